Background: an optimization exercise with open tools, aiming at small area, a short achievable clock period and few clock cycles. Do not read the settings as production practice.
RTL that was checked went through simulation tests only; none was proved equivalent to the original.
The runs stand in the order in which they began. Some may have run side by side, so a run need not build on the results above it, and the first need not be the original design.
The series may have gaps, and a smaller design here may also do less where the tests do not look.
Function not checked in runs 6 to 8: the RTL went through the layout flow alone.

==> design/flow/design.v <==
`timescale 1ns/1ps
  module small_fifo
    #(parameter WIDTH = 72,
      parameter MAX_DEPTH_BITS = 3,
      parameter PROG_FULL_THRESHOLD = 2**MAX_DEPTH_BITS - 1
      )
    (
     input [WIDTH-1:0] din,      
     input          wr_en,    
     input          rd_en,    
     output reg [WIDTH-1:0]  dout,     
     output         full,
     output         nearly_full,
     output         prog_full,
     output         empty,
     input          reset,
     input          clk
     );
parameter MAX_DEPTH        = 2 ** MAX_DEPTH_BITS;
reg [WIDTH-1:0] queue [MAX_DEPTH - 1 : 0];
reg [MAX_DEPTH_BITS - 1 : 0] rd_ptr;
reg [MAX_DEPTH_BITS - 1 : 0] wr_ptr;
reg [MAX_DEPTH_BITS : 0] depth;
always @(posedge clk)
begin
   if (wr_en)
      queue[wr_ptr] <= din;
   if (rd_en)
      dout <=
	      queue[rd_ptr];
end
always @(posedge clk)
begin
   if (reset) begin
      rd_ptr <= 'h0;
      wr_ptr <= 'h0;
      depth  <= 'h0;
   end
   else begin
      if (wr_en) wr_ptr <= wr_ptr + 'h1;
      if (rd_en) rd_ptr <= rd_ptr + 'h1;
      if (wr_en & ~rd_en) depth <=
				   depth + 'h1;
      else if (~wr_en & rd_en) depth <=
				   depth - 'h1;
   end
end
assign full = depth == MAX_DEPTH;
assign prog_full = (depth >= PROG_FULL_THRESHOLD);
assign nearly_full = depth >= MAX_DEPTH-1;
assign empty = depth == 'h0;
always @(posedge clk)
begin
   if (wr_en && depth == MAX_DEPTH && !rd_en)
      $display($time, " ERROR: Attempt to write to full FIFO: %m");
   if (rd_en && depth == 'h0)
      $display($time, " ERROR: Attempt to read an empty FIFO: %m");
end
endmodule  
`timescale 1ns/1ps
  module fallthrough_small_fifo
    #(parameter WIDTH = 72,
      parameter MAX_DEPTH_BITS = 3,
      parameter PROG_FULL_THRESHOLD = 2**MAX_DEPTH_BITS - 1)
    (
     input [WIDTH-1:0] din,      
     input          wr_en,    
     input          rd_en,    
     output [WIDTH-1:0]  dout,     
     output         full,
     output         nearly_full,
     output         prog_full,
     output reg     empty,
     input          reset,
     input          clk
     );
   reg  fifo_rd_en, empty_nxt;
   small_fifo
     #(.WIDTH (WIDTH),
       .MAX_DEPTH_BITS (MAX_DEPTH_BITS),
       .PROG_FULL_THRESHOLD (PROG_FULL_THRESHOLD))
       fifo
        (.din           (din),
         .wr_en         (wr_en),
         .rd_en         (fifo_rd_en),
         .dout          (dout),
         .full          (full),
         .nearly_full   (nearly_full),
         .prog_full     (prog_full),
         .empty         (fifo_empty),
         .reset         (reset),
         .clk           (clk)
         );
   always @(*) begin
      empty_nxt  = empty;
      fifo_rd_en = 0;
      case (empty)
         1'b1: begin
            if(!fifo_empty) begin
               fifo_rd_en = 1;
               empty_nxt  = 0;
            end
         end
         1'b0: begin
            if(rd_en) begin
               if(fifo_empty) begin
                  empty_nxt = 1;
               end
               else begin
                  fifo_rd_en = 1;
               end
            end
         end
      endcase  
   end  
   always @(posedge clk) begin
      if(reset) begin
         empty <= 1'b1;
      end
      else begin
         empty <= empty_nxt;
      end
   end
   always @(posedge clk)
   begin
      if (wr_en && full) begin
         $display("%t ERROR: Attempt to write to full FIFO: %m", $time);
      end
      if (rd_en && empty) begin
         $display("%t ERROR: Attempt to read an empty FIFO: %m", $time);
      end
   end  
endmodule  
module tpp_ram #(
  parameter DEPTH_BITS = 4
) (
  input         clka,
  input         rsta,
  input  [0:0]  wea,
  input  [9:0]  addra,
  input  [63:0] dina,
  output reg [63:0] douta
);
reg [63:0] mem [0:(1<<DEPTH_BITS)-1];
wire [DEPTH_BITS-1:0] a = addra[DEPTH_BITS-1:0];
always @(posedge clka) begin
  if (wea[0])
    mem[a] <= dina;
end
always @(posedge clka) begin
  if (rsta)
    douta <= 64'd0;
  else if (wea[0])
    douta <= dina;
  else
    douta <= mem[a];
end
endmodule
module tpp
#(
    parameter C_FAMILY              = "virtex5",
    parameter C_M_AXIS_DATA_WIDTH=256,
    parameter C_S_AXIS_DATA_WIDTH=256,
    parameter C_M_AXIS_TUSER_WIDTH=128,
    parameter C_S_AXIS_TUSER_WIDTH=128,
    parameter TPP_STAGE=0,
    parameter TPP_REG_WRITE_PERMISSION = 8'b11111111,
    parameter TPP_REG0_DEFAULT = 64'd0,
    parameter TPP_REG1_DEFAULT = 64'd0,
    parameter TPP_REG2_DEFAULT = 64'd0,
    parameter TPP_REG3_DEFAULT = 64'd0,
    parameter TPP_REG4_DEFAULT = 64'd0,
    parameter TPP_REG5_DEFAULT = 64'd0,
    parameter TPP_REG6_DEFAULT = 64'd0,
    parameter TPP_REG7_DEFAULT = 64'd0
)
(
    input [63:0] tpp_reg0_in,
    input [63:0] tpp_reg1_in,
    input [63:0] tpp_reg2_in,
    input [63:0] tpp_reg3_in,
    input [63:0] tpp_reg4_in,
    input [63:0] tpp_reg5_in,
    input [63:0] tpp_reg6_in,
    input [63:0] tpp_reg7_in,
    output [63:0] tpp_reg0_out,
    output [63:0] tpp_reg1_out,
    output [63:0] tpp_reg2_out,
    output [63:0] tpp_reg3_out,
    output [63:0] tpp_reg4_out,
    output [63:0] tpp_reg5_out,
    output [63:0] tpp_reg6_out,
    output [63:0] tpp_reg7_out,
    input axi_aclk,
    input axi_resetn,
    output reg [C_M_AXIS_DATA_WIDTH - 1:0] m_axis_tdata,
    output reg [((C_M_AXIS_DATA_WIDTH / 8)) - 1:0] m_axis_tstrb,
    output reg [C_M_AXIS_TUSER_WIDTH-1:0] m_axis_tuser,
    output reg m_axis_tvalid,
    input  m_axis_tready,
    output reg m_axis_tlast,
    input [C_S_AXIS_DATA_WIDTH - 1:0] s_axis_tdata,
    input [((C_S_AXIS_DATA_WIDTH / 8)) - 1:0] s_axis_tstrb,
    input [C_S_AXIS_TUSER_WIDTH-1:0] s_axis_tuser,
    input  s_axis_tvalid,
    output s_axis_tready,
    input  s_axis_tlast
);
   function integer log2;
      input integer number;
      begin
         log2=0;
         while(2**log2<number) begin
            log2=log2+1;
         end
      end
   endfunction  
   reg [63:0] tpp_reg0, tpp_reg0_next;
   reg [63:0] tpp_reg1, tpp_reg1_next;
   reg [63:0] tpp_reg2, tpp_reg2_next;
   reg [63:0] tpp_reg3, tpp_reg3_next;
   reg [63:0] tpp_reg4, tpp_reg4_next;
   reg [63:0] tpp_reg5, tpp_reg5_next;
   reg [63:0] tpp_reg6, tpp_reg6_next;
   reg [63:0] tpp_reg7, tpp_reg7_next;
   assign tpp_reg0_out = tpp_reg0;
   assign tpp_reg1_out = tpp_reg1;
   assign tpp_reg2_out = tpp_reg2;
   assign tpp_reg3_out = tpp_reg3;
   assign tpp_reg4_out = tpp_reg4;
   assign tpp_reg5_out = tpp_reg5;
   assign tpp_reg6_out = tpp_reg6;
   assign tpp_reg7_out = tpp_reg7;
   always @(posedge axi_aclk) begin
      if(~axi_resetn) begin
	 tpp_reg0 <= TPP_REG0_DEFAULT;
	 tpp_reg1 <= TPP_REG1_DEFAULT;
	 tpp_reg2 <= TPP_REG2_DEFAULT;
	 tpp_reg3 <= TPP_REG3_DEFAULT;
	 tpp_reg4 <= TPP_REG4_DEFAULT;
	 tpp_reg5 <= TPP_REG5_DEFAULT;
	 tpp_reg6 <= TPP_REG6_DEFAULT;
	 tpp_reg7 <= TPP_REG7_DEFAULT;
      end
      else begin
	 if(~TPP_REG_WRITE_PERMISSION[0]) begin
             tpp_reg0 <= tpp_reg0_in;
         end
         else begin
             tpp_reg0 <= tpp_reg0_next;
         end
	 if(~TPP_REG_WRITE_PERMISSION[1]) begin
             tpp_reg1 <= tpp_reg1_in;
         end
         else begin
             tpp_reg1 <= tpp_reg1_next;
         end
	 if(~TPP_REG_WRITE_PERMISSION[2]) begin
             tpp_reg2 <= tpp_reg2_in;
         end
         else begin
             tpp_reg2 <= tpp_reg2_next;
         end
	 if(~TPP_REG_WRITE_PERMISSION[3]) begin
             tpp_reg3 <= tpp_reg3_in;
         end
         else begin
             tpp_reg3 <= tpp_reg3_next;
         end
	 if(~TPP_REG_WRITE_PERMISSION[4]) begin
             tpp_reg4 <= tpp_reg4_in;
         end
         else begin
             tpp_reg4 <= tpp_reg4_next;
         end
	 if(~TPP_REG_WRITE_PERMISSION[5]) begin
             tpp_reg5 <= tpp_reg5_in;
         end
         else begin
             tpp_reg5 <= tpp_reg5_next;
         end
	 if(~TPP_REG_WRITE_PERMISSION[6]) begin
             tpp_reg6 <= tpp_reg6_in;
         end
         else begin
             tpp_reg6 <= tpp_reg6_next;
         end
	 if(~TPP_REG_WRITE_PERMISSION[7]) begin
             tpp_reg7 <= tpp_reg7_in;
         end
         else begin
             tpp_reg7 <= tpp_reg7_next;
         end
      end
   end
   localparam MODULE_HEADER = 0;
   localparam HEADER_2      = 1;
   localparam INS           = 2;
   localparam INS_LOAD_REG_HOPMEM = 3;
   localparam INS_LOAD_SMEM_HOPMEM = 4;
   localparam INS_STORE_HOPMEM_REG = 5;
   localparam INS_STORE_HOPMEM_SMEM = 6;
   localparam INS_STOREC_HOPMEM_HOPMEM_REG_0 = 7;
   localparam INS_STOREC_HOPMEM_HOPMEM_REG_1 = 8;
   localparam INS_STOREC_HOPMEM_HOPMEM_REG_2 = 9;
   localparam INS_STOREC_HOPMEM_HOPMEM_SMEM_0 = 11;
   localparam INS_STOREC_HOPMEM_HOPMEM_SMEM_1 = 12;
   localparam INS_STOREC_HOPMEM_HOPMEM_SMEM_2 = 13;
   localparam IN_PACKET     = 14;
   localparam LOAD_REG_HOPMEM = 0;
   localparam LOAD_SMEM_HOPMEM = 1;
   localparam STORE_HOPMEM_REG = 2;
   localparam STORE_HOPMEM_SMEM = 3;
   localparam STOREC_HOPMEM_HOPMEM_REG = 4;
   localparam STOREC_HOPMEM_HOPMEM_SMEM = 5;
   wire [255:0] tdata_fifo_out;
   wire  [C_M_AXIS_TUSER_WIDTH-1:0] tuser_fifo_out;
   wire [31:0] tstrb_fifo_out;
   wire tlast_fifo_out;
   reg in_fifo_rd_en;
   reg [7:0] tpp_reg_addr, tpp_reg_addr_next;
   reg [3:0] tpp_hopmem_addr_0, tpp_hopmem_addr_0_next;
   reg [3:0] tpp_hopmem_addr_1, tpp_hopmem_addr_1_next;
   reg [63:0] tpp_hopmem_0, tpp_hopmem_0_next, tpp_hopmem_1, tpp_hopmem_1_next;
   reg [3:0] state, state_next;
   fallthrough_small_fifo
        #( .WIDTH(C_M_AXIS_DATA_WIDTH+C_M_AXIS_TUSER_WIDTH+C_M_AXIS_DATA_WIDTH/8+1),
           .MAX_DEPTH_BITS(2))
      input_fifo
        ( 
         .dout                           ({tlast_fifo_out, tuser_fifo_out, tstrb_fifo_out, tdata_fifo_out}),
         .full                           (),
         .nearly_full                    (in_fifo_nearly_full),
         .prog_full                      (),
         .empty                          (in_fifo_empty),
         .din                            ({s_axis_tlast, s_axis_tuser, s_axis_tstrb, s_axis_tdata}),
         .wr_en                          (s_axis_tvalid & ~in_fifo_nearly_full),
         .rd_en                          (in_fifo_rd_en),
         .reset                          (~axi_resetn),
         .clk                            (axi_aclk));
   reg ram_wr_en;
   reg [9:0] ram_addr, ram_addr_reg, ram_addr_next;
   reg [63:0] ram_din;
   wire [63:0] ram_dout;
   tpp_ram ram(axi_aclk, ~axi_resetn, ram_wr_en, ram_addr, ram_din, ram_dout);
   assign s_axis_tready = !in_fifo_nearly_full;
   always @(*) begin
      m_axis_tdata = tdata_fifo_out;
      m_axis_tuser = tuser_fifo_out;
      m_axis_tstrb = tstrb_fifo_out;
      m_axis_tlast = tlast_fifo_out;
      m_axis_tvalid = 0;
      in_fifo_rd_en = 0;
      state_next      = state;
      tpp_reg_addr_next = tpp_reg_addr;
      tpp_reg0_next = tpp_reg0;
      tpp_reg1_next = tpp_reg1;
      tpp_reg2_next = tpp_reg2;
      tpp_reg3_next = tpp_reg3;
      tpp_reg4_next = tpp_reg4;
      tpp_reg5_next = tpp_reg5;
      tpp_reg6_next = tpp_reg6;
      tpp_reg7_next = tpp_reg7;
      ram_wr_en = 0;
      ram_addr = ram_addr_reg;
      ram_din = 0;
      ram_addr_next = ram_addr_reg;
      tpp_hopmem_addr_0_next = tpp_hopmem_addr_0;
      tpp_hopmem_addr_1_next = tpp_hopmem_addr_1;
      tpp_hopmem_0_next = tpp_hopmem_0;
      tpp_hopmem_1_next = tpp_hopmem_1;
      case(state)
	MODULE_HEADER: begin
           if(~in_fifo_empty) begin
              m_axis_tvalid = 1;
              if(m_axis_tready) begin
                 in_fifo_rd_en = 1;
                 if(~m_axis_tlast) begin
                    state_next = HEADER_2;
                 end
                 else begin
                    state_next = MODULE_HEADER;
                 end
              end
           end
	end  
        HEADER_2: begin
           if(~in_fifo_empty) begin
              m_axis_tvalid = 1;
              if(m_axis_tready) begin
                 in_fifo_rd_en = 1;
                 if(~m_axis_tlast) begin
                    state_next = INS;
                 end
                 else begin
                    state_next = MODULE_HEADER;
                 end
              end
           end
        end
        INS: begin
           if(~in_fifo_empty) begin
              m_axis_tvalid = 1;
              if(m_axis_tready) begin
                 in_fifo_rd_en = 1;
                 if(~m_axis_tlast) begin
                    case(m_axis_tdata[7+TPP_STAGE*32:TPP_STAGE*32])
                       LOAD_REG_HOPMEM: begin
                          tpp_reg_addr_next = m_axis_tdata[15+TPP_STAGE*32:8+TPP_STAGE*32];
                          state_next = INS_LOAD_REG_HOPMEM;
                       end
                       LOAD_SMEM_HOPMEM: begin
                          ram_addr = m_axis_tdata[17+TPP_STAGE*32:8+TPP_STAGE*32];
                          ram_addr_next = m_axis_tdata[17+TPP_STAGE*32:8+TPP_STAGE*32];
                          state_next = INS_LOAD_SMEM_HOPMEM;
                       end
                       STORE_HOPMEM_REG: begin
                          tpp_reg_addr_next = m_axis_tdata[15+TPP_STAGE*32:8+TPP_STAGE*32];
                          state_next = INS_STORE_HOPMEM_REG;
                       end
                       STORE_HOPMEM_SMEM: begin
                          ram_addr_next = m_axis_tdata[17+TPP_STAGE*32:8+TPP_STAGE*32];
                          state_next = INS_STORE_HOPMEM_SMEM;
                       end
                       STOREC_HOPMEM_HOPMEM_REG: begin
                          tpp_reg_addr_next = m_axis_tdata[23+TPP_STAGE*32:16+TPP_STAGE*32];
                          tpp_hopmem_addr_0_next = m_axis_tdata[11+TPP_STAGE*32:8+TPP_STAGE*32];
                          tpp_hopmem_addr_1_next = m_axis_tdata[15+TPP_STAGE*32:12+TPP_STAGE*32];
                          state_next = INS_STOREC_HOPMEM_HOPMEM_REG_0;
                       end
                       STOREC_HOPMEM_HOPMEM_SMEM: begin
                          ram_addr_next = m_axis_tdata[25+TPP_STAGE*32:16+TPP_STAGE*32];
                          tpp_hopmem_addr_0_next = m_axis_tdata[11+TPP_STAGE*32:8+TPP_STAGE*32];
                          tpp_hopmem_addr_1_next = m_axis_tdata[15+TPP_STAGE*32:12+TPP_STAGE*32];
                          state_next = INS_STOREC_HOPMEM_HOPMEM_SMEM_0;
                       end
                       default: begin
                          state_next = IN_PACKET;
                       end
                    endcase
                 end
                 else begin
                    state_next = MODULE_HEADER;
                 end
              end
           end
        end
        INS_LOAD_REG_HOPMEM: begin
           case(tpp_reg_addr[2:0])
              3'd0: begin
                 m_axis_tdata[63+64*TPP_STAGE:64*TPP_STAGE] = tpp_reg0;
              end
              3'd1: begin
                 m_axis_tdata[63+64*TPP_STAGE:64*TPP_STAGE] = tpp_reg1;
              end
              3'd2: begin
                 m_axis_tdata[63+64*TPP_STAGE:64*TPP_STAGE] = tpp_reg2;
              end
              3'd3: begin
                 m_axis_tdata[63+64*TPP_STAGE:64*TPP_STAGE] = tpp_reg3;
              end
              3'd4: begin
                 m_axis_tdata[63+64*TPP_STAGE:64*TPP_STAGE] = tpp_reg4;
              end
              3'd5: begin
                 m_axis_tdata[63+64*TPP_STAGE:64*TPP_STAGE] = tpp_reg5;
              end
              3'd6: begin
                 m_axis_tdata[63+64*TPP_STAGE:64*TPP_STAGE] = tpp_reg6;
              end
              3'd7: begin
                 m_axis_tdata[63+64*TPP_STAGE:64*TPP_STAGE] = tpp_reg7;
              end
           endcase
           if(~in_fifo_empty) begin
              m_axis_tvalid = 1;
              if(m_axis_tready) begin
                 in_fifo_rd_en = 1;
                 if(~m_axis_tlast) begin
                    state_next = IN_PACKET;
                 end
                 else begin
                    state_next = MODULE_HEADER;
                 end
              end
           end
        end
        INS_LOAD_SMEM_HOPMEM: begin
           m_axis_tdata[63+64*TPP_STAGE:64*TPP_STAGE] = ram_dout;
           if(~in_fifo_empty) begin
              m_axis_tvalid = 1;
              if(m_axis_tready) begin
                 in_fifo_rd_en = 1;
                 if(~m_axis_tlast) begin
                    state_next = IN_PACKET;
                 end
                 else begin
                    state_next = MODULE_HEADER;
                 end
              end
           end
        end
        INS_STORE_HOPMEM_REG: begin
           if(~in_fifo_empty) begin
              m_axis_tvalid = 1;
              case(tpp_reg_addr[2:0])
                 3'd0: begin
                    tpp_reg0_next = m_axis_tdata[63+64*TPP_STAGE:64*TPP_STAGE];
                 end
                 3'd1: begin
                    tpp_reg1_next = m_axis_tdata[63+64*TPP_STAGE:64*TPP_STAGE];
                 end
                 3'd2: begin
                    tpp_reg2_next = m_axis_tdata[63+64*TPP_STAGE:64*TPP_STAGE];
                 end
                 3'd3: begin
                    tpp_reg3_next = m_axis_tdata[63+64*TPP_STAGE:64*TPP_STAGE];
                 end
                 3'd4: begin
                    tpp_reg4_next = m_axis_tdata[63+64*TPP_STAGE:64*TPP_STAGE];
                 end
                 3'd5: begin
                    tpp_reg5_next = m_axis_tdata[63+64*TPP_STAGE:64*TPP_STAGE];
                 end
                 3'd6: begin
                    tpp_reg6_next = m_axis_tdata[63+64*TPP_STAGE:64*TPP_STAGE];
                 end
                 3'd7: begin
                    tpp_reg7_next = m_axis_tdata[63+64*TPP_STAGE:64*TPP_STAGE];
                 end
              endcase
              if(m_axis_tready) begin
                 in_fifo_rd_en = 1;
                 if(~m_axis_tlast) begin
                    state_next = IN_PACKET;
                 end
                 else begin
                    state_next = MODULE_HEADER;
                 end
              end
           end
        end
        INS_STORE_HOPMEM_SMEM: begin
           if(~in_fifo_empty) begin
              m_axis_tvalid = 1;
              if(m_axis_tready) begin
                 in_fifo_rd_en = 1;
                 ram_din = m_axis_tdata[63+64*TPP_STAGE:64*TPP_STAGE];
                 ram_wr_en = 1;
                 if(~m_axis_tlast) begin
                    state_next = IN_PACKET;
                 end
                 else begin
                    state_next = MODULE_HEADER;
                 end
              end
           end
        end
        INS_STOREC_HOPMEM_HOPMEM_REG_0: begin
           case(tpp_hopmem_addr_0[1:0])
             2'd0: begin
                tpp_hopmem_0_next = m_axis_tdata[63:0];
             end
             2'd1: begin
                tpp_hopmem_0_next = m_axis_tdata[127:64];
             end
             2'd2: begin
                tpp_hopmem_0_next = m_axis_tdata[191:128];
             end
             2'd3: begin
                tpp_hopmem_0_next = m_axis_tdata[255:192];
             end   
           endcase
           case(tpp_hopmem_addr_1[1:0])
             2'd0: begin
                tpp_hopmem_1_next = m_axis_tdata[63:0];
             end
             2'd1: begin
                tpp_hopmem_1_next = m_axis_tdata[127:64];
             end
             2'd2: begin
                tpp_hopmem_1_next = m_axis_tdata[191:128];
             end
             2'd3: begin
                tpp_hopmem_1_next = m_axis_tdata[255:192];
             end   
           endcase
           if(~in_fifo_empty) begin
              m_axis_tvalid = 1;
              if(m_axis_tready) begin
                 in_fifo_rd_en = 1;
                 if(~m_axis_tlast) begin
                    state_next = INS_STOREC_HOPMEM_HOPMEM_REG_1;
                 end
                 else begin
                    state_next = INS_STOREC_HOPMEM_HOPMEM_REG_2;
                 end
              end
           end
        end
        INS_STOREC_HOPMEM_HOPMEM_REG_1: begin
           if(tpp_hopmem_0 == tpp_hopmem_1) begin
              case(tpp_reg_addr[2:0])
                 3'd0: begin
                    tpp_reg0_next = tpp_hopmem_1;
                 end
                 3'd1: begin
                    tpp_reg1_next = tpp_hopmem_1;
                 end
                 3'd2: begin
                    tpp_reg2_next = tpp_hopmem_1;
                 end
                 3'd3: begin
                    tpp_reg3_next = tpp_hopmem_1;
                 end
                 3'd4: begin
                    tpp_reg4_next = tpp_hopmem_1;
                 end
                 3'd5: begin
                    tpp_reg5_next = tpp_hopmem_1;
                 end
                 3'd6: begin
                    tpp_reg6_next = tpp_hopmem_1;
                 end
                 3'd7: begin
                    tpp_reg7_next = tpp_hopmem_1;
                 end
              endcase
           end
           if(~in_fifo_empty) begin
              m_axis_tvalid = 1;
              if(m_axis_tready) begin
                 in_fifo_rd_en = 1;
                 if(~m_axis_tlast) begin
                    state_next = IN_PACKET;
                 end
                 else begin
                    state_next = MODULE_HEADER;
                 end
              end
           end
        end
        INS_STOREC_HOPMEM_HOPMEM_REG_2: begin
           if(tpp_hopmem_0 == tpp_hopmem_1) begin
              case(tpp_reg_addr[2:0])
                 3'd0: begin
                    tpp_reg0_next = tpp_hopmem_1;
                 end
                 3'd1: begin
                    tpp_reg1_next = tpp_hopmem_1;
                 end
                 3'd2: begin
                    tpp_reg2_next = tpp_hopmem_1;
                 end
                 3'd3: begin
                    tpp_reg3_next = tpp_hopmem_1;
                 end
                 3'd4: begin
                    tpp_reg4_next = tpp_hopmem_1;
                 end
                 3'd5: begin
                    tpp_reg5_next = tpp_hopmem_1;
                 end
                 3'd6: begin
                    tpp_reg6_next = tpp_hopmem_1;
                 end
                 3'd7: begin
                    tpp_reg7_next = tpp_hopmem_1;
                 end
              endcase
           end
           state_next = MODULE_HEADER;
        end
        INS_STOREC_HOPMEM_HOPMEM_SMEM_0: begin
           case(tpp_hopmem_addr_0[1:0])
             2'd0: begin
                tpp_hopmem_0_next = m_axis_tdata[63:0];
             end
             2'd1: begin
                tpp_hopmem_0_next = m_axis_tdata[127:64];
             end
             2'd2: begin
                tpp_hopmem_0_next = m_axis_tdata[191:128];
             end
             2'd3: begin
                tpp_hopmem_0_next = m_axis_tdata[255:192];
             end   
           endcase
           case(tpp_hopmem_addr_1[1:0])
             2'd0: begin
                tpp_hopmem_1_next = m_axis_tdata[63:0];
             end
             2'd1: begin
                tpp_hopmem_1_next = m_axis_tdata[127:64];
             end
             2'd2: begin
                tpp_hopmem_1_next = m_axis_tdata[191:128];
             end
             2'd3: begin
                tpp_hopmem_1_next = m_axis_tdata[255:192];
             end   
           endcase
           if(~in_fifo_empty) begin
              m_axis_tvalid = 1;
              if(m_axis_tready) begin
                 in_fifo_rd_en = 1;
                 if(~m_axis_tlast) begin
                    state_next = INS_STOREC_HOPMEM_HOPMEM_SMEM_1;
                 end
                 else begin
                    state_next = INS_STOREC_HOPMEM_HOPMEM_SMEM_2;
                 end
              end
           end
        end
        INS_STOREC_HOPMEM_HOPMEM_SMEM_1: begin
            if(tpp_hopmem_0 == tpp_hopmem_1) begin
                ram_din = tpp_hopmem_1;
                ram_wr_en = 1;
            end
           if(~in_fifo_empty) begin
              m_axis_tvalid = 1;
              if(m_axis_tready) begin
                 in_fifo_rd_en = 1;
                 if(~m_axis_tlast) begin
                    state_next = IN_PACKET;
                 end
                 else begin
                    state_next = MODULE_HEADER;
                 end
              end
           end
        end
        INS_STOREC_HOPMEM_HOPMEM_SMEM_2: begin
            if(tpp_hopmem_0 == tpp_hopmem_1) begin
                ram_din = tpp_hopmem_1;
                ram_wr_en = 1;
            end
            state_next = MODULE_HEADER;
        end
	IN_PACKET: begin
           if(~in_fifo_empty) begin
              m_axis_tvalid = 1;
              if(m_axis_tready) begin
                 in_fifo_rd_en = 1;
                 if(m_axis_tlast) begin
                    state_next = MODULE_HEADER;
                 end
              end
           end
	end
      endcase  
   end  
   always @(posedge axi_aclk) begin
      if(~axi_resetn) begin
	 state <= MODULE_HEADER;
         tpp_reg_addr <= 0;
         ram_addr_reg <= 0;
         tpp_hopmem_addr_0 <= 0;
         tpp_hopmem_addr_1 <= 0;
         tpp_hopmem_0 <= 0;
         tpp_hopmem_1 <= 0;
      end
      else begin
	 state <= state_next;
         tpp_reg_addr <= tpp_reg_addr_next;
         ram_addr_reg <= ram_addr_next;
         tpp_hopmem_addr_0 <= tpp_hopmem_addr_0_next;
         tpp_hopmem_addr_1 <= tpp_hopmem_addr_1_next;
         tpp_hopmem_0 <= tpp_hopmem_0_next;
         tpp_hopmem_1 <= tpp_hopmem_1_next;
      end
   end
endmodule  
module tpp_top (
    input         axi_aclk,
    input         axi_resetn,
    input  [63:0] tpp_reg0_in,
    input  [63:0] tpp_reg1_in,
    input  [63:0] tpp_reg2_in,
    output [63:0] tpp_reg0_out,
    output [63:0] tpp_reg1_out,
    output [63:0] tpp_reg2_out,
    output [63:0] tpp_reg3_out,
    output [63:0] tpp_reg4_out,
    output [63:0] tpp_reg5_out,
    output [63:0] tpp_reg6_out,
    output [63:0] tpp_reg7_out,
    output [255:0] m_axis_tdata,
    output [31:0]  m_axis_tstrb,
    output [127:0] m_axis_tuser,
    output         m_axis_tvalid,
    input          m_axis_tready,
    output         m_axis_tlast,
    input  [255:0] s_axis_tdata,
    input  [31:0]  s_axis_tstrb,
    input  [127:0] s_axis_tuser,
    input          s_axis_tvalid,
    output         s_axis_tready,
    input          s_axis_tlast
);
   tpp
     #(.TPP_STAGE(0),
       .TPP_REG_WRITE_PERMISSION(8'b11111000),
       .TPP_REG3_DEFAULT(64'd160000))
   tpp_processor_0
     (.tpp_reg0_in(tpp_reg0_in),
      .tpp_reg1_in(tpp_reg1_in),
      .tpp_reg2_in(tpp_reg2_in),
      .tpp_reg3_in(64'd0),
      .tpp_reg4_in(64'd0),
      .tpp_reg5_in(64'd0),
      .tpp_reg6_in(64'd0),
      .tpp_reg7_in(64'd0),
      .tpp_reg0_out(tpp_reg0_out),
      .tpp_reg1_out(tpp_reg1_out),
      .tpp_reg2_out(tpp_reg2_out),
      .tpp_reg3_out(tpp_reg3_out),
      .tpp_reg4_out(tpp_reg4_out),
      .tpp_reg5_out(tpp_reg5_out),
      .tpp_reg6_out(tpp_reg6_out),
      .tpp_reg7_out(tpp_reg7_out),
      .axi_aclk(axi_aclk),
      .axi_resetn(axi_resetn),
      .m_axis_tdata(m_axis_tdata),
      .m_axis_tstrb(m_axis_tstrb),
      .m_axis_tuser(m_axis_tuser),
      .m_axis_tvalid(m_axis_tvalid),
      .m_axis_tready(m_axis_tready),
      .m_axis_tlast(m_axis_tlast),
      .s_axis_tdata(s_axis_tdata),
      .s_axis_tstrb(s_axis_tstrb),
      .s_axis_tuser(s_axis_tuser),
      .s_axis_tvalid(s_axis_tvalid),
      .s_axis_tready(s_axis_tready),
      .s_axis_tlast(s_axis_tlast));
endmodule
==> design/flow/run.sh <==
#!/bin/bash
# synth_recipe.tcl (not shown) runs the flow's synth.tcl, then flattens the netlist and writes it again
# the make line also repeats each setting of config.mk as NAME=value (left out here)
make -C /OpenROAD-flow-scripts/flow DESIGN_CONFIG=/design/flow/config.mk WORK_HOME=/design/flow/orfs CLKGATE_MAP_FILE= SYNTH_SCRIPT=/design/flow/synth_recipe.tcl finish
==> design/flow/config.mk <==
export PLATFORM = sky130hd
export DESIGN_NAME = tpp_top
export DESIGN_NICKNAME = tpp_top
export VERILOG_FILES = /design/flow/design.v
export SDC_FILE = /design/flow/constraint.sdc
export NUM_CORES = 4
export LEC_CHECK = 0
export CAP_MARGIN = 20
export CORE_MARGIN = 2
export CORE_UTILIZATION = 40
export PLACE_DENSITY = 0.6
export SLEW_MARGIN = 20
==> design/flow/constraint.sdc <==
create_clock -name core_clock -period 6.0 [get_ports {axi_aclk}]
set_input_delay 1.2000 -clock core_clock [delete_from_list [all_inputs] [get_ports {axi_aclk}]]
set_output_delay 1.2000 -clock core_clock [all_outputs]
set_load 0.01 [all_outputs]
==> results of run 1 <==
==> area by class of cell <==
cell class / count / area, sq um / share of cell area
Multi-Input combinational cell: 3943 / 35600 / 0.196
Inverter: 18 / 80.1 / 0.000442
Clock buffer: 518 / 10700 / 0.0592
Timing Repair Buffer: 1823 / 18300 / 0.101
Sequential cell: 3836 / 108000 / 0.596
Antenna cell: 69 / 173 / 0.000954
Clock inverter: 215 / 2050 / 0.0113
Tap cell: 4950 / 6190 / 0.0342
==> per-layer routing <==
layer  up-vias  wire length, microns  GRT usage
met3      1043                 62900     0.0965
li1      36539                     -          -
met5         -                   488          0
met2      4708                259000      0.454
met4        76                 28700      0.134
met1     46192                210000      0.367
==> worst max-delay path: cells and delay by family (launching register included) <==
kind	cells	cell delay (ns)
compound gates	3	1.34
buf+inv	2	1.11
flops	1	0.78
mux	1	0.49
==> kinds of logic after synthesis <==
| logic type | share of synthesized area |
|---|---|
| buffers and inverters | 0.0347 |
| AO/OA/AOI/OAI | 0.0529 |
| XOR/XNOR | 0.00437 |
| AND/OR/NAND/NOR | 0.0385 |
| flip-flops | 0.728 |
| multiplexers | 0.141 |
| adder cells (fa/ha/maj) | 0.000557 |
==> layout by cell type (no fill, tap or decap), types with 19 or more instances in the layout <==
master	netlist	layout
a211oi_1	228	227
a21oi_1	288	288
a221oi_1	61	61
a22oi_1	70	66
and2_1	194	193
buf_12	0	62
buf_4	363	217
bufinv_16	0	28
clkbuf_1	333	92
clkbuf_16	0	401
clkbuf_8	0	24
clkdlybuf4s50_1	0	1541
clkinv_1	1	66
clkinv_2	0	83
dfxtp_1	727	715
diode_2	0	69
edfxtp_1	3109	3109
mux2_2	19	19
mux2i_1	788	782
mux4_2	564	564
nand2_1	539	533
nand2b_1	78	78
nand3_1	68	67
nor2_1	214	193
nor2_4	0	20
nor4_1	71	71
o21ai_0	289	288
o22ai_1	265	265
xnor2_1	69	69
==> final timing paths <==
kind | start | end | slack (ns) | depth (start not counted)
min reg2reg | tpp_processor_0.tpp_hopmem_0[47] | tpp_processor_0.tpp_hopmem_0[47] | 0.47 | 2
max | tpp_processor_0.tpp_reg_addr[1] | m_axis_tdata[54] | 0.07 | 6
max reg2reg | tpp_processor_0.tpp_hopmem_1[42] | tpp_processor_0.tpp_reg6[16] | 1.22 | 9
min | tpp_processor_0.tpp_hopmem_0[47] | tpp_processor_0.tpp_hopmem_0[47] | 0.47 | 2
==> timing repair <==
item / 4_1_cts / 5_1_grt
endpoints found under the setup margin: 5 / 9
endpoints found under the hold margin: 0 / 0
resized for setup: 5 / 2
==> metrics by stage <==
| step | setup slack (ns) | utilization | cells | cell area [sq um] | hold slack [ns] |
|---|---|---|---|---|---|
| floorplan | -1.27 | - | 8707 | 148000 | 0.449 |
| global placement | 0.709 | 0.456 | 14568 | 168000 | 0.455 |
| detailed placement | 0.701 | 0.456 | 14570 | 168000 | 0.462 |
| CTS | 0.00609 | 0.490 | 15303 | 181000 | 0.469 |
| global route | 0.0136 | 0.491 | 15329 | 181000 | 0.489 |
| finish | 0.0667 | 0.491 | 15372 | 181000 | 0.466 |
==> results.sh, run 1 <==
export IMPL_status="complete, no violations"
export IMPL_fmax_mhz=169
export IMPL_place_gp_congestion=0.918
export IMPL_setup_violations=0
export IMPL_crit_slowest_cell="dfxtp_4"
export IMPL_clock_skew_ns=0.102
export IMPL_ys_async_sr_fraction=0
export IMPL_fillers=30698
export IMPL_io_pins=1544
export IMPL_crit_path_start_kind="register"
export IMPL_cp_required_ns=4.80
export IMPL_tns_ns=0
export IMPL_cts_buffers=398
export IMPL_rsz0062_at_grt="no"
export IMPL_synthesis_area_sq_um=148000
export IMPL_vias=88558
export IMPL_synth_top_area_frac=0.630
export IMPL_finalMaxSlewViolations=0
export IMPL_netlist_top_cells_area="edfxtp_1, dfxtp_1, mux4_2, mux2i_1, buf_4"
export IMPL_synth_top_cells_by_count="edfxtp_1, mux2i_1, dfxtp_1"
export IMPL_largestRegisters="tpp_processor_0.input_fifo.fifo.queue: 1668 flops, tpp_processor_0.ram.mem: 1024 flops, tpp_processor_0.input_fifo.fifo.dout: 417 flops"
export IMPL_largest_reg_flops=1668
export IMPL_period_share=0.989
export IMPL_timing_critical_path_mode_cell="o21ai_0"
export IMPL_synth_cell_types=63
export IMPL_cp_slowest_stage_delay_ns=0.78
export IMPL_routed_wirelength_mm=561
export IMPL_maxCapViolCount=0
export IMPL_overflow=0
export IMPL_arrival_ns=4.73
export IMPL_ys_ff_latch=3836
export IMPL_first_iter_violations=11649
export IMPL_hold_viol=0
export IMPL_detail_route_wl_per_cell_microns=36.5
export IMPL_portBuffers=1543
export IMPL_layout_drive_gt1_share=0.148
export IMPL_synth_edf_count=3109
export IMPL_initial_utilization=0.402
export IMPL_cts_tree="done"
export IMPL_period_needed_ns=5.93
export IMPL_syn_inst=8707
export IMPL_htree_levels=5
export IMPL_synth_most_common_cell="edfxtp_1"
export IMPL_grt_max_degree=166
export IMPL_synth_net_count=9326
export IMPL_ys_seq_area_frac=0.728
export IMPL_clock_path_buffers=4
export IMPL_slew_headroom=0.256
export IMPL_antenna_found_initial=169
export IMPL_core_area_sq_um=369000
export IMPL_drt_pre_antenna_iters=6
export IMPL_postCtsSetupBuffers=0
export IMPL_die_x_microns=613
export IMPL_grt_pass1_vias=85633
export IMPL_regMostFlops="tpp_processor_0.input_fifo.fifo.queue"
export IMPL_clockRootBuffer="clkbuf_16"
export IMPL_synth_area_leader_cell="edfxtp_1"
export IMPL_grt_pass1_wl_mm=744
export IMPL_avgViaCountPerCell=5.76
export IMPL_ant_nets=0
export IMPL_hold_class="reg -> reg"
export IMPL_synth_main_ff_cell="edfxtp_1"
export IMPL_crit_type="reg -> out"
export IMPL_nNetsFinal=10639
export IMPL_ys_warn_count=7
export IMPL_dieArea_sq_um=375000
export IMPL_worst_pin_slew_ns=1.09
export IMPL_path_cells="buf_6 > mux2i_1 > o21ai_0 > a221oi_1 > o21ai_0 > clkdlybuf4s50_1"
export IMPL_clkSinkCount=3836
export IMPL_drcViolationCount=0
export IMPL_cts_hold_buffers_added=0
export IMPL_area_growth_pct=22.2
export IMPL_syn_area_per_cell_sq_um=17.0
export IMPL_rows=223
export IMPL_clk_latency_ns=0.98
export IMPL_cp_max_fo=26
export IMPL_die_h_microns=613
export IMPL_track_usage=0.291
export IMPL_clk_pin_slew_ns=0.07
export IMPL_hpwlAfterDp_mm=390
export IMPL_cp_end_kind="primary output"
Testbench counts, summed over its fixed seeds: cycles 16,647.
Power of run 1 is not shown: the default activity estimate is doubtful for this run.
==> run 2, diff against run 1 <==
==> design/flow/design.v (replaced) <==
module tpp_top (
    input         axi_aclk,
    input         axi_resetn,
    input  [63:0] tpp_reg0_in,
    input  [63:0] tpp_reg1_in,
    input  [63:0] tpp_reg2_in,
    output [63:0] tpp_reg0_out,
    output [63:0] tpp_reg1_out,
    output [63:0] tpp_reg2_out,
    output [63:0] tpp_reg3_out,
    output [63:0] tpp_reg4_out,
    output [63:0] tpp_reg5_out,
    output [63:0] tpp_reg6_out,
    output [63:0] tpp_reg7_out,
    output [255:0] m_axis_tdata,
    output [31:0]  m_axis_tstrb,
    output [127:0] m_axis_tuser,
    output         m_axis_tvalid,
    input          m_axis_tready,
    output         m_axis_tlast,
    input  [255:0] s_axis_tdata,
    input  [31:0]  s_axis_tstrb,
    input  [127:0] s_axis_tuser,
    input          s_axis_tvalid,
    output         s_axis_tready,
    input          s_axis_tlast
);
   localparam [63:0] REG3_DEFAULT = 64'd160000;
   wire acc = axi_resetn & s_axis_tvalid & m_axis_tready;
   assign s_axis_tready = m_axis_tready;
   assign m_axis_tvalid = s_axis_tvalid;
   assign m_axis_tstrb  = s_axis_tstrb;
   assign m_axis_tuser  = s_axis_tuser;
   assign m_axis_tlast  = s_axis_tlast;
   assign m_axis_tdata[255:64] = s_axis_tdata[255:64];
   reg p0, p1, p2, w3;
   reg use_ld;                  
   reg [7:0]  rsel;             
   reg [15:0] asel;             
   reg        st;               
   reg        cond;             
   reg [1:0]  isel, jsel;       
   wire [7:0] op = s_axis_tdata[7:0];
   wire op0 = op == 8'd0;
   wire op1 = op == 8'd1;
   wire op2 = op == 8'd2;
   wire op3 = op == 8'd3;
   wire op4 = op == 8'd4;
   wire op5 = op == 8'd5;
   wire [2:0] r_in = op4 ? s_axis_tdata[18:16] : s_axis_tdata[10:8];
   wire [3:0] a_in = op5 ? s_axis_tdata[19:16] : s_axis_tdata[11:8];
   always @(posedge axi_aclk) begin
      if (~axi_resetn) begin
         p0 <= 1'b1;
         p1 <= 1'b0;
         p2 <= 1'b0;
         w3 <= 1'b0;
         use_ld <= 1'b0;
      end else if (acc) begin
         p0 <= s_axis_tlast;
         p1 <= p0 & ~s_axis_tlast;
         p2 <= p1 & ~s_axis_tlast;
         w3 <= p2 & ~s_axis_tlast;
         use_ld <= p2 & ~s_axis_tlast & (op0 | op1);
      end
   end
   always @(posedge axi_aclk) begin
      if (acc & p2) begin
         rsel <= (op0 | op2 | op4) ? (8'd1 << r_in) : 8'd0;
         asel <= (op1 | op3 | op5) ? (16'd1 << a_in) : 16'd0;
         st   <= op2 | op3 | op4 | op5;
         cond <= op4 | op5;
         isel <= s_axis_tdata[9:8];
         jsel <= (op4 | op5) ? s_axis_tdata[13:12] : 2'd0;
      end
   end
   wire [63:0] lane_i = s_axis_tdata[64*isel +: 64];
   wire [63:0] lane_j = s_axis_tdata[64*jsel +: 64];
   wire do_st = acc & w3 & st & (~cond | (lane_i == lane_j));
   reg [63:0] wd;
   reg [7:3]  wen_r;
   reg [15:0] wen_m;
   always @(posedge axi_aclk) begin
      wd    <= lane_j;
      wen_r <= do_st ? rsel[7:3] : 5'd0;
      wen_m <= do_st ? asel : 16'd0;
   end
   reg [63:0] r0, r1, r2, r3, r4, r5, r6, r7;
   always @(posedge axi_aclk) begin
      r0 <= axi_resetn ? tpp_reg0_in : 64'd0;
      r1 <= axi_resetn ? tpp_reg1_in : 64'd0;
      r2 <= axi_resetn ? tpp_reg2_in : 64'd0;
   end
   always @(posedge axi_aclk) begin
      if (~axi_resetn) begin
         r3 <= REG3_DEFAULT;
         r4 <= 64'd0;
         r5 <= 64'd0;
         r6 <= 64'd0;
         r7 <= 64'd0;
      end else begin
         if (wen_r[3]) r3 <= wd;
         if (wen_r[4]) r4 <= wd;
         if (wen_r[5]) r5 <= wd;
         if (wen_r[6]) r6 <= wd;
         if (wen_r[7]) r7 <= wd;
      end
   end
   assign tpp_reg0_out = r0;
   assign tpp_reg1_out = r1;
   assign tpp_reg2_out = r2;
   assign tpp_reg3_out = r3;
   assign tpp_reg4_out = r4;
   assign tpp_reg5_out = r5;
   assign tpp_reg6_out = r6;
   assign tpp_reg7_out = r7;
   reg [1023:0] mem;
   integer k;
   always @(posedge axi_aclk) begin
      for (k = 0; k < 16; k = k + 1)
         if (wen_m[k]) mem[64*k +: 64] <= wd;
   end
   reg [63:0] ld_data;
   always @(*) begin
      ld_data = ({64{rsel[0]}} & r0) | ({64{rsel[1]}} & r1) |
                ({64{rsel[2]}} & r2) | ({64{rsel[3]}} & r3) |
                ({64{rsel[4]}} & r4) | ({64{rsel[5]}} & r5) |
                ({64{rsel[6]}} & r6) | ({64{rsel[7]}} & r7);
      for (k = 0; k < 16; k = k + 1)
         ld_data = ld_data | ({64{asel[k]}} & mem[64*k +: 64]);
   end
   assign m_axis_tdata[63:0] = use_ld ? ld_data : s_axis_tdata[63:0];
endmodule
==> results.sh, run 2 <==
export IMPL_status="did not finish"
export IMPL_synthesis_area_sq_um=66200
export IMPL_synth_top_area_frac=0.478
export IMPL_rows=149
export IMPL_ys_seq_area_frac=0.661
export IMPL_netlist_top_cells_area="edfxtp_1, dfxtp_1, mux2i_1, mux4_2, buf_4"
export IMPL_synth_top_cells_by_count="edfxtp_1, dfxtp_1, buf_4"
export IMPL_error_line="[ERROR PPL-0024] Number of IO pins (1544) exceeds maximum number of available positions (1486). Increase the die perimeter from 1642.84um to 2099.84um."
export IMPL_synth_area_leader_cell="edfxtp_1"
export IMPL_synth_cell_types=37
export IMPL_ys_warn_count=1
export IMPL_flow_stopped_at="I/O pin placement"
export IMPL_initial_utilization=0.402
export IMPL_die_h_microns=411
export IMPL_synth_edf_count=1054
export IMPL_ys_async_sr_fraction=0
export IMPL_syn_inst=4525
export IMPL_syn_area_per_cell_sq_um=14.6
export IMPL_die_x_microns=411
export IMPL_synth_main_ff_cell="edfxtp_1"
export IMPL_synth_most_common_cell="edfxtp_1"
export IMPL_ys_ff_latch=1656
export IMPL_synth_net_count=5138
## run 2: cell count changes after synthesis, moves of 228 or more
cell      before   now
edfxtp_1    3109  1054
nand2_1      539    76
mux2i_1      788   326
mux4_2       564   128
nor2b_1        4   326
o21ai_0      289     1
a21oi_1      288     6
a22oi_1       70   334
o22ai_1      265     2
a211oi_1     228     0
## run 2: kinds of logic after synthesis
family / share of synthesized area
DFF: 0.661
and+or+nand+nor: 0.0781
AOI/OAI and AO/OA: 0.100
buffers and inverters: 0.0593
muxes: 0.0931
xor gates and xnor gates: 0.00860
Testbench counts for the RTL of run 2, summed over its fixed seeds: cycles 16,624.
==> run 3, diff against run 2 <==
--- a/design/flow/config.mk
+++ b/design/flow/config.mk
@@ -6,7 +6,7 @@
 export NUM_CORES = 4
 export LEC_CHECK = 0
 export CAP_MARGIN = 20
-export CORE_MARGIN = 2
-export CORE_UTILIZATION = 40
+export CORE_AREA = 4 4 536 536
+export DIE_AREA = 0 0 540 540
 export PLACE_DENSITY = 0.6
 export SLEW_MARGIN = 20
==> results.sh, run 3 <==
export IMPL_status="complete, no violations"
export IMPL_io_pins=1544
export IMPL_grt_pass1_wl_mm=457
export IMPL_antenna_found_initial=37
export IMPL_clk_latency_ns=0.89
export IMPL_rsz0062_at_grt="no"
export IMPL_cts_tree="done"
export IMPL_path_cells="buf_12 > a22o_1 > a221oi_1 > nand4_1 > o22a_1 > clkdlybuf4s50_1"
export IMPL_reg2reg_depth=8
export IMPL_clk_pin_slew_ns=0.06
export IMPL_arrival_ns=4.07
export IMPL_crit_path_start_kind="register"
export IMPL_crit_slowest_cell="edfxtp_1"
export IMPL_synth_most_common_cell="edfxtp_1"
export IMPL_syn_inst=4525
export IMPL_overflow=0
export IMPL_reg2reg_from="jsel[0]"
export IMPL_synth_cell_types=37
export IMPL_core_area_sq_um=282000
export IMPL_maxCapViolCount=0
export IMPL_hold_class="reg -> reg"
export IMPL_initial_utilization=0.235
export IMPL_ys_warn_count=1
export IMPL_place_gp_congestion=0.865
export IMPL_htree_levels=4
export IMPL_ys_ff_latch=1656
export IMPL_worst_pin_slew_ns=1.15
export IMPL_fin_cells=9346
export IMPL_ys_seq_area_frac=0.661
export IMPL_clock_skew_ns=0.0814
export IMPL_crit_type="reg -> out"
export IMPL_vias=48539
export IMPL_cp_slowest_stage_delay_ns=0.77
export IMPL_largest_reg_flops=1024
export IMPL_ys_async_sr_fraction=0
export IMPL_cts_buffers=191
export IMPL_fillers=27949
export IMPL_crit_start="asel[11]"
export IMPL_synth_top_cells_by_count="edfxtp_1, dfxtp_1, buf_4"
export IMPL_placed_cells=8981
export IMPL_synth_edf_count=1054
export IMPL_ctsResizeCount=0
export IMPL_period_share=0.879
export IMPL_die_x_microns=540
export IMPL_final_common_cell="clkdlybuf4s50_1"
export IMPL_grt_max_degree=160
export IMPL_synth_area_leader_cell="edfxtp_1"
export IMPL_tns_ns=0
export IMPL_first_iter_violations=7368
export IMPL_avgViaCountPerCell=5.19
export IMPL_detail_route_wl_per_cell_microns=37.7
export IMPL_regMostFlops="mem"
export IMPL_layout_drive_gt1_share=0.113
export IMPL_drcViolationCount=0
export IMPL_dieArea_sq_um=292000
export IMPL_fmax_mhz=190
export IMPL_clkSinkCount=1656
export IMPL_grt_pass1_vias=46644
export IMPL_finalMaxSlewViolations=0
export IMPL_postCtsSetupBuffers=0
export IMPL_clock_path_buffers=4
export IMPL_ant_nets=0
export IMPL_cts_hold_buffers_added=0
export IMPL_period_needed_ns=5.27
export IMPL_cp_max_fo=19
export IMPL_rows=195
export IMPL_die_h_microns=540
export IMPL_clockRootBuffer="clkbuf_16"
export IMPL_cp_depth=6
export IMPL_holdPathStages=2
export IMPL_area_growth_pct=32.0
export IMPL_synth_main_ff_cell="edfxtp_1"
export IMPL_syn_area_per_cell_sq_um=14.6
export IMPL_netlist_top_cells_area="edfxtp_1, dfxtp_1, mux2i_1, mux4_2, buf_4"
export IMPL_slew_headroom=0.229
export IMPL_hpwlAfterDp_mm=250
export IMPL_setup_violations=0
export IMPL_layout_common_cells="clkdlybuf4s50_1, edfxtp_1, dfxtp_1, a22oi_1"
export IMPL_routed_wirelength_mm=352
export IMPL_synthesis_area_sq_um=66200
export IMPL_portBuffers=1223
export IMPL_critPathTopFamily="compound AO/OA/AOI/OAI gates"
export IMPL_track_usage=0.230
export IMPL_synth_net_count=5138
export IMPL_hold_viol=0
export IMPL_hold_path_startpoint="p0"
export IMPL_drt_pre_antenna_iters=7
export IMPL_cp_required_ns=4.80
export IMPL_synth_top_area_frac=0.478
export IMPL_cp_end_kind="primary output"
export IMPL_path_buf_inv=2
export IMPL_nNetsFinal=6044
-- run 3: path summary, 6_finish.rpt --
path | endpoint | slack [ns]
worst min-delay path | p0 | 0.48
worst max register to register | wen_m[2] | 1.63
worst min register to register | p0 | 0.48
worst max-delay path | m_axis_tdata[52] | 0.73
-- run 3: worst reg2reg max path: stages (launching register included) --
cell and delay (ns):
edfxtp_1 0.39, buf_4 0.64, mux4_2 0.72, xnor2_1 0.70
nand4_1 0.52, nor4_1 0.51, nand4_1 0.28, buf_4 0.34
a21oi_2 0.19
-- run 3: cell type report --
type / count / area, sq um / share of cell area
clock inverter: 85 / 933 / 0.0107
timing repair buffer: 1383 / 13900 / 0.159
multi-input combinational: 2199 / 18600 / 0.213
antenna: 9 / 22.5 / 0.000258
clock buffer: 271 / 5370 / 0.0615
tap: 3743 / 4680 / 0.0536
sequential: 1656 / 43800 / 0.501
-- run 3: metal layers --
layer	part of all wire	vias up	track usage
li1	-	19167	-
met1	0.35	24929	0.274
met2	0.48	3686	0.385
met3	0.11	747	0.0597
met4	0.057	10	0.112
met5	0.00018	-	0
-- run 3: kinds of logic after synthesis --
family | synth area share
multiplexers | 0.0931
AND/OR/NAND/NOR | 0.0781
buffers and inverters | 0.0593
AO/OA/AOI/OAI | 0.100
flip-flops | 0.661
XOR/XNOR | 0.00860
-- run 3: through the flow --
| step | setup WS (ns) | util | hold WS, ns | cell area, sq um |
|---|---|---|---|---|
| 6_report | 0.727 | 0.310 | 0.478 | 87300 |
| 3_5_place_dp | 0.944 | 0.287 | 0.452 | 81000 |
| 5_1_grt | 0.726 | 0.310 | 0.513 | 87300 |
| 2_1_floorplan | 2.91 | - | 0.432 | 66200 |
| 3_3_place_gp | 0.764 | 0.287 | 0.451 | 81000 |
| 4_1_cts | 0.730 | 0.310 | 0.477 | 87300 |
Power of run 3 is not shown: the default activity estimate is doubtful for this run.
==> run 4, diff against run 3 <==
--- a/design/flow/design.v
+++ b/design/flow/design.v
@@ -91,20 +91,14 @@
       r1 <= axi_resetn ? tpp_reg1_in : 64'd0;
       r2 <= axi_resetn ? tpp_reg2_in : 64'd0;
    end
+   wire [63:0] wd_z = wd & {64{axi_resetn}};
+   wire [63:0] wd_3 = (wd & {64{axi_resetn}}) | (REG3_DEFAULT & {64{~axi_resetn}});
    always @(posedge axi_aclk) begin
-      if (~axi_resetn) begin
-         r3 <= REG3_DEFAULT;
-         r4 <= 64'd0;
-         r5 <= 64'd0;
-         r6 <= 64'd0;
-         r7 <= 64'd0;
-      end else begin
-         if (wen_r[3]) r3 <= wd;
-         if (wen_r[4]) r4 <= wd;
-         if (wen_r[5]) r5 <= wd;
-         if (wen_r[6]) r6 <= wd;
-         if (wen_r[7]) r7 <= wd;
-      end
+      if (wen_r[3] | ~axi_resetn) r3 <= wd_3;
+      if (wen_r[4] | ~axi_resetn) r4 <= wd_z;
+      if (wen_r[5] | ~axi_resetn) r5 <= wd_z;
+      if (wen_r[6] | ~axi_resetn) r6 <= wd_z;
+      if (wen_r[7] | ~axi_resetn) r7 <= wd_z;
    end
    assign tpp_reg0_out = r0;
    assign tpp_reg1_out = r1;
==> results.sh, run 4 <==
export IMPL_arrival_ns=4.46
export IMPL_fmax_mhz=177
export IMPL_ys_seq_area_frac=0.729
export IMPL_fin_cells=8778
export IMPL_postCtsSetupBuffers=0
export IMPL_layout_drive_gt1_share=0.114
export IMPL_synth_most_common_cell="edfxtp_1"
export IMPL_hold_class="reg -> reg"
export IMPL_synth_top_cells_by_count="edfxtp_1, buf_4, a22oi_1"
export IMPL_ff_latch_area_sq_um=47000
export IMPL_ys_ff_latch=1656
export IMPL_reg2reg_from="jsel[1]"
export IMPL_hpwlAfterDp_mm=284
export IMPL_hold_path_startpoint="p0"
export IMPL_avgViaCountPerCell=5.31
export IMPL_grt_max_degree=105
export IMPL_layout_common_cells="edfxtp_1, clkdlybuf4s50_1, a22oi_1, dfxtp_1, and2_1"
export IMPL_die_h_microns=540
export IMPL_synth_edf_count=1374
export IMPL_cp_end_kind="primary output"
export IMPL_die_x_microns=540
export IMPL_detail_route_wl_per_cell_microns=44.4
export IMPL_period_share=0.943
export IMPL_htree_levels=4
export IMPL_ant_nets=0
export IMPL_ys_async_sr_fraction=0
export IMPL_multi_input_area_sq_um=13800
export IMPL_cts_tree="done"
export IMPL_clk_pin_slew_ns=0.06
export IMPL_ctsResizeCount=0
export IMPL_overflow=0
export IMPL_place_gp_congestion=0.921
export IMPL_hold_viol=0
export IMPL_first_iter_violations=8341
export IMPL_ys_warn_count=1
export IMPL_clockRootBuffer="clkbuf_16"
export IMPL_area_growth_pct=32.3
export IMPL_vias=46607
export IMPL_r2r_slack_ns=1.72
export IMPL_reg2reg_to="wen_m[11]"
export IMPL_crit_type="reg -> out"
export IMPL_portBuffers=1223
export IMPL_cp_max_fo=37
export IMPL_synth_net_count=4512
export IMPL_setup_violations=0
export IMPL_worst_pin_slew_ns=1.27
export IMPL_core_area_sq_um=282000
export IMPL_hold_path_end="p0"
export IMPL_grt_pass1_wl_mm=486
export IMPL_holdPathStages=2
export IMPL_syn_area_per_cell_sq_um=16.5
export IMPL_nNetsFinal=5470
export IMPL_tns_ns=0
export IMPL_largest_reg_flops=1024
export IMPL_regMostFlops="mem"
export IMPL_clk_latency_ns=0.87
export IMPL_reg2reg_depth=10
export IMPL_finalCoreUtilization=0.302
export IMPL_syn_inst=3899
export IMPL_io_pins=1544
export IMPL_synth_area_leader_cell="edfxtp_1"
export IMPL_drcViolationCount=0
export IMPL_drt_pre_antenna_iters=8
export IMPL_grt_pass1_vias=43966
export IMPL_synth_cell_types=41
export IMPL_finalMaxSlewViolations=0
export IMPL_synth_main_ff_cell="edfxtp_1"
export IMPL_slew_headroom=0.144
export IMPL_clkSinkCount=1656
export IMPL_synthesis_area_sq_um=64300
export IMPL_fillers=27920
export IMPL_clock_path_buffers=4
export IMPL_cts_buffers=187
export IMPL_final_common_cell="edfxtp_1"
export IMPL_maxCapViolCount=0
export IMPL_antenna_found_initial=100
export IMPL_netlist_top_cells_area="edfxtp_1, dfxtp_1, mux4_2, buf_4, a22oi_1"
export IMPL_rsz0062_at_grt="no"
export IMPL_routed_wirelength_mm=389
export IMPL_synth_top_area_frac=0.642
export IMPL_crit_path_start_kind="register"
export IMPL_cts_hold_buffers_added=0
export IMPL_track_usage=0.255
export IMPL_clock_skew_ns=0.0992
export IMPL_cp_required_ns=4.80
export IMPL_dieArea_sq_um=292000
export IMPL_rows=195
export IMPL_placed_cells=8411
export IMPL_period_needed_ns=5.66
export IMPL_status="complete, no violations"
export IMPL_initial_utilization=0.228
==> run 4: cell types whose count changed after synthesis, sizes merged, moves of 11 or more <==
cell	before	now
a221oi	179	190
o22a	51	62
dfxtp	602	282
and2	195	259
clkbuf	250	190
edfxtp	1054	1374
o32a	13	2
nor4	4	21
mux2i	326	1
nor2b	326	5
nor2	29	11
a22oi	334	322
==> run 4: layer usage <==
layer	track usage	share of wire	up-vias
li1	-	-	17470
met1	0.267	0.31	24055
met2	0.422	0.47	4065
met3	0.0996	0.13	925
met4	0.170	0.084	92
met5	0.000164	0.0015	-
==> run 4: worst max-delay path, cell delays in order (launching register included) <==
cell,delay [ns]
edfxtp_1,0.42
buf_12,0.20
buf_4,0.35
a22oi_1,0.18
nand3_1,0.09
a221oi_1,0.31
nand4_1,0.61
o22a_1,0.66
clkdlybuf4s50_1,0.61
==> run 4: how the worst max path moves through the flow <==
stage | startpoint | endpoint | cells after the start
2_1_floorplan | axi_resetn | r3[0] | 3
3_3_place_gp | s_axis_tdata[6] | rsel[2] | 7
3_5_place_dp | s_axis_tdata[6] | asel[12] | 6
4_1_cts | rsel[6] | m_axis_tdata[15] | 6
5_1_grt | rsel[7] | m_axis_tdata[4] | 7
6_report | asel[13] | m_axis_tdata[15] | 8
==> run 4: logic make-up after synthesis <==
kind of cell              count (synthesis)  share of synthesized area
AOI/OAI and AO/OA                       807                      0.103
xor gates and xnor gates                 64                    0.00872
buffers and inverters                   616                     0.0571
DFF                                    1656                      0.729
muxes                                   130                     0.0452
and+or+nand+nor                         626                     0.0566
==> run 4: area by class of cell <==
cell class,instances,area share
Antenna cell,33,0.000970
Clock buffer,260,0.0596
Clock inverter,74,0.00857
Inverter,5,0.000221
Multi-Input combinational cell,1627,0.162
Sequential cell,1656,0.552
Tap cell,3743,0.0550
Timing Repair Buffer,1380,0.162
==> run 4: through the flow <==
stage	cell area, sq um	worst slack (ns)	hold WS, ns
2_1_floorplan	64300	2.44	0.433
3_3_place_gp	79200	1.13	0.443
3_5_place_dp	79200	1.16	0.458
4_1_cts	85000	0.346	0.466
5_1_grt	85000	0.341	0.507
6_report	85100	0.345	0.464
Testbench counts for the RTL of run 4, summed over its fixed seeds: cycles 16,624.
Power of run 4 is not shown: the default activity estimate is doubtful for this run.
==> run 5, diff against run 4 <==
--- a/design/flow/config.mk
+++ b/design/flow/config.mk
@@ -9,4 +9,5 @@
 export CORE_AREA = 4 4 536 536
 export DIE_AREA = 0 0 540 540
 export PLACE_DENSITY = 0.6
+export SETUP_SLACK_MARGIN = 3.4
 export SLEW_MARGIN = 20
==> results.sh, run 5 <==
export IMPL_clock_skew_ns=0.0694
export IMPL_drt_pre_antenna_iters=6
export IMPL_syn_inst=3899
export IMPL_core_area_sq_um=282000
export IMPL_hold_class="reg -> reg"
export IMPL_drcViolationCount=0
export IMPL_ys_warn_count=1
export IMPL_place_gp_congestion=0.878
export IMPL_cp_depth=8
export IMPL_routed_wirelength_mm=416
export IMPL_path_buf_inv=3
export IMPL_setup_violations=0
export IMPL_overflow=0
export IMPL_synth_edf_count=1374
export IMPL_clk_pin_slew_ns=0.06
export IMPL_cp_end_kind="primary output"
export IMPL_die_x_microns=540
export IMPL_synth_top_cells_by_count="edfxtp_1, buf_4, a22oi_1"
export IMPL_cts_tree="done"
export IMPL_ys_ff_latch=1656
export IMPL_period_needed_ns=4.83
export IMPL_grt_pass1_vias=46532
export IMPL_area_growth_pct=47.9
export IMPL_fmax_mhz=207
export IMPL_cts_hold_buffers_added=0
export IMPL_largest_reg_flops=1024
export IMPL_period_share=0.806
export IMPL_fillers=26943
export IMPL_cp_max_fo=12
export IMPL_ant_nets=0
export IMPL_grt_pass1_wl_mm=514
export IMPL_syn_area_per_cell_sq_um=16.5
export IMPL_crit_slowest_cell="nand4_1"
export IMPL_worst_pin_slew_ns=1.23
export IMPL_antenna_found_initial=69
export IMPL_reg2reg_depth=11
export IMPL_synth_area_leader_cell="edfxtp_1"
export IMPL_holdPathStages=2
export IMPL_clk_latency_ns=0.88
export IMPL_netlist_top_cells_area="edfxtp_1, dfxtp_1, mux4_2, buf_4, a22oi_1"
export IMPL_grt_max_degree=103
export IMPL_synth_main_ff_cell="edfxtp_1"
export IMPL_cts_buffers=186
export IMPL_maxCapViolCount=0
export IMPL_portBuffers=1223
export IMPL_vias=49207
export IMPL_crit_type="reg -> out"
export IMPL_layout_drive_gt1_share=0.458
export IMPL_die_h_microns=540
export IMPL_status="complete, no violations"
export IMPL_critPathTopFamily="compound AO/OA/AOI/OAI gates"
export IMPL_cp_required_ns=4.80
export IMPL_hold_viol=0
export IMPL_clkSinkCount=1656
export IMPL_dieArea_sq_um=292000
export IMPL_arrival_ns=3.63
export IMPL_ys_seq_area_frac=0.729
export IMPL_synthesis_area_sq_um=64300
export IMPL_synth_most_common_cell="edfxtp_1"
export IMPL_slew_headroom=0.181
export IMPL_finalMaxSlewViolations=0
export IMPL_detail_route_wl_per_cell_microns=44.7
export IMPL_rsz0062_at_grt="yes"
export IMPL_hpwlAfterDp_mm=283
export IMPL_clock_path_buffers=4
export IMPL_avgViaCountPerCell=5.28
export IMPL_first_iter_violations=7919
export IMPL_synth_net_count=4512
export IMPL_synth_cell_types=41
export IMPL_initial_utilization=0.228
export IMPL_crit_path_start_kind="register"
export IMPL_clockRootBuffer="clkbuf_16"
export IMPL_path_cells="buf_4 > buf_12 > a22oi_2 > nand3_2 > a221oi_2 > nand4_1 > o22a_4 > buf_6"
export IMPL_io_pins=1544
export IMPL_cp_slowest_stage_delay_ns=0.76
export IMPL_htree_levels=4
export IMPL_synth_top_area_frac=0.642
export IMPL_layout_common_cells="edfxtp_1, buf_6, buf_4, a22oi_1, and2_1"
export IMPL_nNetsFinal=5990
export IMPL_tns_ns=0
export IMPL_final_common_cell="edfxtp_1"
export IMPL_regMostFlops="mem"
export IMPL_rows=195
export IMPL_ys_async_sr_fraction=0
export IMPL_finalCoreUtilization=0.337
export IMPL_track_usage=0.270
[run 5: cell types whose count changed in the layout (fill, tap and decap cells not counted), moves of 125 or more]
cell             before  now
buf_8                 1  195
clkdlybuf4s50_1    1220  243
buf_2                 2  127
buf_4               129  286
buf_6                 0  906
dfxtp_1             265   78
[run 5: worst reg2reg max path: stages (launching register included)]
cell	delay (ns)
edfxtp_1	0.46
buf_12	0.30
buf_6	0.35
mux4_2	0.58
xnor2_1	0.55
nand4_1	0.20
nor4_2	0.38
nand4_1	0.16
buf_6	0.19
buf_12	0.15
buf_16	0.13
a21oi_2	0.11
[run 5: final timing paths]
| path | start | end | slack (ns) |
|---|---|---|---|
| setup / recovery | asel[6] | m_axis_tdata[15] | 1.17 |
| hold / removal | p0 | p0 | 0.47 |
| setup reg to reg | isel[0] | wen_m[0] | 2.38 |
| hold reg to reg | p0 | p0 | 0.47 |
[run 5: kinds of logic after synthesis]
kind of cell,Yosys count,synth area share
flops,1656,0.729
compound gates,807,0.103
simple gates,626,0.0566
buf+inv,616,0.0571
mux,130,0.0452
xor+xnor,64,0.00872
[run 5: metrics by stage]
stage                     worst slack (ns)  hold WS, ns  std cells  cell area (sq um)
after floorplan                       3.01        0.433       3899              65000
after global placement              0.0880        0.447       8410              79500
after detailed placement             0.603        0.459       8410              79500
after CTS                             1.25        0.468       9179              92700
after global routing                 0.997        0.490       9289              95000
final                                 1.17        0.469       9314              95100
[run 5: layer usage]
metal  global-route usage  part of all wire  vias up
met4                0.202             0.097       48
li1                     -                 -    18549
met1                0.287              0.31    25177
met3                0.107              0.14     1064
met2                0.435              0.45     4369
met5                    0           0.00080        -
[run 5: what timing repair did]
item	in CTS	in global routing
setup buffers	404	87
resized for setup	5997	403
setup endpoints to repair	851	748
pin swaps	172	176
cloned	25	5
[run 5: layout make-up]
class	count	area, sq um	share of cell area
diodes	42	105	0.00111
clock buffers	230	4920	0.0518
clock inverters	110	1090	0.0114
inverters	5	18.8	0.000197
multi-input cells	1627	15400	0.162
flip-flops and latches	1656	47500	0.499
well taps	3743	4680	0.0492
repair buffers	1901	21400	0.226
Power of run 5 is not shown: the default activity estimate is doubtful for this run.
==> run 6, diff against run 5 <==
--- a/design/flow/design.v
+++ b/design/flow/design.v
@@ -35,6 +35,8 @@
    assign m_axis_tdata[255:64] = s_axis_tdata[255:64];
    reg p0, p1, p2, w3;
    reg use_ld;                  
+   reg use_st;                  
+   reg [2:0] lsel;              
    reg [7:0]  rsel;             
    reg [15:0] asel;             
    reg        st;               
@@ -56,18 +58,22 @@
          p2 <= 1'b0;
          w3 <= 1'b0;
          use_ld <= 1'b0;
+         use_st <= 1'b0;
+         lsel <= 3'd0;
       end else if (acc) begin
          p0 <= s_axis_tlast;
          p1 <= p0 & ~s_axis_tlast;
          p2 <= p1 & ~s_axis_tlast;
          w3 <= p2 & ~s_axis_tlast;
          use_ld <= p2 & ~s_axis_tlast & (op0 | op1);
+         use_st <= p2 & ~s_axis_tlast & (op1 | (op0 & (r_in >= 3'd3)));
+         lsel <= (p2 & ~s_axis_tlast & op0) ? (3'd1 << r_in) : 3'd0;
       end
    end
    always @(posedge axi_aclk) begin
       if (acc & p2) begin
-         rsel <= (op0 | op2 | op4) ? (8'd1 << r_in) : 8'd0;
-         asel <= (op1 | op3 | op5) ? (16'd1 << a_in) : 16'd0;
+         rsel <= (op2 | op4) ? (8'd1 << r_in) : 8'd0;
+         asel <= (op3 | op5) ? (16'd1 << a_in) : 16'd0;
          st   <= op2 | op3 | op4 | op5;
          cond <= op4 | op5;
          isel <= s_axis_tdata[9:8];
@@ -114,14 +120,21 @@
       for (k = 0; k < 16; k = k + 1)
          if (wen_m[k]) mem[64*k +: 64] <= wd;
    end
-   reg [63:0] ld_data;
+   wire [7:0]  lr_in = op0 ? (8'd1 << r_in) : 8'd0;
+   wire [15:0] la_in = op1 ? (16'd1 << a_in) : 16'd0;
+   reg [63:0] ld_next, ld_data;
    always @(*) begin
-      ld_data = ({64{rsel[0]}} & r0) | ({64{rsel[1]}} & r1) |
-                ({64{rsel[2]}} & r2) | ({64{rsel[3]}} & r3) |
-                ({64{rsel[4]}} & r4) | ({64{rsel[5]}} & r5) |
-                ({64{rsel[6]}} & r6) | ({64{rsel[7]}} & r7);
+      ld_next = ({64{lr_in[3]}} & r3) | ({64{lr_in[4]}} & r4) |
+                ({64{lr_in[5]}} & r5) | ({64{lr_in[6]}} & r6) |
+                ({64{lr_in[7]}} & r7);
       for (k = 0; k < 16; k = k + 1)
-         ld_data = ld_data | ({64{asel[k]}} & mem[64*k +: 64]);
+         ld_next = ld_next | ({64{la_in[k]}} & mem[64*k +: 64]);
    end
-   assign m_axis_tdata[63:0] = use_ld ? ld_data : s_axis_tdata[63:0];
+   always @(posedge axi_aclk) begin
+      if (acc & p2) ld_data <= ld_next;
+   end
+   wire [63:0] ld_word = use_st ? ld_data :
+                         (({64{lsel[0]}} & r0) | ({64{lsel[1]}} & r1) |
+                          ({64{lsel[2]}} & r2));
+   assign m_axis_tdata[63:0] = use_ld ? ld_word : s_axis_tdata[63:0];
 endmodule
--- a/design/flow/config.mk
+++ b/design/flow/config.mk
@@ -9,5 +9,6 @@
 export CORE_AREA = 4 4 536 536
 export DIE_AREA = 0 0 540 540
 export PLACE_DENSITY = 0.6
-export SETUP_SLACK_MARGIN = 3.4
+export SETUP_SLACK_MARGIN = 3.2
 export SLEW_MARGIN = 20
+export TNS_END_PERCENT = 20
==> results.sh, run 6 <==
export IMPL_arrival_ns=3.13
export IMPL_place_gp_congestion=0.943
export IMPL_layout_common_cells="edfxtp_1, clkdlybuf4s50_1, buf_4, and2_1, dfxtp_1"
export IMPL_drcViolationCount=0
export IMPL_reg2reg_to="wen_m[0]"
export IMPL_dieArea_sq_um=292000
export IMPL_syn_inst=4310
export IMPL_synth_edf_count=1435
export IMPL_finalMaxSlewViolations=0
export IMPL_period_share=0.721
export IMPL_die_h_microns=540
export IMPL_crit_type="reg -> out"
export IMPL_setup_violations=0
export IMPL_htree_levels=4
export IMPL_reg2reg_from="jsel[0]"
export IMPL_detail_route_wl_per_cell_microns=48.3
export IMPL_first_iter_violations=8558
export IMPL_ant_nets=0
export IMPL_clockRootBuffer="clkbuf_16"
export IMPL_vias=51027
export IMPL_portBuffers=1223
export IMPL_grt_max_degree=126
export IMPL_synth_area_leader_cell="edfxtp_1"
export IMPL_ys_ff_latch=1721
export IMPL_drt_pre_antenna_iters=10
export IMPL_syn_area_per_cell_sq_um=15.9
export IMPL_r2r_slack_ns=2.80
export IMPL_synth_top_cells_by_count="edfxtp_1, buf_4, dfxtp_1"
export IMPL_track_usage=0.303
export IMPL_rsz0062_at_grt="yes"
export IMPL_die_x_microns=540
export IMPL_nNetsFinal=6164
export IMPL_hold_viol=0
export IMPL_synth_cell_types=71
export IMPL_antenna_found_initial=158
export IMPL_clkSinkCount=1721
export IMPL_netlist_top_cells_area="edfxtp_1, dfxtp_1, mux4_2, buf_4, a222oi_1"
export IMPL_ys_seq_area_frac=0.713
export IMPL_avgViaCountPerCell=5.35
export IMPL_clock_skew_ns=0.0774
export IMPL_synth_net_count=4923
export IMPL_area_growth_pct=39.6
export IMPL_regMostFlops="mem"
export IMPL_initial_utilization=0.243
export IMPL_clock_path_buffers=4
export IMPL_holdPathStages=2
export IMPL_layout_drive_gt1_share=0.274
export IMPL_cp_max_fo=5
export IMPL_hold_path_startpoint="p0"
export IMPL_tns_ns=0
export IMPL_clk_latency_ns=0.86
export IMPL_overflow=0
export IMPL_grt_pass1_vias=48154
export IMPL_cts_tree="done"
export IMPL_synthesis_area_sq_um=68400
export IMPL_fmax_mhz=231
export IMPL_final_common_cell="edfxtp_1"
export IMPL_rows=195
export IMPL_cp_end_kind="primary output"
export IMPL_timing_hold_ws_ns=0.466
export IMPL_worst_pin_slew_ns=1.18
export IMPL_slew_headroom=0.216
export IMPL_status="complete, no violations"
export IMPL_core_area_sq_um=282000
export IMPL_hold_class="reg -> reg"
export IMPL_clk_pin_slew_ns=0.06
export IMPL_crit_path_start_kind="register"
export IMPL_period_needed_ns=4.33
export IMPL_routed_wirelength_mm=461
export IMPL_cp_required_ns=4.80
export IMPL_reg2reg_depth=10
export IMPL_synth_most_common_cell="edfxtp_1"
export IMPL_hpwlAfterDp_mm=352
export IMPL_largest_reg_flops=1024
export IMPL_io_pins=1544
export IMPL_ys_async_sr_fraction=0
export IMPL_cts_buffers=184
export IMPL_synth_top_area_frac=0.630
export IMPL_maxCapViolCount=0
export IMPL_ys_warn_count=1
export IMPL_grt_pass1_wl_mm=569
export IMPL_synth_main_ff_cell="edfxtp_1"
export IMPL_hold_path_end="p0"
[run 6: cell types whose count changed after synthesis, sizes merged, moves of 61 or more]
| cell | previous run | this run |
|---|---|---|
| o21ai | 3 | 83 |
| a21oi | 25 | 87 |
| nand2 | 73 | 216 |
| mux2 | 1 | 83 |
| o22a | 62 | 0 |
| a222oi | 64 | 194 |
| a22oi | 322 | 193 |
| edfxtp | 1374 | 1435 |
| a221oi | 190 | 59 |
| nand4 | 166 | 44 |
[run 6: through the flow]
stage / cell area, sq um / cells / setup WS, ns / utilization
global placement: 83300 / 8810 / 0.163 / 0.295
global route: 95500 / 9504 / 1.70 / 0.338
finish: 95500 / 9536 / 1.67 / 0.339
CTS: 94800 / 9409 / 1.56 / 0.336
detailed placement: 83400 / 8814 / 0.339 / 0.296
floorplan: 68500 / 4310 / 2.20 / -
[run 6: worst max path at each step]
stage	depth (start not counted)	slack [ns]	endpoint	from
after floorplan	9	2.20	ld_data[45]	s_axis_tdata[3]
after global placement	7	0.16	wen_m[8]	s_axis_tdata[31]
after detailed placement	9	0.34	ld_data[34]	s_axis_tdata[7]
after CTS	6	1.56	m_axis_tdata[12]	lsel[0]
after global routing	7	1.70	m_axis_tdata[21]	lsel[0]
final	6	1.67	m_axis_tdata[12]	lsel[0]
[run 6: cell type report]
cell class | count | area [sq um]
well taps | 3743 | 4680
flip-flops and latches | 1721 | 48900
clock buffers | 219 | 4890
inverters | 9 | 35.0
fillers | 27190 | 187000
repair buffers | 1682 | 18000
diodes | 101 | 253
multi-input cells | 1953 | 17700
clock inverters | 108 | 1160
[run 6: kinds of logic (layout without fill, tap and decap cells)]
| family | count (synthesis) | after routing | synth area share |
|---|---|---|---|
| muxes | 271 | 272 | 0.0648 |
| DFF | 1721 | 1721 | 0.713 |
| other | 0 | 101 | 0 |
| buffers and inverters | 642 | 2018 | 0.0558 |
| and+or+nand+nor | 765 | 767 | 0.0595 |
| AOI/OAI and AO/OA | 847 | 850 | 0.0983 |
| xor gates and xnor gates | 64 | 64 | 0.00819 |
[run 6: critical path: stages, from the launching register on]
cell	delay (ns)
dfxtp_4	0.39
buf_12	0.16
buf_12	0.14
a222oi_1	0.92
o21ai_1	0.21
mux2_4	0.36
buf_6	0.14
[run 6: timing repair]
| action | CTS | global route |
|---|---|---|
| gates resized for setup | 1497 | 781 |
| hold buffers | 0 | 0 |
| endpoints found under the setup margin | 972 | 899 |
| pin swaps | 249 | 94 |
| buffers inserted | 228 | 25 |
| gates cloned | 40 | 1 |
[run 6: metal layers]
| metal | GRT usage | share of wire |
|---|---|---|
| met1 | 0.361 | 0.35 |
| met4 | 0.116 | 0.047 |
| met5 | 0 | 0.00045 |
| met2 | 0.494 | 0.47 |
| met3 | 0.119 | 0.14 |
Power of run 6 is not shown: the default activity estimate is doubtful for this run.
==> run 7, diff against run 6 <==
--- a/design/flow/design.v
+++ b/design/flow/design.v
@@ -82,15 +82,19 @@
    end
    wire [63:0] lane_i = s_axis_tdata[64*isel +: 64];
    wire [63:0] lane_j = s_axis_tdata[64*jsel +: 64];
-   wire do_st = acc & w3 & st & (~cond | (lane_i == lane_j));
    reg [63:0] wd;
-   reg [7:3]  wen_r;
-   reg [15:0] wen_m;
+   reg [7:0]  eqb;
+   reg        do_w;
+   integer b;
    always @(posedge axi_aclk) begin
-      wd    <= lane_j;
-      wen_r <= do_st ? rsel[7:3] : 5'd0;
-      wen_m <= do_st ? asel : 16'd0;
+      wd   <= lane_j;
+      for (b = 0; b < 8; b = b + 1)
+         eqb[b] <= lane_i[8*b +: 8] == lane_j[8*b +: 8];
+      do_w <= acc & w3 & st;
    end
+   wire       wr    = do_w & (~cond | (&eqb));
+   wire [7:3] wen_r = wr ? rsel[7:3] : 5'd0;
+   wire [15:0] wen_m = wr ? asel : 16'd0;
    reg [63:0] r0, r1, r2, r3, r4, r5, r6, r7;
    always @(posedge axi_aclk) begin
       r0 <= axi_resetn ? tpp_reg0_in : 64'd0;
--- a/design/flow/config.mk
+++ b/design/flow/config.mk
@@ -9,6 +9,6 @@
 export CORE_AREA = 4 4 536 536
 export DIE_AREA = 0 0 540 540
 export PLACE_DENSITY = 0.6
-export SETUP_SLACK_MARGIN = 3.2
+export SETUP_SLACK_MARGIN = 3.3
 export SLEW_MARGIN = 20
 export TNS_END_PERCENT = 20
==> results.sh, run 7 <==
export IMPL_status="complete, no violations"
export IMPL_synth_top_cells_by_count="edfxtp_1, buf_4, dfxtp_1"
export IMPL_arrival_ns=3.17
export IMPL_ant_nets=0
export IMPL_antenna_found_initial=119
export IMPL_cp_required_ns=4.80
export IMPL_grt_max_degree=146
export IMPL_synthesis_area_sq_um=69400
export IMPL_cts_tree="done"
export IMPL_multi_input_area_sq_um=18500
export IMPL_final_common_cell="edfxtp_1"
export IMPL_cts_hold_buffers_added=0
export IMPL_fin_area_sq_um=95600
export IMPL_portBuffers=1223
export IMPL_ys_seq_area_frac=0.700
export IMPL_track_usage=0.314
export IMPL_period_share=0.729
export IMPL_ys_async_sr_fraction=0
export IMPL_setup_violations=0
export IMPL_maxCapViolCount=0
export IMPL_synth_main_ff_cell="edfxtp_1"
export IMPL_synth_edf_count=1435
export IMPL_crit_path_start_kind="register"
export IMPL_crit_type="reg -> out"
export IMPL_routed_wirelength_mm=483
export IMPL_hold_path_startpoint="w3"
export IMPL_dpl_cell_area_sq_um=84500
export IMPL_netlist_top_cells_area="edfxtp_1, dfxtp_1, mux4_2, buf_4, and2_1"
export IMPL_regMostFlops="mem"
export IMPL_cts_buffers=184
export IMPL_htree_levels=4
export IMPL_hpwlAfterDp_mm=362
export IMPL_grt_pass1_vias=49165
export IMPL_slew_headroom=0.111
export IMPL_layout_drive_gt1_share=0.311
export IMPL_syn_inst=4415
export IMPL_vias=53120
export IMPL_period_needed_ns=4.37
export IMPL_hold_class="reg -> reg"
export IMPL_rows=195
export IMPL_nNetsFinal=6284
export IMPL_area_growth_pct=37.7
export IMPL_cp_end_kind="primary output"
export IMPL_clock_skew_ns=0.0715
export IMPL_drcViolationCount=0
export IMPL_worst_pin_slew_ns=1.33
export IMPL_finalMaxSlewViolations=0
export IMPL_clkSinkCount=1709
export IMPL_clk_latency_ns=0.87
export IMPL_core_area_sq_um=282000
export IMPL_drt_pre_antenna_iters=10
export IMPL_syn_area_per_cell_sq_um=15.7
export IMPL_synth_cell_types=73
export IMPL_timing_hold_ws_ns=0.429
export IMPL_grt_pass1_wl_mm=589
export IMPL_avgViaCountPerCell=5.54
export IMPL_ys_ff_latch=1709
export IMPL_io_pins=1544
export IMPL_hold_viol=0
export IMPL_dieArea_sq_um=292000
export IMPL_clk_pin_slew_ns=0.06
export IMPL_overflow=0
export IMPL_fillers=27068
export IMPL_synth_area_leader_cell="edfxtp_1"
export IMPL_synth_most_common_cell="edfxtp_1"
export IMPL_layout_common_cells="edfxtp_1, clkdlybuf4s50_1, buf_4, buf_6, and2_1"
export IMPL_fmax_mhz=229
export IMPL_clock_path_buffers=4
export IMPL_cp_max_fo=4
export IMPL_crit_start="lsel[0]"
export IMPL_synth_net_count=5028
export IMPL_ff_latch_area_sq_um=48700
export IMPL_detail_route_wl_per_cell_microns=50.3
export IMPL_rsz0062_at_grt="yes"
export IMPL_initial_utilization=0.246
export IMPL_die_h_microns=540
export IMPL_reg2reg_from="eqb[5]"
export IMPL_largest_reg_flops=1024
export IMPL_synth_top_area_frac=0.621
export IMPL_ys_warn_count=1
export IMPL_clockRootBuffer="clkbuf_16"
export IMPL_place_gp_congestion=0.946
export IMPL_die_x_microns=540
export IMPL_tns_ns=0
export IMPL_first_iter_violations=9634
[run 7: cell types whose count changed after synthesis, moves of 25 or more]
cell and delta:
mux2i_1 +97, a222oi_1 -84, clkbuf_1 -53, o21ai_0 +43, nor2_1 +41, buf_2 +35
mux2_2 +32, xnor2_1 +32, xor2_1 -31, nand2_1 -25
[run 7: repair_timing]
item / CTS / global route
gates cloned: 37 / 11
setup buffers: 161 / 71
pin swaps: 133 / 90
endpoints found under the setup margin: 2304 / 1727
resized for setup: 2457 / 1039
[run 7: metrics by stage]
| step | setup slack (ns) | utilization | instances |
|---|---|---|---|
| after floorplan | 2.60 | - | 4415 |
| after global placement | 0.874 | 0.300 | 8947 |
| after CTS | 1.47 | 0.336 | 9475 |
| after global routing | 1.63 | 0.339 | 9580 |
| after detailed placement | 0.786 | 0.300 | 8947 |
| final | 1.63 | 0.339 | 9593 |
[run 7: layer usage]
layer / track usage / up-vias / wire length (microns)
met1: 0.377 / 26982 / 165000
met3: 0.142 / 833 / 75600
met2: 0.497 / 5533 / 217000
met4: 0.113 / 30 / 24500
li1: - / 19742 / -
met5: 0 / - / 231
[run 7: worst max-delay path: stages (launching register included)]
cell,delay (ns)
dfxtp_4,0.37
buf_12,0.14
buf_16,0.12
buf_4,0.21
buf_4,0.17
a222oi_1,0.56
o21ai_2,0.22
mux2_4,0.34
buf_2,0.15
[run 7: final cells by class]
cell class                 count  area share
antenna                       35    0.000916
clock buffer                 236      0.0524
clock inverter                94      0.0100
inverter                      10    0.000576
multi-input combinational   2088       0.193
sequential                  1709       0.510
tap                         3743      0.0490
timing repair buffer        1677       0.184
timing repair inverter         1   0.0000523
[run 7: logic make-up (layout without fill, tap and decap cells)]
logic type	after synthesis	count (layout)	share of synthesized area
other	0	35	0
buffers and inverters	631	2018	0.0554
xor gates and xnor gates	65	65	0.00820
muxes	404	404	0.0836
and+or+nand+nor	748	761	0.0582
AOI/OAI and AO/OA	858	858	0.0949
DFF	1709	1709	0.700
[run 7: final timing paths]
path                                          to  slack (ns)  cells after the start
worst min register to register              do_w        0.43                      2
worst min-delay path                        do_w        0.43                      2
worst max register to register          mem[244]        2.92                      6
worst max-delay path            m_axis_tdata[34]        1.63                      8
Power of run 7 is not shown: the default activity estimate is doubtful for this run.
==> run 8, diff against run 7 <==
==> design/flow/flow/run.sh (new file) <==
#!/bin/bash
# Layout flow: the standard ORFS flow (standard.sh, unchanged synthesis,
# floorplan, power grid, placement, CTS and routing) with these changes:
#  - each pass-through input pin is placed next to the output pin it feeds
#    (flow/pins.tcl, sourced just before ORFS places the pins);
#  - the port buffers that ORFS inserts are buf_1 cells.
# The make output goes to layout.log; ORFS keeps each step's log under orfs/logs.
set -euo pipefail
here=$(pwd)
export PRE_IO_PLACEMENT_TCL=$here/flow/pins.tcl
export BUFFER_PORTS_ARGS="-buffer_cell sky130_fd_sc_hd__buf_1"
bash standard.sh > "$here/layout.log" 2>&1
==> design/flow/flow/pins.tcl (new file) <==
# Keep each pass-through input next to the output it feeds.
set_io_pin_constraint -group -order -pin_names {s_axis_tdata[0] m_axis_tdata[0]}
set_io_pin_constraint -group -order -pin_names {s_axis_tdata[1] m_axis_tdata[1]}
set_io_pin_constraint -group -order -pin_names {s_axis_tdata[2] m_axis_tdata[2]}
set_io_pin_constraint -group -order -pin_names {s_axis_tdata[3] m_axis_tdata[3]}
set_io_pin_constraint -group -order -pin_names {s_axis_tdata[4] m_axis_tdata[4]}
set_io_pin_constraint -group -order -pin_names {s_axis_tdata[5] m_axis_tdata[5]}
set_io_pin_constraint -group -order -pin_names {s_axis_tdata[6] m_axis_tdata[6]}
set_io_pin_constraint -group -order -pin_names {s_axis_tdata[7] m_axis_tdata[7]}
set_io_pin_constraint -group -order -pin_names {s_axis_tdata[8] m_axis_tdata[8]}
set_io_pin_constraint -group -order -pin_names {s_axis_tdata[9] m_axis_tdata[9]}
set_io_pin_constraint -group -order -pin_names {s_axis_tdata[10] m_axis_tdata[10]}
set_io_pin_constraint -group -order -pin_names {s_axis_tdata[11] m_axis_tdata[11]}
set_io_pin_constraint -group -order -pin_names {s_axis_tdata[12] m_axis_tdata[12]}
set_io_pin_constraint -group -order -pin_names {s_axis_tdata[13] m_axis_tdata[13]}
set_io_pin_constraint -group -order -pin_names {s_axis_tdata[14] m_axis_tdata[14]}
set_io_pin_constraint -group -order -pin_names {s_axis_tdata[15] m_axis_tdata[15]}
set_io_pin_constraint -group -order -pin_names {s_axis_tdata[16] m_axis_tdata[16]}
set_io_pin_constraint -group -order -pin_names {s_axis_tdata[17] m_axis_tdata[17]}
set_io_pin_constraint -group -order -pin_names {s_axis_tdata[18] m_axis_tdata[18]}
set_io_pin_constraint -group -order -pin_names {s_axis_tdata[19] m_axis_tdata[19]}
set_io_pin_constraint -group -order -pin_names {s_axis_tdata[20] m_axis_tdata[20]}
set_io_pin_constraint -group -order -pin_names {s_axis_tdata[21] m_axis_tdata[21]}
set_io_pin_constraint -group -order -pin_names {s_axis_tdata[22] m_axis_tdata[22]}
set_io_pin_constraint -group -order -pin_names {s_axis_tdata[23] m_axis_tdata[23]}
set_io_pin_constraint -group -order -pin_names {s_axis_tdata[24] m_axis_tdata[24]}
set_io_pin_constraint -group -order -pin_names {s_axis_tdata[25] m_axis_tdata[25]}
set_io_pin_constraint -group -order -pin_names {s_axis_tdata[26] m_axis_tdata[26]}
set_io_pin_constraint -group -order -pin_names {s_axis_tdata[27] m_axis_tdata[27]}
set_io_pin_constraint -group -order -pin_names {s_axis_tdata[28] m_axis_tdata[28]}
set_io_pin_constraint -group -order -pin_names {s_axis_tdata[29] m_axis_tdata[29]}
set_io_pin_constraint -group -order -pin_names {s_axis_tdata[30] m_axis_tdata[30]}
set_io_pin_constraint -group -order -pin_names {s_axis_tdata[31] m_axis_tdata[31]}
set_io_pin_constraint -group -order -pin_names {s_axis_tdata[32] m_axis_tdata[32]}
set_io_pin_constraint -group -order -pin_names {s_axis_tdata[33] m_axis_tdata[33]}
set_io_pin_constraint -group -order -pin_names {s_axis_tdata[34] m_axis_tdata[34]}
set_io_pin_constraint -group -order -pin_names {s_axis_tdata[35] m_axis_tdata[35]}
set_io_pin_constraint -group -order -pin_names {s_axis_tdata[36] m_axis_tdata[36]}
set_io_pin_constraint -group -order -pin_names {s_axis_tdata[37] m_axis_tdata[37]}
set_io_pin_constraint -group -order -pin_names {s_axis_tdata[38] m_axis_tdata[38]}
set_io_pin_constraint -group -order -pin_names {s_axis_tdata[39] m_axis_tdata[39]}
set_io_pin_constraint -group -order -pin_names {s_axis_tdata[40] m_axis_tdata[40]}
set_io_pin_constraint -group -order -pin_names {s_axis_tdata[41] m_axis_tdata[41]}
set_io_pin_constraint -group -order -pin_names {s_axis_tdata[42] m_axis_tdata[42]}
set_io_pin_constraint -group -order -pin_names {s_axis_tdata[43] m_axis_tdata[43]}
set_io_pin_constraint -group -order -pin_names {s_axis_tdata[44] m_axis_tdata[44]}
set_io_pin_constraint -group -order -pin_names {s_axis_tdata[45] m_axis_tdata[45]}
set_io_pin_constraint -group -order -pin_names {s_axis_tdata[46] m_axis_tdata[46]}
set_io_pin_constraint -group -order -pin_names {s_axis_tdata[47] m_axis_tdata[47]}
set_io_pin_constraint -group -order -pin_names {s_axis_tdata[48] m_axis_tdata[48]}
set_io_pin_constraint -group -order -pin_names {s_axis_tdata[49] m_axis_tdata[49]}
set_io_pin_constraint -group -order -pin_names {s_axis_tdata[50] m_axis_tdata[50]}
set_io_pin_constraint -group -order -pin_names {s_axis_tdata[51] m_axis_tdata[51]}
set_io_pin_constraint -group -order -pin_names {s_axis_tdata[52] m_axis_tdata[52]}
set_io_pin_constraint -group -order -pin_names {s_axis_tdata[53] m_axis_tdata[53]}
set_io_pin_constraint -group -order -pin_names {s_axis_tdata[54] m_axis_tdata[54]}
set_io_pin_constraint -group -order -pin_names {s_axis_tdata[55] m_axis_tdata[55]}
set_io_pin_constraint -group -order -pin_names {s_axis_tdata[56] m_axis_tdata[56]}
set_io_pin_constraint -group -order -pin_names {s_axis_tdata[57] m_axis_tdata[57]}
set_io_pin_constraint -group -order -pin_names {s_axis_tdata[58] m_axis_tdata[58]}
set_io_pin_constraint -group -order -pin_names {s_axis_tdata[59] m_axis_tdata[59]}
set_io_pin_constraint -group -order -pin_names {s_axis_tdata[60] m_axis_tdata[60]}
set_io_pin_constraint -group -order -pin_names {s_axis_tdata[61] m_axis_tdata[61]}
set_io_pin_constraint -group -order -pin_names {s_axis_tdata[62] m_axis_tdata[62]}
set_io_pin_constraint -group -order -pin_names {s_axis_tdata[63] m_axis_tdata[63]}
set_io_pin_constraint -group -order -pin_names {s_axis_tdata[64] m_axis_tdata[64]}
set_io_pin_constraint -group -order -pin_names {s_axis_tdata[65] m_axis_tdata[65]}
set_io_pin_constraint -group -order -pin_names {s_axis_tdata[66] m_axis_tdata[66]}
set_io_pin_constraint -group -order -pin_names {s_axis_tdata[67] m_axis_tdata[67]}
set_io_pin_constraint -group -order -pin_names {s_axis_tdata[68] m_axis_tdata[68]}
set_io_pin_constraint -group -order -pin_names {s_axis_tdata[69] m_axis_tdata[69]}
set_io_pin_constraint -group -order -pin_names {s_axis_tdata[70] m_axis_tdata[70]}
set_io_pin_constraint -group -order -pin_names {s_axis_tdata[71] m_axis_tdata[71]}
set_io_pin_constraint -group -order -pin_names {s_axis_tdata[72] m_axis_tdata[72]}
set_io_pin_constraint -group -order -pin_names {s_axis_tdata[73] m_axis_tdata[73]}
set_io_pin_constraint -group -order -pin_names {s_axis_tdata[74] m_axis_tdata[74]}
set_io_pin_constraint -group -order -pin_names {s_axis_tdata[75] m_axis_tdata[75]}
set_io_pin_constraint -group -order -pin_names {s_axis_tdata[76] m_axis_tdata[76]}
set_io_pin_constraint -group -order -pin_names {s_axis_tdata[77] m_axis_tdata[77]}
set_io_pin_constraint -group -order -pin_names {s_axis_tdata[78] m_axis_tdata[78]}
set_io_pin_constraint -group -order -pin_names {s_axis_tdata[79] m_axis_tdata[79]}
set_io_pin_constraint -group -order -pin_names {s_axis_tdata[80] m_axis_tdata[80]}
set_io_pin_constraint -group -order -pin_names {s_axis_tdata[81] m_axis_tdata[81]}
set_io_pin_constraint -group -order -pin_names {s_axis_tdata[82] m_axis_tdata[82]}
set_io_pin_constraint -group -order -pin_names {s_axis_tdata[83] m_axis_tdata[83]}
set_io_pin_constraint -group -order -pin_names {s_axis_tdata[84] m_axis_tdata[84]}
set_io_pin_constraint -group -order -pin_names {s_axis_tdata[85] m_axis_tdata[85]}
set_io_pin_constraint -group -order -pin_names {s_axis_tdata[86] m_axis_tdata[86]}
set_io_pin_constraint -group -order -pin_names {s_axis_tdata[87] m_axis_tdata[87]}
set_io_pin_constraint -group -order -pin_names {s_axis_tdata[88] m_axis_tdata[88]}
set_io_pin_constraint -group -order -pin_names {s_axis_tdata[89] m_axis_tdata[89]}
set_io_pin_constraint -group -order -pin_names {s_axis_tdata[90] m_axis_tdata[90]}
set_io_pin_constraint -group -order -pin_names {s_axis_tdata[91] m_axis_tdata[91]}
set_io_pin_constraint -group -order -pin_names {s_axis_tdata[92] m_axis_tdata[92]}
set_io_pin_constraint -group -order -pin_names {s_axis_tdata[93] m_axis_tdata[93]}
set_io_pin_constraint -group -order -pin_names {s_axis_tdata[94] m_axis_tdata[94]}
set_io_pin_constraint -group -order -pin_names {s_axis_tdata[95] m_axis_tdata[95]}
set_io_pin_constraint -group -order -pin_names {s_axis_tdata[96] m_axis_tdata[96]}
set_io_pin_constraint -group -order -pin_names {s_axis_tdata[97] m_axis_tdata[97]}
set_io_pin_constraint -group -order -pin_names {s_axis_tdata[98] m_axis_tdata[98]}
set_io_pin_constraint -group -order -pin_names {s_axis_tdata[99] m_axis_tdata[99]}
set_io_pin_constraint -group -order -pin_names {s_axis_tdata[100] m_axis_tdata[100]}
set_io_pin_constraint -group -order -pin_names {s_axis_tdata[101] m_axis_tdata[101]}
set_io_pin_constraint -group -order -pin_names {s_axis_tdata[102] m_axis_tdata[102]}
set_io_pin_constraint -group -order -pin_names {s_axis_tdata[103] m_axis_tdata[103]}
set_io_pin_constraint -group -order -pin_names {s_axis_tdata[104] m_axis_tdata[104]}
set_io_pin_constraint -group -order -pin_names {s_axis_tdata[105] m_axis_tdata[105]}
set_io_pin_constraint -group -order -pin_names {s_axis_tdata[106] m_axis_tdata[106]}
set_io_pin_constraint -group -order -pin_names {s_axis_tdata[107] m_axis_tdata[107]}
set_io_pin_constraint -group -order -pin_names {s_axis_tdata[108] m_axis_tdata[108]}
set_io_pin_constraint -group -order -pin_names {s_axis_tdata[109] m_axis_tdata[109]}
set_io_pin_constraint -group -order -pin_names {s_axis_tdata[110] m_axis_tdata[110]}
set_io_pin_constraint -group -order -pin_names {s_axis_tdata[111] m_axis_tdata[111]}
set_io_pin_constraint -group -order -pin_names {s_axis_tdata[112] m_axis_tdata[112]}
set_io_pin_constraint -group -order -pin_names {s_axis_tdata[113] m_axis_tdata[113]}
set_io_pin_constraint -group -order -pin_names {s_axis_tdata[114] m_axis_tdata[114]}
set_io_pin_constraint -group -order -pin_names {s_axis_tdata[115] m_axis_tdata[115]}
set_io_pin_constraint -group -order -pin_names {s_axis_tdata[116] m_axis_tdata[116]}
set_io_pin_constraint -group -order -pin_names {s_axis_tdata[117] m_axis_tdata[117]}
set_io_pin_constraint -group -order -pin_names {s_axis_tdata[118] m_axis_tdata[118]}
set_io_pin_constraint -group -order -pin_names {s_axis_tdata[119] m_axis_tdata[119]}
set_io_pin_constraint -group -order -pin_names {s_axis_tdata[120] m_axis_tdata[120]}
set_io_pin_constraint -group -order -pin_names {s_axis_tdata[121] m_axis_tdata[121]}
set_io_pin_constraint -group -order -pin_names {s_axis_tdata[122] m_axis_tdata[122]}
set_io_pin_constraint -group -order -pin_names {s_axis_tdata[123] m_axis_tdata[123]}
set_io_pin_constraint -group -order -pin_names {s_axis_tdata[124] m_axis_tdata[124]}
set_io_pin_constraint -group -order -pin_names {s_axis_tdata[125] m_axis_tdata[125]}
set_io_pin_constraint -group -order -pin_names {s_axis_tdata[126] m_axis_tdata[126]}
set_io_pin_constraint -group -order -pin_names {s_axis_tdata[127] m_axis_tdata[127]}
set_io_pin_constraint -group -order -pin_names {s_axis_tdata[128] m_axis_tdata[128]}
set_io_pin_constraint -group -order -pin_names {s_axis_tdata[129] m_axis_tdata[129]}
set_io_pin_constraint -group -order -pin_names {s_axis_tdata[130] m_axis_tdata[130]}
set_io_pin_constraint -group -order -pin_names {s_axis_tdata[131] m_axis_tdata[131]}
set_io_pin_constraint -group -order -pin_names {s_axis_tdata[132] m_axis_tdata[132]}
set_io_pin_constraint -group -order -pin_names {s_axis_tdata[133] m_axis_tdata[133]}
set_io_pin_constraint -group -order -pin_names {s_axis_tdata[134] m_axis_tdata[134]}
set_io_pin_constraint -group -order -pin_names {s_axis_tdata[135] m_axis_tdata[135]}
set_io_pin_constraint -group -order -pin_names {s_axis_tdata[136] m_axis_tdata[136]}
set_io_pin_constraint -group -order -pin_names {s_axis_tdata[137] m_axis_tdata[137]}
set_io_pin_constraint -group -order -pin_names {s_axis_tdata[138] m_axis_tdata[138]}
set_io_pin_constraint -group -order -pin_names {s_axis_tdata[139] m_axis_tdata[139]}
set_io_pin_constraint -group -order -pin_names {s_axis_tdata[140] m_axis_tdata[140]}
set_io_pin_constraint -group -order -pin_names {s_axis_tdata[141] m_axis_tdata[141]}
set_io_pin_constraint -group -order -pin_names {s_axis_tdata[142] m_axis_tdata[142]}
set_io_pin_constraint -group -order -pin_names {s_axis_tdata[143] m_axis_tdata[143]}
set_io_pin_constraint -group -order -pin_names {s_axis_tdata[144] m_axis_tdata[144]}
set_io_pin_constraint -group -order -pin_names {s_axis_tdata[145] m_axis_tdata[145]}
set_io_pin_constraint -group -order -pin_names {s_axis_tdata[146] m_axis_tdata[146]}
set_io_pin_constraint -group -order -pin_names {s_axis_tdata[147] m_axis_tdata[147]}
set_io_pin_constraint -group -order -pin_names {s_axis_tdata[148] m_axis_tdata[148]}
set_io_pin_constraint -group -order -pin_names {s_axis_tdata[149] m_axis_tdata[149]}
set_io_pin_constraint -group -order -pin_names {s_axis_tdata[150] m_axis_tdata[150]}
set_io_pin_constraint -group -order -pin_names {s_axis_tdata[151] m_axis_tdata[151]}
set_io_pin_constraint -group -order -pin_names {s_axis_tdata[152] m_axis_tdata[152]}
set_io_pin_constraint -group -order -pin_names {s_axis_tdata[153] m_axis_tdata[153]}
set_io_pin_constraint -group -order -pin_names {s_axis_tdata[154] m_axis_tdata[154]}
set_io_pin_constraint -group -order -pin_names {s_axis_tdata[155] m_axis_tdata[155]}
set_io_pin_constraint -group -order -pin_names {s_axis_tdata[156] m_axis_tdata[156]}
set_io_pin_constraint -group -order -pin_names {s_axis_tdata[157] m_axis_tdata[157]}
set_io_pin_constraint -group -order -pin_names {s_axis_tdata[158] m_axis_tdata[158]}
set_io_pin_constraint -group -order -pin_names {s_axis_tdata[159] m_axis_tdata[159]}
set_io_pin_constraint -group -order -pin_names {s_axis_tdata[160] m_axis_tdata[160]}
set_io_pin_constraint -group -order -pin_names {s_axis_tdata[161] m_axis_tdata[161]}
set_io_pin_constraint -group -order -pin_names {s_axis_tdata[162] m_axis_tdata[162]}
set_io_pin_constraint -group -order -pin_names {s_axis_tdata[163] m_axis_tdata[163]}
set_io_pin_constraint -group -order -pin_names {s_axis_tdata[164] m_axis_tdata[164]}
set_io_pin_constraint -group -order -pin_names {s_axis_tdata[165] m_axis_tdata[165]}
set_io_pin_constraint -group -order -pin_names {s_axis_tdata[166] m_axis_tdata[166]}
set_io_pin_constraint -group -order -pin_names {s_axis_tdata[167] m_axis_tdata[167]}
set_io_pin_constraint -group -order -pin_names {s_axis_tdata[168] m_axis_tdata[168]}
set_io_pin_constraint -group -order -pin_names {s_axis_tdata[169] m_axis_tdata[169]}
set_io_pin_constraint -group -order -pin_names {s_axis_tdata[170] m_axis_tdata[170]}
set_io_pin_constraint -group -order -pin_names {s_axis_tdata[171] m_axis_tdata[171]}
set_io_pin_constraint -group -order -pin_names {s_axis_tdata[172] m_axis_tdata[172]}
set_io_pin_constraint -group -order -pin_names {s_axis_tdata[173] m_axis_tdata[173]}
set_io_pin_constraint -group -order -pin_names {s_axis_tdata[174] m_axis_tdata[174]}
set_io_pin_constraint -group -order -pin_names {s_axis_tdata[175] m_axis_tdata[175]}
set_io_pin_constraint -group -order -pin_names {s_axis_tdata[176] m_axis_tdata[176]}
set_io_pin_constraint -group -order -pin_names {s_axis_tdata[177] m_axis_tdata[177]}
set_io_pin_constraint -group -order -pin_names {s_axis_tdata[178] m_axis_tdata[178]}
set_io_pin_constraint -group -order -pin_names {s_axis_tdata[179] m_axis_tdata[179]}
set_io_pin_constraint -group -order -pin_names {s_axis_tdata[180] m_axis_tdata[180]}
set_io_pin_constraint -group -order -pin_names {s_axis_tdata[181] m_axis_tdata[181]}
set_io_pin_constraint -group -order -pin_names {s_axis_tdata[182] m_axis_tdata[182]}
set_io_pin_constraint -group -order -pin_names {s_axis_tdata[183] m_axis_tdata[183]}
set_io_pin_constraint -group -order -pin_names {s_axis_tdata[184] m_axis_tdata[184]}
set_io_pin_constraint -group -order -pin_names {s_axis_tdata[185] m_axis_tdata[185]}
set_io_pin_constraint -group -order -pin_names {s_axis_tdata[186] m_axis_tdata[186]}
set_io_pin_constraint -group -order -pin_names {s_axis_tdata[187] m_axis_tdata[187]}
set_io_pin_constraint -group -order -pin_names {s_axis_tdata[188] m_axis_tdata[188]}
set_io_pin_constraint -group -order -pin_names {s_axis_tdata[189] m_axis_tdata[189]}
set_io_pin_constraint -group -order -pin_names {s_axis_tdata[190] m_axis_tdata[190]}
set_io_pin_constraint -group -order -pin_names {s_axis_tdata[191] m_axis_tdata[191]}
set_io_pin_constraint -group -order -pin_names {s_axis_tdata[192] m_axis_tdata[192]}
set_io_pin_constraint -group -order -pin_names {s_axis_tdata[193] m_axis_tdata[193]}
set_io_pin_constraint -group -order -pin_names {s_axis_tdata[194] m_axis_tdata[194]}
set_io_pin_constraint -group -order -pin_names {s_axis_tdata[195] m_axis_tdata[195]}
set_io_pin_constraint -group -order -pin_names {s_axis_tdata[196] m_axis_tdata[196]}
set_io_pin_constraint -group -order -pin_names {s_axis_tdata[197] m_axis_tdata[197]}
set_io_pin_constraint -group -order -pin_names {s_axis_tdata[198] m_axis_tdata[198]}
set_io_pin_constraint -group -order -pin_names {s_axis_tdata[199] m_axis_tdata[199]}
set_io_pin_constraint -group -order -pin_names {s_axis_tdata[200] m_axis_tdata[200]}
set_io_pin_constraint -group -order -pin_names {s_axis_tdata[201] m_axis_tdata[201]}
set_io_pin_constraint -group -order -pin_names {s_axis_tdata[202] m_axis_tdata[202]}
set_io_pin_constraint -group -order -pin_names {s_axis_tdata[203] m_axis_tdata[203]}
set_io_pin_constraint -group -order -pin_names {s_axis_tdata[204] m_axis_tdata[204]}
set_io_pin_constraint -group -order -pin_names {s_axis_tdata[205] m_axis_tdata[205]}
set_io_pin_constraint -group -order -pin_names {s_axis_tdata[206] m_axis_tdata[206]}
set_io_pin_constraint -group -order -pin_names {s_axis_tdata[207] m_axis_tdata[207]}
set_io_pin_constraint -group -order -pin_names {s_axis_tdata[208] m_axis_tdata[208]}
set_io_pin_constraint -group -order -pin_names {s_axis_tdata[209] m_axis_tdata[209]}
set_io_pin_constraint -group -order -pin_names {s_axis_tdata[210] m_axis_tdata[210]}
set_io_pin_constraint -group -order -pin_names {s_axis_tdata[211] m_axis_tdata[211]}
set_io_pin_constraint -group -order -pin_names {s_axis_tdata[212] m_axis_tdata[212]}
set_io_pin_constraint -group -order -pin_names {s_axis_tdata[213] m_axis_tdata[213]}
set_io_pin_constraint -group -order -pin_names {s_axis_tdata[214] m_axis_tdata[214]}
set_io_pin_constraint -group -order -pin_names {s_axis_tdata[215] m_axis_tdata[215]}
set_io_pin_constraint -group -order -pin_names {s_axis_tdata[216] m_axis_tdata[216]}
set_io_pin_constraint -group -order -pin_names {s_axis_tdata[217] m_axis_tdata[217]}
set_io_pin_constraint -group -order -pin_names {s_axis_tdata[218] m_axis_tdata[218]}
set_io_pin_constraint -group -order -pin_names {s_axis_tdata[219] m_axis_tdata[219]}
set_io_pin_constraint -group -order -pin_names {s_axis_tdata[220] m_axis_tdata[220]}
set_io_pin_constraint -group -order -pin_names {s_axis_tdata[221] m_axis_tdata[221]}
set_io_pin_constraint -group -order -pin_names {s_axis_tdata[222] m_axis_tdata[222]}
set_io_pin_constraint -group -order -pin_names {s_axis_tdata[223] m_axis_tdata[223]}
set_io_pin_constraint -group -order -pin_names {s_axis_tdata[224] m_axis_tdata[224]}
set_io_pin_constraint -group -order -pin_names {s_axis_tdata[225] m_axis_tdata[225]}
set_io_pin_constraint -group -order -pin_names {s_axis_tdata[226] m_axis_tdata[226]}
set_io_pin_constraint -group -order -pin_names {s_axis_tdata[227] m_axis_tdata[227]}
set_io_pin_constraint -group -order -pin_names {s_axis_tdata[228] m_axis_tdata[228]}
set_io_pin_constraint -group -order -pin_names {s_axis_tdata[229] m_axis_tdata[229]}
set_io_pin_constraint -group -order -pin_names {s_axis_tdata[230] m_axis_tdata[230]}
set_io_pin_constraint -group -order -pin_names {s_axis_tdata[231] m_axis_tdata[231]}
set_io_pin_constraint -group -order -pin_names {s_axis_tdata[232] m_axis_tdata[232]}
set_io_pin_constraint -group -order -pin_names {s_axis_tdata[233] m_axis_tdata[233]}
set_io_pin_constraint -group -order -pin_names {s_axis_tdata[234] m_axis_tdata[234]}
set_io_pin_constraint -group -order -pin_names {s_axis_tdata[235] m_axis_tdata[235]}
set_io_pin_constraint -group -order -pin_names {s_axis_tdata[236] m_axis_tdata[236]}
set_io_pin_constraint -group -order -pin_names {s_axis_tdata[237] m_axis_tdata[237]}
set_io_pin_constraint -group -order -pin_names {s_axis_tdata[238] m_axis_tdata[238]}
set_io_pin_constraint -group -order -pin_names {s_axis_tdata[239] m_axis_tdata[239]}
set_io_pin_constraint -group -order -pin_names {s_axis_tdata[240] m_axis_tdata[240]}
set_io_pin_constraint -group -order -pin_names {s_axis_tdata[241] m_axis_tdata[241]}
set_io_pin_constraint -group -order -pin_names {s_axis_tdata[242] m_axis_tdata[242]}
set_io_pin_constraint -group -order -pin_names {s_axis_tdata[243] m_axis_tdata[243]}
set_io_pin_constraint -group -order -pin_names {s_axis_tdata[244] m_axis_tdata[244]}
set_io_pin_constraint -group -order -pin_names {s_axis_tdata[245] m_axis_tdata[245]}
set_io_pin_constraint -group -order -pin_names {s_axis_tdata[246] m_axis_tdata[246]}
set_io_pin_constraint -group -order -pin_names {s_axis_tdata[247] m_axis_tdata[247]}
set_io_pin_constraint -group -order -pin_names {s_axis_tdata[248] m_axis_tdata[248]}
set_io_pin_constraint -group -order -pin_names {s_axis_tdata[249] m_axis_tdata[249]}
set_io_pin_constraint -group -order -pin_names {s_axis_tdata[250] m_axis_tdata[250]}
set_io_pin_constraint -group -order -pin_names {s_axis_tdata[251] m_axis_tdata[251]}
set_io_pin_constraint -group -order -pin_names {s_axis_tdata[252] m_axis_tdata[252]}
set_io_pin_constraint -group -order -pin_names {s_axis_tdata[253] m_axis_tdata[253]}
set_io_pin_constraint -group -order -pin_names {s_axis_tdata[254] m_axis_tdata[254]}
set_io_pin_constraint -group -order -pin_names {s_axis_tdata[255] m_axis_tdata[255]}
set_io_pin_constraint -group -order -pin_names {s_axis_tstrb[0] m_axis_tstrb[0]}
set_io_pin_constraint -group -order -pin_names {s_axis_tstrb[1] m_axis_tstrb[1]}
set_io_pin_constraint -group -order -pin_names {s_axis_tstrb[2] m_axis_tstrb[2]}
set_io_pin_constraint -group -order -pin_names {s_axis_tstrb[3] m_axis_tstrb[3]}
set_io_pin_constraint -group -order -pin_names {s_axis_tstrb[4] m_axis_tstrb[4]}
set_io_pin_constraint -group -order -pin_names {s_axis_tstrb[5] m_axis_tstrb[5]}
set_io_pin_constraint -group -order -pin_names {s_axis_tstrb[6] m_axis_tstrb[6]}
set_io_pin_constraint -group -order -pin_names {s_axis_tstrb[7] m_axis_tstrb[7]}
set_io_pin_constraint -group -order -pin_names {s_axis_tstrb[8] m_axis_tstrb[8]}
set_io_pin_constraint -group -order -pin_names {s_axis_tstrb[9] m_axis_tstrb[9]}
set_io_pin_constraint -group -order -pin_names {s_axis_tstrb[10] m_axis_tstrb[10]}
set_io_pin_constraint -group -order -pin_names {s_axis_tstrb[11] m_axis_tstrb[11]}
set_io_pin_constraint -group -order -pin_names {s_axis_tstrb[12] m_axis_tstrb[12]}
set_io_pin_constraint -group -order -pin_names {s_axis_tstrb[13] m_axis_tstrb[13]}
set_io_pin_constraint -group -order -pin_names {s_axis_tstrb[14] m_axis_tstrb[14]}
set_io_pin_constraint -group -order -pin_names {s_axis_tstrb[15] m_axis_tstrb[15]}
set_io_pin_constraint -group -order -pin_names {s_axis_tstrb[16] m_axis_tstrb[16]}
set_io_pin_constraint -group -order -pin_names {s_axis_tstrb[17] m_axis_tstrb[17]}
set_io_pin_constraint -group -order -pin_names {s_axis_tstrb[18] m_axis_tstrb[18]}
set_io_pin_constraint -group -order -pin_names {s_axis_tstrb[19] m_axis_tstrb[19]}
set_io_pin_constraint -group -order -pin_names {s_axis_tstrb[20] m_axis_tstrb[20]}
set_io_pin_constraint -group -order -pin_names {s_axis_tstrb[21] m_axis_tstrb[21]}
set_io_pin_constraint -group -order -pin_names {s_axis_tstrb[22] m_axis_tstrb[22]}
set_io_pin_constraint -group -order -pin_names {s_axis_tstrb[23] m_axis_tstrb[23]}
set_io_pin_constraint -group -order -pin_names {s_axis_tstrb[24] m_axis_tstrb[24]}
set_io_pin_constraint -group -order -pin_names {s_axis_tstrb[25] m_axis_tstrb[25]}
set_io_pin_constraint -group -order -pin_names {s_axis_tstrb[26] m_axis_tstrb[26]}
set_io_pin_constraint -group -order -pin_names {s_axis_tstrb[27] m_axis_tstrb[27]}
set_io_pin_constraint -group -order -pin_names {s_axis_tstrb[28] m_axis_tstrb[28]}
set_io_pin_constraint -group -order -pin_names {s_axis_tstrb[29] m_axis_tstrb[29]}
set_io_pin_constraint -group -order -pin_names {s_axis_tstrb[30] m_axis_tstrb[30]}
set_io_pin_constraint -group -order -pin_names {s_axis_tstrb[31] m_axis_tstrb[31]}
set_io_pin_constraint -group -order -pin_names {s_axis_tuser[0] m_axis_tuser[0]}
set_io_pin_constraint -group -order -pin_names {s_axis_tuser[1] m_axis_tuser[1]}
set_io_pin_constraint -group -order -pin_names {s_axis_tuser[2] m_axis_tuser[2]}
set_io_pin_constraint -group -order -pin_names {s_axis_tuser[3] m_axis_tuser[3]}
set_io_pin_constraint -group -order -pin_names {s_axis_tuser[4] m_axis_tuser[4]}
set_io_pin_constraint -group -order -pin_names {s_axis_tuser[5] m_axis_tuser[5]}
set_io_pin_constraint -group -order -pin_names {s_axis_tuser[6] m_axis_tuser[6]}
set_io_pin_constraint -group -order -pin_names {s_axis_tuser[7] m_axis_tuser[7]}
set_io_pin_constraint -group -order -pin_names {s_axis_tuser[8] m_axis_tuser[8]}
set_io_pin_constraint -group -order -pin_names {s_axis_tuser[9] m_axis_tuser[9]}
set_io_pin_constraint -group -order -pin_names {s_axis_tuser[10] m_axis_tuser[10]}
set_io_pin_constraint -group -order -pin_names {s_axis_tuser[11] m_axis_tuser[11]}
set_io_pin_constraint -group -order -pin_names {s_axis_tuser[12] m_axis_tuser[12]}
set_io_pin_constraint -group -order -pin_names {s_axis_tuser[13] m_axis_tuser[13]}
set_io_pin_constraint -group -order -pin_names {s_axis_tuser[14] m_axis_tuser[14]}
set_io_pin_constraint -group -order -pin_names {s_axis_tuser[15] m_axis_tuser[15]}
set_io_pin_constraint -group -order -pin_names {s_axis_tuser[16] m_axis_tuser[16]}
set_io_pin_constraint -group -order -pin_names {s_axis_tuser[17] m_axis_tuser[17]}
set_io_pin_constraint -group -order -pin_names {s_axis_tuser[18] m_axis_tuser[18]}
set_io_pin_constraint -group -order -pin_names {s_axis_tuser[19] m_axis_tuser[19]}
set_io_pin_constraint -group -order -pin_names {s_axis_tuser[20] m_axis_tuser[20]}
set_io_pin_constraint -group -order -pin_names {s_axis_tuser[21] m_axis_tuser[21]}
set_io_pin_constraint -group -order -pin_names {s_axis_tuser[22] m_axis_tuser[22]}
set_io_pin_constraint -group -order -pin_names {s_axis_tuser[23] m_axis_tuser[23]}
set_io_pin_constraint -group -order -pin_names {s_axis_tuser[24] m_axis_tuser[24]}
set_io_pin_constraint -group -order -pin_names {s_axis_tuser[25] m_axis_tuser[25]}
set_io_pin_constraint -group -order -pin_names {s_axis_tuser[26] m_axis_tuser[26]}
set_io_pin_constraint -group -order -pin_names {s_axis_tuser[27] m_axis_tuser[27]}
set_io_pin_constraint -group -order -pin_names {s_axis_tuser[28] m_axis_tuser[28]}
set_io_pin_constraint -group -order -pin_names {s_axis_tuser[29] m_axis_tuser[29]}
set_io_pin_constraint -group -order -pin_names {s_axis_tuser[30] m_axis_tuser[30]}
set_io_pin_constraint -group -order -pin_names {s_axis_tuser[31] m_axis_tuser[31]}
set_io_pin_constraint -group -order -pin_names {s_axis_tuser[32] m_axis_tuser[32]}
set_io_pin_constraint -group -order -pin_names {s_axis_tuser[33] m_axis_tuser[33]}
set_io_pin_constraint -group -order -pin_names {s_axis_tuser[34] m_axis_tuser[34]}
set_io_pin_constraint -group -order -pin_names {s_axis_tuser[35] m_axis_tuser[35]}
set_io_pin_constraint -group -order -pin_names {s_axis_tuser[36] m_axis_tuser[36]}
set_io_pin_constraint -group -order -pin_names {s_axis_tuser[37] m_axis_tuser[37]}
set_io_pin_constraint -group -order -pin_names {s_axis_tuser[38] m_axis_tuser[38]}
set_io_pin_constraint -group -order -pin_names {s_axis_tuser[39] m_axis_tuser[39]}
set_io_pin_constraint -group -order -pin_names {s_axis_tuser[40] m_axis_tuser[40]}
set_io_pin_constraint -group -order -pin_names {s_axis_tuser[41] m_axis_tuser[41]}
set_io_pin_constraint -group -order -pin_names {s_axis_tuser[42] m_axis_tuser[42]}
set_io_pin_constraint -group -order -pin_names {s_axis_tuser[43] m_axis_tuser[43]}
set_io_pin_constraint -group -order -pin_names {s_axis_tuser[44] m_axis_tuser[44]}
set_io_pin_constraint -group -order -pin_names {s_axis_tuser[45] m_axis_tuser[45]}
set_io_pin_constraint -group -order -pin_names {s_axis_tuser[46] m_axis_tuser[46]}
set_io_pin_constraint -group -order -pin_names {s_axis_tuser[47] m_axis_tuser[47]}
set_io_pin_constraint -group -order -pin_names {s_axis_tuser[48] m_axis_tuser[48]}
set_io_pin_constraint -group -order -pin_names {s_axis_tuser[49] m_axis_tuser[49]}
set_io_pin_constraint -group -order -pin_names {s_axis_tuser[50] m_axis_tuser[50]}
set_io_pin_constraint -group -order -pin_names {s_axis_tuser[51] m_axis_tuser[51]}
set_io_pin_constraint -group -order -pin_names {s_axis_tuser[52] m_axis_tuser[52]}
set_io_pin_constraint -group -order -pin_names {s_axis_tuser[53] m_axis_tuser[53]}
set_io_pin_constraint -group -order -pin_names {s_axis_tuser[54] m_axis_tuser[54]}
set_io_pin_constraint -group -order -pin_names {s_axis_tuser[55] m_axis_tuser[55]}
set_io_pin_constraint -group -order -pin_names {s_axis_tuser[56] m_axis_tuser[56]}
set_io_pin_constraint -group -order -pin_names {s_axis_tuser[57] m_axis_tuser[57]}
set_io_pin_constraint -group -order -pin_names {s_axis_tuser[58] m_axis_tuser[58]}
set_io_pin_constraint -group -order -pin_names {s_axis_tuser[59] m_axis_tuser[59]}
set_io_pin_constraint -group -order -pin_names {s_axis_tuser[60] m_axis_tuser[60]}
set_io_pin_constraint -group -order -pin_names {s_axis_tuser[61] m_axis_tuser[61]}
set_io_pin_constraint -group -order -pin_names {s_axis_tuser[62] m_axis_tuser[62]}
set_io_pin_constraint -group -order -pin_names {s_axis_tuser[63] m_axis_tuser[63]}
set_io_pin_constraint -group -order -pin_names {s_axis_tuser[64] m_axis_tuser[64]}
set_io_pin_constraint -group -order -pin_names {s_axis_tuser[65] m_axis_tuser[65]}
set_io_pin_constraint -group -order -pin_names {s_axis_tuser[66] m_axis_tuser[66]}
set_io_pin_constraint -group -order -pin_names {s_axis_tuser[67] m_axis_tuser[67]}
set_io_pin_constraint -group -order -pin_names {s_axis_tuser[68] m_axis_tuser[68]}
set_io_pin_constraint -group -order -pin_names {s_axis_tuser[69] m_axis_tuser[69]}
set_io_pin_constraint -group -order -pin_names {s_axis_tuser[70] m_axis_tuser[70]}
set_io_pin_constraint -group -order -pin_names {s_axis_tuser[71] m_axis_tuser[71]}
set_io_pin_constraint -group -order -pin_names {s_axis_tuser[72] m_axis_tuser[72]}
set_io_pin_constraint -group -order -pin_names {s_axis_tuser[73] m_axis_tuser[73]}
set_io_pin_constraint -group -order -pin_names {s_axis_tuser[74] m_axis_tuser[74]}
set_io_pin_constraint -group -order -pin_names {s_axis_tuser[75] m_axis_tuser[75]}
set_io_pin_constraint -group -order -pin_names {s_axis_tuser[76] m_axis_tuser[76]}
set_io_pin_constraint -group -order -pin_names {s_axis_tuser[77] m_axis_tuser[77]}
set_io_pin_constraint -group -order -pin_names {s_axis_tuser[78] m_axis_tuser[78]}
set_io_pin_constraint -group -order -pin_names {s_axis_tuser[79] m_axis_tuser[79]}
set_io_pin_constraint -group -order -pin_names {s_axis_tuser[80] m_axis_tuser[80]}
set_io_pin_constraint -group -order -pin_names {s_axis_tuser[81] m_axis_tuser[81]}
set_io_pin_constraint -group -order -pin_names {s_axis_tuser[82] m_axis_tuser[82]}
set_io_pin_constraint -group -order -pin_names {s_axis_tuser[83] m_axis_tuser[83]}
set_io_pin_constraint -group -order -pin_names {s_axis_tuser[84] m_axis_tuser[84]}
set_io_pin_constraint -group -order -pin_names {s_axis_tuser[85] m_axis_tuser[85]}
set_io_pin_constraint -group -order -pin_names {s_axis_tuser[86] m_axis_tuser[86]}
set_io_pin_constraint -group -order -pin_names {s_axis_tuser[87] m_axis_tuser[87]}
set_io_pin_constraint -group -order -pin_names {s_axis_tuser[88] m_axis_tuser[88]}
set_io_pin_constraint -group -order -pin_names {s_axis_tuser[89] m_axis_tuser[89]}
set_io_pin_constraint -group -order -pin_names {s_axis_tuser[90] m_axis_tuser[90]}
set_io_pin_constraint -group -order -pin_names {s_axis_tuser[91] m_axis_tuser[91]}
set_io_pin_constraint -group -order -pin_names {s_axis_tuser[92] m_axis_tuser[92]}
set_io_pin_constraint -group -order -pin_names {s_axis_tuser[93] m_axis_tuser[93]}
set_io_pin_constraint -group -order -pin_names {s_axis_tuser[94] m_axis_tuser[94]}
set_io_pin_constraint -group -order -pin_names {s_axis_tuser[95] m_axis_tuser[95]}
set_io_pin_constraint -group -order -pin_names {s_axis_tuser[96] m_axis_tuser[96]}
set_io_pin_constraint -group -order -pin_names {s_axis_tuser[97] m_axis_tuser[97]}
set_io_pin_constraint -group -order -pin_names {s_axis_tuser[98] m_axis_tuser[98]}
set_io_pin_constraint -group -order -pin_names {s_axis_tuser[99] m_axis_tuser[99]}
set_io_pin_constraint -group -order -pin_names {s_axis_tuser[100] m_axis_tuser[100]}
set_io_pin_constraint -group -order -pin_names {s_axis_tuser[101] m_axis_tuser[101]}
set_io_pin_constraint -group -order -pin_names {s_axis_tuser[102] m_axis_tuser[102]}
set_io_pin_constraint -group -order -pin_names {s_axis_tuser[103] m_axis_tuser[103]}
set_io_pin_constraint -group -order -pin_names {s_axis_tuser[104] m_axis_tuser[104]}
set_io_pin_constraint -group -order -pin_names {s_axis_tuser[105] m_axis_tuser[105]}
set_io_pin_constraint -group -order -pin_names {s_axis_tuser[106] m_axis_tuser[106]}
set_io_pin_constraint -group -order -pin_names {s_axis_tuser[107] m_axis_tuser[107]}
set_io_pin_constraint -group -order -pin_names {s_axis_tuser[108] m_axis_tuser[108]}
set_io_pin_constraint -group -order -pin_names {s_axis_tuser[109] m_axis_tuser[109]}
set_io_pin_constraint -group -order -pin_names {s_axis_tuser[110] m_axis_tuser[110]}
set_io_pin_constraint -group -order -pin_names {s_axis_tuser[111] m_axis_tuser[111]}
set_io_pin_constraint -group -order -pin_names {s_axis_tuser[112] m_axis_tuser[112]}
set_io_pin_constraint -group -order -pin_names {s_axis_tuser[113] m_axis_tuser[113]}
set_io_pin_constraint -group -order -pin_names {s_axis_tuser[114] m_axis_tuser[114]}
set_io_pin_constraint -group -order -pin_names {s_axis_tuser[115] m_axis_tuser[115]}
set_io_pin_constraint -group -order -pin_names {s_axis_tuser[116] m_axis_tuser[116]}
set_io_pin_constraint -group -order -pin_names {s_axis_tuser[117] m_axis_tuser[117]}
set_io_pin_constraint -group -order -pin_names {s_axis_tuser[118] m_axis_tuser[118]}
set_io_pin_constraint -group -order -pin_names {s_axis_tuser[119] m_axis_tuser[119]}
set_io_pin_constraint -group -order -pin_names {s_axis_tuser[120] m_axis_tuser[120]}
set_io_pin_constraint -group -order -pin_names {s_axis_tuser[121] m_axis_tuser[121]}
set_io_pin_constraint -group -order -pin_names {s_axis_tuser[122] m_axis_tuser[122]}
set_io_pin_constraint -group -order -pin_names {s_axis_tuser[123] m_axis_tuser[123]}
set_io_pin_constraint -group -order -pin_names {s_axis_tuser[124] m_axis_tuser[124]}
set_io_pin_constraint -group -order -pin_names {s_axis_tuser[125] m_axis_tuser[125]}
set_io_pin_constraint -group -order -pin_names {s_axis_tuser[126] m_axis_tuser[126]}
set_io_pin_constraint -group -order -pin_names {s_axis_tuser[127] m_axis_tuser[127]}
set_io_pin_constraint -group -order -pin_names {s_axis_tlast m_axis_tlast}
set_io_pin_constraint -group -order -pin_names {s_axis_tvalid m_axis_tvalid}
set_io_pin_constraint -group -order -pin_names {m_axis_tready s_axis_tready}
set_io_pin_constraint -group -order -pin_names {tpp_reg0_in[0] tpp_reg0_out[0]}
set_io_pin_constraint -group -order -pin_names {tpp_reg0_in[1] tpp_reg0_out[1]}
set_io_pin_constraint -group -order -pin_names {tpp_reg0_in[2] tpp_reg0_out[2]}
set_io_pin_constraint -group -order -pin_names {tpp_reg0_in[3] tpp_reg0_out[3]}
set_io_pin_constraint -group -order -pin_names {tpp_reg0_in[4] tpp_reg0_out[4]}
set_io_pin_constraint -group -order -pin_names {tpp_reg0_in[5] tpp_reg0_out[5]}
set_io_pin_constraint -group -order -pin_names {tpp_reg0_in[6] tpp_reg0_out[6]}
set_io_pin_constraint -group -order -pin_names {tpp_reg0_in[7] tpp_reg0_out[7]}
set_io_pin_constraint -group -order -pin_names {tpp_reg0_in[8] tpp_reg0_out[8]}
set_io_pin_constraint -group -order -pin_names {tpp_reg0_in[9] tpp_reg0_out[9]}
set_io_pin_constraint -group -order -pin_names {tpp_reg0_in[10] tpp_reg0_out[10]}
set_io_pin_constraint -group -order -pin_names {tpp_reg0_in[11] tpp_reg0_out[11]}
set_io_pin_constraint -group -order -pin_names {tpp_reg0_in[12] tpp_reg0_out[12]}
set_io_pin_constraint -group -order -pin_names {tpp_reg0_in[13] tpp_reg0_out[13]}
set_io_pin_constraint -group -order -pin_names {tpp_reg0_in[14] tpp_reg0_out[14]}
set_io_pin_constraint -group -order -pin_names {tpp_reg0_in[15] tpp_reg0_out[15]}
set_io_pin_constraint -group -order -pin_names {tpp_reg0_in[16] tpp_reg0_out[16]}
set_io_pin_constraint -group -order -pin_names {tpp_reg0_in[17] tpp_reg0_out[17]}
set_io_pin_constraint -group -order -pin_names {tpp_reg0_in[18] tpp_reg0_out[18]}
set_io_pin_constraint -group -order -pin_names {tpp_reg0_in[19] tpp_reg0_out[19]}
set_io_pin_constraint -group -order -pin_names {tpp_reg0_in[20] tpp_reg0_out[20]}
set_io_pin_constraint -group -order -pin_names {tpp_reg0_in[21] tpp_reg0_out[21]}
set_io_pin_constraint -group -order -pin_names {tpp_reg0_in[22] tpp_reg0_out[22]}
set_io_pin_constraint -group -order -pin_names {tpp_reg0_in[23] tpp_reg0_out[23]}
set_io_pin_constraint -group -order -pin_names {tpp_reg0_in[24] tpp_reg0_out[24]}
set_io_pin_constraint -group -order -pin_names {tpp_reg0_in[25] tpp_reg0_out[25]}
set_io_pin_constraint -group -order -pin_names {tpp_reg0_in[26] tpp_reg0_out[26]}
set_io_pin_constraint -group -order -pin_names {tpp_reg0_in[27] tpp_reg0_out[27]}
set_io_pin_constraint -group -order -pin_names {tpp_reg0_in[28] tpp_reg0_out[28]}
set_io_pin_constraint -group -order -pin_names {tpp_reg0_in[29] tpp_reg0_out[29]}
set_io_pin_constraint -group -order -pin_names {tpp_reg0_in[30] tpp_reg0_out[30]}
set_io_pin_constraint -group -order -pin_names {tpp_reg0_in[31] tpp_reg0_out[31]}
set_io_pin_constraint -group -order -pin_names {tpp_reg0_in[32] tpp_reg0_out[32]}
set_io_pin_constraint -group -order -pin_names {tpp_reg0_in[33] tpp_reg0_out[33]}
set_io_pin_constraint -group -order -pin_names {tpp_reg0_in[34] tpp_reg0_out[34]}
set_io_pin_constraint -group -order -pin_names {tpp_reg0_in[35] tpp_reg0_out[35]}
set_io_pin_constraint -group -order -pin_names {tpp_reg0_in[36] tpp_reg0_out[36]}
set_io_pin_constraint -group -order -pin_names {tpp_reg0_in[37] tpp_reg0_out[37]}
set_io_pin_constraint -group -order -pin_names {tpp_reg0_in[38] tpp_reg0_out[38]}
set_io_pin_constraint -group -order -pin_names {tpp_reg0_in[39] tpp_reg0_out[39]}
set_io_pin_constraint -group -order -pin_names {tpp_reg0_in[40] tpp_reg0_out[40]}
set_io_pin_constraint -group -order -pin_names {tpp_reg0_in[41] tpp_reg0_out[41]}
set_io_pin_constraint -group -order -pin_names {tpp_reg0_in[42] tpp_reg0_out[42]}
set_io_pin_constraint -group -order -pin_names {tpp_reg0_in[43] tpp_reg0_out[43]}
set_io_pin_constraint -group -order -pin_names {tpp_reg0_in[44] tpp_reg0_out[44]}
set_io_pin_constraint -group -order -pin_names {tpp_reg0_in[45] tpp_reg0_out[45]}
set_io_pin_constraint -group -order -pin_names {tpp_reg0_in[46] tpp_reg0_out[46]}
set_io_pin_constraint -group -order -pin_names {tpp_reg0_in[47] tpp_reg0_out[47]}
set_io_pin_constraint -group -order -pin_names {tpp_reg0_in[48] tpp_reg0_out[48]}
set_io_pin_constraint -group -order -pin_names {tpp_reg0_in[49] tpp_reg0_out[49]}
set_io_pin_constraint -group -order -pin_names {tpp_reg0_in[50] tpp_reg0_out[50]}
set_io_pin_constraint -group -order -pin_names {tpp_reg0_in[51] tpp_reg0_out[51]}
set_io_pin_constraint -group -order -pin_names {tpp_reg0_in[52] tpp_reg0_out[52]}
set_io_pin_constraint -group -order -pin_names {tpp_reg0_in[53] tpp_reg0_out[53]}
set_io_pin_constraint -group -order -pin_names {tpp_reg0_in[54] tpp_reg0_out[54]}
set_io_pin_constraint -group -order -pin_names {tpp_reg0_in[55] tpp_reg0_out[55]}
set_io_pin_constraint -group -order -pin_names {tpp_reg0_in[56] tpp_reg0_out[56]}
set_io_pin_constraint -group -order -pin_names {tpp_reg0_in[57] tpp_reg0_out[57]}
set_io_pin_constraint -group -order -pin_names {tpp_reg0_in[58] tpp_reg0_out[58]}
set_io_pin_constraint -group -order -pin_names {tpp_reg0_in[59] tpp_reg0_out[59]}
set_io_pin_constraint -group -order -pin_names {tpp_reg0_in[60] tpp_reg0_out[60]}
set_io_pin_constraint -group -order -pin_names {tpp_reg0_in[61] tpp_reg0_out[61]}
set_io_pin_constraint -group -order -pin_names {tpp_reg0_in[62] tpp_reg0_out[62]}
set_io_pin_constraint -group -order -pin_names {tpp_reg0_in[63] tpp_reg0_out[63]}
set_io_pin_constraint -group -order -pin_names {tpp_reg1_in[0] tpp_reg1_out[0]}
set_io_pin_constraint -group -order -pin_names {tpp_reg1_in[1] tpp_reg1_out[1]}
set_io_pin_constraint -group -order -pin_names {tpp_reg1_in[2] tpp_reg1_out[2]}
set_io_pin_constraint -group -order -pin_names {tpp_reg1_in[3] tpp_reg1_out[3]}
set_io_pin_constraint -group -order -pin_names {tpp_reg1_in[4] tpp_reg1_out[4]}
set_io_pin_constraint -group -order -pin_names {tpp_reg1_in[5] tpp_reg1_out[5]}
set_io_pin_constraint -group -order -pin_names {tpp_reg1_in[6] tpp_reg1_out[6]}
set_io_pin_constraint -group -order -pin_names {tpp_reg1_in[7] tpp_reg1_out[7]}
set_io_pin_constraint -group -order -pin_names {tpp_reg1_in[8] tpp_reg1_out[8]}
set_io_pin_constraint -group -order -pin_names {tpp_reg1_in[9] tpp_reg1_out[9]}
set_io_pin_constraint -group -order -pin_names {tpp_reg1_in[10] tpp_reg1_out[10]}
set_io_pin_constraint -group -order -pin_names {tpp_reg1_in[11] tpp_reg1_out[11]}
set_io_pin_constraint -group -order -pin_names {tpp_reg1_in[12] tpp_reg1_out[12]}
set_io_pin_constraint -group -order -pin_names {tpp_reg1_in[13] tpp_reg1_out[13]}
set_io_pin_constraint -group -order -pin_names {tpp_reg1_in[14] tpp_reg1_out[14]}
set_io_pin_constraint -group -order -pin_names {tpp_reg1_in[15] tpp_reg1_out[15]}
set_io_pin_constraint -group -order -pin_names {tpp_reg1_in[16] tpp_reg1_out[16]}
set_io_pin_constraint -group -order -pin_names {tpp_reg1_in[17] tpp_reg1_out[17]}
set_io_pin_constraint -group -order -pin_names {tpp_reg1_in[18] tpp_reg1_out[18]}
set_io_pin_constraint -group -order -pin_names {tpp_reg1_in[19] tpp_reg1_out[19]}
set_io_pin_constraint -group -order -pin_names {tpp_reg1_in[20] tpp_reg1_out[20]}
set_io_pin_constraint -group -order -pin_names {tpp_reg1_in[21] tpp_reg1_out[21]}
set_io_pin_constraint -group -order -pin_names {tpp_reg1_in[22] tpp_reg1_out[22]}
set_io_pin_constraint -group -order -pin_names {tpp_reg1_in[23] tpp_reg1_out[23]}
set_io_pin_constraint -group -order -pin_names {tpp_reg1_in[24] tpp_reg1_out[24]}
set_io_pin_constraint -group -order -pin_names {tpp_reg1_in[25] tpp_reg1_out[25]}
set_io_pin_constraint -group -order -pin_names {tpp_reg1_in[26] tpp_reg1_out[26]}
set_io_pin_constraint -group -order -pin_names {tpp_reg1_in[27] tpp_reg1_out[27]}
set_io_pin_constraint -group -order -pin_names {tpp_reg1_in[28] tpp_reg1_out[28]}
set_io_pin_constraint -group -order -pin_names {tpp_reg1_in[29] tpp_reg1_out[29]}
set_io_pin_constraint -group -order -pin_names {tpp_reg1_in[30] tpp_reg1_out[30]}
set_io_pin_constraint -group -order -pin_names {tpp_reg1_in[31] tpp_reg1_out[31]}
set_io_pin_constraint -group -order -pin_names {tpp_reg1_in[32] tpp_reg1_out[32]}
set_io_pin_constraint -group -order -pin_names {tpp_reg1_in[33] tpp_reg1_out[33]}
set_io_pin_constraint -group -order -pin_names {tpp_reg1_in[34] tpp_reg1_out[34]}
set_io_pin_constraint -group -order -pin_names {tpp_reg1_in[35] tpp_reg1_out[35]}
set_io_pin_constraint -group -order -pin_names {tpp_reg1_in[36] tpp_reg1_out[36]}
set_io_pin_constraint -group -order -pin_names {tpp_reg1_in[37] tpp_reg1_out[37]}
set_io_pin_constraint -group -order -pin_names {tpp_reg1_in[38] tpp_reg1_out[38]}
set_io_pin_constraint -group -order -pin_names {tpp_reg1_in[39] tpp_reg1_out[39]}
set_io_pin_constraint -group -order -pin_names {tpp_reg1_in[40] tpp_reg1_out[40]}
set_io_pin_constraint -group -order -pin_names {tpp_reg1_in[41] tpp_reg1_out[41]}
set_io_pin_constraint -group -order -pin_names {tpp_reg1_in[42] tpp_reg1_out[42]}
set_io_pin_constraint -group -order -pin_names {tpp_reg1_in[43] tpp_reg1_out[43]}
set_io_pin_constraint -group -order -pin_names {tpp_reg1_in[44] tpp_reg1_out[44]}
set_io_pin_constraint -group -order -pin_names {tpp_reg1_in[45] tpp_reg1_out[45]}
set_io_pin_constraint -group -order -pin_names {tpp_reg1_in[46] tpp_reg1_out[46]}
set_io_pin_constraint -group -order -pin_names {tpp_reg1_in[47] tpp_reg1_out[47]}
set_io_pin_constraint -group -order -pin_names {tpp_reg1_in[48] tpp_reg1_out[48]}
set_io_pin_constraint -group -order -pin_names {tpp_reg1_in[49] tpp_reg1_out[49]}
set_io_pin_constraint -group -order -pin_names {tpp_reg1_in[50] tpp_reg1_out[50]}
set_io_pin_constraint -group -order -pin_names {tpp_reg1_in[51] tpp_reg1_out[51]}
set_io_pin_constraint -group -order -pin_names {tpp_reg1_in[52] tpp_reg1_out[52]}
set_io_pin_constraint -group -order -pin_names {tpp_reg1_in[53] tpp_reg1_out[53]}
set_io_pin_constraint -group -order -pin_names {tpp_reg1_in[54] tpp_reg1_out[54]}
set_io_pin_constraint -group -order -pin_names {tpp_reg1_in[55] tpp_reg1_out[55]}
set_io_pin_constraint -group -order -pin_names {tpp_reg1_in[56] tpp_reg1_out[56]}
set_io_pin_constraint -group -order -pin_names {tpp_reg1_in[57] tpp_reg1_out[57]}
set_io_pin_constraint -group -order -pin_names {tpp_reg1_in[58] tpp_reg1_out[58]}
set_io_pin_constraint -group -order -pin_names {tpp_reg1_in[59] tpp_reg1_out[59]}
set_io_pin_constraint -group -order -pin_names {tpp_reg1_in[60] tpp_reg1_out[60]}
set_io_pin_constraint -group -order -pin_names {tpp_reg1_in[61] tpp_reg1_out[61]}
set_io_pin_constraint -group -order -pin_names {tpp_reg1_in[62] tpp_reg1_out[62]}
set_io_pin_constraint -group -order -pin_names {tpp_reg1_in[63] tpp_reg1_out[63]}
set_io_pin_constraint -group -order -pin_names {tpp_reg2_in[0] tpp_reg2_out[0]}
set_io_pin_constraint -group -order -pin_names {tpp_reg2_in[1] tpp_reg2_out[1]}
set_io_pin_constraint -group -order -pin_names {tpp_reg2_in[2] tpp_reg2_out[2]}
set_io_pin_constraint -group -order -pin_names {tpp_reg2_in[3] tpp_reg2_out[3]}
set_io_pin_constraint -group -order -pin_names {tpp_reg2_in[4] tpp_reg2_out[4]}
set_io_pin_constraint -group -order -pin_names {tpp_reg2_in[5] tpp_reg2_out[5]}
set_io_pin_constraint -group -order -pin_names {tpp_reg2_in[6] tpp_reg2_out[6]}
set_io_pin_constraint -group -order -pin_names {tpp_reg2_in[7] tpp_reg2_out[7]}
set_io_pin_constraint -group -order -pin_names {tpp_reg2_in[8] tpp_reg2_out[8]}
set_io_pin_constraint -group -order -pin_names {tpp_reg2_in[9] tpp_reg2_out[9]}
set_io_pin_constraint -group -order -pin_names {tpp_reg2_in[10] tpp_reg2_out[10]}
set_io_pin_constraint -group -order -pin_names {tpp_reg2_in[11] tpp_reg2_out[11]}
set_io_pin_constraint -group -order -pin_names {tpp_reg2_in[12] tpp_reg2_out[12]}
set_io_pin_constraint -group -order -pin_names {tpp_reg2_in[13] tpp_reg2_out[13]}
set_io_pin_constraint -group -order -pin_names {tpp_reg2_in[14] tpp_reg2_out[14]}
set_io_pin_constraint -group -order -pin_names {tpp_reg2_in[15] tpp_reg2_out[15]}
set_io_pin_constraint -group -order -pin_names {tpp_reg2_in[16] tpp_reg2_out[16]}
set_io_pin_constraint -group -order -pin_names {tpp_reg2_in[17] tpp_reg2_out[17]}
set_io_pin_constraint -group -order -pin_names {tpp_reg2_in[18] tpp_reg2_out[18]}
set_io_pin_constraint -group -order -pin_names {tpp_reg2_in[19] tpp_reg2_out[19]}
set_io_pin_constraint -group -order -pin_names {tpp_reg2_in[20] tpp_reg2_out[20]}
set_io_pin_constraint -group -order -pin_names {tpp_reg2_in[21] tpp_reg2_out[21]}
set_io_pin_constraint -group -order -pin_names {tpp_reg2_in[22] tpp_reg2_out[22]}
set_io_pin_constraint -group -order -pin_names {tpp_reg2_in[23] tpp_reg2_out[23]}
set_io_pin_constraint -group -order -pin_names {tpp_reg2_in[24] tpp_reg2_out[24]}
set_io_pin_constraint -group -order -pin_names {tpp_reg2_in[25] tpp_reg2_out[25]}
set_io_pin_constraint -group -order -pin_names {tpp_reg2_in[26] tpp_reg2_out[26]}
set_io_pin_constraint -group -order -pin_names {tpp_reg2_in[27] tpp_reg2_out[27]}
set_io_pin_constraint -group -order -pin_names {tpp_reg2_in[28] tpp_reg2_out[28]}
set_io_pin_constraint -group -order -pin_names {tpp_reg2_in[29] tpp_reg2_out[29]}
set_io_pin_constraint -group -order -pin_names {tpp_reg2_in[30] tpp_reg2_out[30]}
set_io_pin_constraint -group -order -pin_names {tpp_reg2_in[31] tpp_reg2_out[31]}
set_io_pin_constraint -group -order -pin_names {tpp_reg2_in[32] tpp_reg2_out[32]}
set_io_pin_constraint -group -order -pin_names {tpp_reg2_in[33] tpp_reg2_out[33]}
set_io_pin_constraint -group -order -pin_names {tpp_reg2_in[34] tpp_reg2_out[34]}
set_io_pin_constraint -group -order -pin_names {tpp_reg2_in[35] tpp_reg2_out[35]}
set_io_pin_constraint -group -order -pin_names {tpp_reg2_in[36] tpp_reg2_out[36]}
set_io_pin_constraint -group -order -pin_names {tpp_reg2_in[37] tpp_reg2_out[37]}
set_io_pin_constraint -group -order -pin_names {tpp_reg2_in[38] tpp_reg2_out[38]}
set_io_pin_constraint -group -order -pin_names {tpp_reg2_in[39] tpp_reg2_out[39]}
set_io_pin_constraint -group -order -pin_names {tpp_reg2_in[40] tpp_reg2_out[40]}
set_io_pin_constraint -group -order -pin_names {tpp_reg2_in[41] tpp_reg2_out[41]}
set_io_pin_constraint -group -order -pin_names {tpp_reg2_in[42] tpp_reg2_out[42]}
set_io_pin_constraint -group -order -pin_names {tpp_reg2_in[43] tpp_reg2_out[43]}
set_io_pin_constraint -group -order -pin_names {tpp_reg2_in[44] tpp_reg2_out[44]}
set_io_pin_constraint -group -order -pin_names {tpp_reg2_in[45] tpp_reg2_out[45]}
set_io_pin_constraint -group -order -pin_names {tpp_reg2_in[46] tpp_reg2_out[46]}
set_io_pin_constraint -group -order -pin_names {tpp_reg2_in[47] tpp_reg2_out[47]}
set_io_pin_constraint -group -order -pin_names {tpp_reg2_in[48] tpp_reg2_out[48]}
set_io_pin_constraint -group -order -pin_names {tpp_reg2_in[49] tpp_reg2_out[49]}
set_io_pin_constraint -group -order -pin_names {tpp_reg2_in[50] tpp_reg2_out[50]}
set_io_pin_constraint -group -order -pin_names {tpp_reg2_in[51] tpp_reg2_out[51]}
set_io_pin_constraint -group -order -pin_names {tpp_reg2_in[52] tpp_reg2_out[52]}
set_io_pin_constraint -group -order -pin_names {tpp_reg2_in[53] tpp_reg2_out[53]}
set_io_pin_constraint -group -order -pin_names {tpp_reg2_in[54] tpp_reg2_out[54]}
set_io_pin_constraint -group -order -pin_names {tpp_reg2_in[55] tpp_reg2_out[55]}
set_io_pin_constraint -group -order -pin_names {tpp_reg2_in[56] tpp_reg2_out[56]}
set_io_pin_constraint -group -order -pin_names {tpp_reg2_in[57] tpp_reg2_out[57]}
set_io_pin_constraint -group -order -pin_names {tpp_reg2_in[58] tpp_reg2_out[58]}
set_io_pin_constraint -group -order -pin_names {tpp_reg2_in[59] tpp_reg2_out[59]}
set_io_pin_constraint -group -order -pin_names {tpp_reg2_in[60] tpp_reg2_out[60]}
set_io_pin_constraint -group -order -pin_names {tpp_reg2_in[61] tpp_reg2_out[61]}
set_io_pin_constraint -group -order -pin_names {tpp_reg2_in[62] tpp_reg2_out[62]}
set_io_pin_constraint -group -order -pin_names {tpp_reg2_in[63] tpp_reg2_out[63]}
==> design/flow/standard.sh (new file) <==
#!/bin/bash
# synth_recipe.tcl (not shown) runs the flow's synth.tcl, then flattens the netlist and writes it again
# the make line also repeats each setting of config.mk as NAME=value (left out here)
make -C /OpenROAD-flow-scripts/flow DESIGN_CONFIG=/design/flow/config.mk WORK_HOME=/design/flow/orfs CLKGATE_MAP_FILE= SYNTH_SCRIPT=/design/flow/synth_recipe.tcl "${@:-finish}"
removed: design/flow/run.sh
==> results.sh, run 8 <==
export IMPL_rsz0062_at_grt="yes"
export IMPL_cp_required_ns=4.80
export IMPL_drt_pre_antenna_iters=9
export IMPL_fmax_mhz=229
export IMPL_nNetsFinal=6247
export IMPL_tns_ns=0
export IMPL_cp_slowest_stage_delay_ns=0.76
export IMPL_core_area_sq_um=282000
export IMPL_track_usage=0.254
export IMPL_hold_path_end="do_w"
export IMPL_grt_pass1_vias=47230
export IMPL_finalCoreUtilization=0.318
export IMPL_avgViaCountPerCell=5.38
export IMPL_cp_max_fo=5
export IMPL_clkSinkCount=1709
export IMPL_layout_common_cells="edfxtp_1, buf_1, and2_1, buf_4, dfxtp_1"
export IMPL_hold_viol=0
export IMPL_regMostFlops="mem"
export IMPL_ys_warn_count=1
export IMPL_ys_async_sr_fraction=0
export IMPL_dieArea_sq_um=292000
export IMPL_synth_net_count=5028
export IMPL_crit_slowest_cell="a222oi_1"
export IMPL_holdPathStages=2
export IMPL_maxCapViolCount=0
export IMPL_clock_skew_ns=0.0921
export IMPL_synth_main_ff_cell="edfxtp_1"
export IMPL_synth_top_area_frac=0.621
export IMPL_syn_inst=4415
export IMPL_finalMaxSlewViolations=0
export IMPL_reg2reg_to="r3[27]"
export IMPL_detail_route_wl_per_cell_microns=41.2
export IMPL_reg2reg_depth=6
export IMPL_critPathTopFamily="compound AO/OA/AOI/OAI gates"
export IMPL_ant_nets=0
export IMPL_arrival_ns=3.17
export IMPL_crit_path_start_kind="register"
export IMPL_grt_pass1_wl_mm=489
export IMPL_cp_end_kind="primary output"
export IMPL_status="complete, no violations"
export IMPL_hpwlAfterDp_mm=276
export IMPL_layout_drive_gt1_share=0.246
export IMPL_routed_wirelength_mm=394
export IMPL_antenna_found_initial=103
export IMPL_rows=195
export IMPL_synth_most_common_cell="edfxtp_1"
export IMPL_period_share=0.728
export IMPL_path_cells="buf_12 > buf_4 > a222oi_1 > o21ai_2 > mux2_2 > buf_1"
export IMPL_clk_latency_ns=0.88
export IMPL_portBuffers=1223
export IMPL_synthesis_area_sq_um=69400
export IMPL_clk_pin_slew_ns=0.06
export IMPL_path_buf_inv=3
export IMPL_fin_area_sq_um=89600
export IMPL_reg2reg_from="eqb[4]"
export IMPL_setup_violations=0
export IMPL_synth_top_cells_by_count="edfxtp_1, buf_4, dfxtp_1"
export IMPL_crit_type="reg -> out"
export IMPL_cts_buffers=190
export IMPL_htree_levels=4
export IMPL_die_h_microns=540
export IMPL_synth_cell_types=73
export IMPL_grt_max_degree=173
export IMPL_cts_tree="done"
export IMPL_netlist_top_cells_area="edfxtp_1, dfxtp_1, mux4_2, buf_4, and2_1"
export IMPL_drcViolationCount=0
export IMPL_largest_reg_flops=1024
export IMPL_place_gp_congestion=0.955
export IMPL_overflow=0
export IMPL_clockRootBuffer="clkbuf_16"
export IMPL_final_common_cell="edfxtp_1"
export IMPL_synth_area_leader_cell="edfxtp_1"
export IMPL_syn_area_per_cell_sq_um=15.7
export IMPL_vias=51438
export IMPL_first_iter_violations=8839
export IMPL_area_growth_pct=29.0
export IMPL_dpl_cell_area_sq_um=77100
export IMPL_ys_ff_latch=1709
export IMPL_synth_edf_count=1435
export IMPL_worst_pin_slew_ns=1.31
export IMPL_ys_seq_area_frac=0.700
export IMPL_r2r_slack_ns=3.23
export IMPL_initial_utilization=0.246
export IMPL_io_pins=1544
export IMPL_clock_path_buffers=4
export IMPL_cts_hold_buffers_added=0
export IMPL_period_needed_ns=4.37
export IMPL_hold_path_startpoint="w3"
export IMPL_slew_headroom=0.129
export IMPL_die_x_microns=540
export IMPL_hold_class="reg -> reg"
==> run 8: cell count changes in the layout (fill, tap and decap cells not counted), moves of 17 or more <==
cell / previous run / this run
buf_1: 0 / 1036
clkdlybuf4s50_1: 641 / 0
buf_6: 310 / 167
buf_2: 99 / 10
clkbuf_2: 93 / 18
buf_4: 316 / 251
buf_12: 93 / 67
buf_8: 48 / 25
mux2_2: 60 / 81
mux2i_1: 153 / 134
mux2_4: 52 / 35
==> run 8: worst min-delay path, stage by stage, from the launching register on <==
cell and delay, ns:
dfxtp_1 0.32, nand2_1 0.05, nor2_1 0.04
==> run 8: layer usage <==
metal / share of wire / wire length (microns) / global-route usage
met4: 0.055 / 21600 / 0.113
met5: 0.00084 / 329 / 0
met3: 0.13 / 52100 / 0.0791
met2: 0.42 / 166000 / 0.369
met1: 0.39 / 153000 / 0.345
==> run 8: worst max path at each step <==
stage,from,to,slack (ns),cells past startpoint
final,lsel[1],m_axis_tdata[38],1.63,6
after CTS,lsel[0],m_axis_tdata[37],1.46,5
after global placement,s_axis_tdata[0],ld_data[46],0.63,8
after floorplan,s_axis_tdata[1],ld_data[62],2.60,7
after detailed placement,s_axis_tdata[0],ld_data[40],0.81,7
after global routing,lsel[0],m_axis_tdata[8],1.60,9
==> run 8: cell type report <==
type                    instances  area (sq um)
flip-flops and latches       1709         48700
clock buffers                 225          4960
repair buffers               1637         11100
multi-input cells            2086         18700
inverters                      10          47.5
well taps                    3743          4680
diodes                         43           108
clock inverters               112          1220
fillers                     27684        192000
==> run 8: logic make-up (layout without fill, tap and decap cells) <==
family | Yosys count | after routing | share of synthesized area
xor gates and xnor gates | 65 | 65 | 0.00820
other | 0 | 43 | 0
buffers and inverters | 631 | 1984 | 0.0554
DFF | 1709 | 1709 | 0.700
muxes | 404 | 404 | 0.0836
AOI/OAI and AO/OA | 858 | 858 | 0.0949
and+or+nand+nor | 748 | 759 | 0.0582
==> run 8: what timing repair did <==
item                       in CTS  in global routing
pin swaps                     119                102
setup endpoints to repair    1924               1206
gates resized for setup       549                622
buffers inserted              124                 56
cloned                         30                 13
==> run 8: per-stage QoR <==
| step | std cells | hold WS (ns) | setup slack [ns] |
|---|---|---|---|
| final | 9565 | 0.448 | 1.63 |
| after global routing | 9528 | 0.486 | 1.60 |
| after CTS | 9451 | 0.433 | 1.46 |
| after detailed placement | 8960 | 0.426 | 0.812 |
| after global placement | 8959 | 0.432 | 0.633 |
| after floorplan | 4415 | 0.410 | 2.60 |
Power of run 8 is not shown: the default activity estimate is doubtful for this run.
==> run 9, diff against run 8 <==
--- a/design/flow/design.v
+++ b/design/flow/design.v
@@ -35,7 +35,7 @@
    assign m_axis_tdata[255:64] = s_axis_tdata[255:64];
    reg p0, p1, p2, w3;
    reg use_ld;                  
-   reg use_st;                  
+   reg use_live;                
    reg [2:0] lsel;              
    reg [7:0]  rsel;             
    reg [15:0] asel;             
@@ -58,24 +58,23 @@
          p2 <= 1'b0;
          w3 <= 1'b0;
          use_ld <= 1'b0;
-         use_st <= 1'b0;
-         lsel <= 3'd0;
+         use_live <= 1'b0;
       end else if (acc) begin
          p0 <= s_axis_tlast;
          p1 <= p0 & ~s_axis_tlast;
          p2 <= p1 & ~s_axis_tlast;
          w3 <= p2 & ~s_axis_tlast;
          use_ld <= p2 & ~s_axis_tlast & (op0 | op1);
-         use_st <= p2 & ~s_axis_tlast & (op1 | (op0 & (r_in >= 3'd3)));
-         lsel <= (p2 & ~s_axis_tlast & op0) ? (3'd1 << r_in) : 3'd0;
+         use_live <= p2 & ~s_axis_tlast & op0 & (r_in < 3'd3);
       end
    end
    always @(posedge axi_aclk) begin
-      if (acc & p2) begin
+      if (p2) begin
          rsel <= (op2 | op4) ? (8'd1 << r_in) : 8'd0;
          asel <= (op3 | op5) ? (16'd1 << a_in) : 16'd0;
          st   <= op2 | op3 | op4 | op5;
          cond <= op4 | op5;
+         lsel <= op0 ? (3'd1 << r_in) : 3'd0;
          isel <= s_axis_tdata[9:8];
          jsel <= (op4 | op5) ? s_axis_tdata[13:12] : 2'd0;
       end
@@ -128,17 +127,18 @@
    wire [15:0] la_in = op1 ? (16'd1 << a_in) : 16'd0;
    reg [63:0] ld_next, ld_data;
    always @(*) begin
-      ld_next = ({64{lr_in[3]}} & r3) | ({64{lr_in[4]}} & r4) |
-                ({64{lr_in[5]}} & r5) | ({64{lr_in[6]}} & r6) |
-                ({64{lr_in[7]}} & r7);
+      ld_next = ({64{lr_in[0]}} & r0) | ({64{lr_in[1]}} & r1) |
+                ({64{lr_in[2]}} & r2) | ({64{lr_in[3]}} & r3) |
+                ({64{lr_in[4]}} & r4) | ({64{lr_in[5]}} & r5) |
+                ({64{lr_in[6]}} & r6) | ({64{lr_in[7]}} & r7);
       for (k = 0; k < 16; k = k + 1)
          ld_next = ld_next | ({64{la_in[k]}} & mem[64*k +: 64]);
    end
+   wire [63:0] ld_live = ({64{lsel[0]}} & r0) | ({64{lsel[1]}} & r1) |
+                         ({64{lsel[2]}} & r2);
    always @(posedge axi_aclk) begin
-      if (acc & p2) ld_data <= ld_next;
+      if (p2) ld_data <= ld_next;
+      else if (use_live) ld_data <= ld_live;
    end
-   wire [63:0] ld_word = use_st ? ld_data :
-                         (({64{lsel[0]}} & r0) | ({64{lsel[1]}} & r1) |
-                          ({64{lsel[2]}} & r2));
-   assign m_axis_tdata[63:0] = use_ld ? ld_word : s_axis_tdata[63:0];
+   assign m_axis_tdata[63:0] = use_ld ? ld_data : s_axis_tdata[63:0];
 endmodule
==> results.sh, run 9 <==
export IMPL_status="complete, no violations"
export IMPL_path_cells="mux2_4 > buf_6"
export IMPL_io_pins=1544
export IMPL_hold_viol=0
export IMPL_hold_path_startpoint="w3"
export IMPL_rows=195
export IMPL_hold_class="reg -> reg"
export IMPL_clock_path_buffers=4
export IMPL_layout_common_cells="edfxtp_1, buf_1, mux2i_1, buf_4, dfxtp_1"
export IMPL_crit_type="reg -> out"
export IMPL_cts_tree="done"
export IMPL_fillers=27405
export IMPL_first_iter_violations=8262
export IMPL_regMostFlops="mem"
export IMPL_fin_cells=9961
export IMPL_initial_utilization=0.257
export IMPL_setup_violations=0
export IMPL_period_needed_ns=3.54
export IMPL_period_share=0.589
export IMPL_ys_seq_area_frac=0.671
export IMPL_largest_reg_flops=1024
export IMPL_antenna_found_initial=72
export IMPL_arrival_ns=2.34
export IMPL_core_area_sq_um=282000
export IMPL_clk_latency_ns=0.92
export IMPL_synth_top_cells_by_count="edfxtp_1, buf_4, mux2i_1"
export IMPL_synthesis_area_sq_um=72500
export IMPL_reg2reg_to="mem[961]"
export IMPL_fmax_mhz=283
export IMPL_cp_max_fo=1
export IMPL_critPathTopFamily="flip-flops"
export IMPL_crit_slowest_cell="edfxtp_1"
export IMPL_grt_pass1_wl_mm=511
export IMPL_hold_path_end="do_w"
export IMPL_tns_ns=0
export IMPL_netlist_top_cells_area="edfxtp_1, dfxtp_1, mux2i_1, mux4_2, buf_4"
export IMPL_cp_end_kind="primary output"
export IMPL_routed_wirelength_mm=411
export IMPL_area_growth_pct=28.8
export IMPL_syn_inst=4796
export IMPL_die_x_microns=540
export IMPL_maxCapViolCount=0
export IMPL_reg2reg_from="eqb[7]"
export IMPL_ys_ff_latch=1709
export IMPL_portBuffers=1223
export IMPL_overflow=0
export IMPL_synth_edf_count=1438
export IMPL_clock_skew_ns=0.0716
export IMPL_ys_async_sr_fraction=0
export IMPL_synth_net_count=5409
export IMPL_finalMaxSlewViolations=0
export IMPL_synth_area_leader_cell="edfxtp_1"
export IMPL_worst_pin_slew_ns=1.33
export IMPL_grt_max_degree=160
export IMPL_layout_drive_gt1_share=0.257
export IMPL_avgViaCountPerCell=5.51
export IMPL_cp_required_ns=4.80
export IMPL_hpwlAfterDp_mm=290
export IMPL_htree_levels=4
export IMPL_path_buf_inv=1
export IMPL_clk_pin_slew_ns=0.06
export IMPL_synth_top_area_frac=0.596
export IMPL_clockRootBuffer="clkbuf_16"
export IMPL_dieArea_sq_um=292000
export IMPL_final_common_cell="edfxtp_1"
export IMPL_die_h_microns=540
export IMPL_drt_pre_antenna_iters=9
export IMPL_r2r_slack_ns=2.75
export IMPL_crit_path_start_kind="register"
export IMPL_cts_buffers=188
export IMPL_place_gp_congestion=0.961
export IMPL_detail_route_wl_per_cell_microns=41.2
export IMPL_clkSinkCount=1709
export IMPL_timing_hold_ws_ns=0.455
export IMPL_synth_cell_types=78
export IMPL_drcViolationCount=0
export IMPL_ant_nets=0
export IMPL_synth_most_common_cell="edfxtp_1"
export IMPL_slew_headroom=0.0914
export IMPL_nNetsFinal=6641
export IMPL_reg2reg_depth=5
export IMPL_synth_main_ff_cell="edfxtp_1"
export IMPL_placed_cells=9268
export IMPL_cp_slowest_stage_delay_ns=0.92
export IMPL_ys_warn_count=1
export IMPL_holdPathStages=2
export IMPL_track_usage=0.264
export IMPL_vias=54851
export IMPL_grt_pass1_vias=50636
export IMPL_syn_area_per_cell_sq_um=15.1
export IMPL_rsz0062_at_grt="yes"
==> run 9: changes by cell type after synthesis, sizes merged, moves of 33 or more <==
cell and change:
o21ai -33, a22oi +36, a222oi -97, a221oi -36, buf +41, a211oi +41, a21oi +49, o2111ai -42
mux2i +143, a2111oi +40, o22ai +35
==> run 9: worst max path at each step <==
stage / start / depth (start not counted) / end / slack (ns)
final: ld_data[18] / 2 / m_axis_tdata[18] / 2.46
after global routing: ld_data[18] / 2 / m_axis_tdata[18] / 2.42
after CTS: ld_data[18] / 2 / m_axis_tdata[18] / 2.33
after detailed placement: s_axis_tdata[3] / 10 / ld_data[16] / 1.24
after global placement: s_axis_tdata[3] / 10 / ld_data[16] / 1.26
after floorplan: s_axis_tdata[9] / 8 / m_axis_tdata[9] / 2.45
==> run 9: final cells by class <==
class / count / area [sq um] / share of cell area
multi-input cells: 2430 / 21900 / 0.235
well taps: 3743 / 4680 / 0.0502
clock inverters: 85 / 853 / 0.00915
clock buffers: 264 / 5280 / 0.0565
diodes: 31 / 77.6 / 0.000831
inverters: 11 / 50.0 / 0.000536
repair buffers: 1688 / 11800 / 0.127
flip-flops and latches: 1709 / 48600 / 0.521
==> run 9: worst register-to-register path: stages, from the launching register on <==
cell     delay [ns]
dfxtp_1        0.32
nand4_1        0.13
o21ai_1        0.17
buf_4          0.51
and3_4         0.95
buf_4          0.71
==> run 9: cells by family (layout without fill, tap and decap cells) <==
kind of cell	count (synthesis)	count (layout)	share of synthesized area
buf+inv	671	2048	0.0572
simple gates	853	867	0.0680
mux	564	564	0.103
other cells	0	31	0
compound gates	935	935	0.0931
xor+xnor	64	64	0.00774
flops	1709	1709	0.671
==> run 9: timing repair <==
action / CTS / global route
hold endpoints to repair: 0 / 0
cloned: 33 / 15
resized for setup: 908 / 419
endpoints found under the setup margin: 1184 / 1182
hold buffers: 0 / 0
pin swaps: 157 / 101
setup buffers: 202 / 63
==> run 9: through the flow <==
stage / setup slack [ns] / area, sq um / util
after CTS: 2.33 / 91400 / 0.324
final: 2.46 / 93300 / 0.331
after global routing: 2.42 / 93200 / 0.331
after floorplan: 2.45 / 72600 / -
after global placement: 1.26 / 79300 / 0.281
after detailed placement: 1.24 / 79300 / 0.281
==> run 9: routing by layer <==
layer  routed length, microns  vias to the layer above  GRT usage
met3                    62100                     1114      0.116
li1                         -                    21054          -
met2                   167000                     5235      0.377
met1                   152000                    27431      0.334
met5                      377                        -          0
met4                    29500                       17      0.140
Testbench counts for the RTL of run 9, summed over its fixed seeds: cycles 16,624.
Power of run 9 is not shown: the default activity estimate is doubtful for this run.
==> run 10, diff against run 9 <==
--- a/design/flow/design.v
+++ b/design/flow/design.v
@@ -35,8 +35,8 @@
    assign m_axis_tdata[255:64] = s_axis_tdata[255:64];
    reg p0, p1, p2, w3;
    reg use_ld;                  
-   reg use_live;                
-   reg [2:0] lsel;              
+   reg        lsm;              
+   reg [3:0]  laddr;            
    reg [7:0]  rsel;             
    reg [15:0] asel;             
    reg        st;               
@@ -58,14 +58,12 @@
          p2 <= 1'b0;
          w3 <= 1'b0;
          use_ld <= 1'b0;
-         use_live <= 1'b0;
       end else if (acc) begin
          p0 <= s_axis_tlast;
          p1 <= p0 & ~s_axis_tlast;
          p2 <= p1 & ~s_axis_tlast;
          w3 <= p2 & ~s_axis_tlast;
          use_ld <= p2 & ~s_axis_tlast & (op0 | op1);
-         use_live <= p2 & ~s_axis_tlast & op0 & (r_in < 3'd3);
       end
    end
    always @(posedge axi_aclk) begin
@@ -74,7 +72,8 @@
          asel <= (op3 | op5) ? (16'd1 << a_in) : 16'd0;
          st   <= op2 | op3 | op4 | op5;
          cond <= op4 | op5;
-         lsel <= op0 ? (3'd1 << r_in) : 3'd0;
+         lsm   <= s_axis_tdata[0];
+         laddr <= s_axis_tdata[11:8];
          isel <= s_axis_tdata[9:8];
          jsel <= (op4 | op5) ? s_axis_tdata[13:12] : 2'd0;
       end
@@ -123,22 +122,22 @@
       for (k = 0; k < 16; k = k + 1)
          if (wen_m[k]) mem[64*k +: 64] <= wd;
    end
-   wire [7:0]  lr_in = op0 ? (8'd1 << r_in) : 8'd0;
-   wire [15:0] la_in = op1 ? (16'd1 << a_in) : 16'd0;
-   reg [63:0] ld_next, ld_data;
+   wire       ls = p2 ? s_axis_tdata[0] : lsm;
+   wire [3:0] la = p2 ? s_axis_tdata[11:8] : laddr;
+   reg [63:0] rd_reg, rd_mem, ld_data;
    always @(*) begin
-      ld_next = ({64{lr_in[0]}} & r0) | ({64{lr_in[1]}} & r1) |
-                ({64{lr_in[2]}} & r2) | ({64{lr_in[3]}} & r3) |
-                ({64{lr_in[4]}} & r4) | ({64{lr_in[5]}} & r5) |
-                ({64{lr_in[6]}} & r6) | ({64{lr_in[7]}} & r7);
-      for (k = 0; k < 16; k = k + 1)
-         ld_next = ld_next | ({64{la_in[k]}} & mem[64*k +: 64]);
+      case (la[2:0])
+        3'd0: rd_reg = r0;
+        3'd1: rd_reg = r1;
+        3'd2: rd_reg = r2;
+        3'd3: rd_reg = r3;
+        3'd4: rd_reg = r4;
+        3'd5: rd_reg = r5;
+        3'd6: rd_reg = r6;
+        default: rd_reg = r7;
+      endcase
+      rd_mem = mem[64*la +: 64];
    end
-   wire [63:0] ld_live = ({64{lsel[0]}} & r0) | ({64{lsel[1]}} & r1) |
-                         ({64{lsel[2]}} & r2);
-   always @(posedge axi_aclk) begin
-      if (p2) ld_data <= ld_next;
-      else if (use_live) ld_data <= ld_live;
-   end
+   always @(posedge axi_aclk) ld_data <= ls ? rd_mem : rd_reg;
    assign m_axis_tdata[63:0] = use_ld ? ld_data : s_axis_tdata[63:0];
 endmodule
==> design/flow/flow/run.sh (replaced) <==
#!/bin/bash
# Layout flow: the standard ORFS flow (standard.sh, unchanged synthesis,
# floorplan, power grid, placement, CTS and routing) with these changes:
#  - pin placement constraints (flow/pins.tcl,
#    sourced just before ORFS places the pins): each pass-through input pin
#    sits next to the output pin it feeds, and each group of pins is kept on
#    one edge of the die;
#  - the port buffers that ORFS inserts are buf_1 cells.
# The make output goes to layout.log; ORFS keeps each step's log under orfs/logs.
set -euo pipefail
here=$(pwd)
export PRE_IO_PLACEMENT_TCL=$here/flow/pins.tcl
export BUFFER_PORTS_ARGS="-buffer_cell sky130_fd_sc_hd__buf_1"
bash standard.sh > "$here/layout.log" 2>&1
==> design/flow/flow/pins.tcl (replaced) <==
# Pin placement constraints, sourced by ORFS just before it places the pins.
#  - each pass-through input pin sits next to the output pin it feeds;
#  - the stream data and control pins share the bottom edge, so that the
#    LOAD/STORE logic can sit close to all of them;
#  - tuser/tstrb (plain wires) go on the left edge, register mirrors 0-1 on
#    the right, mirror 2 and registers 3-7 on the top.
proc tpp_pair {edge a b} {
  set_io_pin_constraint -group -order -region $edge:* -pin_names [list $a $b]
}
for {set k 0} {$k < 256} {incr k} {
  tpp_pair bottom "s_axis_tdata\[$k\]" "m_axis_tdata\[$k\]"
}
tpp_pair bottom s_axis_tlast m_axis_tlast
tpp_pair bottom s_axis_tvalid m_axis_tvalid
tpp_pair bottom m_axis_tready s_axis_tready
set_io_pin_constraint -region bottom:* -pin_names {axi_resetn}
for {set k 0} {$k < 32} {incr k} {
  tpp_pair left "s_axis_tstrb\[$k\]" "m_axis_tstrb\[$k\]"
}
for {set k 0} {$k < 128} {incr k} {
  tpp_pair left "s_axis_tuser\[$k\]" "m_axis_tuser\[$k\]"
}
foreach r {0 1} {
  for {set k 0} {$k < 64} {incr k} {
    tpp_pair right "tpp_reg${r}_in\[$k\]" "tpp_reg${r}_out\[$k\]"
  }
}
for {set k 0} {$k < 64} {incr k} {
  tpp_pair top "tpp_reg2_in\[$k\]" "tpp_reg2_out\[$k\]"
}
set tpp_top_pins {}
foreach r {3 4 5 6 7} {
  for {set k 0} {$k < 64} {incr k} { lappend tpp_top_pins "tpp_reg${r}_out\[$k\]" }
}
set_io_pin_constraint -region top:* -pin_names $tpp_top_pins
==> results.sh, run 10 <==
export IMPL_status="complete, no violations"
export IMPL_drcViolationCount=0
export IMPL_crit_path_start_kind="primary input"
export IMPL_cts_hold_buffers_added=0
export IMPL_hold_class="reg -> reg"
export IMPL_drt_pre_antenna_iters=7
export IMPL_cts_buffers=180
export IMPL_layout_drive_gt1_share=0.199
export IMPL_track_usage=0.257
export IMPL_finalMaxSlewViolations=0
export IMPL_fillers=27859
export IMPL_die_x_microns=540
export IMPL_portBuffers=1223
export IMPL_ys_ff_latch=1710
export IMPL_synth_compound_area_frac=0.0818
export IMPL_die_h_microns=540
export IMPL_fin_cells=10026
export IMPL_grt_pass1_wl_mm=498
export IMPL_clk_latency_ns=0.90
export IMPL_clkSinkCount=1710
export IMPL_timing_hold_ws_ns=0.467
export IMPL_synth_xor_area_share=0.00793
export IMPL_largest_reg_flops=1024
export IMPL_clock_path_buffers=4
export IMPL_synth_simple_area_share=0.0870
export IMPL_ys_async_sr_fraction=0
export IMPL_cp_end_kind="primary output"
export IMPL_area_growth_pct=25.7
export IMPL_period_share=0.559
export IMPL_ant_nets=0
export IMPL_grt_max_degree=93
export IMPL_cp_max_fo=3
export IMPL_overflow=0
export IMPL_core_area_sq_um=282000
export IMPL_layout_common_cells="edfxtp_1, buf_1, nand2_1, and2_1, dfxtp_1"
export IMPL_place_gp_congestion=1.03
export IMPL_hold_path_startpoint="p0"
export IMPL_period_needed_ns=3.35
export IMPL_cts_tree="done"
export IMPL_crit_type="in -> out"
export IMPL_synthesis_area_sq_um=70700
export IMPL_synth_main_ff_cell="edfxtp_1"
export IMPL_ys_warn_count=1
export IMPL_setup_violations=0
export IMPL_rsz0062_at_grt="yes"
export IMPL_reg2reg_to="ld_data[34]"
export IMPL_r2r_slack_ns=3.01
export IMPL_synthAdderAreaFrac=0
export IMPL_clockRootBuffer="clkbuf_16"
export IMPL_reg2reg_depth=13
export IMPL_syn_inst=5009
export IMPL_placed_cells=9427
export IMPL_antenna_found_initial=54
export IMPL_arrival_ns=2.15
export IMPL_detail_route_wl_per_cell_microns=39.3
export IMPL_synth_top_family_by_area="simple AND/OR/NAND/NOR gates"
export IMPL_synth_area_leader_cell="edfxtp_1"
export IMPL_holdPathStages=2
export IMPL_reg2reg_from="p2"
export IMPL_fmax_mhz=298
export IMPL_hold_viol=0
export IMPL_dieArea_sq_um=292000
export IMPL_regMostFlops="mem"
export IMPL_synth_cell_types=69
export IMPL_grt_pass1_vias=49163
export IMPL_synth_top_cells_by_count="edfxtp_1, nand2_1, buf_4"
export IMPL_netlist_top_cells_area="edfxtp_1, dfxtp_1, mux4_2, buf_4, nand2_1"
export IMPL_worst_pin_slew_ns=1.19
export IMPL_routed_wirelength_mm=394
export IMPL_hpwlAfterDp_mm=288
export IMPL_synth_net_count=5622
export IMPL_clk_pin_slew_ns=0.06
export IMPL_io_pins=1544
export IMPL_rows=195
export IMPL_synth_edf_count=1371
export IMPL_synth_top_area_frac=0.583
export IMPL_vias=52715
export IMPL_initial_utilization=0.251
export IMPL_ys_seq_area_frac=0.679
export IMPL_synth_most_common_cell="edfxtp_1"
export IMPL_htree_levels=4
export IMPL_slew_headroom=0.206
export IMPL_tns_ns=0
export IMPL_first_iter_violations=7725
export IMPL_cp_required_ns=4.80
export IMPL_nNetsFinal=6729
export IMPL_avgViaCountPerCell=5.26
export IMPL_hold_path_end="p0"
export IMPL_final_common_cell="edfxtp_1"
export IMPL_clock_skew_ns=0.110
export IMPL_syn_area_per_cell_sq_um=14.1
export IMPL_yosys_mux_area_fraction=0.0854
export IMPL_maxCapViolCount=0
-- run 10: cell types whose count changed in the layout (fill, tap and decap cells not counted), moves of 63 or more --
cell      delta
nand2_1    +436
nand3_1    +217
a22oi_1    -181
buf_1      +139
buf_6      -139
mux2i_1    -103
a221oi_1    +81
dfxtp_4     +72
a22o_1      -71
edfxtp_1    -67
a31oi_1     +66
o21ai_0     +63
-- run 10: routing by layer --
layer | vias to the layer above | share of wire | GRT usage
met5 | - | 0.00027 | 0
met2 | 3804 | 0.47 | 0.420
li1 | 21012 | - | -
met1 | 26881 | 0.30 | 0.265
met3 | 1002 | 0.12 | 0.0873
met4 | 16 | 0.11 | 0.222
-- run 10: repair_timing --
item | in CTS | in global routing
pin swaps | 47 | 42
endpoints found under the hold margin | 0 | 0
cloned | 36 | 7
resized for setup | 438 | 449
buffers inserted | 116 | 90
setup endpoints to repair | 1764 | 1449
-- run 10: cell families after synthesis --
| family | count (synthesis) |
|---|---|
| buffers and inverters | 690 |
| and+or+nand+nor | 1291 |
| xor gates and xnor gates | 64 |
| muxes | 408 |
| DFF | 1710 |
| AOI/OAI and AO/OA | 846 |
-- run 10: how the worst max path moves through the flow --
| stage | start | depth (start not counted) | slack [ns] | to |
|---|---|---|---|---|
| after floorplan | eqb[6] | 4 | 2.99 | mem[384] |
| after global placement | s_axis_tdata[8] | 9 | 1.33 | ld_data[63] |
| after detailed placement | s_axis_tdata[8] | 9 | 1.32 | ld_data[63] |
| after CTS | use_ld | 5 | 2.70 | m_axis_tdata[10] |
| after global routing | use_ld | 5 | 2.66 | m_axis_tdata[38] |
| final | s_axis_tdata[8] | 5 | 2.65 | m_axis_tdata[8] |
-- run 10: cell type report --
type                    instances  area (sq um)  share of cell area
clock buffers                 249          5000              0.0562
repair inverters                6          57.6            0.000648
repair buffers               1592          9790               0.110
flip-flops and latches       1710         48300               0.543
inverters                      10           114             0.00128
well taps                    3743          4680              0.0527
diodes                         26          65.1            0.000732
multi-input cells            2616         20100               0.226
clock inverters                74           822             0.00925
-- run 10: stage by stage --
step,utilization,setup WS (ns),instance area (sq um)
6_report,0.315,2.65,88900
5_1_grt,0.315,2.66,88800
4_1_cts,0.307,2.70,86600
3_5_place_dp,0.274,1.32,77200
3_3_place_gp,0.274,1.33,77200
2_1_floorplan,-,2.99,70700
-- run 10: worst max-delay path, cell delays in order --
cell and delay [ns]:
clkbuf_16 0.15, buf_8 0.11, clkinvlp_4 0.25, o21ai_2 0.23, buf_6 0.17
Testbench counts for the RTL of run 10, summed over its fixed seeds: cycles 16,624.
Power of run 10 is not shown: the default activity estimate is doubtful for this run.
==> run 11, diff against run 10 <==
--- a/design/flow/config.mk
+++ b/design/flow/config.mk
@@ -7,6 +7,7 @@
 export LEC_CHECK = 0
 export CAP_MARGIN = 20
 export CORE_AREA = 4 4 536 536
+export CTS_BUF_LIST = sky130_fd_sc_hd__clkbuf_8
 export DIE_AREA = 0 0 540 540
 export PLACE_DENSITY = 0.6
 export SETUP_SLACK_MARGIN = 3.3
==> results.sh, run 11 <==
export IMPL_largest_reg_flops=1024
export IMPL_portBuffers=1223
export IMPL_layout_drive_gt1_share=0.247
export IMPL_synth_most_common_cell="edfxtp_1"
export IMPL_cp_slowest_stage_delay_ns=0.29
export IMPL_grt_max_degree=93
export IMPL_nNetsFinal=6951
export IMPL_setup_violations=0
export IMPL_antenna_found_initial=47
export IMPL_status="complete, no violations"
export IMPL_maxCapViolCount=0
export IMPL_cp_required_ns=4.80
export IMPL_rows=195
export IMPL_path_cells="clkbuf_16 > buf_6 > clkinvlp_4 > o21ai_1 > buf_4"
export IMPL_ys_warn_count=1
export IMPL_ys_async_sr_fraction=0
export IMPL_synthesis_area_sq_um=70700
export IMPL_synth_cell_types=69
export IMPL_overflow=0
export IMPL_die_h_microns=540
export IMPL_cts_tree="done"
export IMPL_hold_class="in -> reg"
export IMPL_clock_skew_ns=0.114
export IMPL_arrival_ns=2.34
export IMPL_crit_path_start_kind="primary input"
export IMPL_area_growth_pct=28.5
export IMPL_synth_net_count=5622
export IMPL_syn_area_per_cell_sq_um=14.1
export IMPL_cp_max_fo=18
export IMPL_ys_ff_latch=1710
export IMPL_core_area_sq_um=282000
export IMPL_synth_area_leader_cell="edfxtp_1"
export IMPL_path_buf_inv=4
export IMPL_clkSinkCount=1710
export IMPL_ant_nets=0
export IMPL_drcViolationCount=0
export IMPL_synth_top_cells_by_count="edfxtp_1, nand2_1, buf_4"
export IMPL_clk_latency_ns=1.00
export IMPL_netlist_top_cells_area="edfxtp_1, dfxtp_1, mux4_2, buf_4, nand2_1"
export IMPL_finalMaxSlewViolations=0
export IMPL_clk_pin_slew_ns=0.06
export IMPL_io_pins=1544
export IMPL_place_gp_congestion=1.03
export IMPL_avgViaCountPerCell=5.27
export IMPL_first_iter_violations=7996
export IMPL_fmax_mhz=282
export IMPL_hold_viol=0
export IMPL_dieArea_sq_um=292000
export IMPL_synth_top_area_frac=0.583
export IMPL_ys_seq_area_frac=0.679
export IMPL_grt_pass1_vias=50381
export IMPL_cp_end_kind="primary output"
export IMPL_layout_common_cells="edfxtp_1, buf_1, nand2_1, clkbuf_8, buf_4"
export IMPL_synth_main_ff_cell="edfxtp_1"
export IMPL_tns_ns=0
export IMPL_die_x_microns=540
export IMPL_synth_edf_count=1371
export IMPL_period_share=0.590
export IMPL_grt_pass1_wl_mm=502
export IMPL_critPathTopFamily="buffers and inverters"
export IMPL_drt_pre_antenna_iters=6
export IMPL_regMostFlops="mem"
export IMPL_syn_inst=5009
export IMPL_detail_route_wl_per_cell_microns=38.9
export IMPL_period_needed_ns=3.54
export IMPL_crit_slowest_cell="clkinvlp_4"
export IMPL_clock_path_buffers=4
export IMPL_htree_levels=5
export IMPL_slew_headroom=0.201
export IMPL_routed_wirelength_mm=402
export IMPL_clockRootBuffer="clkbuf_8"
export IMPL_track_usage=0.259
export IMPL_crit_type="in -> out"
export IMPL_cts_buffers=285
export IMPL_final_common_cell="edfxtp_1"
export IMPL_vias=54398
export IMPL_rsz0062_at_grt="yes"
export IMPL_worst_pin_slew_ns=1.20
export IMPL_initial_utilization=0.251
export IMPL_hpwlAfterDp_mm=288
## run 11: cell type report
type                    instances  area [sq um]
well taps                    3743          4680
flip-flops and latches       1710         48400
clock buffers                 323          4450
diodes                         27          67.6
fillers                     27722        191000
repair buffers               1711         11200
multi-input cells            2615         21000
repair inverters                5          60.1
clock inverters               184           897
inverters                      10          98.8
## run 11: cells by family (layout without fill, tap and decap cells)
kind of cell              after synthesis  after routing  share of synthesized area
xor gates and xnor gates               64             64                    0.00793
muxes                                 408            408                     0.0854
AOI/OAI and AO/OA                     846            850                     0.0818
DFF                                  1710           1710                      0.679
and+or+nand+nor                      1291           1293                     0.0870
buffers and inverters                 690           2233                     0.0592
other                                   0             27                          0
## run 11: what timing repair did
action	4_1_cts	5_1_grt
setup buffers	143	165
resized for setup	490	679
pin swaps	63	127
gates cloned	39	19
hold buffers	0	0
endpoints found under the setup margin	1982	1694
## run 11: worst reg2reg max path: cells and delay by family (launching register included)
kind / cells / cell delay, ns
mux: 1 / 0.19
compound gates: 2 / 0.76
simple gates: 1 / 0.16
flops: 1 / 0.38
buf+inv: 13 / 1.51
## run 11: path summary, 6_finish.rpt
kind	slack [ns]	start	depth (start not counted)	endpoint
min	0.41	tpp_reg2_in[52]	2	r2[52]
max	2.46	s_axis_tdata[8]	5	m_axis_tdata[8]
max reg2reg	2.86	p2	17	ld_data[17]
min reg2reg	0.48	p0	2	p0
## run 11: metrics by stage
step	setup slack (ns)	std cells	utilization	area (sq um)	hold slack (ns)
floorplan	2.99	5009	-	70700	0.422
finish	2.46	10328	0.322	90800	0.412
detailed placement	1.32	9427	0.274	77200	0.458
global placement	1.33	9427	0.274	77200	0.452
CTS	2.59	10116	0.307	86700	0.362
global route	2.46	10313	0.322	90800	0.391
## run 11: layer usage
layer	GRT usage	wire length, microns	vias to the layer above
li1	-	-	21518
met5	0	80	-
met4	0.214	44000	12
met1	0.268	122000	27553
met3	0.0895	50300	1089
met2	0.424	185000	4226
Power of run 11 is not shown: the default activity estimate is doubtful for this run.
==> run 12, diff against run 11 <==
--- a/design/flow/config.mk
+++ b/design/flow/config.mk
@@ -7,9 +7,8 @@
 export LEC_CHECK = 0
 export CAP_MARGIN = 20
 export CORE_AREA = 4 4 536 536
-export CTS_BUF_LIST = sky130_fd_sc_hd__clkbuf_8
 export DIE_AREA = 0 0 540 540
 export PLACE_DENSITY = 0.6
-export SETUP_SLACK_MARGIN = 3.3
+export SETUP_SLACK_MARGIN = 3.0
 export SLEW_MARGIN = 20
-export TNS_END_PERCENT = 20
+export TNS_END_PERCENT = 5
==> results.sh, run 12 <==
export IMPL_cp_max_fo=100
export IMPL_rsz0062_at_grt="yes"
export IMPL_ys_seq_area_frac=0.679
export IMPL_netlist_top_cells_area="edfxtp_1, dfxtp_1, mux4_2, buf_4, nand2_1"
export IMPL_layout_common_cells="edfxtp_1, buf_1, nand2_1, dfxtp_1, and2_1"
export IMPL_initial_utilization=0.251
export IMPL_nNetsFinal=6518
export IMPL_die_h_microns=540
export IMPL_crit_path_end="ld_data[10]"
export IMPL_synth_main_ff_cell="edfxtp_1"
export IMPL_top_usage_layer="met2"
export IMPL_drcViolationCount=0
export IMPL_synth_net_count=5622
export IMPL_clockRootBuffer="clkbuf_16"
export IMPL_final_common_cell="edfxtp_1"
export IMPL_clkSinkCount=1710
export IMPL_vias=50940
export IMPL_routed_wirelength_mm=378
export IMPL_crit_start="p2"
export IMPL_grt_util_met1=0.256
export IMPL_cp_required_ns=6.77
export IMPL_ys_ff_latch=1710
export IMPL_arrival_ns=4.06
export IMPL_avgViaCountPerCell=5.16
export IMPL_cts_tree="done"
export IMPL_holdPathStages=2
export IMPL_core_area_sq_um=282000
export IMPL_hpwlAfterDp_mm=285
export IMPL_layout_drive_gt1_share=0.129
export IMPL_setup_violations=0
export IMPL_syn_area_per_cell_sq_um=14.1
export IMPL_finalMaxSlewViolations=0
export IMPL_slew_headroom=0.210
export IMPL_crit_type="reg -> reg"
export IMPL_synth_most_common_cell="edfxtp_1"
export IMPL_regMostFlops="mem"
export IMPL_cts_hold_buffers_added=0
export IMPL_largest_reg_flops=1024
export IMPL_synth_edf_count=1371
export IMPL_drt_pre_antenna_iters=7
export IMPL_track_usage=0.246
export IMPL_multi_input_area_sq_um=18900
export IMPL_tns_ns=0
export IMPL_antenna_found_initial=54
export IMPL_worst_pin_slew_ns=1.18
export IMPL_reg2reg_to="ld_data[10]"
export IMPL_ant_nets=0
export IMPL_grt_pass1_wl_mm=478
export IMPL_reg2reg_depth=7
export IMPL_die_x_microns=540
export IMPL_synth_area_leader_cell="edfxtp_1"
export IMPL_met2_usage=0.414
export IMPL_met3_usage=0.0759
export IMPL_ff_latch_area_sq_um=48000
export IMPL_htree_levels=4
export IMPL_cts_buffers=182
export IMPL_hold_viol=0
export IMPL_period_needed_ns=3.29
export IMPL_fillers=28459
export IMPL_detail_route_wl_per_cell_microns=38.3
export IMPL_portBuffers=1223
export IMPL_clock_path_buffers=4
export IMPL_hold_class="reg -> reg"
export IMPL_io_pins=1544
export IMPL_cp_end_kind="register"
export IMPL_period_share=0.549
export IMPL_first_iter_violations=7193
export IMPL_synthesis_area_sq_um=70700
export IMPL_synth_cell_types=69
export IMPL_clk_latency_ns=0.88
export IMPL_maxCapViolCount=0
export IMPL_rows=195
export IMPL_clk_pin_slew_ns=0.07
export IMPL_reg2reg_from="p2"
export IMPL_place_gp_congestion=1.03
export IMPL_synth_top_area_frac=0.583
export IMPL_syn_inst=5009
export IMPL_fmax_mhz=304
export IMPL_clock_skew_ns=0.0974
export IMPL_area_growth_pct=19.5
export IMPL_grt_max_degree=138
export IMPL_grt_pass1_vias=48032
export IMPL_ys_async_sr_fraction=0
export IMPL_status="complete, no violations"
export IMPL_ys_warn_count=1
export IMPL_overflow=0
export IMPL_synth_top_cells_by_count="edfxtp_1, nand2_1, buf_4"
export IMPL_crit_path_start_kind="register"
export IMPL_dieArea_sq_um=292000
export IMPL_r2r_slack_ns=2.71
==> run 12: how the worst min path moves through the flow <==
stage	to	slack [ns]	start
global route	r2[16]	0.50	tpp_reg2_in[16]
floorplan	do_w	0.42	w3
detailed placement	p0	0.48	p0
CTS	r2[49]	0.48	tpp_reg2_in[49]
global placement	p0	0.47	p0
finish	p0	0.49	p0
==> run 12: cell families after synthesis <==
| group | share of synthesized area |
|---|---|
| xor gates and xnor gates | 0.00793 |
| DFF | 0.679 |
| AOI/OAI and AO/OA | 0.0818 |
| muxes | 0.0854 |
| and+or+nand+nor | 0.0870 |
| buffers and inverters | 0.0592 |
==> run 12: critical path, cell delays in order, from the launching register on <==
cell and delay [ns]:
dfxtp_4 0.60, mux2i_4 0.33, buf_12 0.17, buf_12 0.47, nand2_1 0.65, nand3_1 0.35, a31oi_2 0.24, o2111ai_1 0.26
==> run 12: per-layer routing <==
layer	wire, microns	share of wire	vias to the layer above
met2	185000	0.49	3296
li1	-	-	20613
met5	99	0.00026	-
met1	120000	0.32	26266
met3	39200	0.10	751
met4	33300	0.088	14
==> run 12: cell type report <==
class	count	share of cell area
antenna	87	0.00258
clock buffer	237	0.0593
clock inverter	88	0.0121
inverter	10	0.000741
multi-input combinational	2611	0.223
sequential	1710	0.568
tap	3743	0.0555
timing repair buffer	1390	0.0783
==> run 12: timing repair <==
item                       in CTS  in global routing
pin swaps                       2                  2
gates cloned                    5                  5
buffers inserted               17                 13
gates resized for setup        99                 46
setup endpoints to repair     865                418
==> run 12: per-stage QoR <==
stage | instance area [sq um] | setup slack (ns) | utilization | hold slack [ns] | instances
finish | 84500 | 2.71 | 0.299 | 0.487 | 9876
global route | 84400 | 2.70 | 0.299 | 0.504 | 9863
CTS | 83800 | 2.65 | 0.297 | 0.477 | 9768
detailed placement | 77200 | 1.39 | 0.274 | 0.481 | 9421
global placement | 77200 | 1.45 | 0.274 | 0.467 | 9421
floorplan | 70700 | 2.49 | - | 0.422 | 5009
Power of run 12 is not shown: the default activity estimate is doubtful for this run.
==> run 13, diff against run 12 <==
--- a/design/flow/design.v
+++ b/design/flow/design.v
@@ -57,15 +57,15 @@
          p1 <= 1'b0;
          p2 <= 1'b0;
          w3 <= 1'b0;
-         use_ld <= 1'b0;
       end else if (acc) begin
          p0 <= s_axis_tlast;
          p1 <= p0 & ~s_axis_tlast;
          p2 <= p1 & ~s_axis_tlast;
          w3 <= p2 & ~s_axis_tlast;
-         use_ld <= p2 & ~s_axis_tlast & (op0 | op1);
       end
    end
+   wire use_ld_nx = axi_resetn & (acc ? (p2 & ~s_axis_tlast & (op0 | op1)) : use_ld);
+   always @(posedge axi_aclk) use_ld <= use_ld_nx;
    always @(posedge axi_aclk) begin
       if (p2) begin
          rsel <= (op2 | op4) ? (8'd1 << r_in) : 8'd0;
@@ -78,8 +78,9 @@
          jsel <= (op4 | op5) ? s_axis_tdata[13:12] : 2'd0;
       end
    end
-   wire [63:0] lane_i = s_axis_tdata[64*isel +: 64];
-   wire [63:0] lane_j = s_axis_tdata[64*jsel +: 64];
+   wire [255:0] w3_data = {s_axis_tdata[255:64], m_axis_tdata[63:0]};
+   wire [63:0] lane_i = w3_data[64*isel +: 64];
+   wire [63:0] lane_j = w3_data[64*jsel +: 64];
    reg [63:0] wd;
    reg [7:0]  eqb;
    reg        do_w;
@@ -124,7 +125,7 @@
    end
    wire       ls = p2 ? s_axis_tdata[0] : lsm;
    wire [3:0] la = p2 ? s_axis_tdata[11:8] : laddr;
-   reg [63:0] rd_reg, rd_mem, ld_data;
+   reg [63:0] rd_reg, rd_mem;
    always @(*) begin
       case (la[2:0])
         3'd0: rd_reg = r0;
@@ -138,6 +139,11 @@
       endcase
       rd_mem = mem[64*la +: 64];
    end
-   always @(posedge axi_aclk) ld_data <= ls ? rd_mem : rd_reg;
-   assign m_axis_tdata[63:0] = use_ld ? ld_data : s_axis_tdata[63:0];
+   wire [63:0] ld_next = ls ? rd_mem : rd_reg;
+   reg [63:0] ld_one, ld_keep;
+   always @(posedge axi_aclk) begin
+      ld_one  <= {64{use_ld_nx}} & ld_next;
+      ld_keep <= ~({64{use_ld_nx}} & ~ld_next);
+   end
+   assign m_axis_tdata[63:0] = (s_axis_tdata[63:0] | ld_one) & ld_keep;
 endmodule
==> results.sh, run 13 <==
export IMPL_finalCoreUtilization=0.315
export IMPL_synth_edf_count=1371
export IMPL_regMostFlops="mem"
export IMPL_cp_end_kind="register"
export IMPL_htree_levels=4
export IMPL_die_x_microns=540
export IMPL_arrival_ns=4.20
export IMPL_synth_net_count=5864
export IMPL_route_met3_wl_mm=58.6
export IMPL_crit_path_start_kind="register"
export IMPL_fin_cells=10176
export IMPL_synth_main_ff_cell="edfxtp_1"
export IMPL_synth_cell_types=79
export IMPL_routed_wirelength_mm=467
export IMPL_io_pins=1544
export IMPL_crit_slowest_cell="o21ai_0"
export IMPL_synthesis_area_sq_um=73100
export IMPL_clkSinkCount=1774
export IMPL_overflow=0
export IMPL_netlist_top_cells_area="edfxtp_1, dfxtp_1, mux4_2, buf_4, and2_1"
export IMPL_synth_area_leader_cell="edfxtp_1"
export IMPL_final_common_cell="edfxtp_1"
export IMPL_critPathTopFamily="simple AND/OR/NAND/NOR gates"
export IMPL_synth_top_cells_by_count="edfxtp_1, o21ai_0, dfxtp_1"
export IMPL_period_share=0.574
export IMPL_worst_pin_slew_ns=1.35
export IMPL_syn_inst=5251
export IMPL_cp_slowest_stage_delay_ns=0.78
export IMPL_tns_ns=0
export IMPL_status="complete, no violations"
export IMPL_initial_utilization=0.259
export IMPL_area_growth_pct=21.5
export IMPL_drt_pre_antenna_iters=9
export IMPL_hpwlAfterDp_mm=352
export IMPL_grt_pass1_wl_mm=581
export IMPL_clk_pin_slew_ns=0.06
export IMPL_synth_most_common_cell="edfxtp_1"
export IMPL_detail_route_wl_per_cell_microns=45.8
export IMPL_portBuffers=1223
export IMPL_first_iter_violations=10181
export IMPL_largest_reg_flops=1024
export IMPL_syn_area_per_cell_sq_um=13.9
export IMPL_place_gp_congestion=1.08
export IMPL_grt_max_degree=129
export IMPL_setup_violations=0
export IMPL_period_needed_ns=3.45
export IMPL_clock_path_buffers=3
export IMPL_maxCapViolCount=0
export IMPL_clock_skew_ns=0.0528
export IMPL_cts_hold_buffers_added=0
export IMPL_avgViaCountPerCell=5.71
export IMPL_hold_class="reg -> reg"
export IMPL_clockRootBuffer="clkbuf_16"
export IMPL_ys_warn_count=1
export IMPL_vias=58116
export IMPL_layout_drive_gt1_share=0.149
export IMPL_path_buf_inv=2
export IMPL_ys_seq_area_frac=0.674
export IMPL_cp_max_fo=22
export IMPL_placed_cells=9647
export IMPL_grt_pass1_vias=52804
export IMPL_cp_required_ns=6.75
export IMPL_drcViolationCount=0
export IMPL_path_cells="buf_12 > nor4_2 > buf_4 > o21ai_0 > and4_1 > a31oi_1 > or4_1 > or2_1"
export IMPL_track_usage=0.307
export IMPL_met2_length_mm=198
export IMPL_fmax_mhz=290
export IMPL_antenna_found_initial=145
export IMPL_cts_tree="done"
export IMPL_rows=195
export IMPL_clk_latency_ns=0.87
export IMPL_top_layer_used="met5"
export IMPL_ant_nets=0
export IMPL_hold_viol=0
export IMPL_nNetsFinal=6826
export IMPL_core_area_sq_um=282000
export IMPL_die_h_microns=540
export IMPL_cts_buffers=187
export IMPL_layout_common_cells="edfxtp_1, buf_1, o21ai_0, dfxtp_1, and2_1"
export IMPL_m1WireLength_mm=167
export IMPL_synth_top_area_frac=0.563
export IMPL_finalMaxSlewViolations=0
export IMPL_dieArea_sq_um=292000
export IMPL_rsz0062_at_grt="yes"
export IMPL_slew_headroom=0.103
export IMPL_crit_type="reg -> reg"
export IMPL_ys_ff_latch=1774
export IMPL_ys_async_sr_fraction=0
run 13: area by class of cell:
type                    count  area (sq um)
flip-flops and latches   1774         49300
fillers                 28252        193000
repair buffers           1490          7900
multi-input cells        2752         20600
well taps                3743          4680
diodes                     61           153
clock buffers             259          5150
clock inverters            89           990
inverters                   8          40.0
run 13: final timing paths:
kind,from,end,slack (ns),depth (start not counted)
max,laddr[0],ld_keep[61],2.55,8
min,w3,do_w,0.46,2
max reg2reg,laddr[0],ld_keep[61],2.55,8
min reg2reg,w3,do_w,0.46,2
run 13: per-stage QoR:
| step | hold WS (ns) | worst slack, ns | cell area (sq um) |
|---|---|---|---|
| finish | 0.461 | 2.55 | 88800 |
| global route | 0.479 | 2.76 | 88700 |
| CTS | 0.453 | 2.74 | 88500 |
| detailed placement | 0.444 | 1.05 | 79800 |
| global placement | 0.433 | 1.08 | 79800 |
| floorplan | 0.422 | 2.74 | 73200 |
run 13: what timing repair did:
| item | 4_1_cts | 5_1_grt |
|---|---|---|
| endpoints found under the setup margin | 859 | 808 |
| cloned | 22 | 1 |
| setup buffers | 93 | 3 |
| resized for setup | 315 | 21 |
| pin swaps | 32 | 4 |
run 13: worst reg2reg max path, stage by stage (launching register included):
cell	delay, ns
dfxtp_4	0.52
buf_12	0.25
nor4_2	0.06
buf_4	0.24
o21ai_0	0.79
and4_1	0.44
a31oi_1	0.21
or4_1	0.57
or2_1	0.26
run 13: kinds of logic (layout without fill, tap and decap cells):
kind of cell / Yosys count / after routing / share of synthesized area
compound gates: 1300 / 1301 / 0.117
xor+xnor: 65 / 65 / 0.00779
buf+inv: 733 / 1846 / 0.0584
flops: 1774 / 1774 / 0.674
mux: 234 / 234 / 0.0542
other cells: 0 / 61 / 0
simple gates: 1145 / 1152 / 0.0893
run 13: routing by layer:
layer,up-vias,GRT usage
li1,21923,-
met1,29943,0.367
met2,4904,0.451
met3,1302,0.115
met4,44,0.219
met5,-,0.0141
Testbench counts for the RTL of run 13, summed over its fixed seeds: cycles 16,624.
Power of run 13 is not shown: the default activity estimate is doubtful for this run.
==> run 14, diff against run 13 <==
--- a/design/flow/design.v
+++ b/design/flow/design.v
@@ -57,15 +57,15 @@
          p1 <= 1'b0;
          p2 <= 1'b0;
          w3 <= 1'b0;
+         use_ld <= 1'b0;
       end else if (acc) begin
          p0 <= s_axis_tlast;
          p1 <= p0 & ~s_axis_tlast;
          p2 <= p1 & ~s_axis_tlast;
          w3 <= p2 & ~s_axis_tlast;
+         use_ld <= p2 & ~s_axis_tlast & (op0 | op1);
       end
    end
-   wire use_ld_nx = axi_resetn & (acc ? (p2 & ~s_axis_tlast & (op0 | op1)) : use_ld);
-   always @(posedge axi_aclk) use_ld <= use_ld_nx;
    always @(posedge axi_aclk) begin
       if (p2) begin
          rsel <= (op2 | op4) ? (8'd1 << r_in) : 8'd0;
@@ -78,9 +78,8 @@
          jsel <= (op4 | op5) ? s_axis_tdata[13:12] : 2'd0;
       end
    end
-   wire [255:0] w3_data = {s_axis_tdata[255:64], m_axis_tdata[63:0]};
-   wire [63:0] lane_i = w3_data[64*isel +: 64];
-   wire [63:0] lane_j = w3_data[64*jsel +: 64];
+   wire [63:0] lane_i = s_axis_tdata[64*isel +: 64];
+   wire [63:0] lane_j = s_axis_tdata[64*jsel +: 64];
    reg [63:0] wd;
    reg [7:0]  eqb;
    reg        do_w;
@@ -125,7 +124,7 @@
    end
    wire       ls = p2 ? s_axis_tdata[0] : lsm;
    wire [3:0] la = p2 ? s_axis_tdata[11:8] : laddr;
-   reg [63:0] rd_reg, rd_mem;
+   reg [63:0] rd_reg, rd_mem, ld_data;
    always @(*) begin
       case (la[2:0])
         3'd0: rd_reg = r0;
@@ -139,11 +138,6 @@
       endcase
       rd_mem = mem[64*la +: 64];
    end
-   wire [63:0] ld_next = ls ? rd_mem : rd_reg;
-   reg [63:0] ld_one, ld_keep;
-   always @(posedge axi_aclk) begin
-      ld_one  <= {64{use_ld_nx}} & ld_next;
-      ld_keep <= ~({64{use_ld_nx}} & ~ld_next);
-   end
-   assign m_axis_tdata[63:0] = (s_axis_tdata[63:0] | ld_one) & ld_keep;
+   always @(posedge axi_aclk) ld_data <= ls ? rd_mem : rd_reg;
+   assign m_axis_tdata[63:0] = use_ld ? ld_data : s_axis_tdata[63:0];
 endmodule
--- a/design/flow/config.mk
+++ b/design/flow/config.mk
@@ -9,6 +9,6 @@
 export CORE_AREA = 4 4 536 536
 export DIE_AREA = 0 0 540 540
 export PLACE_DENSITY = 0.6
-export SETUP_SLACK_MARGIN = 3.0
+export SETUP_SLACK_MARGIN = 2.85
 export SLEW_MARGIN = 20
-export TNS_END_PERCENT = 5
+export TNS_END_PERCENT = 0
==> results.sh, run 14 <==
export IMPL_clock_skew_ns=0.110
export IMPL_m1WireLength_mm=120
export IMPL_cp_required_ns=6.77
export IMPL_drcViolationCount=0
export IMPL_rows=195
export IMPL_hold_viol=0
export IMPL_synth_net_count=5622
export IMPL_grt_pass1_vias=47939
export IMPL_avgViaCountPerCell=5.14
export IMPL_overflow=0
export IMPL_place_gp_congestion=1.03
export IMPL_synth_main_ff_cell="edfxtp_1"
export IMPL_largest_reg_flops=1024
export IMPL_io_pins=1544
export IMPL_syn_area_per_cell_sq_um=14.1
export IMPL_crit_path_start_kind="register"
export IMPL_routed_wirelength_mm=375
export IMPL_nNetsFinal=6490
export IMPL_cp_max_fo=100
export IMPL_die_x_microns=540
export IMPL_detail_route_wl_per_cell_microns=38.0
export IMPL_timing_hold_ws_ns=0.486
export IMPL_clkSinkCount=1710
export IMPL_ys_warn_count=1
export IMPL_vias=50729
export IMPL_cts_buffers=182
export IMPL_ys_async_sr_fraction=0
export IMPL_period_share=0.573
export IMPL_clockRootBuffer="clkbuf_16"
export IMPL_synth_edf_count=1371
export IMPL_clk_latency_ns=0.89
export IMPL_area_growth_pct=18.7
export IMPL_initial_utilization=0.251
export IMPL_synth_top_cells_by_count="edfxtp_1, nand2_1, buf_4"
export IMPL_synthesis_area_sq_um=70700
export IMPL_track_usage=0.245
export IMPL_top_layer_used="met5"
export IMPL_ys_seq_area_frac=0.679
export IMPL_drt_pre_antenna_iters=8
export IMPL_fmax_mhz=291
export IMPL_first_iter_violations=6920
export IMPL_core_area_sq_um=282000
export IMPL_reg2reg_from="p2"
export IMPL_cts_tree="done"
export IMPL_clock_path_buffers=4
export IMPL_antenna_found_initial=65
export IMPL_crit_start="p2"
export IMPL_crit_type="reg -> reg"
export IMPL_worst_pin_slew_ns=1.20
export IMPL_maxCapViolCount=0
export IMPL_regMostFlops="mem"
export IMPL_finalCoreUtilization=0.297
export IMPL_arrival_ns=4.21
export IMPL_grt_pass1_wl_mm=478
export IMPL_die_h_microns=540
export IMPL_tns_ns=0
export IMPL_setup_violations=0
export IMPL_clk_pin_slew_ns=0.07
export IMPL_portBuffers=1223
export IMPL_met2_length_mm=182
export IMPL_cp_end_kind="register"
export IMPL_finalMaxSlewViolations=0
export IMPL_netlist_top_cells_area="edfxtp_1, dfxtp_1, mux4_2, buf_4, nand2_1"
export IMPL_dieArea_sq_um=292000
export IMPL_synth_cell_types=69
export IMPL_slew_headroom=0.193
export IMPL_synth_top_area_frac=0.583
export IMPL_ant_nets=0
export IMPL_hold_path_startpoint="p0"
export IMPL_fillers=28538
export IMPL_layout_drive_gt1_share=0.117
export IMPL_r2r_slack_ns=2.56
export IMPL_hpwlAfterDp_mm=285
export IMPL_htree_levels=4
export IMPL_ys_ff_latch=1710
export IMPL_period_needed_ns=3.44
export IMPL_syn_inst=5009
export IMPL_final_common_cell="edfxtp_1"
export IMPL_hold_class="reg -> reg"
export IMPL_layout_common_cells="edfxtp_1, buf_1, nand2_1, dfxtp_1, and2_1"
export IMPL_rsz0062_at_grt="yes"
export IMPL_synth_area_leader_cell="edfxtp_1"
export IMPL_grt_max_degree=138
export IMPL_synth_most_common_cell="edfxtp_1"
export IMPL_route_met3_wl_mm=37.8
export IMPL_status="complete, no violations"
## run 14: changes by cell type after synthesis, sizes merged, moves of 94 or more
cell / before / now
a221oi: 8 / 151
and2: 364 / 264
clkbuf: 237 / 143
mux2i: 95 / 195
nand2: 39 / 594
nand3: 16 / 244
nor2: 248 / 62
nor3: 157 / 22
o21a: 95 / 0
o21ai: 431 / 185
o22ai: 203 / 42
## run 14: per-layer routing
| layer | vias up | GRT usage |
|---|---|---|
| met5 | - | 0 |
| met4 | 12 | 0.192 |
| met3 | 738 | 0.0796 |
| met2 | 3060 | 0.412 |
| met1 | 26322 | 0.253 |
| li1 | 20597 | - |
## run 14: metrics by stage
stage / cell area (sq um) / cells / setup WS [ns]
after global placement: 77200 / 9421 / 1.45
after floorplan: 70700 / 5009 / 2.49
after global routing: 83800 / 9866 / 2.62
final: 83800 / 9877 / 2.56
after CTS: 83500 / 9759 / 2.60
after detailed placement: 77200 / 9421 / 1.39
## run 14: what timing repair did
item                       4_1_cts  5_1_grt
buffers inserted                12        0
gates resized for setup         31       13
hold buffers                     0        0
pin swaps                        0        1
setup endpoints to repair      524      400
cloned                           1        1
## run 14: cell type report
class / count / area (sq um) / share of cell area
sequential: 1710 / 48000 / 0.572
multi-input combinational: 2610 / 18800 / 0.224
timing repair buffer: 1363 / 6060 / 0.0723
clock buffer: 237 / 5010 / 0.0597
tap: 3743 / 4680 / 0.0559
clock inverter: 88 / 1020 / 0.0122
antenna: 116 / 290 / 0.00346
inverter: 10 / 57.6 / 0.000686
## run 14: worst paths after layout
check           endpoint  cells after the start
max          ld_data[10]                      7
min                   p0                      2
min reg2reg           p0                      2
max reg2reg  ld_data[10]                      7
## run 14: cell families after synthesis
logic type | count (synthesis) | synth area share
xor+xnor | 64 | 0.00793
mux | 408 | 0.0854
flops | 1710 | 0.679
simple gates | 1291 | 0.0870
buf+inv | 690 | 0.0592
compound gates | 846 | 0.0818
## run 14: critical path: stages, from the launching register on
cell and delay (ns):
dfxtp_4 0.67, mux2i_4 0.35, buf_12 0.17, buf_12 0.45
nand2_1 0.62, nand3_1 0.33, a31oi_1 0.31, o2111ai_1 0.30
Testbench counts for the RTL of run 14, summed over its fixed seeds: cycles 16,624.
Power of run 14 is not shown: the default activity estimate is doubtful for this run.
==> run 15, diff against run 14 <==
--- a/design/flow/flow/run.sh
+++ b/design/flow/flow/run.sh
@@ -4,7 +4,7 @@
 #  - pin placement constraints (flow/pins.tcl,
 #    sourced just before ORFS places the pins): each pass-through input pin
 #    sits next to the output pin it feeds, and each group of pins is kept on
-#    one edge of the die;
+#    one part of the edge of the die;
 #  - the port buffers that ORFS inserts are buf_1 cells.
 # The make output goes to layout.log; ORFS keeps each step's log under orfs/logs.
 set -euo pipefail
==> design/flow/flow/pins.tcl (replaced) <==
# Pin placement constraints, sourced by ORFS just before it places the pins.
#  - each pass-through input pin sits next to the output pin it feeds;
#  - the stream data and control pins share the bottom edge (lane 0, which
#    LOADs replace, at its left end) and registers 3-7 the left edge, so that
#    the scratch memory, the registers and the LOAD/STORE logic can sit in
#    the bottom-left corner, close to all of them;
#  - tuser/tstrb (plain wires) and register mirror 2 go on the top edge,
#    register mirrors 0-1 on the right.
proc tpp_pair {edge a b} {
  set_io_pin_constraint -group -order -region $edge -pin_names [list $a $b]
}
for {set k 0} {$k < 64} {incr k} {
  tpp_pair bottom:0-200 "s_axis_tdata\[$k\]" "m_axis_tdata\[$k\]"
}
for {set k 64} {$k < 256} {incr k} {
  tpp_pair bottom:* "s_axis_tdata\[$k\]" "m_axis_tdata\[$k\]"
}
tpp_pair bottom:* s_axis_tlast m_axis_tlast
tpp_pair bottom:* s_axis_tvalid m_axis_tvalid
tpp_pair bottom:* m_axis_tready s_axis_tready
set_io_pin_constraint -region bottom:* -pin_names {axi_resetn}
set tpp_left_pins {}
foreach r {3 4 5 6 7} {
  for {set k 0} {$k < 64} {incr k} { lappend tpp_left_pins "tpp_reg${r}_out\[$k\]" }
}
set_io_pin_constraint -region left:* -pin_names $tpp_left_pins
for {set k 0} {$k < 32} {incr k} {
  tpp_pair top:* "s_axis_tstrb\[$k\]" "m_axis_tstrb\[$k\]"
}
for {set k 0} {$k < 128} {incr k} {
  tpp_pair top:* "s_axis_tuser\[$k\]" "m_axis_tuser\[$k\]"
}
for {set k 0} {$k < 64} {incr k} {
  tpp_pair top:* "tpp_reg2_in\[$k\]" "tpp_reg2_out\[$k\]"
}
foreach r {0 1} {
  for {set k 0} {$k < 64} {incr k} {
    tpp_pair right:* "tpp_reg${r}_in\[$k\]" "tpp_reg${r}_out\[$k\]"
  }
}
--- a/design/flow/config.mk
+++ b/design/flow/config.mk
@@ -9,6 +9,6 @@
 export CORE_AREA = 4 4 536 536
 export DIE_AREA = 0 0 540 540
 export PLACE_DENSITY = 0.6
-export SETUP_SLACK_MARGIN = 2.85
+export SETUP_SLACK_MARGIN = 3.0
 export SLEW_MARGIN = 20
-export TNS_END_PERCENT = 0
+export TNS_END_PERCENT = 5
==> results.sh, run 15 <==
export IMPL_status="complete, no violations"
export IMPL_clock_path_buffers=4
export IMPL_period_needed_ns=3.55
export IMPL_routed_wirelength_mm=442
export IMPL_area_growth_pct=21.3
export IMPL_drt_pre_antenna_iters=8
export IMPL_hold_path_startpoint="w3"
export IMPL_vias=54866
export IMPL_portBuffers=1223
export IMPL_ys_warn_count=1
export IMPL_reg2reg_to="ld_data[34]"
export IMPL_holdPathStages=2
export IMPL_clk_pin_slew_ns=0.06
export IMPL_fmax_mhz=281
export IMPL_r2r_slack_ns=2.53
export IMPL_synth_most_common_cell="edfxtp_1"
export IMPL_route_met3_wl_mm=75.5
export IMPL_antenna_found_initial=97
export IMPL_synth_top_area_frac=0.583
export IMPL_path_cells="clkbuf_2 > buf_4 > and3_1 > nor2_2 > buf_4 > o221ai_1 > a31oi_2 > a21oi_1 > o211ai_1"
export IMPL_synth_main_ff_cell="edfxtp_1"
export IMPL_ys_seq_area_frac=0.679
export IMPL_critPathTopFamily="compound AO/OA/AOI/OAI gates"
export IMPL_syn_inst=5009
export IMPL_rows=195
export IMPL_finalCoreUtilization=0.304
export IMPL_avgViaCountPerCell=5.53
export IMPL_synth_net_count=5622
export IMPL_arrival_ns=4.35
export IMPL_hold_class="reg -> reg"
export IMPL_dpl_cell_area_sq_um=77500
export IMPL_nNetsFinal=6585
export IMPL_setup_violations=0
export IMPL_io_pins=1544
export IMPL_finalMaxSlewViolations=0
export IMPL_cts_tree="done"
export IMPL_final_common_cell="edfxtp_1"
export IMPL_clkSinkCount=1710
export IMPL_ys_ff_latch=1710
export IMPL_syn_area_per_cell_sq_um=14.1
export IMPL_overflow=0
export IMPL_hold_viol=0
export IMPL_maxCapViolCount=0
export IMPL_fin_area_sq_um=85700
export IMPL_period_share=0.592
export IMPL_grt_max_degree=130
export IMPL_synthesis_area_sq_um=70700
export IMPL_timing_critical_path_mode_cell="buf_4"
export IMPL_regMostFlops="mem"
export IMPL_netlist_top_cells_area="edfxtp_1, dfxtp_1, mux4_2, buf_4, nand2_1"
export IMPL_place_gp_congestion=1.10
export IMPL_cts_buffers=188
export IMPL_layout_common_cells="edfxtp_1, buf_1, nand2_1, dfxtp_1, and2_1"
export IMPL_hpwlAfterDp_mm=338
export IMPL_dieArea_sq_um=292000
export IMPL_crit_type="in -> reg"
export IMPL_clk_latency_ns=0.95
export IMPL_met2_length_mm=166
export IMPL_top_layer_used="met5"
export IMPL_tns_ns=0
export IMPL_drcViolationCount=0
export IMPL_fin_cells=9916
export IMPL_synth_area_leader_cell="edfxtp_1"
export IMPL_die_h_microns=540
export IMPL_worst_pin_slew_ns=1.27
export IMPL_slew_headroom=0.144
export IMPL_die_x_microns=540
export IMPL_synth_cell_types=69
export IMPL_layout_drive_gt1_share=0.147
export IMPL_reg2reg_depth=10
export IMPL_track_usage=0.289
export IMPL_first_iter_violations=10440
export IMPL_clockRootBuffer="clkbuf_16"
export IMPL_crit_slowest_cell="a31oi_2"
export IMPL_cp_max_fo=29
export IMPL_cp_required_ns=6.79
export IMPL_initial_utilization=0.251
export IMPL_htree_levels=4
export IMPL_largest_reg_flops=1024
export IMPL_detail_route_wl_per_cell_microns=44.6
export IMPL_rsz0062_at_grt="yes"
export IMPL_ant_nets=0
export IMPL_crit_path_start_kind="primary input"
export IMPL_path_buf_inv=3
export IMPL_core_area_sq_um=282000
export IMPL_cp_slowest_stage_delay_ns=0.84
export IMPL_grt_pass1_vias=49409
export IMPL_synth_top_cells_by_count="edfxtp_1, nand2_1, buf_4"
export IMPL_hold_path_end="do_w"
export IMPL_synth_edf_count=1371
export IMPL_ys_async_sr_fraction=0
export IMPL_reg2reg_from="p2"
export IMPL_placed_cells=9459
export IMPL_cp_end_kind="register"
export IMPL_grt_pass1_wl_mm=549
export IMPL_clock_skew_ns=0.137
export IMPL_m1WireLength_mm=163
## run 15: cell types whose count changed in the layout (fill, tap and decap cells not counted), moves of 9 or more
cell | before | now
mux2_2 | 66 | 35
diode_2 | 116 | 48
buf_1 | 1211 | 1163
inv_6 | 2 | 11
clkbuf_8 | 16 | 27
mux2_4 | 0 | 31
buf_4 | 111 | 170
clkinv_2 | 25 | 37
clkinv_1 | 24 | 14
buf_6 | 4 | 41
a211oi_2 | 1 | 10
buf_12 | 22 | 31
a211oi_1 | 52 | 40
## run 15: per-layer routing
metal,GRT usage,up-vias
met3,0.152,835
met1,0.370,28199
met5,0.0146,-
met2,0.371,5051
li1,-,20731
met4,0.191,50
## run 15: area by class of cell
type,instances,area (sq um)
Clock inverter,90,1000
Fill cell,28467,196000
Tap cell,3743,4680
Multi-Input combinational cell,2613,19100
Clock buffer,253,5300
Timing Repair Buffer,1449,7450
Sequential cell,1710,48000
Antenna cell,48,120
Inverter,10,68.8
## run 15: what timing repair did
action	4_1_cts	5_1_grt
hold buffers	0	0
buffers inserted	42	4
pin swaps	15	0
setup endpoints to repair	459	576
gates cloned	16	4
gates resized for setup	165	107
## run 15: through the flow
step,setup slack (ns),hold slack [ns]
after floorplan,2.49,0.422
after global routing,2.57,0.460
after CTS,2.58,0.427
final,2.45,0.469
after global placement,1.00,0.434
after detailed placement,1.26,0.446
## run 15: worst reg2reg max path, cell delays in order, from the launching register on
cell,delay [ns]
dfxtp_4,0.51
buf_8,0.27
mux2i_4,0.09
buf_4,0.18
inv_16,0.28
buf_4,0.34
buf_4,0.26
nand2_1,0.10
a31oi_2,0.84
a21oi_1,0.24
o211ai_1,0.24
## run 15: kinds of logic (layout without fill, tap and decap cells)
group	after synthesis	after routing	share of synthesized area
other cells	0	48	0
buf+inv	690	1802	0.0592
compound gates	846	848	0.0818
simple gates	1291	1293	0.0870
flops	1710	1710	0.679
mux	408	408	0.0854
xor+xnor	64	64	0.00793
## run 15: worst max path at each step
| stage | slack (ns) | start | cells after the start | to |
|---|---|---|---|---|
| detailed placement | 1.26 | s_axis_tdata[9] | 8 | ld_data[41] |
| global route | 2.57 | use_ld | 4 | m_axis_tdata[4] |
| finish | 2.45 | s_axis_tdata[8] | 9 | ld_data[34] |
| floorplan | 2.49 | axi_resetn | 3 | r3[0] |
| CTS | 2.58 | use_ld | 4 | m_axis_tdata[27] |
| global placement | 1.00 | s_axis_tdata[9] | 8 | ld_data[5] |
Power of run 15 is not shown: the default activity estimate is doubtful for this run.
==> run 16, diff against run 15 <==
--- a/design/flow/config.mk
+++ b/design/flow/config.mk
@@ -8,7 +8,7 @@
 export CAP_MARGIN = 20
 export CORE_AREA = 4 4 536 536
 export DIE_AREA = 0 0 540 540
-export PLACE_DENSITY = 0.6
+export PLACE_DENSITY = 0.75
 export SETUP_SLACK_MARGIN = 3.0
 export SLEW_MARGIN = 20
 export TNS_END_PERCENT = 5
==> results.sh, run 16 <==
export IMPL_vias=55606
export IMPL_reg2reg_depth=7
export IMPL_io_pins=1544
export IMPL_synthesis_area_sq_um=70700
export IMPL_synth_net_count=5622
export IMPL_synth_edf_count=1371
export IMPL_crit_path_end="ld_data[51]"
export IMPL_regMostFlops="mem"
export IMPL_crit_start="p2"
export IMPL_arrival_ns=4.24
export IMPL_core_area_sq_um=282000
export IMPL_dieArea_sq_um=292000
export IMPL_hpwlAfterDp_mm=338
export IMPL_initial_utilization=0.251
export IMPL_grt_pass1_vias=49574
export IMPL_grt_pass1_wl_mm=541
export IMPL_layout_common_cells="edfxtp_1, buf_1, nand2_1, dfxtp_1, and2_1"
export IMPL_cts_buffers=185
export IMPL_cp_max_fo=25
export IMPL_fmax_mhz=287
export IMPL_tns_ns=0
export IMPL_crit_path_start_kind="register"
export IMPL_worst_pin_slew_ns=1.25
export IMPL_clockRootBuffer="clkbuf_16"
export IMPL_ant_nets=0
export IMPL_synth_cell_types=69
export IMPL_synth_area_leader_cell="edfxtp_1"
export IMPL_setup_violations=0
export IMPL_syn_inst=5009
export IMPL_drcViolationCount=0
export IMPL_clk_latency_ns=0.94
export IMPL_cp_required_ns=6.75
export IMPL_slew_headroom=0.168
export IMPL_area_growth_pct=19.5
export IMPL_rows=195
export IMPL_synth_top_cells_by_count="edfxtp_1, nand2_1, buf_4"
export IMPL_status="complete, no violations"
export IMPL_htree_levels=4
export IMPL_ys_seq_area_frac=0.679
export IMPL_synth_most_common_cell="edfxtp_1"
export IMPL_grt_max_degree=129
export IMPL_antenna_found_initial=100
export IMPL_portBuffers=1223
export IMPL_cts_hold_buffers_added=0
export IMPL_die_h_microns=540
export IMPL_overflow=0
export IMPL_first_iter_violations=11334
export IMPL_cp_end_kind="register"
export IMPL_finalMaxSlewViolations=0
export IMPL_maxCapViolCount=0
export IMPL_cts_tree="done"
export IMPL_clock_skew_ns=0.135
export IMPL_synth_top_area_frac=0.583
export IMPL_place_gp_congestion=1.08
export IMPL_netlist_top_cells_area="edfxtp_1, dfxtp_1, mux4_2, buf_4, nand2_1"
export IMPL_period_needed_ns=3.48
export IMPL_nNetsFinal=6534
export IMPL_largest_reg_flops=1024
export IMPL_final_common_cell="edfxtp_1"
export IMPL_clk_pin_slew_ns=0.06
export IMPL_ys_ff_latch=1710
export IMPL_track_usage=0.284
export IMPL_reg2reg_to="ld_data[51]"
export IMPL_clock_path_buffers=4
export IMPL_r2r_slack_ns=2.52
export IMPL_drt_pre_antenna_iters=11
export IMPL_die_x_microns=540
export IMPL_syn_area_per_cell_sq_um=14.1
export IMPL_routed_wirelength_mm=436
export IMPL_crit_type="reg -> reg"
export IMPL_ys_async_sr_fraction=0
export IMPL_layout_drive_gt1_share=0.131
export IMPL_avgViaCountPerCell=5.62
export IMPL_hold_viol=0
export IMPL_rsz0062_at_grt="yes"
export IMPL_clkSinkCount=1710
export IMPL_detail_route_wl_per_cell_microns=44.1
export IMPL_period_share=0.581
export IMPL_ys_warn_count=1
export IMPL_hold_class="reg -> reg"
export IMPL_reg2reg_from="p2"
export IMPL_synth_main_ff_cell="edfxtp_1"
[run 16: cell types whose count changed in the layout (fill, tap and decap cells not counted), sizes merged]
cell	before	now
diode	48	73
bufbuf	6	1
clkinv	62	54
inv	20	18
clkbuf	269	263
clkinvlp	2	5
buf	1426	1397
bufinv	16	13
a21o	5	4
nor2	64	62
clkdlybuf4s15	1	0
[run 16: repair_timing]
item	in CTS	in global routing
gates resized for setup	94	69
setup endpoints to repair	772	802
gates cloned	4	2
pin swaps	4	1
buffers inserted	20	4
[run 16: final cells by class]
class | instances | area [sq um]
inverters | 10 | 66.3
flip-flops and latches | 1710 | 48000
well taps | 3743 | 4680
diodes | 73 | 183
fillers | 28376 | 198000
clock inverters | 80 | 920
multi-input cells | 2610 | 18800
repair buffers | 1404 | 6670
clock buffers | 257 | 5130
[run 16: stage by stage]
step / hold WS [ns] / area (sq um) / util / instances / worst slack, ns
floorplan: 0.422 / 70700 / - / 5009 / 2.49
global placement: 0.439 / 77400 / 0.274 / 9446 / 1.29
detailed placement: 0.437 / 77400 / 0.274 / 9447 / 1.61
CTS: 0.440 / 84000 / 0.298 / 9808 / 2.60
global route: 0.454 / 84300 / 0.299 / 9823 / 2.55
finish: 0.447 / 84500 / 0.299 / 9887 / 2.52
[run 16: layer usage]
layer	share of wire	global-route usage
met1	0.34	0.343
met2	0.37	0.365
met3	0.20	0.184
met4	0.085	0.187
met5	0.00046	0
[run 16: worst min-delay path by stage]
| stage | slack (ns) | start | cells after the start | to |
|---|---|---|---|---|
| 6_report | 0.45 | w3 | 2 | do_w |
| 3_5_place_dp | 0.44 | w3 | 2 | do_w |
| 4_1_cts | 0.44 | tpp_reg0_in[26] | 2 | r0[26] |
| 5_1_grt | 0.45 | w3 | 2 | do_w |
| 2_1_floorplan | 0.42 | w3 | 2 | do_w |
| 3_3_place_gp | 0.44 | w3 | 2 | do_w |
[run 16: cells by family (layout without fill, tap and decap cells)]
family,after synthesis,after routing,share of synthesized area
flip-flops,1710,1710,0.679
XOR/XNOR,64,64,0.00793
AND/OR/NAND/NOR,1291,1291,0.0870
buffers and inverters,690,1751,0.0592
multiplexers,408,408,0.0854
AO/OA/AOI/OAI,846,847,0.0818
other,0,73,0
[run 16: worst max-delay path: stages (launching register included)]
cell	delay, ns
dfxtp_4	0.53
nand2b_1	0.61
o22ai_4	0.23
buf_4	0.32
a222oi_1	0.42
a21oi_1	0.14
o221ai_1	0.75
o311ai_1	0.28
Power of run 16 is not shown: the default activity estimate is doubtful for this run.
==> run 17, diff against run 16 <==
--- a/design/flow/flow/run.sh
+++ b/design/flow/flow/run.sh
@@ -4,7 +4,7 @@
 #  - pin placement constraints (flow/pins.tcl,
 #    sourced just before ORFS places the pins): each pass-through input pin
 #    sits next to the output pin it feeds, and each group of pins is kept on
-#    one part of the edge of the die;
+#    one edge of the die;
 #  - the port buffers that ORFS inserts are buf_1 cells.
 # The make output goes to layout.log; ORFS keeps each step's log under orfs/logs.
 set -euo pipefail
==> design/flow/flow/pins.tcl (replaced) <==
# Pin placement constraints, sourced by ORFS just before it places the pins.
#  - each pass-through input pin sits next to the output pin it feeds;
#  - the stream data and control pins share the bottom edge, so that the
#    LOAD/STORE logic can sit close to all of them;
#  - tuser/tstrb (plain wires) go on the left edge, register mirrors 0-1 on
#    the right, mirror 2 and registers 3-7 on the top.
proc tpp_pair {edge a b} {
  set_io_pin_constraint -group -order -region $edge:* -pin_names [list $a $b]
}
for {set k 0} {$k < 256} {incr k} {
  tpp_pair bottom "s_axis_tdata\[$k\]" "m_axis_tdata\[$k\]"
}
tpp_pair bottom s_axis_tlast m_axis_tlast
tpp_pair bottom s_axis_tvalid m_axis_tvalid
tpp_pair bottom m_axis_tready s_axis_tready
set_io_pin_constraint -region bottom:* -pin_names {axi_resetn}
for {set k 0} {$k < 32} {incr k} {
  tpp_pair left "s_axis_tstrb\[$k\]" "m_axis_tstrb\[$k\]"
}
for {set k 0} {$k < 128} {incr k} {
  tpp_pair left "s_axis_tuser\[$k\]" "m_axis_tuser\[$k\]"
}
foreach r {0 1} {
  for {set k 0} {$k < 64} {incr k} {
    tpp_pair right "tpp_reg${r}_in\[$k\]" "tpp_reg${r}_out\[$k\]"
  }
}
for {set k 0} {$k < 64} {incr k} {
  tpp_pair top "tpp_reg2_in\[$k\]" "tpp_reg2_out\[$k\]"
}
set tpp_top_pins {}
foreach r {3 4 5 6 7} {
  for {set k 0} {$k < 64} {incr k} { lappend tpp_top_pins "tpp_reg${r}_out\[$k\]" }
}
set_io_pin_constraint -region top:* -pin_names $tpp_top_pins
--- a/design/flow/config.mk
+++ b/design/flow/config.mk
@@ -7,8 +7,10 @@
 export LEC_CHECK = 0
 export CAP_MARGIN = 20
 export CORE_AREA = 4 4 536 536
+export CTS_CLUSTER_DIAMETER = 80
+export CTS_CLUSTER_SIZE = 26
 export DIE_AREA = 0 0 540 540
-export PLACE_DENSITY = 0.75
+export PLACE_DENSITY = 0.6
 export SETUP_SLACK_MARGIN = 3.0
 export SLEW_MARGIN = 20
 export TNS_END_PERCENT = 5
==> results.sh, run 17 <==
export IMPL_ys_async_sr_fraction=0
export IMPL_drcViolationCount=0
export IMPL_final_common_cell="edfxtp_1"
export IMPL_first_iter_violations=7067
export IMPL_clkSinkCount=1710
export IMPL_overflow=0
export IMPL_tns_ns=0
export IMPL_clock_skew_ns=0.0570
export IMPL_avgViaCountPerCell=5.17
export IMPL_place_gp_congestion=1.03
export IMPL_fmax_mhz=301
export IMPL_die_h_microns=540
export IMPL_layout_common_cells="edfxtp_1, buf_1, nand2_1, dfxtp_1, and2_1"
export IMPL_dieArea_sq_um=292000
export IMPL_synth_edf_count=1371
export IMPL_finalMaxSlewViolations=0
export IMPL_ys_warn_count=1
export IMPL_cts_hold_buffers_added=0
export IMPL_track_usage=0.244
export IMPL_largest_reg_flops=1024
export IMPL_clock_path_buffers=3
export IMPL_arrival_ns=2.12
export IMPL_antenna_found_initial=67
export IMPL_ant_nets=0
export IMPL_clk_pin_slew_ns=0.10
export IMPL_slew_headroom=0.181
export IMPL_detail_route_wl_per_cell_microns=38.5
export IMPL_cts_buffers=89
export IMPL_netlist_top_cells_area="edfxtp_1, dfxtp_1, mux4_2, buf_4, nand2_1"
export IMPL_portBuffers=1223
export IMPL_die_x_microns=540
export IMPL_ys_seq_area_frac=0.679
export IMPL_status="complete, no violations"
export IMPL_synth_most_common_cell="edfxtp_1"
export IMPL_syn_area_per_cell_sq_um=14.1
export IMPL_grt_pass1_vias=47046
export IMPL_layout_drive_gt1_share=0.109
export IMPL_synth_net_count=5622
export IMPL_htree_levels=3
export IMPL_grt_max_degree=138
export IMPL_period_needed_ns=3.32
export IMPL_drt_pre_antenna_iters=6
export IMPL_clk_latency_ns=0.82
export IMPL_hold_viol=0
export IMPL_area_growth_pct=15.5
export IMPL_cts_tree="done"
export IMPL_cp_max_fo=9
export IMPL_vias=50399
export IMPL_crit_type="reg -> out"
export IMPL_crit_path_start_kind="register"
export IMPL_grt_pass1_wl_mm=474
export IMPL_period_share=0.554
export IMPL_maxCapViolCount=0
export IMPL_synthesis_area_sq_um=70700
export IMPL_core_area_sq_um=282000
export IMPL_synth_main_ff_cell="edfxtp_1"
export IMPL_setup_violations=0
export IMPL_rows=195
export IMPL_hpwlAfterDp_mm=285
export IMPL_synth_cell_types=69
export IMPL_synth_top_cells_by_count="edfxtp_1, nand2_1, buf_4"
export IMPL_synth_area_leader_cell="edfxtp_1"
export IMPL_regMostFlops="mem"
export IMPL_rsz0062_at_grt="yes"
export IMPL_initial_utilization=0.251
export IMPL_placed_cells=9421
export IMPL_fin_cells=9755
export IMPL_cp_end_kind="primary output"
export IMPL_ys_ff_latch=1710
export IMPL_routed_wirelength_mm=375
export IMPL_synth_top_area_frac=0.583
export IMPL_worst_pin_slew_ns=1.22
export IMPL_cp_required_ns=4.80
export IMPL_syn_inst=5009
export IMPL_hold_class="reg -> reg"
export IMPL_clockRootBuffer="clkbuf_16"
export IMPL_io_pins=1544
export IMPL_nNetsFinal=6435
[run 17: changes by cell type in the layout (fill, tap and decap cells not counted), sizes merged]
cell | previous run | this run
bufinv | 13 | 1
diode | 73 | 114
a21o | 4 | 5
nor2 | 62 | 63
clkbuf | 263 | 138
clkinv | 54 | 18
clkinvlp | 5 | 2
inv | 18 | 21
buf | 1397 | 1395
[run 17: cell type report]
cell class,count,area [sq um]
flip-flops and latches,1710,48000
well taps,3743,4680
fillers,28741,200000
diodes,114,285
clock buffers,135,2430
multi-input cells,2612,18900
clock inverters,32,623
inverters,10,62.6
repair buffers,1399,6640
[run 17: worst paths after layout]
kind | from | endpoint | depth (start not counted) | slack (ns)
max | ld_data[27] | m_axis_tdata[27] | 2 | 2.68
min | p0 | p0 | 2 | 0.48
max reg2reg | laddr[0] | ld_data[46] | 10 | 2.70
min reg2reg | p0 | p0 | 2 | 0.48
[run 17: kinds of logic after synthesis]
kind of cell              share of synthesized area
and+or+nand+nor                              0.0870
xor gates and xnor gates                    0.00793
AOI/OAI and AO/OA                            0.0818
buffers and inverters                        0.0592
DFF                                           0.679
muxes                                        0.0854
[run 17: per-stage QoR]
step	utilization	setup WS (ns)	cell area (sq um)	hold slack, ns
2_1_floorplan	-	2.49	70700	0.422
3_3_place_gp	0.274	1.45	77200	0.467
3_5_place_dp	0.274	1.39	77200	0.481
4_1_cts	0.287	2.67	80800	0.498
5_1_grt	0.289	2.64	81600	0.517
6_report	0.289	2.68	81600	0.484
[run 17: routing by layer]
metal,share of wire,track usage
met3,0.10,0.0742
met4,0.095,0.185
met5,0.00032,0
met2,0.48,0.413
met1,0.32,0.255
[run 17: critical path, stage by stage, from the launching register on]
cell     delay, ns
dfxtp_1       0.86
mux2_2        0.31
buf_1         0.17
[run 17: timing repair]
action / CTS / global route
gates resized for setup: 97 / 55
endpoints found under the setup margin: 814 / 423
buffers inserted: 17 / 27
pin swaps: 2 / 5
gates cloned: 5 / 4
Power of run 17 is not shown: the default activity estimate is doubtful for this run.
==> run 18, diff against run 17 <==
==> design/flow/config.mk (replaced) <==
export PLATFORM = sky130hd
export DESIGN_NAME = tpp_top
export DESIGN_NICKNAME = tpp_top
export VERILOG_FILES = /design/flow/design.v
export SDC_FILE = /design/flow/constraint.sdc
export NUM_CORES = 4
export LEC_CHECK = 0
export CAP_MARGIN = 5
export CORE_AREA = 4 4 536 536
export DIE_AREA = 0 0 540 540
export PLACE_DENSITY = 0.6
export SETUP_SLACK_MARGIN = 3.0
export SLEW_MARGIN = 5
export TNS_END_PERCENT = 5
==> results.sh, run 18 <==
export IMPL_period_share=0.549
export IMPL_first_iter_violations=6939
export IMPL_synth_top_area_frac=0.583
export IMPL_ys_ff_latch=1710
export IMPL_hold_path_startpoint="p0"
export IMPL_rows=195
export IMPL_grt_max_degree=138
export IMPL_cp_end_kind="primary output"
export IMPL_clk_latency_ns=0.88
export IMPL_die_x_microns=540
export IMPL_hold_class="reg -> reg"
export IMPL_ant_nets=0
export IMPL_hpwlAfterDp_mm=285
export IMPL_cts_tree="done"
export IMPL_core_area_sq_um=282000
export IMPL_fillers=28456
export IMPL_syn_inst=5009
export IMPL_ys_seq_area_frac=0.679
export IMPL_synth_area_leader_cell="edfxtp_1"
export IMPL_io_pins=1544
export IMPL_place_gp_congestion=1.03
export IMPL_crit_path_start_kind="register"
export IMPL_maxCapViolCount=0
export IMPL_clock_path_buffers=4
export IMPL_crit_type="reg -> out"
export IMPL_hold_viol=0
export IMPL_regMostFlops="mem"
export IMPL_largest_reg_flops=1024
export IMPL_dpl_worst_slack_ns=1.44
export IMPL_layout_drive_gt1_share=0.131
export IMPL_slew_headroom=0.194
export IMPL_portBuffers=1223
export IMPL_reg2reg_from="p2"
export IMPL_routed_wirelength_mm=378
export IMPL_ff_latch_area_sq_um=48000
export IMPL_grt_pass1_wl_mm=479
export IMPL_cts_hold_buffers_added=0
export IMPL_die_h_microns=540
export IMPL_synth_cell_types=69
export IMPL_layout_common_cells="edfxtp_1, buf_1, nand2_1, dfxtp_1, and2_1"
export IMPL_track_usage=0.246
export IMPL_antenna_found_initial=62
export IMPL_syn_area_per_cell_sq_um=14.1
export IMPL_clock_skew_ns=0.106
export IMPL_cts_buffers=182
export IMPL_synth_main_ff_cell="edfxtp_1"
export IMPL_multi_input_area_sq_um=18900
export IMPL_rsz0062_at_grt="yes"
export IMPL_area_growth_pct=19.7
export IMPL_clockRootBuffer="clkbuf_16"
export IMPL_drcViolationCount=0
export IMPL_synth_most_common_cell="edfxtp_1"
export IMPL_initial_utilization=0.251
export IMPL_synthesis_area_sq_um=70700
export IMPL_status="complete, no violations"
export IMPL_period_needed_ns=3.29
export IMPL_ys_async_sr_fraction=0
export IMPL_clkSinkCount=1710
export IMPL_synth_edf_count=1371
export IMPL_synth_top_cells_by_count="edfxtp_1, nand2_1, buf_4"
export IMPL_cp_required_ns=4.80
export IMPL_dieArea_sq_um=292000
export IMPL_setup_violations=0
export IMPL_overflow=0
export IMPL_ys_warn_count=1
export IMPL_netlist_top_cells_area="edfxtp_1, dfxtp_1, mux4_2, buf_4, nand2_1"
export IMPL_nNetsFinal=6515
export IMPL_fmax_mhz=303
export IMPL_grt_pass1_vias=48165
export IMPL_clk_pin_slew_ns=0.06
export IMPL_detail_route_wl_per_cell_microns=38.3
export IMPL_vias=51095
export IMPL_cp_max_fo=8
export IMPL_crit_start="ld_data[1]"
export IMPL_arrival_ns=2.09
export IMPL_layout_setup_ws_ns=2.71
export IMPL_finalMaxSlewViolations=0
export IMPL_worst_pin_slew_ns=1.21
export IMPL_tns_ns=0
export IMPL_htree_levels=4
export IMPL_synth_net_count=5622
export IMPL_avgViaCountPerCell=5.18
export IMPL_drt_pre_antenna_iters=8
export IMPL_final_common_cell="edfxtp_1"
[run 18: what timing repair did]
action | CTS | global route
cloned | 6 | 4
buffers inserted | 17 | 12
endpoints found under the setup margin | 795 | 561
pin swaps | 2 | 3
gates resized for setup | 121 | 60
[run 18: logic make-up after synthesis]
family / count (synthesis) / share of synthesized area
multiplexers: 408 / 0.0854
AO/OA/AOI/OAI: 846 / 0.0818
flip-flops: 1710 / 0.679
buffers and inverters: 690 / 0.0592
XOR/XNOR: 64 / 0.00793
AND/OR/NAND/NOR: 1291 / 0.0870
[run 18: cell type report]
type	count	share of cell area
Multi-Input combinational cell	2612	0.223
Sequential cell	1710	0.567
Clock inverter	91	0.0133
Tap cell	3743	0.0554
Antenna cell	83	0.00246
Clock buffer	238	0.0592
Inverter	10	0.000739
Timing Repair Buffer	1386	0.0784
[run 18: through the flow]
stage                     hold slack [ns]   util  cells  instance area, sq um
after CTS                           0.493  0.298   9773                 84000
final                               0.483  0.300   9873                 84600
after floorplan                     0.422      -   5009                 70700
after global routing                0.511  0.300   9852                 84500
after detailed placement            0.478  0.274   9421                 77200
after global placement              0.467  0.274   9421                 77200
[run 18: path summary, 6_finish.rpt]
check | endpoint | slack (ns) | depth (start not counted)
setup / recovery | m_axis_tdata[1] | 2.71 | 2
hold / removal | p0 | 0.48 | 2
setup reg to reg | ld_data[45] | 2.75 | 7
hold reg to reg | p0 | 0.48 | 2
[run 18: worst max-delay path: stages, from the launching register on]
cell     delay [ns]
dfxtp_1        0.77
mux2_2         0.28
buf_1          0.23
[run 18: routing by layer]
metal / part of all wire / wire [microns] / vias up / global-route usage
met4: 0.091 / 34300 / 8 / 0.182
met5: 0.00014 / 54 / - / 0
met3: 0.10 / 37700 / 722 / 0.0734
met1: 0.32 / 122000 / 26528 / 0.258
met2: 0.49 / 184000 / 3224 / 0.418
li1: - / - / 20613 / -
Power of run 18 is not shown: the default activity estimate is doubtful for this run.
==> run 19, diff against run 18 <==
--- a/design/flow/config.mk
+++ b/design/flow/config.mk
@@ -7,6 +7,8 @@
 export LEC_CHECK = 0
 export CAP_MARGIN = 5
 export CORE_AREA = 4 4 536 536
+export CTS_CLUSTER_DIAMETER = 80
+export CTS_CLUSTER_SIZE = 26
 export DIE_AREA = 0 0 540 540
 export PLACE_DENSITY = 0.6
 export SETUP_SLACK_MARGIN = 3.0
==> results.sh, run 19 <==
export IMPL_status="complete, no violations"
export IMPL_ys_warn_count=1
export IMPL_crit_type="in -> out"
export IMPL_hold_viol=0
export IMPL_syn_inst=5009
export IMPL_fmax_mhz=306
export IMPL_layout_common_cells="edfxtp_1, buf_1, nand2_1, dfxtp_1, and2_1"
export IMPL_avgViaCountPerCell=5.19
export IMPL_ant_nets=0
export IMPL_rsz0062_at_grt="yes"
export IMPL_hold_class="reg -> reg"
export IMPL_netlist_top_cells_area="edfxtp_1, dfxtp_1, mux4_2, buf_4, nand2_1"
export IMPL_synth_area_leader_cell="edfxtp_1"
export IMPL_synth_edf_count=1371
export IMPL_cp_end_kind="primary output"
export IMPL_clk_pin_slew_ns=0.07
export IMPL_die_x_microns=540
export IMPL_clkSinkCount=1710
export IMPL_nNetsFinal=6417
export IMPL_worst_pin_slew_ns=1.24
export IMPL_syn_area_per_cell_sq_um=14.1
export IMPL_dieArea_sq_um=292000
export IMPL_layout_drive_gt1_share=0.104
export IMPL_fin_area_sq_um=81400
export IMPL_rows=195
export IMPL_ys_ff_latch=1710
export IMPL_dpl_worst_slack_ns=1.44
export IMPL_clock_path_buffers=3
export IMPL_detail_route_wl_per_cell_microns=38.6
export IMPL_place_gp_congestion=1.03
export IMPL_largest_reg_flops=1024
export IMPL_cp_required_ns=4.80
export IMPL_hpwlAfterDp_mm=285
export IMPL_cts_tree="done"
export IMPL_core_area_sq_um=282000
export IMPL_synthesis_area_sq_um=70700
export IMPL_clock_skew_ns=0.0944
export IMPL_cts_buffers=90
export IMPL_vias=50454
export IMPL_ys_seq_area_frac=0.679
export IMPL_track_usage=0.244
export IMPL_grt_max_degree=138
export IMPL_drcViolationCount=0
export IMPL_grt_pass1_vias=47159
export IMPL_routed_wirelength_mm=375
export IMPL_portBuffers=1223
export IMPL_cp_max_fo=13
export IMPL_setup_violations=0
export IMPL_synth_main_ff_cell="edfxtp_1"
export IMPL_period_share=0.545
export IMPL_synth_top_cells_by_count="edfxtp_1, nand2_1, buf_4"
export IMPL_finalMaxSlewViolations=0
export IMPL_grt_pass1_wl_mm=474
export IMPL_period_needed_ns=3.27
export IMPL_ys_async_sr_fraction=0
export IMPL_synth_most_common_cell="edfxtp_1"
export IMPL_initial_utilization=0.251
export IMPL_clockRootBuffer="clkbuf_16"
export IMPL_fillers=28727
export IMPL_synth_net_count=5622
export IMPL_synth_top_area_frac=0.583
export IMPL_drt_pre_antenna_iters=6
export IMPL_slew_headroom=0.171
export IMPL_layout_setup_ws_ns=2.73
export IMPL_maxCapViolCount=0
export IMPL_io_pins=1544
export IMPL_dpl_cell_area_sq_um=77200
export IMPL_arrival_ns=2.07
export IMPL_overflow=0
export IMPL_crit_path_start_kind="primary input"
export IMPL_synth_cell_types=69
export IMPL_final_common_cell="edfxtp_1"
export IMPL_area_growth_pct=15.2
export IMPL_first_iter_violations=7025
export IMPL_htree_levels=3
export IMPL_clk_latency_ns=0.84
export IMPL_die_h_microns=540
export IMPL_regMostFlops="mem"
export IMPL_antenna_found_initial=67
export IMPL_tns_ns=0
[run 19: cell counts after synthesis]
No cell type changed its count.
[run 19: final timing paths]
check,from,end,slack (ns),cells past startpoint
max reg2reg,laddr[0],ld_data[46],2.74,10
max,s_axis_tdata[0],m_axis_tdata[0],2.73,4
min,p0,p0,0.48,2
min reg2reg,p0,p0,0.48,2
[run 19: worst max-delay path, stage by stage]
cell and delay (ns):
buf_1 0.08, buf_4 0.26, mux2_2 0.20, buf_1 0.31
[run 19: routing by layer]
layer	vias to the layer above	wire, microns	global-route usage
met1	26236	121000	0.258
met3	684	36800	0.0696
met4	12	34300	0.190
met2	3189	183000	0.412
met5	-	77	0
li1	20333	-	-
[run 19: logic make-up (layout without fill, tap and decap cells)]
group	Yosys count	count (layout)	share of synthesized area
other	0	99	0
multiplexers	408	408	0.0854
AO/OA/AOI/OAI	846	848	0.0818
buffers and inverters	690	1559	0.0592
XOR/XNOR	64	64	0.00793
flip-flops	1710	1710	0.679
AND/OR/NAND/NOR	1291	1292	0.0870
[run 19: area by class of cell]
type	instances	area, sq um	share of cell area
sequential	1710	48000	0.590
multi-input combinational	2612	18800	0.231
timing repair buffer	1380	6430	0.0791
tap	3743	4680	0.0576
clock buffer	132	2420	0.0297
clock inverter	37	747	0.00918
antenna	99	248	0.00304
inverter	10	62.6	0.000769
[run 19: metrics by stage]
stage / utilization / hold slack [ns] / cells
final: 0.289 / 0.485 / 9723
after detailed placement: 0.274 / 0.478 / 9421
after floorplan: - / 0.422 / 5009
after global placement: 0.274 / 0.467 / 9421
after CTS: 0.287 / 0.487 / 9612
after global routing: 0.288 / 0.511 / 9710
[run 19: repair_timing]
action                     CTS  global route
setup endpoints to repair  741           847
pin swaps                    2             3
hold buffers                 0             0
gates cloned                 5             3
setup buffers               17             8
resized for setup           88            26
Power of run 19 is not shown: the default activity estimate is doubtful for this run.
==> run 20, diff against run 19 <==
==> design/flow/config.mk (replaced) <==
export PLATFORM = sky130hd
export DESIGN_NAME = tpp_top
export DESIGN_NICKNAME = tpp_top
export VERILOG_FILES = /design/flow/design.v
export SDC_FILE = /design/flow/constraint.sdc
export NUM_CORES = 4
export LEC_CHECK = 0
export CAP_MARGIN = 20
export CORE_AREA = 4 4 536 536
export CTS_CLUSTER_DIAMETER = 80
export CTS_CLUSTER_SIZE = 26
export DIE_AREA = 0 0 540 540
export PLACE_DENSITY = 0.5
export SETUP_SLACK_MARGIN = 3.0
export SLEW_MARGIN = 20
export TNS_END_PERCENT = 5
==> results.sh, run 20 <==
export IMPL_period_share=0.547
export IMPL_cts_buffers=95
export IMPL_arrival_ns=2.08
export IMPL_layout_drive_gt1_share=0.116
export IMPL_routed_wirelength_mm=381
export IMPL_synth_net_count=5622
export IMPL_regMostFlops="mem"
export IMPL_syn_inst=5009
export IMPL_initial_utilization=0.251
export IMPL_avgViaCountPerCell=5.18
export IMPL_ant_nets=0
export IMPL_finalCoreUtilization=0.291
export IMPL_detail_route_wl_per_cell_microns=39.1
export IMPL_dieArea_sq_um=292000
export IMPL_slew_headroom=0.260
export IMPL_grt_pass1_vias=47669
export IMPL_ys_async_sr_fraction=0
export IMPL_status="complete, no violations"
export IMPL_clkSinkCount=1710
export IMPL_portBuffers=1223
export IMPL_grt_pass1_wl_mm=481
export IMPL_hpwlAfterDp_mm=288
export IMPL_maxCapViolCount=0
export IMPL_setup_violations=0
export IMPL_nNetsFinal=6458
export IMPL_clockRootBuffer="clkbuf_16"
export IMPL_netlist_top_cells_area="edfxtp_1, dfxtp_1, mux4_2, buf_4, nand2_1"
export IMPL_worst_pin_slew_ns=1.11
export IMPL_clk_pin_slew_ns=0.08
export IMPL_vias=50498
export IMPL_track_usage=0.248
export IMPL_synth_edf_count=1371
export IMPL_first_iter_violations=6337
export IMPL_r2r_slack_ns=2.73
export IMPL_layout_common_cells="edfxtp_1, buf_1, nand2_1, dfxtp_1, and2_1"
export IMPL_htree_levels=3
export IMPL_synth_cell_types=69
export IMPL_overflow=0
export IMPL_hold_viol=0
export IMPL_syn_area_per_cell_sq_um=14.1
export IMPL_crit_type="in -> out"
export IMPL_cts_tree="done"
export IMPL_placed_cells=9450
export IMPL_layout_setup_ws_ns=2.72
export IMPL_synth_main_ff_cell="edfxtp_1"
export IMPL_cts_hold_buffers_added=0
export IMPL_dpl_worst_slack_ns=1.37
export IMPL_cp_max_fo=9
export IMPL_synthesis_area_sq_um=70700
export IMPL_clock_skew_ns=0.115
export IMPL_drt_pre_antenna_iters=6
export IMPL_area_growth_pct=16.1
export IMPL_die_x_microns=540
export IMPL_grt_max_degree=118
export IMPL_synth_area_leader_cell="edfxtp_1"
export IMPL_synth_top_area_frac=0.583
export IMPL_tns_ns=0
export IMPL_ys_ff_latch=1710
export IMPL_fmax_mhz=305
export IMPL_hold_path_startpoint="p0"
export IMPL_clk_latency_ns=0.82
export IMPL_cp_end_kind="primary output"
export IMPL_place_gp_congestion=1.01
export IMPL_synth_top_cells_by_count="edfxtp_1, nand2_1, buf_4"
export IMPL_largest_reg_flops=1024
export IMPL_hold_class="reg -> reg"
export IMPL_crit_start="s_axis_tdata[17]"
export IMPL_period_needed_ns=3.28
export IMPL_clock_path_buffers=3
export IMPL_antenna_found_initial=65
export IMPL_cp_required_ns=4.80
export IMPL_reg2reg_from="laddr[2]"
export IMPL_synth_most_common_cell="edfxtp_1"
export IMPL_final_common_cell="edfxtp_1"
export IMPL_rsz0062_at_grt="yes"
export IMPL_fin_cells=9756
export IMPL_drcViolationCount=0
export IMPL_rows=195
export IMPL_crit_path_start_kind="primary input"
export IMPL_die_h_microns=540
export IMPL_finalMaxSlewViolations=0
export IMPL_ys_warn_count=1
export IMPL_io_pins=1544
export IMPL_core_area_sq_um=282000
export IMPL_ys_seq_area_frac=0.679
==> run 20: worst paths after layout <==
path                 endpoint  depth (start not counted)
min reg2reg                p0                          2
max          m_axis_tdata[17]                          5
min                        p0                          2
max reg2reg       ld_data[39]                          8
==> run 20: final cells by class <==
type                            count  area (sq um)
Clock buffer                      129          2680
Timing Repair inverter              2          17.5
Inverter                           10          81.3
Clock inverter                     49           748
Multi-Input combinational cell   2612         18900
Tap cell                         3743          4680
Fill cell                       28854        200000
Antenna cell                       87           218
Timing Repair Buffer             1414          6670
Sequential cell                  1710         48000
==> run 20: cells by family after synthesis <==
logic type / after synthesis / synth area share
flops: 1710 / 0.679
compound gates: 846 / 0.0818
xor+xnor: 64 / 0.00793
simple gates: 1291 / 0.0870
buf+inv: 690 / 0.0592
mux: 408 / 0.0854
==> run 20: metal layers <==
layer | global-route usage | vias up | routed length (microns)
met5 | 0 | - | 111
met4 | 0.188 | 16 | 33500
met3 | 0.0648 | 676 | 33200
met2 | 0.423 | 2907 | 188000
met1 | 0.263 | 26476 | 127000
li1 | - | 20423 | -
==> run 20: timing repair <==
| action | CTS | global route |
|---|---|---|
| gates resized for setup | 83 | 66 |
| pin swaps | 2 | 5 |
| cloned | 3 | 6 |
| buffers inserted | 15 | 17 |
| endpoints found under the setup margin | 1009 | 568 |
==> run 20: critical path, cell delays in order <==
cell and delay (ns):
buf_1 0.07, buf_4 0.21, inv_1 0.15, o21ai_4 0.25
buf_1 0.19
==> run 20: per-stage QoR <==
stage	hold slack, ns	instance area (sq um)
6_report	0.475	82000
5_1_grt	0.521	82000
3_3_place_gp	0.456	77400
4_1_cts	0.482	81300
3_5_place_dp	0.456	77400
2_1_floorplan	0.422	70700
Power of run 20 is not shown: the default activity estimate is doubtful for this run.
==> run 21, diff against run 20 <==
==> design/flow/config.mk (replaced) <==
export PLATFORM = sky130hd
export DESIGN_NAME = tpp_top
export DESIGN_NICKNAME = tpp_top
export VERILOG_FILES = /design/flow/design.v
export SDC_FILE = /design/flow/constraint.sdc
export NUM_CORES = 4
export LEC_CHECK = 0
export CAP_MARGIN = 5
export CORE_AREA = 4 4 536 536
export CTS_CLUSTER_DIAMETER = 80
export CTS_CLUSTER_SIZE = 26
export DIE_AREA = 0 0 540 540
export PLACE_DENSITY = 0.6
export SETUP_SLACK_MARGIN = 3.15
export SLEW_MARGIN = 5
export TNS_END_PERCENT = 5
==> results.sh, run 21 <==
export IMPL_status="complete, no violations"
export IMPL_maxCapViolCount=0
export IMPL_period_needed_ns=3.27
export IMPL_detail_route_wl_per_cell_microns=38.9
export IMPL_synth_most_common_cell="edfxtp_1"
export IMPL_place_gp_congestion=1.03
export IMPL_largest_reg_flops=1024
export IMPL_cts_hold_buffers_added=0
export IMPL_hold_class="reg -> reg"
export IMPL_ys_async_sr_fraction=0
export IMPL_track_usage=0.248
export IMPL_rsz0062_at_grt="yes"
export IMPL_clockRootBuffer="clkbuf_16"
export IMPL_nNetsFinal=6457
export IMPL_reg2reg_from="p2"
export IMPL_grt_max_degree=124
export IMPL_path_cells="clkbuf_16 > buf_8 > clkinvlp_4 > o21ai_2 > buf_6"
export IMPL_layout_drive_gt1_share=0.120
export IMPL_synth_top_area_frac=0.583
export IMPL_routed_wirelength_mm=378
export IMPL_area_growth_pct=16.3
export IMPL_cp_required_ns=4.80
export IMPL_synth_net_count=5622
export IMPL_rows=195
export IMPL_drcViolationCount=0
export IMPL_regMostFlops="mem"
export IMPL_multi_input_area_sq_um=19000
export IMPL_synth_top_cells_by_count="edfxtp_1, nand2_1, buf_4"
export IMPL_critPathTopFamily="buffers and inverters"
export IMPL_die_h_microns=540
export IMPL_syn_area_per_cell_sq_um=14.1
export IMPL_cp_slowest_stage_delay_ns=0.22
export IMPL_syn_inst=5009
export IMPL_synth_area_leader_cell="edfxtp_1"
export IMPL_crit_start="s_axis_tdata[8]"
export IMPL_synth_edf_count=1371
export IMPL_clkSinkCount=1710
export IMPL_ys_seq_area_frac=0.679
export IMPL_synthesis_area_sq_um=70700
export IMPL_vias=50514
export IMPL_cp_max_fo=3
export IMPL_antenna_found_initial=65
export IMPL_drt_pre_antenna_iters=7
export IMPL_grt_pass1_vias=46857
export IMPL_clock_path_buffers=3
export IMPL_first_iter_violations=7140
export IMPL_core_area_sq_um=282000
export IMPL_ys_ff_latch=1710
export IMPL_grt_pass1_wl_mm=479
export IMPL_overflow=0
export IMPL_fmax_mhz=306
export IMPL_tns_ns=0
export IMPL_hpwlAfterDp_mm=288
export IMPL_fillers=28560
export IMPL_arrival_ns=2.07
export IMPL_io_pins=1544
export IMPL_ys_warn_count=1
export IMPL_hold_viol=0
export IMPL_crit_path_start_kind="primary input"
export IMPL_crit_slowest_cell="clkinvlp_4"
export IMPL_clk_pin_slew_ns=0.08
export IMPL_dieArea_sq_um=292000
export IMPL_finalMaxSlewViolations=0
export IMPL_avgViaCountPerCell=5.20
export IMPL_initial_utilization=0.251
export IMPL_crit_type="in -> out"
export IMPL_setup_violations=0
export IMPL_synth_main_ff_cell="edfxtp_1"
export IMPL_synth_cell_types=69
export IMPL_portBuffers=1223
export IMPL_clock_skew_ns=0.0748
export IMPL_final_common_cell="edfxtp_1"
export IMPL_clk_latency_ns=0.80
export IMPL_htree_levels=3
export IMPL_period_share=0.545
export IMPL_path_buf_inv=4
export IMPL_ant_nets=0
export IMPL_layout_common_cells="edfxtp_1, buf_1, nand2_1, dfxtp_1, and2_1"
export IMPL_die_x_microns=540
export IMPL_slew_headroom=0.193
export IMPL_cts_buffers=90
export IMPL_cp_end_kind="primary output"
export IMPL_cts_tree="done"
export IMPL_ff_latch_area_sq_um=48000
export IMPL_netlist_top_cells_area="edfxtp_1, dfxtp_1, mux4_2, buf_4, nand2_1"
export IMPL_worst_pin_slew_ns=1.18
export IMPL_hold_path_startpoint="p0"
## run 21: cell counts after synthesis
Identical to the previous run, type by type.
## run 21: final timing paths
path              cells after the start  slack, ns         endpoint
hold / removal                        2       0.47               p0
hold reg to reg                       2       0.47               p0
setup reg to reg                      9       2.87      ld_data[63]
setup / recovery                      5       2.73  m_axis_tdata[8]
## run 21: area by class of cell
| type | count | area share |
|---|---|---|
| flip-flops and latches | 1710 | 0.584 |
| diodes | 60 | 0.00183 |
| multi-input cells | 2613 | 0.231 |
| inverters | 10 | 0.00104 |
| repair inverters | 1 | 0.000107 |
| well taps | 3743 | 0.0570 |
| clock inverters | 37 | 0.00869 |
| clock buffers | 128 | 0.0296 |
| repair buffers | 1418 | 0.0864 |
## run 21: worst register-to-register path, delay by kind of cell, from the launching register on
kind	cells	cell delay, ns
and+or+nand+nor	2	0.49
buffers and inverters	3	0.76
DFF	1	0.52
AOI/OAI and AO/OA	4	1.27
## run 21: metal layers
metal  global-route usage  part of all wire  up-vias  wire length, microns
met5                    0           0.00039        -                   149
met4                0.196             0.099       22                 37500
met3               0.0747              0.11      738                 40500
met2                0.415              0.48     3453                181000
met1                0.260              0.31    25929                119000
li1                     -                 -    20372                     -
## run 21: metrics by stage
step | area (sq um) | util | hold WS, ns | instances | worst slack [ns]
floorplan | 70700 | - | 0.422 | 5009 | 2.99
global placement | 77200 | 0.274 | 0.452 | 9427 | 1.33
detailed placement | 77200 | 0.274 | 0.462 | 9427 | 1.32
CTS | 81400 | 0.289 | 0.481 | 9644 | 2.72
global route | 82200 | 0.291 | 0.491 | 9705 | 2.70
finish | 82200 | 0.291 | 0.475 | 9720 | 2.73
## run 21: logic make-up (layout without fill, tap and decap cells)
kind of cell,after synthesis,in the layout,synth area share
flops,1710,1710,0.679
simple gates,1291,1292,0.0870
compound gates,846,849,0.0818
buf+inv,690,1594,0.0592
mux,408,408,0.0854
xor+xnor,64,64,0.00793
other cells,0,60,0
## run 21: timing repair
item / in CTS / in global routing
cloned: 11 / 3
endpoints found under the setup margin: 1249 / 1308
setup buffers: 41 / 13
pin swaps: 12 / 3
resized for setup: 133 / 154
Power of run 21 is not shown: the default activity estimate is doubtful for this run.

-- re-timing with driven ports --
The results above use ideal ports. As a check the final layouts listed here were re-extracted and re-timed, cells and wires unchanged. Step 1, drivers: a clkbuf_16 drives axi_aclk and a buf_2 each remaining input, both assumed. Step 2 adds t to the input delays and takes it off the output delays; t is the mean of the earliest and latest rising clock arrival at the registers after step 1. Input paths then give back, and output paths get back, about the clock's delay inside the block. Three values: ideal ports, drivers, drivers and shift; two values: the first two.
| run | t, ns | setup WS [ns] | hold WS [ns] | slew at the worst register clock pin (ns) | pins driven straight from the clock port |
|---|---|---|---|---|---|
| run 1 | 1.055 | 0.067 / -0.054 / 0.765 | 0.466 / 0.466 / 0.466 | 0.07 / 0.07 | 1 |
| run 3 | 0.916 | 0.727 / 0.654 / 1.072 | 0.478 / 0.478 / 0.478 | 0.08 / 0.08 | 1 |
| run 4 | 0.888 | 0.345 / 0.275 / 1.002 | 0.464 / 0.464 / 0.464 | 0.07 / 0.07 | 1 |
| run 5 | 0.948 | 1.165 / 1.065 / 1.350 | 0.469 / 0.469 / 0.469 | 0.07 / 0.07 | 1 |
| run 6 | 0.920 | 1.675 / 1.581 / 1.571 | 0.466 / 0.466 / 0.466 | 0.08 / 0.08 | 1 |
| run 7 | 0.936 | 1.627 / 1.521 / 2.002 | 0.429 / 0.429 / 0.429 | 0.07 / 0.07 | 1 |
| run 8 | 0.937 | 1.632 / 1.526 / 2.029 | 0.448 / 0.432 / 0.448 | 0.07 / 0.07 | 1 |
| run 9 | 0.984 | 2.464 / 2.333 / 1.856 | 0.455 / 0.412 / 0.455 | 0.07 / 0.07 | 1 |
| run 10 | 0.933 | 2.646 / 2.571 / 2.080 | 0.467 / 0.432 / 0.467 | 0.07 / 0.07 | 1 |
| run 11 | 1.040 | 2.460 / 2.378 / 1.964 | 0.412 / 0.334 / 0.477 | 0.07 / 0.07 | 1 |
| run 12 | 0.941 | 2.708 / 2.618 / 1.895 | 0.487 / 0.434 / 0.487 | 0.07 / 0.07 | 1 |
| run 13 | 0.934 | 2.554 / 2.346 / 1.412 | 0.461 / 0.461 / 0.461 | 0.07 / 0.07 | 1 |
| run 14 | 0.933 | 2.561 / 2.561 / 1.858 | 0.486 / 0.432 / 0.486 | 0.07 / 0.07 | 1 |
| run 15 | 0.990 | 2.446 / 2.317 / 1.396 | 0.469 / 0.396 / 0.469 | 0.07 / 0.07 | 1 |
| run 16 | 0.955 | 2.516 / 2.496 / 1.668 | 0.447 / 0.433 / 0.447 | 0.07 / 0.07 | 1 |
| run 17 | 0.895 | 2.678 / 2.568 / 1.942 | 0.484 / 0.484 / 0.484 | 0.11 / 0.11 | 1 |
| run 18 | 0.934 | 2.705 / 2.595 / 1.929 | 0.483 / 0.448 / 0.483 | 0.07 / 0.07 | 1 |
| run 19 | 0.905 | 2.729 / 2.621 / 1.975 | 0.485 / 0.464 / 0.485 | 0.11 / 0.11 | 1 |
| run 20 | 0.875 | 2.717 / 2.605 / 2.024 | 0.475 / 0.475 / 0.475 | 0.11 / 0.11 | 1 |
| run 21 | 0.857 | 2.730 / 2.652 / 1.966 | 0.475 / 0.475 / 0.475 | 0.11 / 0.11 | 1 |
After both steps every run listed still meets setup and hold. For run 13, which loses most, drivers alone change the setup slack by -0.208 ns; drivers and shift together by -1.142 ns.
